What follows belongs to an exercise in optimizing a design on an open flow for small area and a short achievable clock period; a production flow would make more cautious choices.
RTL that was checked went through simulation tests only; none was proved equivalent to the original.
Order is by start time. A run may have started before the one above it ended, and the first run may already hold edits.
The series may have gaps, and a smaller design here may also do less where the tests do not look.
No functional check of the RTL was part of runs 3, 4, 6, 7 and 10.
Power and IR drop assume default switching activity.

$ cat design/flow/config.mk
export PLATFORM = sky130hd
export DESIGN_NAME = proc
export DESIGN_NICKNAME = proc
export VERILOG_FILES = /design/flow/design.v
export SDC_FILE = /design/flow/constraint.sdc
export NUM_CORES = 4
export LEC_CHECK = 0
export CAP_MARGIN = 20
export CORE_MARGIN = 2
export CORE_UTILIZATION = 40
export SLEW_MARGIN = 20
$ cat design/flow/design.v
module xor2 (in1,in2,out);
    input in1,in2;
    output out;
    assign out = in1 ^ in2;
endmodule
module xor3 (in1,in2,in3,out);
   input in1,in2,in3;
   output out;
   assign out = in1 ^ in2 ^ in3;
endmodule
module nand2 (in1,in2,out);
    input in1,in2;
    output out;
    assign out = ~(in1 & in2);
endmodule
module fullAdder_1b(A, B, C_in, S, C_out);
    input  A, B;
    input  C_in;
    output S;
    output C_out;
    wire AnB, AxB, CnAxB;
    xor3 sum(.in1(A), .in2(B), .in3(C_in), .out(S));
    nand2 part1(.in1(A), .in2(B), .out(AnB));
    xor2 subpart2(.in1(A), .in2(B), .out(AxB));
    nand2 part2(.in1(C_in), .in2(AxB), .out(CnAxB));
    nand2 carry(.in1(AnB), .in2(CnAxB), .out(C_out));
endmodule
module rca_4b(A, B, C_in, S, C_out);
    parameter   N = 4;
    input [N-1: 0] A, B;
    input          C_in;
    output [N-1:0] S;
    output         C_out;
    wire c1, c2, c3;   
    fullAdder_1b adder1(.A(A[0]), .B(B[0]), .C_in(C_in), .S(S[0]), .C_out(c1));
    fullAdder_1b adder2(.A(A[1]), .B(B[1]), .C_in(c1), .S(S[1]), .C_out(c2));
    fullAdder_1b adder3(.A(A[2]), .B(B[2]), .C_in(c2), .S(S[2]), .C_out(c3));
    fullAdder_1b adder4(.A(A[3]), .B(B[3]), .C_in(c3), .S(S[3]), .C_out(C_out));
endmodule
module rca_16b(A, B, C_in, S, C_out);
    parameter   N = 16;
    input [N-1: 0] A, B;
    input          C_in;
    output [N-1:0] S;
    output         C_out;
    wire c4, c8, c12;   
    rca_4b adder4_1(.A(A[3:0]), .B(B[3:0]), .C_in(C_in), .S(S[3:0]), .C_out(c4));
    rca_4b adder4_2(.A(A[7:4]), .B(B[7:4]), .C_in(c4), .S(S[7:4]), .C_out(c8));
    rca_4b adder4_3(.A(A[11:8]), .B(B[11:8]), .C_in(c8), .S(S[11:8]), .C_out(c12));
    rca_4b adder4_4(.A(A[15:12]), .B(B[15:12]), .C_in(c12), .S(S[15:12]), .C_out(C_out));
endmodule
module dff_stall (q, d, clk, rst, enable);
    output         q;
    input          d;
    input          clk;
    input          rst;
    input          enable;
    reg            state;
    assign q = state;
    always @(posedge clk) begin
      state <= rst ? 1'b0 : (enable ? q : d);
    end
endmodule
module register (
            q,
            d, clk, rst, enable
            );
    output [15:0]         q;
    input [15:0]          d;
    input          clk;
    input          rst;
    input          enable;
    dff_stall dff0(.q(q[0]), .d(d[0]), .clk(clk), .rst(rst), .enable(enable)); 
    dff_stall dff_stall1(.q(q[1]), .d(d[1]), .clk(clk), .rst(rst), .enable(enable)); 
    dff_stall dff_stall2(.q(q[2]), .d(d[2]), .clk(clk), .rst(rst), .enable(enable)); 
    dff_stall dff3(.q(q[3]), .d(d[3]), .clk(clk), .rst(rst), .enable(enable)); 
    dff_stall dff4(.q(q[4]), .d(d[4]), .clk(clk), .rst(rst), .enable(enable)); 
    dff_stall dff5(.q(q[5]), .d(d[5]), .clk(clk), .rst(rst), .enable(enable)); 
    dff_stall dff6(.q(q[6]), .d(d[6]), .clk(clk), .rst(rst), .enable(enable)); 
    dff_stall dff7(.q(q[7]), .d(d[7]), .clk(clk), .rst(rst), .enable(enable)); 
    dff_stall dff8(.q(q[8]), .d(d[8]), .clk(clk), .rst(rst), .enable(enable)); 
    dff_stall dff9(.q(q[9]), .d(d[9]), .clk(clk), .rst(rst), .enable(enable)); 
    dff_stall dff10(.q(q[10]), .d(d[10]), .clk(clk), .rst(rst), .enable(enable)); 
    dff_stall dff11(.q(q[11]), .d(d[11]), .clk(clk), .rst(rst), .enable(enable)); 
    dff_stall dff12(.q(q[12]), .d(d[12]), .clk(clk), .rst(rst), .enable(enable)); 
    dff_stall dff13(.q(q[13]), .d(d[13]), .clk(clk), .rst(rst), .enable(enable)); 
    dff_stall dff14(.q(q[14]), .d(d[14]), .clk(clk), .rst(rst), .enable(enable)); 
    dff_stall dff15(.q(q[15]), .d(d[15]), .clk(clk), .rst(rst), .enable(enable)); 
endmodule
module register2b(
            q,
            d, clk, rst, enable
            );
    output [1:0]         q;
    input [1:0]          d;
    input          clk;
    input          rst;
    input          enable;
    dff_stall dff0(.q(q[0]), .d(d[0]), .clk(clk), .rst(rst), .enable(enable)); 
    dff_stall dff1(.q(q[1]), .d(d[1]), .clk(clk), .rst(rst), .enable(enable)); 
endmodule
module register3b(
            q,
            d, clk, rst, enable
            );
    output [2:0]         q;
    input [2:0]          d;
    input          clk;
    input          rst;
    input          enable;
    dff_stall dff0(.q(q[0]), .d(d[0]), .clk(clk), .rst(rst), .enable(enable)); 
    dff_stall dff1(.q(q[1]), .d(d[1]), .clk(clk), .rst(rst), .enable(enable)); 
    dff_stall dff2(.q(q[2]), .d(d[2]), .clk(clk), .rst(rst), .enable(enable)); 
endmodule
module rf (
           readData1, readData2, err,
           clk, rst, readReg1Sel, readReg2Sel, writeRegSel, writeData, writeEn, enable
           );
   input        clk, rst;
   input [2:0]  readReg1Sel;
   input [2:0]  readReg2Sel;
   input [2:0]  writeRegSel;
   input [15:0] writeData;
   input        writeEn;
   input        enable;
   output [15:0] readData1;
   output [15:0] readData2;
   output        err;
   wire [15:0] d0, d1, d2, d3, d4, d5, d6, d7; 
   reg [15:0] readData1i, readData2i;
   wire [15:0] qr0, qr1, qr2, qr3, qr4, qr5, qr6, qr7;
   assign err = 1'b0;
   register r0(.q(qr0), .d(d0), .clk(clk), .rst(rst), .enable(enable));
   register r1(.q(qr1), .d(d1), .clk(clk), .rst(rst), .enable(enable));
   register r2(.q(qr2), .d(d2), .clk(clk), .rst(rst), .enable(enable));
   register r3(.q(qr3), .d(d3), .clk(clk), .rst(rst), .enable(enable));
   register r4(.q(qr4), .d(d4), .clk(clk), .rst(rst), .enable(enable));
   register r5(.q(qr5), .d(d5), .clk(clk), .rst(rst), .enable(enable));
   register r6(.q(qr6), .d(d6), .clk(clk), .rst(rst), .enable(enable));
   register r7(.q(qr7), .d(d7), .clk(clk), .rst(rst), .enable(enable));
   assign d0 = writeEn ? (writeRegSel == 3'b000 ? writeData : qr0) : qr0;
   assign d1 = writeEn ? (writeRegSel == 3'b001 ? writeData : qr1) : qr1;
   assign d2 = writeEn ? (writeRegSel == 3'b010 ? writeData : qr2) : qr2;
   assign d3 = writeEn ? (writeRegSel == 3'b011 ? writeData : qr3) : qr3;
   assign d4 = writeEn ? (writeRegSel == 3'b100 ? writeData : qr4) : qr4;
   assign d5 = writeEn ? (writeRegSel == 3'b101 ? writeData : qr5) : qr5;
   assign d6 = writeEn ? (writeRegSel == 3'b110 ? writeData : qr6) : qr6;
   assign d7 = writeEn ? (writeRegSel == 3'b111 ? writeData : qr7) : qr7;
   always @* case(readReg1Sel)
	3'b000: readData1i = qr0;
        3'b001: readData1i = qr1;
	3'b010: readData1i = qr2;
	3'b011: readData1i = qr3;
	3'b100: readData1i = qr4;
	3'b101: readData1i = qr5;
	3'b110: readData1i = qr6;
	3'b111: readData1i = qr7;
	default: readData1i = readData1i;
   endcase
   assign readData1 = readData1i;
   always @* case(readReg2Sel)
	3'b000: readData2i = qr0;
        3'b001: readData2i = qr1;
	3'b010: readData2i = qr2;
	3'b011: readData2i = qr3;
	3'b100: readData2i = qr4;
	3'b101: readData2i = qr5;
	3'b110: readData2i = qr6;
	3'b111: readData2i = qr7;
	default: readData2i = readData2i;
   endcase
   assign readData2 = readData2i;
endmodule
module rf_hier (
                readData1, readData2, 
                readReg1Sel, readReg2Sel, writeRegSel, writeData, writeEn, enable, clk, rst
                );
   input [2:0]  readReg1Sel;
   input [2:0]  readReg2Sel;
   input [2:0]  writeRegSel;
   input [15:0] writeData;
   input        writeEn;
   input enable;
   output [15:0] readData1;
   output [15:0] readData2;
   input         clk, rst;
   wire          err;
   rf rf0(
          .readData1                    (readData1[15:0]),
          .readData2                    (readData2[15:0]),
          .err                          (err),
          .clk                          (clk),
          .rst                          (rst),
          .readReg1Sel                  (readReg1Sel[2:0]),
          .readReg2Sel                  (readReg2Sel[2:0]),
          .writeRegSel                  (writeRegSel[2:0]),
          .writeData                    (writeData[15:0]),
          .writeEn                      (writeEn),
          .enable                       (enable));
endmodule
module controlCase( 
                RegDst,
                SESel,
                RegWrite,
                DMemWrite,
                DMemEn,
                ALUSrc2,
                PCSrc,
                PCImm,
                MemToReg,
                DMemDump,
                Jump,
                OpCode,
                Funct
                );
   input [4:0]  OpCode;
   input [1:0]  Funct;
   output reg       RegWrite, DMemWrite, DMemEn, ALUSrc2, PCSrc, 
                PCImm, MemToReg, DMemDump, Jump;
   output reg [1:0] RegDst;
   output reg [2:0] SESel;
  always @* 
    casex(OpCode) 
    5'b00000: begin
	RegDst = 2'b00; 
	PCSrc = 1'b0;   
	SESel = 3'b000;
	RegWrite = 1'b0;
	DMemWrite = 1'b0;
	DMemEn = 1'b0;
	ALUSrc2 = 1'b0;
	MemToReg = 1'b0;
	DMemDump = 1'b1;
	PCImm = 1'b0;
	Jump = 1'b0;
    end
    5'b00001: begin
	RegDst = 2'b00; 
	PCSrc = 1'b0;   
	SESel = 3'b000;
	RegWrite = 1'b0;
	DMemWrite = 1'b0;
	DMemEn = 1'b0;
	ALUSrc2 = 1'b0;
	MemToReg = 1'b0;
	DMemDump = 1'b0;
	PCImm = 1'b0;
	Jump = 1'b0;
    end
    5'b01000: begin
	RegDst = 2'b01; 
	PCSrc = 1'b0;   
	SESel = 3'b010;
	RegWrite = 1'b1;
	DMemWrite = 1'b0;
	DMemEn = 1'b0;
	ALUSrc2 = 1'b0;
	MemToReg = 1'b0;
	DMemDump = 1'b0;
	PCImm = 1'b0;
	Jump = 1'b0;
    end
    5'b01001: begin
	RegDst = 2'b01; 
	PCSrc = 1'b0;   
	SESel = 3'b010;
	RegWrite = 1'b1;
	DMemWrite = 1'b0;
	DMemEn = 1'b0;
	ALUSrc2 = 1'b0;
	MemToReg = 1'b0;
	DMemDump = 1'b0;
	PCImm = 1'b0;
	Jump = 1'b0;
    end
    5'b01010: begin
	RegDst = 2'b01; 
	PCSrc = 1'b0;   
	SESel = 3'b000;
	RegWrite = 1'b1;
	DMemWrite = 1'b0;
	DMemEn = 1'b0;
	ALUSrc2 = 1'b0;
	MemToReg = 1'b0;
	DMemDump = 1'b0;
	PCImm = 1'b0;
	Jump = 1'b0;
    end
    5'b01011: begin
        RegDst = 2'b01; 
	PCSrc = 1'b0;   
	SESel = 3'b000;
	RegWrite = 1'b1;
	DMemWrite = 1'b0;
	DMemEn = 1'b0;
	ALUSrc2 = 1'b0;
	MemToReg = 1'b0;
	DMemDump = 1'b0;
	PCImm = 1'b0;
	Jump = 1'b0;
    end
    5'b10100: begin
        RegDst = 2'b01; 
	PCSrc = 1'b0;   
	SESel = 3'b000;
	RegWrite = 1'b1;
	DMemWrite = 1'b0;
	DMemEn = 1'b0;
	ALUSrc2 = 1'b0;
	MemToReg = 1'b0;
	DMemDump = 1'b0;
	PCImm = 1'b0;
	Jump = 1'b0;
    end
    5'b10101: begin
        RegDst = 2'b01; 
	PCSrc = 1'b0;   
	SESel = 3'b000;
	RegWrite = 1'b1;
	DMemWrite = 1'b0;
	DMemEn = 1'b0;
	ALUSrc2 = 1'b0;
	MemToReg = 1'b0;
	DMemDump = 1'b0;
	PCImm = 1'b0;
	Jump = 1'b0;
    end
    5'b10110: begin
        RegDst = 2'b01; 
	PCSrc = 1'b0;   
	SESel = 3'b000;
	RegWrite = 1'b1;
	DMemWrite = 1'b0;
	DMemEn = 1'b0;
	ALUSrc2 = 1'b0;
	MemToReg = 1'b0;
	DMemDump = 1'b0;
	PCImm = 1'b0;
	Jump = 1'b0;
    end
    5'b10111: begin
        RegDst = 2'b01; 
	PCSrc = 1'b0;   
	SESel = 3'b000;
	RegWrite = 1'b1;
	DMemWrite = 1'b0;
	DMemEn = 1'b0;
	ALUSrc2 = 1'b0;
	MemToReg = 1'b0;
	DMemDump = 1'b0;
	PCImm = 1'b0;
	Jump = 1'b0;
    end
    5'b10000: begin
        RegDst = 2'b00; 
	PCSrc = 1'b0;   
	SESel = 3'b010;
	RegWrite = 1'b0;
	DMemWrite = 1'b1;
	DMemEn = 1'b1;
	ALUSrc2 = 1'b0;
	MemToReg = 1'b0;
	DMemDump = 1'b0;
	PCImm = 1'b0;
	Jump = 1'b0;
    end
    5'b10001: begin
        RegDst = 2'b01; 
	PCSrc = 1'b0;   
	SESel = 3'b010;
	RegWrite = 1'b1;
	DMemWrite = 1'b0;
	DMemEn = 1'b1;
	ALUSrc2 = 1'b0;
	MemToReg = 1'b1;
	DMemDump = 1'b0;
	PCImm = 1'b0;
	Jump = 1'b0;
    end
    5'b10011: begin
        RegDst = 2'b10; 
	PCSrc = 1'b0;   
	SESel = 3'b010;
	RegWrite = 1'b1;
	DMemWrite = 1'b1;
	DMemEn = 1'b1;
	ALUSrc2 = 1'b0;
	MemToReg = 1'b0;
	DMemDump = 1'b0;
	PCImm = 1'b0;
	Jump = 1'b0;
    end
    5'b11001: begin
        RegDst = 2'b00; 
	PCSrc = 1'b0;   
	SESel = 3'b010;
	RegWrite = 1'b1;
	DMemWrite = 1'b0;
	DMemEn = 1'b0;
	ALUSrc2 = 1'b0;
	MemToReg = 1'b0;
	DMemDump = 1'b0;
	PCImm = 1'b0;
	Jump = 1'b0;
    end
    5'b11011: begin
        RegDst = 2'b00; 
	PCSrc = 1'b0;   
	SESel = 3'b000;
	RegWrite = 1'b1;
	DMemWrite = 1'b0;
	DMemEn = 1'b0;
	ALUSrc2 = 1'b1;
	MemToReg = 1'b0;
	DMemDump = 1'b0;
	PCImm = 1'b0;
	Jump = 1'b0;
    end
    5'b11010: begin
        RegDst = 2'b00; 
	PCSrc = 1'b0;   
	SESel = 3'b000;
	RegWrite = 1'b1;
	DMemWrite = 1'b0;
	DMemEn = 1'b0;
	ALUSrc2 = 1'b1;
	MemToReg = 1'b0;
	DMemDump = 1'b0;
	PCImm = 1'b0;
	Jump = 1'b0;
    end
    5'b11100: begin
        RegDst = 2'b00; 
	PCSrc = 1'b0;   
	SESel = 3'b000;
	RegWrite = 1'b1;
	DMemWrite = 1'b0;
	DMemEn = 1'b0;
	ALUSrc2 = 1'b1;
	MemToReg = 1'b0;
	DMemDump = 1'b0;
	PCImm = 1'b0;
	Jump = 1'b0;
    end
    5'b11101: begin
        RegDst = 2'b00; 
	PCSrc = 1'b0;   
	SESel = 3'b000;
	RegWrite = 1'b1;
	DMemWrite = 1'b0;
	DMemEn = 1'b0;
	ALUSrc2 = 1'b1;
	MemToReg = 1'b0;
	DMemDump = 1'b0;
	PCImm = 1'b0;
	Jump = 1'b0;
    end
    5'b11110: begin
        RegDst = 2'b00; 
	PCSrc = 1'b0;   
	SESel = 3'b000;
	RegWrite = 1'b1;
	DMemWrite = 1'b0;
	DMemEn = 1'b0;
	ALUSrc2 = 1'b1;
	MemToReg = 1'b0;
	DMemDump = 1'b0;
	PCImm = 1'b0;
	Jump = 1'b0;
    end
    5'b11111: begin
        RegDst = 2'b00; 
	PCSrc = 1'b0;   
	SESel = 3'b000;
	RegWrite = 1'b1;
	DMemWrite = 1'b0;
	DMemEn = 1'b0;
	ALUSrc2 = 1'b1;
	MemToReg = 1'b0;
	DMemDump = 1'b0;
	PCImm = 1'b0;
	Jump = 1'b0;
    end
    5'b011xx: begin
        RegDst = 2'b00; 
	PCSrc = 1'b1;   
	SESel = 3'b100;
	RegWrite = 1'b0;
	DMemWrite = 1'b0;
	DMemEn = 1'b0;
	ALUSrc2 = 1'b0;
	MemToReg = 1'b0;
	DMemDump = 1'b0;
	PCImm = 1'b0;
	Jump = 1'b0;
    end
    5'b11000: begin
        RegDst = 2'b10; 
	PCSrc = 1'b0;   
	SESel = 3'b100;
	RegWrite = 1'b1;
	DMemWrite = 1'b0;
	DMemEn = 1'b0;
	ALUSrc2 = 1'b0;
	MemToReg = 1'b0;
	DMemDump = 1'b0;
	PCImm = 1'b0;
	Jump = 1'b0;
    end
    5'b10010: begin
        RegDst = 2'b10; 
	PCSrc = 1'b0;   
	SESel = 3'b100;
	RegWrite = 1'b1;
	DMemWrite = 1'b0;
	DMemEn = 1'b0;
	ALUSrc2 = 1'b0;
	MemToReg = 1'b0;
	DMemDump = 1'b0;
	PCImm = 1'b0;
	Jump = 1'b0;
    end
    5'b00100: begin
        RegDst = 2'b00; 
	PCSrc = 1'b1;   
	SESel = 3'b110;
	RegWrite = 1'b0;
	DMemWrite = 1'b0;
	DMemEn = 1'b0;
	ALUSrc2 = 1'b0;
	MemToReg = 1'b0;
	DMemDump = 1'b0;
	PCImm = 1'b1;
	Jump = 1'b0;	
    end
    5'b00101: begin
        RegDst = 2'b00; 
	PCSrc = 1'b1;   
	SESel = 3'b100;
	RegWrite = 1'b0;
	DMemWrite = 1'b0;
	DMemEn = 1'b0;
	ALUSrc2 = 1'b0;
	MemToReg = 1'b0;
	DMemDump = 1'b0;
	PCImm = 1'b0;
	Jump = 1'b1;
    end
    5'b00110: begin
        RegDst = 2'b11; 
	PCSrc = 1'b1;   
	SESel = 3'b110;
	RegWrite = 1'b1;
	DMemWrite = 1'b0;
	DMemEn = 1'b0;
	ALUSrc2 = 1'b0;
	MemToReg = 1'b0;
	DMemDump = 1'b0;
	PCImm = 1'b1;
	Jump = 1'b0;
    end
    5'b00111: begin
        RegDst = 2'b11; 
	PCSrc = 1'b1;   
	SESel = 3'b100;
	RegWrite = 1'b1;
	DMemWrite = 1'b0;
	DMemEn = 1'b0;
	ALUSrc2 = 1'b0;
	MemToReg = 1'b0;
	DMemDump = 1'b0;
	PCImm = 1'b0;
	Jump = 1'b1;
    end
    5'b00011: begin
        RegDst = 2'b00; 
	PCSrc = 1'b0;   
	SESel = 3'b000;
	RegWrite = 1'b0;
	DMemWrite = 1'b0;
	DMemEn = 1'b0;
	ALUSrc2 = 1'b0;
	MemToReg = 1'b0;
	DMemDump = 1'b0;
	PCImm = 1'b0;
	Jump = 1'b0;
    end
    default: begin
	RegDst = 2'b01; 
	PCSrc = 1'b0;   
	SESel = 3'b000;
	RegWrite = 1'b0;
	DMemWrite = 1'b0;
	DMemEn = 1'b0;
	ALUSrc2 = 1'b0;
	MemToReg = 1'b0;
	DMemDump = 1'b0;
	PCImm = 1'b0;
	Jump = 1'b0;
    end
  endcase   
endmodule 
module control ( 
                err, 
                RegDst,
                SESel,
                RegWrite,
                DMemWrite,
                DMemEn,
                ALUSrc2,
                PCSrc,
                PCImm,
                MemToReg,
                DMemDump,
                Jump,
                OpCode,
                Funct
                );
   input [4:0]  OpCode;
   input [1:0]  Funct;
   output       err;
   output       RegWrite, DMemWrite, DMemEn, ALUSrc2, PCSrc, 
                PCImm, MemToReg, DMemDump, Jump;
   output [1:0] RegDst;
   output [2:0] SESel;
   assign err = 1'b0;
   controlCase controlCase(
		.RegDst(RegDst),
                .SESel(SESel),
                .RegWrite(RegWrite),
                .DMemWrite(DMemWrite),
                .DMemEn(DMemEn),
                .ALUSrc2(ALUSrc2),
                .PCSrc(PCSrc),
                .PCImm(PCImm),
                .MemToReg(MemToReg),
                .DMemDump(DMemDump),
                .Jump(Jump),
                .OpCode(OpCode),
                .Funct(Funct)
                );
endmodule
module control_hier ( 
                     err, 
                     RegDst,
                     SESel,
                     RegWrite,
                     DMemWrite,
                     DMemEn,
                     ALUSrc2,
                     PCSrc,
                     PCImm,
                     MemToReg,
                     DMemDump,
                     Jump,
                     OpCode,
                     Funct
                     );
   input [4:0]  OpCode;
   input [1:0]  Funct;
   output       err;
   output       RegWrite, DMemWrite, DMemEn, ALUSrc2, PCSrc, 
                PCImm, MemToReg, DMemDump, Jump;
   output [1:0] RegDst;
   output [2:0] SESel;
   wire         clk, rst, errClkRst;
   control c0(
              .err                          (err),
              .RegDst                       (RegDst),
              .SESel                        (SESel),
              .RegWrite                     (RegWrite),
              .DMemWrite                    (DMemWrite),
              .DMemEn                       (DMemEn),
              .ALUSrc2                      (ALUSrc2),
              .PCSrc                        (PCSrc),
              .PCImm                        (PCImm),
              .MemToReg                     (MemToReg),
              .DMemDump                     (DMemDump),
              .Jump                         (Jump),
              .OpCode                       (OpCode),
              .Funct                        (Funct));
endmodule
module rotateLeft (In, Cnt, Out);
   parameter   N = 16;
   parameter   C = 4;
   input [N-1:0]   In;
   input [C-1:0]   Cnt;
   reg [N-1:0] intermediate;
   output [N-1:0]  Out;
   always @* case(Cnt)
   	4'b0000: intermediate = In;
   	4'b0001: intermediate = {In[14:0],In[15]};
  	4'b0010: intermediate = {In[13:0],In[15:14]};
  	4'b0011: intermediate = {In[12:0],In[15:13]};
  	4'b0100: intermediate = {In[11:0],In[15:12]};
  	4'b0101: intermediate = {In[10:0],In[15:11]};
  	4'b0110: intermediate = {In[9:0],In[15:10]};
  	4'b0111: intermediate = {In[8:0],In[15:9]};
  	4'b1000: intermediate = {In[7:0],In[15:8]};
  	4'b1001: intermediate = {In[6:0],In[15:7]};
  	4'b1010: intermediate = {In[5:0],In[15:6]};
  	4'b1011: intermediate = {In[4:0],In[15:5]};
   	4'b1100: intermediate = {In[3:0],In[15:4]};
   	4'b1101: intermediate = {In[2:0],In[15:3]};
  	4'b1110: intermediate = {In[1:0],In[15:2]};
  	4'b1111: intermediate = {In[0],In[15:1]};
	default: intermediate = In;
   endcase
   assign Out = intermediate;
endmodule
module shiftLeft (In, Cnt, Out);
   parameter   N = 16;
   parameter   C = 4;
   input [N-1:0]   In;
   input [C-1:0]   Cnt;
   reg [N-1:0] intermediate;
   output [N-1:0]  Out;
   always @* case(Cnt)
   	4'b0000: intermediate = In;
   	4'b0001: intermediate = {In[14:0],1'b0};
  	4'b0010: intermediate = {In[13:0],2'b0};
  	4'b0011: intermediate = {In[12:0],3'b0};
  	4'b0100: intermediate = {In[11:0],4'b0};
  	4'b0101: intermediate = {In[10:0],5'b0};
  	4'b0110: intermediate = {In[9:0],6'b0};
  	4'b0111: intermediate = {In[8:0],7'b0};
  	4'b1000: intermediate = {In[7:0],8'b0};
  	4'b1001: intermediate = {In[6:0],9'b0};
  	4'b1010: intermediate = {In[5:0],10'b0};
  	4'b1011: intermediate = {In[4:0],11'b0};
   	4'b1100: intermediate = {In[3:0],12'b0};
   	4'b1101: intermediate = {In[2:0],13'b0};
  	4'b1110: intermediate = {In[1:0],14'b0};
  	4'b1111: intermediate = {In[0],15'b0};
	default: intermediate = In;
   endcase
   assign Out = intermediate;
endmodule
module shiftRightA (In, Cnt, Out);
   parameter   N = 16;
   parameter   C = 4;
   input [N-1:0]   In;
   input [C-1:0]   Cnt;
   reg [N-1:0] intermediate;
   output [N-1:0]  Out;
   always @* case(Cnt)
   	4'b0000: intermediate = In;
   	4'b0001: intermediate = {In[15],In[15:1]};
  	4'b0010: intermediate = {{2{In[15]}},In[15:2]};
  	4'b0011: intermediate = {{3{In[15]}},In[15:3]};
  	4'b0100: intermediate = {{4{In[15]}},In[15:4]};
  	4'b0101: intermediate = {{5{In[15]}},In[15:5]};
  	4'b0110: intermediate = {{6{In[15]}},In[15:6]};
  	4'b0111: intermediate = {{7{In[15]}},In[15:7]};
  	4'b1000: intermediate = {{8{In[15]}},In[15:8]};
  	4'b1001: intermediate = {{9{In[15]}},In[15:9]};
  	4'b1010: intermediate = {{10{In[15]}},In[15:10]};
  	4'b1011: intermediate = {{11{In[15]}},In[15:11]};
   	4'b1100: intermediate = {{12{In[15]}},In[15:12]};
   	4'b1101: intermediate = {{13{In[15]}},In[15:13]};
  	4'b1110: intermediate = {{14{In[15]}},In[15:14]};
  	4'b1111: intermediate = {{15{In[15]}},In[15]};
	default: intermediate = In;
   endcase
   assign Out = intermediate;
endmodule
module shiftRightL (In, Cnt, Out);
   parameter   N = 16;
   parameter   C = 4;
   input [N-1:0]   In;
   input [C-1:0]   Cnt;
   reg [N-1:0] intermediate;
   output [N-1:0]  Out;
   always @* case(Cnt)
   	4'b0000: intermediate = In;
   	4'b0001: intermediate = {1'b0,In[15:1]};
  	4'b0010: intermediate = {2'b0,In[15:2]};
  	4'b0011: intermediate = {3'b0,In[15:3]};
  	4'b0100: intermediate = {4'b0,In[15:4]};
  	4'b0101: intermediate = {5'b0,In[15:5]};
  	4'b0110: intermediate = {6'b0,In[15:6]};
  	4'b0111: intermediate = {7'b0,In[15:7]};
  	4'b1000: intermediate = {8'b0,In[15:8]};
  	4'b1001: intermediate = {9'b0,In[15:9]};
  	4'b1010: intermediate = {10'b0,In[15:10]};
  	4'b1011: intermediate = {11'b0,In[15:11]};
   	4'b1100: intermediate = {12'b0,In[15:12]};
   	4'b1101: intermediate = {13'b0,In[15:13]};
  	4'b1110: intermediate = {14'b0,In[15:14]};
  	4'b1111: intermediate = {15'b0,In[15]};
	default: intermediate = In;
   endcase
   assign Out = intermediate;
endmodule
module barrelShifter (In, Cnt, Op, Out);
   parameter   N = 16;
   parameter   C = 4;
   parameter   O = 2;
   input [N-1:0]   In;
   input [C-1:0]   Cnt;
   input [O-1:0]   Op;
   output [N-1:0]  Out;
   wire [15:0] rleft;
   wire [15:0] sleft;
   wire [15:0] sra;
   wire [15:0] srl;
   reg [15:0] intermediate;
   rotateLeft rotateLeft(.In(In), .Cnt(Cnt), .Out(rleft));
   shiftLeft shiftLeft(.In(In), .Cnt(Cnt), .Out(sleft));
   shiftRightL shiftRightL(.In(In), .Cnt(Cnt), .Out(srl));
   shiftRightA shiftRightA(.In(In), .Cnt(Cnt), .Out(sra));
   always @* case(Op)
	2'b00: intermediate = rleft;
        2'b01: intermediate = sleft;
	2'b10: intermediate = sra;
	2'b11: intermediate = srl;
	default: intermediate = In;
   endcase
   assign Out = intermediate;
endmodule
module barrelShifter_hier(In, Cnt, Op, Out);
   parameter N = 16;
   parameter C = 4;
   parameter O = 2;
   input [N-1:0]  In;
   input [C-1:0]  Cnt;
   input [O-1:0]  Op;
   output [N-1:0] Out;
   wire clk;
   wire rst;
   wire err;
   assign err = 1'b0;
   barrelShifter s0(
                    .Out                      (Out),
                    .In                       (In),
                    .Cnt                      (Cnt),
                    .Op                       (Op)
                    );
endmodule  
module alu(opcode, funct, src1, src2, lt, gt, equalto, aluout);
input [15:0] src1, src2;
input [4:0] opcode;
input [1:0] funct;
output reg equalto, lt, gt;
output reg [15:0] aluout;
reg [15:0] bsIn, adderA, adderB, bsCntRight;
wire [15:0] bsOut, adderOut;
wire [6:0] aluCntrl;
reg [3:0] bsCnt;
reg [1:0] bsOp;
reg adderCin, flag;
wire adderCout;
barrelShifter_hier barrelShifter(.In(bsIn), .Cnt(bsCnt), .Op(bsOp), .Out(bsOut));
rca_16b adder(.A(adderA), .B(adderB), .C_in(adderCin), .S(adderOut), .C_out(adderCout));
assign aluCntrl = {opcode, funct};
always @* begin
    equalto = 1'b0;
    lt = 1'b0;
    gt = 1'b0;
    aluout = 16'b0;
    adderA = 16'b0;
    adderB = 16'b0;
    adderCin = 1'b0;
    bsIn = 16'b0;
    bsCnt = 4'b0;
    bsOp = 2'b0;
    bsCntRight = 16'b0;
    flag = 1'b0;
    casex(aluCntrl) 
    7'b00000xx: begin
    		equalto = 1'b0;
		lt = 1'b0;
		gt = 1'b0;
		aluout = 16'b0; 
    end
    7'b00001xx: begin 
    		equalto = 1'b0;
		lt = 1'b0;
		gt = 1'b0;
		aluout = 16'b0; 
    end		 
    7'b01000xx: begin
		equalto = 1'b0;
		lt = 1'b0;
		gt = 1'b0;
		adderA = src2;
		adderB = ~src1;
		adderCin = 1'b1;
		aluout = adderOut;
    end 
    7'b01001xx: begin
    		equalto = 1'b0;
		lt = 1'b0;
		gt = 1'b0;
		adderA = src1;
		adderB = src2;
		adderCin = 1'b0;
		aluout = adderOut;
    end
    7'b01010xx: begin
    		equalto = 1'b0;
		lt = 1'b0;
		gt = 1'b0;
		aluout = src1 & ~src2;
    end
    7'b01011xx: begin
    		equalto = 1'b0;
		lt = 1'b0;
		gt = 1'b0;
		aluout = src1 ^ src2;
    end
    7'b10100xx: begin
    		equalto = 1'b0;
		lt = 1'b0;
		gt = 1'b0;
		bsOp = 2'b00;
		bsIn = src1;
		bsCnt = src2[3:0];
		aluout = bsOut;
    end
    7'b10101xx: begin
    		equalto = 1'b0;
		lt = 1'b0;
		gt = 1'b0;
		bsOp = 2'b01;
		bsIn = src1;
		bsCnt = src2[3:0];
		aluout = bsOut;
    end
    7'b10110xx: begin
    		equalto = 1'b0;
		lt = 1'b0;
		gt = 1'b0;
		bsOp = 2'b00;
		adderA = 16'h10;
		adderB = ~{{12{1'b0}}, src2[3:0]};
		adderCin = 1'b1;
	        bsCntRight = adderOut;
		bsIn = src1;
		bsCnt = bsCntRight[3:0];
		aluout = bsOut;	
    end
    7'b10111xx: begin
    		equalto = 1'b0;
		lt = 1'b0;
		gt = 1'b0;
		bsIn = src1;
		bsOp = 2'b11;
		bsCnt = src2[3:0];
		aluout = bsOut;
    end
    7'b10000xx: begin
    		equalto = 1'b0;
		lt = 1'b0;
		gt = 1'b0;
		adderA = src1;
		adderB = src2;
		adderCin = 1'b0;
		aluout = adderOut;
    end
    7'b10001xx:  begin
    		equalto = 1'b0;
		lt = 1'b0;
		gt = 1'b0;
		adderA = src1;
		adderB = src2;
		adderCin = 1'b0;
		aluout = adderOut;
    end
    7'b10011xx: begin
    		equalto = 1'b0;
		lt = 1'b0;
		gt = 1'b0;
		adderA = src1;
		adderB = src2;
		adderCin = 1'b0;
		aluout = adderOut;
    end
    7'b11001xx: begin
    		equalto = 1'b0;
		lt = 1'b0;
		gt = 1'b0;
		aluout = {src1[0], src1[1], src1[2], src1[3], 
			  src1[4], src1[5], src1[6], src1[7], 
			  src1[8], src1[9], src1[10], src1[11],
			  src1[12], src1[13], src1[14], src1[15]};
    end
    7'b1101100: begin
    		equalto = 1'b0;
		lt = 1'b0;
		gt = 1'b0;
		adderA = src1;
		adderB = src2;
		adderCin = 1'b0;
		aluout = adderOut;
    end
    7'b1101101: begin
    		equalto = 1'b0;
		lt = 1'b0;
		gt = 1'b0;
		adderA = ~src1;
		adderB = src2;
		adderCin = 1'b1;
		aluout = adderOut;
    end
    7'b1101110: begin
    		equalto = 1'b0;
		lt = 1'b0;
		gt = 1'b0;
		aluout = src1 ^ src2;
    end
    7'b1101111: begin
    		equalto = 1'b0;
		lt = 1'b0;
		gt = 1'b0;
		aluout = src1 & (~src2);
    end
    7'b1101000: begin
    		equalto = 1'b0;
		lt = 1'b0;
		gt = 1'b0;
		bsOp = 2'b00;
		bsCnt = src2[3:0];
		bsIn = src1;
		aluout = bsOut;
    end 
    7'b1101001: begin
    		equalto = 1'b0;
		lt = 1'b0;
		gt = 1'b0;
		bsOp = 2'b01;
		bsCnt = src2[3:0];
		bsIn = src1;
		aluout = bsOut;
    end 
    7'b1101010: begin
    		equalto = 1'b0;
		lt = 1'b0;
		gt = 1'b0;
		bsOp = 2'b00;
		adderA = 16'h10;
		adderB = ~{{12{1'b0}}, src2[3:0]};
		adderCin = 1'b1;
	        bsCntRight = adderOut;
		bsIn = src1;
		bsCnt = bsCntRight[3:0];
		aluout = bsOut;	
    end 
    7'b1101011: begin
    		equalto = 1'b0;
		lt = 1'b0;
		gt = 1'b0;
		bsOp = 2'b11;
		bsCnt = src2[3:0];
		bsIn = src1;
		aluout = bsOut;
    end 
    7'b11100xx: begin
    		equalto = 1'b0;
		lt = 1'b0;
		gt = 1'b0;
		aluout = (src1 == src2) ? 16'b1 : 16'b0; 
    end
    7'b11101xx: begin
    		equalto = 1'b0;
		lt = 1'b0;
		gt = 1'b0;
		adderA = src1;
		adderB = ~src2;
	 	flag = (src1[15] & src2[15]) | (~src1[15] & ~src2[15]);
		adderCin = 1'b1;
		aluout = flag ? {{15{1'b0}}, adderOut[15]} : ((src1[15] & ~src2[15]) ? 16'b1 : 16'b0);
    end
    7'b11110xx: begin
    		equalto = 1'b0;
		lt = 1'b0;
		gt = 1'b0;
		adderA = src1;
		adderB = ~src2;
		adderCin = 1'b0;  
	 	flag = (src1[15] & src2[15]) | (~src1[15] & ~src2[15]);
		aluout = flag ? {{15{1'b0}}, adderOut[15]} : ((src1[15] & ~src2[15]) ? 16'b1 : 16'b0);
    end
    7'b11111xx: begin
    		equalto = 1'b0;
		lt = 1'b0;
		gt = 1'b0;
		adderA = src1;
		adderB = src2;
		adderCin = 1'b0; 
		aluout = adderCout ? 16'b1 : 16'b0;
    end
    7'b011xxxx: begin
		equalto = (src1 == 16'b0) ? 1'b1 : 1'b0;
		lt = src1[15];
		gt = ~src1[15];
		aluout = 16'b0;
    end
    7'b11000xx: begin
    		equalto = 1'b0;
		lt = 1'b0;
		gt = 1'b0;
		aluout = src2;
    end
    7'b10010xx: begin
    		equalto = 1'b0;
		lt = 1'b0;
		gt = 1'b0;
		bsOp = 2'b01;
		bsIn = src1;
		bsCnt = 4'd8;
		aluout = {bsOut[15:8], src2[7:0]};
    end
    7'b00100xx: begin
    		equalto = 1'b0;
		lt = 1'b0;
		gt = 1'b0;
    end 
    7'b00101xx: begin
    		equalto = 1'b0;
		lt = 1'b0;
		gt = 1'b0;
		adderA = src1;
		adderB = src2;
		adderCin = 1'b0;
		aluout = adderOut;
    end 
    7'b00110xx: begin
    		equalto = 1'b0;
		lt = 1'b0;
		gt = 1'b0;
    end
    7'b00111xx: begin
    		equalto = 1'b0;
		lt = 1'b0;
		gt = 1'b0;
		adderA = src1;
		adderB = src2;
		adderCin = 1'b0;
		aluout = adderOut;
    end
    default: begin
	   adderA = 16'b0;
           adderB = 16'b0;
    	   adderCin = 1'b0;
    	   bsCnt = 4'b0;
    	   bsOp = 2'b0;
	   bsIn = 16'b0;
    end
  endcase
    end   
endmodule 
module branchLogic(equalto, lt, gt, opcode, muxsel); 
input equalto, lt, gt;
input [4:0] opcode;
output muxsel;
wire BGEZtrue, BEQZtrue, BLTZtrue, BNEZtrue;
assign BGEZtrue = (opcode == 5'b01111) ? 1'b1 : 1'b0;
assign BEQZtrue = (opcode == 5'b01101) ? 1'b1 : 1'b0;
assign BLTZtrue = (opcode == 5'b01110) ? 1'b1 : 1'b0;
assign BNEZtrue = (opcode == 5'b01100) ? 1'b1 : 1'b0;
assign muxsel = (BGEZtrue & (gt | equalto)) ? 1'b1 :
		((BEQZtrue & equalto) ? 1'b1 :
		((BNEZtrue & (~equalto)) ? 1'b1 :
		((BLTZtrue & lt) ? 1'b1 :
		1'b0)));
endmodule
module hazard(muxselA, muxselB, regWriteEn, regdst_dec, regdst_hazard, instr_hazard, instr_dec, checkInstr, checkInstr1, hazard_or_no, rst, clk);
input rst, clk; 
input [1:0] regdst_hazard, regdst_dec;
input    regWriteEn, muxselB, muxselA;
input [15:0] checkInstr, checkInstr1;
input [15:0] instr_hazard, instr_dec;
wire [2:0] checkReg, checkRegInput;
output hazard_or_no;
wire hazardLayer, hazardLayer2, chk1, chk2, hazardLayer3;
wire [2:0] firstReg, secondReg, thirdReg;
   assign firstReg = instr_dec[4:2];
   assign secondReg = instr_dec[7:5];
   assign thirdReg = instr_dec[10:8];
   assign chk1 = checkReg == instr_dec[10:8];
   assign chk2 = checkReg == instr_dec[7:5];
   assign checkReg = ((instr_hazard[15:11] == 5'b11000  ) | (instr_hazard[15:11] == 5'b10010  )) ? instr_hazard[10:8] : checkRegInput;
   assign checkRegInput = (regdst_hazard == 2'b00) ? instr_hazard[4:2] :
			((regdst_hazard == 2'b01) ? instr_hazard[7:5] :
		        ((regdst_hazard == 2'b10) ? instr_hazard[10:8] :
			  3'b111));
   assign hazard_or_no = (instr_hazard[15:11] == 5'b00110 & instr_dec[15:11] == 5'b10000) & instr_dec[7:5] == 3'b111 ? 1'b1 : hazardLayer3;
   assign hazardLayer3 = (instr_dec[15:11] == 5'b00001) ? 1'b0 : (muxselB & (checkInstr[15:11] == 15'b00001)) | (muxselA & (checkInstr1[15:11] == 15'b00001)) ? 1'b0 : hazardLayer2; 
   assign hazardLayer2 = regWriteEn ? ((instr_hazard[15:11] == 5'b00000 | instr_hazard[15:11] == 5'b00100 | instr_hazard[15:11] == 5'b00110) ? 1'b0 : hazardLayer) : 1'b0;
   assign hazardLayer = (instr_hazard[15:11] == 5'b00001) ? 1'b0 : ((checkReg == instr_dec[10:8])) ? 1'b1 : (checkReg == instr_dec[7:5]) ? 1'b1 : 1'b0; 
endmodule
module exforward(muxselB, regWriteEn, regdst_hazard, instr_hazard, instr_dec, checkInstr, forwardAlogic, forwardBlogic, ldStall, stuForward, clk, rst);
input rst, clk; 
input [1:0] regdst_hazard;
input    regWriteEn, muxselB;
input [15:0] checkInstr;
input [15:0] instr_hazard, instr_dec;
wire [2:0] checkReg, checkRegInput;
output [1:0] forwardAlogic, forwardBlogic;
wire forwardAlogic1, forwardAlogic2, forwardAlogic3, chk1, chk2, forwardBlogic1, forwardBlogic2, forwardBlogic3 , forwardBlogic4, doubleLoads;
wire [2:0] firstReg, secondReg, thirdReg;
output stuForward, ldStall;
wire stuForward1;
   assign firstReg = instr_dec[4:2];
   assign secondReg = instr_dec[7:5];
   assign thirdReg = instr_dec[10:8];
   assign chk1 = checkReg == instr_dec[10:8];
   assign chk2 = checkReg == instr_dec[7:5];
   assign wtflag = (instr_hazard[15:11] == 5'b00000 | instr_hazard[15:13] == 5'b00100 | instr_hazard[15:11] == 5'b00110);
   assign checkReg = ((instr_hazard[15:11] == 5'b11000  ) | (instr_hazard[15:11] == 5'b10010  )) ? instr_hazard[10:8] : checkRegInput;
   assign checkRegInput = (regdst_hazard == 2'b00) ? instr_hazard[4:2] :
			((regdst_hazard == 2'b01) ? instr_hazard[7:5] :
		        ((regdst_hazard == 2'b10) ? instr_hazard[10:8] :
			  3'b111)); 
  assign forwardAlogic = forwardAlogic1 ? 2'b10 : 2'b00;
  assign forwardAlogic1 =  (instr_dec[15:11] == 5'b11000) ? 1'b0 : ((muxselB & (checkInstr[15:11] == 5'b00001))   ? 1'b0 : forwardAlogic2);
  assign forwardAlogic2 = regWriteEn ? ((instr_hazard[15:11] == 5'b00000 | instr_hazard[15:11] == 5'b00100 | instr_hazard[15:11] == 5'b00110) ? 1'b0 : forwardAlogic3) : 1'b0;
  assign forwardAlogic3 = (instr_hazard[15:11] == 5'b00001) ? 1'b0 : (checkReg == instr_dec[10:8]) ? 1'b1 : 1'b0;
  assign forwardBlogic = forwardBlogic1 ? 2'b10 : 2'b00;
  assign forwardBlogic1 =  (instr_dec[15:11] == 5'b11000) ? 1'b0 : ((instr_dec[15:11] == 5'b11001) | doubleLoads  ? 1'b0 : (~(instr_dec[15:13] == 3'b111 | instr_dec[15:13] == 3'b110) ? 1'b0 : forwardBlogic2));
  assign forwardBlogic2 = (muxselB & (checkInstr[15:11] == 5'b00001)) ? 1'b0 : forwardBlogic3;
  assign forwardBlogic3 = regWriteEn ? ((instr_hazard[15:11] == 5'b00000 | instr_hazard[15:11] == 5'b00100 | instr_hazard[15:11] == 5'b00110) ? 1'b0 : forwardBlogic4) : 1'b0;
  assign forwardBlogic4 = (instr_hazard[15:11] == 5'b00001) ? 1'b0 : (checkReg == instr_dec[7:5]) ? 1'b1 : 1'b0;
  assign doubleLoads = ((instr_hazard[15:11] == 5'b11000  ) | (instr_hazard[15:11] == 5'b10010  )) & ((instr_dec[15:11] == 5'b11000  ) | (instr_dec[15:11] == 5'b10010  ));
  assign stuForward = (instr_hazard[15:11] == 5'b10000) ? 1'b0 : stuForward1;
  assign stuForward1 = (((instr_dec[15:11] == 5'b10011) | (instr_dec[15:11] == 5'b10000)) & (checkReg == secondReg) & (instr_hazard[15:11] != 5'b10001 ) & instr_hazard[15:11] != 5'b00001) ? 1'b1 : 1'b0;  
  assign ldStall = ((instr_hazard[15:11] == 5'b10001) & ((checkReg == secondReg) | (checkReg == thirdReg))) ? 1'b1 : 1'b0;
endmodule
module memforward(regWriteEn, regdst_hazard, instr_hazard, instr_dec, forwardAlogic, forwardBlogic, stuForward, clk, rst);
input rst, clk; 
input [1:0] regdst_hazard;
input    regWriteEn;
input [15:0] instr_hazard, instr_dec;
wire [2:0] checkReg, checkRegInput;
output [1:0] forwardAlogic, forwardBlogic;
wire forwardAlogic1, forwardAlogic2, forwardAlogic3, chk1, chk2, forwardBlogic1, forwardBlogic2, forwardBlogic3 , forwardBlogic4, doubleLoads;
wire [2:0] firstReg, secondReg, thirdReg;
wire stuForward2, stuForward3, forwardBlogic5;
output stuForward;
   assign firstReg = instr_dec[4:2];
   assign secondReg = instr_dec[7:5];
   assign thirdReg = instr_dec[10:8];
   assign chk1 = checkReg == instr_dec[10:8];
   assign chk2 = checkReg == instr_dec[7:5];
   assign wtflag = (instr_hazard[15:11] == 5'b00000 | instr_hazard[15:13] == 5'b00100 | instr_hazard[15:11] == 5'b00110);
   assign checkReg = ((instr_hazard[15:11] == 5'b11000  ) | (instr_hazard[15:11] == 5'b10010  )) ? instr_hazard[10:8] : checkRegInput;
   assign checkRegInput = (regdst_hazard == 2'b00) ? instr_hazard[4:2] :
			((regdst_hazard == 2'b01) ? instr_hazard[7:5] :
		        ((regdst_hazard == 2'b10) ? instr_hazard[10:8] :
			  3'b111)); 
  assign forwardAlogic = forwardAlogic1 ? 2'b10 : 2'b00;
  assign forwardAlogic1 = (instr_dec[15:11] == 5'b11000) ? 1'b0 : forwardAlogic2;
  assign forwardAlogic2 = regWriteEn ? ((instr_hazard[15:11] == 5'b00000 | instr_hazard[15:11] == 5'b00100 | instr_hazard[15:11] == 5'b00110) ? 1'b0 : forwardAlogic3) : 1'b0;
  assign forwardAlogic3 = (instr_hazard[15:11] == 5'b00001) ? 1'b0 : (checkReg == instr_dec[10:8]) ? 1'b1 : 1'b0;
  assign forwardBlogic = forwardBlogic5 ? 2'b10 : 2'b00;
  assign forwardBlogic5 = (instr_dec[15:11] == 5'b10010) ? 1'b0 : forwardBlogic1; 
  assign forwardBlogic1 = (instr_dec[15:11] == 5'b11000) ? 1'b0 : forwardBlogic2;
  assign forwardBlogic2 = (instr_dec[15:11] == 5'b11001 | doubleLoads  ? 1'b0 : ~(instr_dec[15:13] == 3'b111 | instr_dec[15:13] == 3'b110)) ? 1'b0 : forwardBlogic3;
  assign forwardBlogic3 = regWriteEn ? ((instr_hazard[15:11] == 5'b00000 | instr_hazard[15:11] == 5'b00100 | instr_hazard[15:11] == 5'b00110) ? 1'b0 : forwardBlogic4) : 1'b0;
  assign forwardBlogic4 = (instr_hazard[15:11] == 5'b00001) ? 1'b0 : (checkReg == instr_dec[7:5]) ? 1'b1 : 1'b0;
  assign doubleLoads = ((instr_hazard[15:11] == 5'b11000  ) | (instr_hazard[15:11] == 5'b10010  )) & ((instr_dec[15:11] == 5'b11000  ) | (instr_dec[15:11] == 5'b10010  ));
  assign stuForward = (((instr_dec[15:11] == 5'b10011) | (instr_dec[15:11] == 5'b10000)) & (checkReg == secondReg) & (instr_hazard[15:11] != 5'b10000 & instr_hazard[15:11] != 5'b00001)) ? 1'b1 : stuForward2;
  assign stuForward2 = (((instr_hazard[15:11] == 5'b11000  ) | (instr_hazard[15:11] == 5'b10010  )) & ((instr_dec[15:11] == 5'b10000)) & (checkReg == secondReg)) ? 1'b1: stuForward3;
  assign stuForward3 = (((instr_hazard[15:11] == 5'b11000  ) | (instr_hazard[15:11] == 5'b10010  )) & ((instr_dec[15:11] == 5'b10011)) & (checkReg == secondReg)) ? 1'b1 : 1'b0;
endmodule
module proc ( 
   halt, imem_addr, dmem_addr, dmem_wdata, dmem_rd, dmem_wr,
   clk, rst, imem_data, dmem_rdata
   );
   input clk;
   input rst;
   output [15:0] imem_addr;
   input  [15:0] imem_data;
   output [15:0] dmem_addr;
   output [15:0] dmem_wdata;
   output        dmem_rd;
   output        dmem_wr;
   input  [15:0] dmem_rdata;
   output        halt;
   wire [15:0] instr, readData, read, PC, PCBeforeHalt, ImmSExt5b, ImmSExt8b, ImmZExt5b, ImmSExt11b, ImmZExt8b, PCplus2, src2, aluout, immediate, ALUorMEMdata, jumpALUA;
   wire [15:0] jumpALUout, jumpALUmuxOut, branchOrNo, writeRegData, PCOut;
   wire [2:0] SESel;
   wire [1:0] RegDst;
   wire memwr, instrDump, memDump, cherr, memEnable, ALUSrc2, PCSrc, PCImm, MemToReg, MemDump, Jump, lt, gt, equalto, muxsel;
   wire dummyCout1, dummyCout2, writeEn;  
   wire [15:0] readData1, readData2;
   wire [2:0]  writeRegSel;
   wire idexRegWrite, idexMemwr, idexMemEnable, idexALUSrc2, idexPCImm, idexMemToReg, idexJump, idexPCSrc;
   wire [15:0] idexPCPlus2, idexInstr, idexReadData1, idexReadData2;
   wire [2:0] idexSESel;
   wire [1:0] idexRegDst;
   wire [15:0] idexImmSExt5b, idexImmZExt5b, idexImmSExt8b, idexImmZExt8b, idexImmSExt11b;
   wire hazard_or_no1, hazard_or_no2, hazard_or_no3;
   wire [15:0] ifidInstr, ifidPCplus2, PCpostMux1, PCpostMux2, PCpostMux2Layer;
   wire [15:0] layer1, layer2, layer3;
   wire exmemRegWrite, exmemMemToReg, exmemPCSrc;
   wire [1:0] exmemRegDst;
   wire [15:0] exmemReadData2, exmemAluout, exmemPCPlus2, exmemInstr;
   wire exmemMemwr, exmemMemEnable;
   wire memwbRegWrite, memwbMemToReg, memwbPCSrc, hazard_flag1, hazard_flag2, hazard_or_no2_input, ifidInstMemStall;
   wire [1:0] memwbRegDst;
   wire [15:0] memwbInstr, memwbPCPlus2, memwbReadData, memwbAluout;
   wire [15:0] idexInstrInput, ifidInstrInput, ifidPCPlus2Input;
   wire exmemALUSrc2, exmemPCImm, exmemJump;
   wire [2:0] exmemSESel, memwbSESel;
   wire memwbMemwr, memwbMemEnable, memwbALUSrc2, memwbPCImm, memwbJump, feauxhalt, ifidFeauxhalt, idexFeauxhalt, exmemFeauxhalt, memwbFeauxhalt, finalFeauxhalt;
   wire [15:0] memwbReadData2;
   wire idexFeauxhaltOutput, ifidFeauxhaltInput, isHazard, PCImmFlushStall, JumpFlushStall;
   wire [15:0] feauxhaltLayer1, feauxhaltLayer2;
   wire [15:0] ifidInstrInputFlush, idexInstrInputFlush, ifidInstrLayer1;
   wire ifidFeauxhaltInputFlush, idexFeauxhaltInputFlush, exmemMuxsel, memwbMuxsel, dataMemErr, instMemErr, instMemCacheHit, instMemRd, instMemWrite, instMemStall, instMemDone, PCSrcFlushStall;
   wire [15:0] PCPlusImmOut, ifidPCPlus2InputFlushBeforeStall, jumpALUoutStall, PCBeforeHaltRegOut;
   wire dataMemRead, dataMemWrite, dataMemStall, dataMemCacheHit, dataMemDone, instMemStall1, dataMemStall1, stuForward, stuForwardReg, stuForwardmem, stuForwardmemReg;
   wire [1:0] forwardA, forwardB, forwardAreg, forwardBreg, forwardAmem, forwardBmem, forwardAmemreg, forwardBmemreg;
   wire [15:0] ifidPCPlus2InputFlush, PCBeforeStall, PCOutReg, src1Input, src2Input; 
   rca_16b jumpAdder(.A(jumpALUA), .B(idexPCPlus2), .C_in(1'b0), .S(PCPlusImmOut), .C_out(dummyCout2));
   register ifidInstrR(.q(ifidInstr), .d(ifidInstrInputFlush), .clk(clk), .rst(rst), .enable(dataMemStall)); 
   register ifidPCR(.q(ifidPCplus2), .d(ifidPCPlus2InputFlush), .clk(clk), .rst(rst), .enable(dataMemStall));
   register pcdff(.q(PCOut), .d(PCpostMux2), .clk(clk), .rst(rst), .enable(dataMemStall));
   register jumpALUoutStallR(.q(jumpALUoutStall), .d(jumpALUout), .clk(clk), .rst(rst), .enable(dataMemStall));
   register PCBeforeHaltRegOutR(.q(PCBeforeHaltRegOut), .d(PCBeforeHalt), .clk(clk), .rst(rst), .enable(dataMemStall));
   dff_stall ifidInstMemStallR(.q(ifidInstMemStall), .d(instMemStall), .clk(clk), .rst(rst), .enable(dataMemStall));
   assign ifidFeauxhaltInput = isHazard ? 1'b0 : finalFeauxhalt;
   dff_stall ifidFeauxhaltR(.q(ifidFeauxhalt), .d(ifidFeauxhaltInputFlush), .clk(clk), .rst(rst), .enable(dataMemStall)); 
   assign ifidPCPlus2InputFlush = (instMemStall & ~muxsel) ? PCOut : ifidPCPlus2InputFlushBeforeStall;
   assign ifidPCPlus2InputFlushBeforeStall = ((idexInstr[15:11] == 5'b00111  ) | (idexInstr[15:11] == 5'b00101)   ) ? PCOut : ifidPCPlus2Input;  
   assign ifidPCPlus2Input = (Jump | PCImm) ? ifidPCplus2 : ((isHazard) ? ifidPCplus2: PCplus2);
   rca_16b PCplus2adder(.A(PCOut), .B(16'h2), .C_in(1'b0), .S(PCplus2), .C_out(dummyCout1));   
  wire [15:0] ifidInstrInputFlushLayer, ifidInstrInputBranchFlush, ifidInstrInputFlushBeforeStall;
   assign ifidInstrInputFlush = (instMemStall & ~muxsel) ? ifidInstr : ifidInstrInputFlushBeforeStall;
   assign ifidInstrInputFlushBeforeStall = ((idexPCImm == PCImm)) ? ifidInstrInputFlushLayer : 16'h0800;
   assign ifidInstrInputFlushLayer = ((idexPCImm | idexJump)) ? 16'h0800 : ((PCImm | Jump) & (ImmSExt11b != 16'b0)) ? 16'h0800 : ifidInstrInputBranchFlush; 
   assign ifidInstrInputBranchFlush = muxsel ? 16'h0800 : ifidInstrInput; 
   assign ifidFeauxhaltInputFlush = ((PCImm | Jump)) ? 1'b0 : ifidFeauxhaltInput;
   assign ifidInstrInput = (finalFeauxhalt & ~isHazard) ? 16'h0800 : feauxhaltLayer1;
   assign feauxhaltLayer1 = (finalFeauxhalt & isHazard) ? ifidInstr : feauxhaltLayer2;
   assign feauxhaltLayer2 = (~finalFeauxhalt & isHazard) ? ifidInstr : instr;
   assign imem_addr = PCOut;
   assign instr = imem_data;
   assign instMemDone = 1'b1;
   assign instMemStall = 1'b0;
   assign instMemCacheHit = 1'b1;
   assign instMemErr = 1'b0;
   assign PCBeforeHalt = ifidInstMemStall ? PCBeforeHaltRegOut : ((idexJump | idexPCImm | muxsel) ? (ifidInstMemStall ? jumpALUoutStall : jumpALUout) : ifidPCPlus2Input);  
   assign finalFeauxhalt = instMemStall | ((PCImm | Jump) | (idexPCImm | idexJump) | (muxsel) | (instr[15:11] != 5'b0)) ? 1'b0 : ((instr[15:11] == 5'b0 & ~rst & instMemDone)  ? 1'b1 : 1'b0); 
   assign halt = memwbFeauxhalt;
   assign PCpostMux1 = idexPCSrc | (forwardA != 2'b0 & PCSrc) ? PC : PCplus2; 
   assign PCpostMux2 = (instMemStall)?  PCOut : (isHazard & ~(idexJump | idexPCImm)) ? ifidPCplus2 : PCpostMux1;
   assign PCBeforeStall = (finalFeauxhalt)  ? PCOut : PCBeforeHalt;  
   assign PC = instMemStall ? ifidPCplus2 : PCBeforeStall;
  wire [1:0] RegDstStall;
  control_hier control( 
                     .err(cherr),  
                     .RegDst(RegDst),
                     .SESel(SESel),
                     .RegWrite(writeEn),
                     .DMemWrite(memwr),
                     .DMemEn(memEnable),
                     .ALUSrc2(ALUSrc2),
                     .PCSrc(PCSrc),
                     .PCImm(PCImm),
                     .MemToReg(MemToReg),
                     .DMemDump(memDump),
                     .Jump(Jump),
                     .OpCode(idexInstrInput[15:11]),
                     .Funct(idexInstrInput[1:0])
                     );
   wire writeEnFlush, MemToRegFlush, PCSrcFlush, memwrFlush, memEnableFlush, ALUSrc2Flush, PCImmFlush, JumpFlush;
   assign writeEnFlush = (muxsel | instMemStall) ? 1'b0 : writeEn;
   assign MemToRegFlush = (muxsel) ? 1'b0 : MemToReg;
   assign PCSrcFlush = (muxsel) ? 1'b0 : PCSrc;
   assign memwrFlush = (muxsel) ? 1'b0 : memwr;
   assign memEnableFlush = (muxsel) ? 1'b0 : memEnable;
   assign ALUSrc2Flush = (muxsel) ? 1'b0 : ALUSrc2; 
   assign PCImmFlush = (muxsel) ? 1'b0 : PCImm;
   assign JumpFlush = (muxsel | instMemStall) ? 1'b0 : Jump;
   assign PCSrcFlushStall = (instMemStall) ? idexPCSrc : PCSrcFlush;
   assign PCImmFlushStall = (instMemStall) ? idexPCImm : PCImmFlush;
   assign JumpFlushStall = (instMemStall) ? idexJump : JumpFlush;
   dff_stall idexRegWriteR(.q(idexRegWrite), .d(writeEnFlush), .clk(clk), .rst(rst), .enable(dataMemStall)); 
   register2b idexRegDstR(.q(idexRegDst), .d(RegDst), .clk(clk), .rst(rst), .enable(dataMemStall));  
   dff_stall idexMemToRegR(.q(idexMemToReg), .d(MemToRegFlush), .clk(clk), .rst(rst), .enable(dataMemStall)); 
   dff_stall idexPCSrcR(.q(idexPCSrc), .d(PCSrcFlushStall), .clk(clk), .rst(rst), .enable(dataMemStall)); 
   dff_stall idexMemwrR(.q(idexMemwr), .d(memwrFlush), .clk(clk), .rst(rst), .enable(dataMemStall)); 
   dff_stall idexMemEnableR(.q(idexMemEnable), .d(memEnableFlush), .clk(clk), .rst(rst), .enable(dataMemStall)); 
   dff_stall idexALUSrc2R(.q(idexALUSrc2), .d(ALUSrc2Flush), .clk(clk), .rst(rst), .enable(dataMemStall)); 
   register3b idexSESelR(.q(idexSESel), .d(SESel), .clk(clk), .rst(rst), .enable(dataMemStall));  
   dff_stall idexPCImmR(.q(idexPCImm), .d(PCImmFlushStall), .clk(clk), .rst(rst), .enable(dataMemStall)); 
   dff_stall idexJumpR(.q(idexJump), .d(JumpFlushStall), .clk(clk), .rst(rst), .enable(dataMemStall));
   assign idexInstrInput = isHazard | instMemStall ? 16'h0800 : ifidInstr;
   assign idexInstrInputFlush = (muxsel) ? 16'h0800 : idexInstrInput;  
   assign idexFeauxhaltInputFlush = ((idexJump | idexPCImm) | muxsel) ? 1'b0 : ifidFeauxhalt;
   assign ImmSExt5b = ifidInstr[4] ? {{11{1'b1}},ifidInstr[4:0]} : {{11{1'b0}},ifidInstr[4:0]};
   assign ImmZExt5b = {{11{1'b0}},ifidInstr[4:0]};
   assign ImmSExt8b = ifidInstr[7] ? {{8{1'b1}},ifidInstr[7:0]} : {{8{1'b0}},ifidInstr[7:0]};
   assign ImmZExt8b = {{8{1'b0}},ifidInstr[7:0]};
   assign ImmSExt11b = ifidInstr[10] ? {{5{1'b1}},ifidInstr[10:0]} : {{5{1'b0}},ifidInstr[10:0]};
   dff_stall idexFeauxhaltR(.q(idexFeauxhalt), .d(idexFeauxhaltInputFlush), .clk(clk), .rst(rst), .enable(dataMemStall));
   register idexPCPlus2R(.q(idexPCPlus2), .d(ifidPCplus2), .clk(clk), .rst(rst), .enable(dataMemStall));
   register idexInstrR(.q(idexInstr), .d(idexInstrInputFlush), .clk(clk), .rst(rst), .enable(dataMemStall));
   register idexImmSExt5bR(.q(idexImmSExt5b), .d(ImmSExt5b), .clk(clk), .rst(rst), .enable(dataMemStall));
   register idexImmZExt5bR(.q(idexImmZExt5b), .d(ImmZExt5b), .clk(clk), .rst(rst), .enable(dataMemStall));
   register idexImmSExt8bR(.q(idexImmSExt8b), .d(ImmSExt8b), .clk(clk), .rst(rst), .enable(dataMemStall));
   register idexImmZExt8bR(.q(idexImmZExt8b), .d(ImmZExt8b), .clk(clk), .rst(rst), .enable(dataMemStall));
   register idexImmSExt11bR(.q(idexImmSExt11b), .d(ImmSExt11b), .clk(clk), .rst(rst), .enable(dataMemStall));
   assign src2 = idexALUSrc2 ? idexReadData2 : immediate; 
   wire readAndWrite;
   wire [15:0] readData1Input, idexReadData2Out;
   rf_hier regFile(
                .readData1(readData1Input), .readData2(readData2), 
                .readReg1Sel( idexInstrInput[10:8]), .readReg2Sel(idexInstrInput[7:5]),.writeRegSel(writeRegSel), .writeData(writeRegData), .writeEn(memwbRegWrite), .enable(dataMemStall), .clk(clk), .rst(rst)
                ); 
   register idexReadData1R(.q(idexReadData1), .d(readData1), .clk(clk), .rst(rst), .enable(dataMemStall));
   register idexReadData2R(.q(idexReadData2Out), .d(readData2), .clk(clk), .rst(rst), .enable(dataMemStall));
   assign readAndWrite = ((idexInstrInput[10:8] == writeRegSel) & ~(idexInstrInput[10:8] == 3'b0) & (memwbInstr[15:13] != 3'b011) & (memwbInstr[15:11] != 5'b10000) & (memwbInstr[15:11] != 5'b00101) & (memwbInstr[15:11] != 5'b00100)) ? 1'b1: 1'b0;
   assign readData1 = readAndWrite ? memwbPCPlus2 : readData1Input;
   wire muxselOut, muxselAssign, muxselFlop;
   assign immediate = (idexSESel == 3'b000) ? idexImmZExt5b : layer1;
   assign layer1 = (idexSESel == 3'b001) ? idexImmZExt8b : layer2;
   assign layer2 = (idexSESel == 3'b010) ? idexImmSExt5b : layer3;
   assign layer3 = (idexSESel == 3'b100) ? idexImmSExt8b : idexImmSExt11b;	
   alu alu(.opcode(idexInstr[15:11]), .funct(idexInstr[1:0]), .src1(src1Input), .src2(src2Input), .lt(lt), .gt(gt), .equalto(equalto), .aluout(aluout));
   assign src1Input = (forwardAreg == 2'b10) ? exmemAluout : ((forwardAmemreg == 2'b10) ? ALUorMEMdata : idexReadData1);
   assign src2Input = (forwardBreg == 2'b10 & idexALUSrc2) ? exmemAluout : ((forwardBmemreg == 2'b10) ? ALUorMEMdata : src2); 
  branchLogic bL(.equalto(equalto), .lt(lt), .gt(gt), .opcode(idexInstr[15:11]), .muxsel(muxselOut));
   dff_stall muxselR(.q(muxselFlop), .d(muxselAssign), .clk(clk), .rst(rst), .enable(dataMemStall));
   assign muxsel = muxselFlop | muxselOut;
   assign muxselAssign = ((muxselOut & instMemStall) | (instMemStall & muxselFlop));
   assign jumpALUA = idexPCImm ? idexImmSExt11b : branchOrNo;
   assign jumpALUout = (idexJump) ? aluout : PCPlusImmOut;
   assign branchOrNo = muxsel ? idexImmSExt8b : 16'b0;
    assign idexReadData2 = stuForwardReg ? exmemAluout : ((stuForwardmemReg) ? ALUorMEMdata : idexReadData2Out);
   dff_stall exmemRegWriteR(.q(exmemRegWrite), .d(idexRegWrite), .clk(clk), .rst(rst), .enable(dataMemStall)); 
   register2b exmemRegDstR(.q(exmemRegDst), .d(idexRegDst), .clk(clk), .rst(rst), .enable(dataMemStall));  
   dff_stall exmemMemToRegR(.q(exmemMemToReg), .d(idexMemToReg), .clk(clk), .rst(rst), .enable(dataMemStall)); 
   dff_stall exmemPCSrcR(.q(exmemPCSrc), .d(idexPCSrc), .clk(clk), .rst(rst), .enable(dataMemStall)); 
   dff_stall exmemMemwrR(.q(exmemMemwr), .d(idexMemwr), .clk(clk), .rst(rst), .enable(dataMemStall)); 
   dff_stall exmemMemEnableR(.q(exmemMemEnable), .d(idexMemEnable), .clk(clk), .rst(rst), .enable(dataMemStall)); 
   dff_stall exmemALUSrc2R(.q(exmemALUSrc2), .d(idexALUSrc2), .clk(clk), .rst(rst), .enable(dataMemStall)); 
   register3b exmemSESelR(.q(exmemSESel), .d(idexSESel), .clk(clk), .rst(rst), .enable(dataMemStall));  
   dff_stall exmemPCImmR(.q(exmemPCImm), .d(idexPCImm), .clk(clk), .rst(rst), .enable(dataMemStall)); 
   dff_stall exmemJumpR(.q(exmemJump), .d(idexJump), .clk(clk), .rst(rst), .enable(dataMemStall));
   register exmemReadData2R(.q(exmemReadData2), .d(idexReadData2), .clk(clk), .rst(rst), .enable(dataMemStall));
   register exmemAluoutR(.q(exmemAluout), .d(aluout), .clk(clk), .rst(rst), .enable(dataMemStall));
   register exmemInstrR(.q(exmemInstr), .d(idexInstr), .clk(clk), .rst(rst), .enable(dataMemStall));
   register exmemPCPlus2R(.q(exmemPCPlus2), .d(idexPCPlus2), .clk(clk), .rst(rst), .enable(dataMemStall));
   dff_stall exmemFeauxhaltR(.q(exmemFeauxhalt), .d(idexFeauxhalt), .clk(clk), .rst(rst), .enable(dataMemStall));
   assign dataMemRead = ~exmemMemwr & exmemMemEnable;
   assign dataMemWrite = exmemMemwr & exmemMemEnable;
   assign dmem_addr = exmemAluout;
   assign dmem_wdata = exmemReadData2;
   assign dmem_rd = dataMemRead;
   assign dmem_wr = dataMemWrite;
   assign readData = dmem_rdata;
   assign dataMemDone = 1'b1;
   assign dataMemStall = 1'b0;
   assign dataMemCacheHit = 1'b1;
   assign dataMemErr = 1'b0;
   wire ldStall;
   wire [15:0] hazCheckInstr = muxsel ? 16'h0800 : ifidInstr;
   hazard hazard_memwb(.muxselA(muxsel), .muxselB(exmemMuxsel), .regWriteEn(memwbRegWrite), .regdst_dec(RegDst),  .regdst_hazard(memwbRegDst), .instr_hazard(memwbInstr), .instr_dec(ifidInstr), .checkInstr(hazCheckInstr), .checkInstr1(16'h0800), .hazard_or_no(hazard_or_no1), .rst(rst), .clk(clk));
   register2b forwardAR(.q(forwardAreg), .d(forwardA), .clk(clk), .rst(rst), .enable(dataMemStall));  
   register2b forwardBR(.q(forwardBreg), .d(forwardB), .clk(clk), .rst(rst), .enable(dataMemStall));  
   register2b forwardAmemR(.q(forwardAmemreg), .d(forwardAmem), .clk(clk), .rst(rst), .enable(dataMemStall));  
   register2b forwardBmemR(.q(forwardBmemreg), .d(forwardBmem), .clk(clk), .rst(rst), .enable(dataMemStall));  
   dff_stall stuForwardR(.q(stuForwardReg), .d(stuForward), .clk(clk), .rst(rst), .enable(dataMemStall));
   dff_stall stuForwardmemR(.q(stuForwardmemReg), .d(stuForwardmem), .clk(clk), .rst(rst), .enable(dataMemStall));
   exforward exforwardR(.muxselB(exmemMuxsel), .regWriteEn(idexRegWrite), .regdst_hazard(idexRegDst), .instr_hazard(idexInstr), .instr_dec(ifidInstr), .checkInstr(idexInstrInputFlush), .forwardAlogic(forwardA), .forwardBlogic(forwardB), .stuForward(stuForward), .ldStall(ldStall), .clk(clk), .rst(rst));
   memforward memforwardR(.regWriteEn(exmemRegWrite), .regdst_hazard(exmemRegDst), .instr_hazard(exmemInstr), .instr_dec(ifidInstr), .forwardAlogic(forwardAmem), .forwardBlogic(forwardBmem), .stuForward(stuForwardmem), .clk(clk), .rst(rst));
   assign isHazard = (hazard_or_no1 | ldStall) ? 1'b1 : 1'b0;
   dff_stall memwbRegWriteR(.q(memwbRegWrite), .d(exmemRegWrite), .clk(clk), .rst(rst), .enable(dataMemStall)); 
   register2b memwbRegDstR(.q(memwbRegDst), .d(exmemRegDst), .clk(clk), .rst(rst), .enable(dataMemStall));  
   dff_stall memwbMemToRegR(.q(memwbMemToReg), .d(exmemMemToReg), .clk(clk), .rst(rst), .enable(dataMemStall)); 
   dff_stall memwbPCSrcR(.q(memwbPCSrc), .d(exmemPCSrc), .clk(clk), .rst(rst), .enable(dataMemStall)); 
   register memwbReadDataR(.q(memwbReadData), .d(readData), .clk(clk), .rst(rst), .enable(dataMemStall));
   register memwbAluoutR(.q(memwbAluout), .d(exmemAluout), .clk(clk), .rst(rst), .enable(dataMemStall));
   register memwbInstrR(.q(memwbInstr), .d(exmemInstr), .clk(clk), .rst(rst), .enable(dataMemStall));
   register memwbPCPlus2R(.q(memwbPCPlus2), .d(exmemPCPlus2), .clk(clk), .rst(rst), .enable(dataMemStall));
   register memwbReadData2R(.q(memwbReadData2), .d(exmemReadData2), .clk(clk), .rst(rst), .enable(dataMemStall));
   dff_stall memwbMemwrR(.q(memwbMemwr), .d(exmemMemwr), .clk(clk), .rst(rst), .enable(dataMemStall)); 
   dff_stall memwbMemEnableR(.q(memwbMemEnable), .d(exmemMemEnable), .clk(clk), .rst(rst), .enable(dataMemStall)); 
   dff_stall memwbALUSrc2R(.q(memwbALUSrc2), .d(exmemALUSrc2), .clk(clk), .rst(rst), .enable(dataMemStall)); 
   register3b memwbSESelR(.q(memwbSESel), .d(exmemSESel), .clk(clk), .rst(rst), .enable(dataMemStall));  
   dff_stall memwbPCImmR(.q(memwbPCImm), .d(exmemPCImm), .clk(clk), .rst(rst), .enable(dataMemStall)); 
   dff_stall memwbJumpR(.q(memwbJump), .d(exmemJump), .clk(clk), .rst(rst), .enable(dataMemStall));
   dff_stall exmemMuxselR(.q(exmemMuxsel), .d(muxsel), .clk(clk), .rst(rst), .enable(dataMemStall)); 
   dff_stall memwbMuxselR(.q(memwbMuxsel), .d(exmemMuxsel), .clk(clk), .rst(rst), .enable(dataMemStall));
   dff_stall memwbFeauxhaltR(.q(memwbFeauxhalt), .d(exmemFeauxhalt), .clk(clk), .rst(rst), .enable(dataMemStall));
   dff_stall finalFeauxhaltR(.q(feauxhalt), .d(finalFeauxhalt), .clk(clk), .rst(rst), .enable(dataMemStall));
   assign ALUorMEMdata = memwbMemToReg ? memwbReadData : memwbAluout;
   assign writeRegData = (memwbRegDst == 2'b11) ? memwbPCPlus2 : ALUorMEMdata;
   assign writeRegSel = (memwbRegDst == 2'b00) ? memwbInstr[4:2] :
			((memwbRegDst == 2'b01) ? memwbInstr[7:5] :
		        ((memwbRegDst == 2'b10) ? memwbInstr[10:8] :
			  3'b111));
endmodule  
$ cat design/flow/run.sh
#!/bin/bash
# synth_recipe.tcl (not shown) runs the flow's synth.tcl, then flattens the netlist and writes it again
# the make line also repeats each setting of config.mk as NAME=value (left out here)
make -C /OpenROAD-flow-scripts/flow DESIGN_CONFIG=/design/flow/config.mk WORK_HOME=/design/flow/orfs CLKGATE_MAP_FILE= SYNTH_SCRIPT=/design/flow/synth_recipe.tcl finish
$ cat design/flow/constraint.sdc
create_clock -name core_clock -period 11.0 [get_ports {clk}]
set_input_delay 2.2000 -clock core_clock [delete_from_list [all_inputs] [get_ports {clk}]]
set_output_delay 2.2000 -clock core_clock [all_outputs]
set_load 0.01 [all_outputs]
==> impl_metrics.xml, run 1 <==
<?xml version="1.0" encoding="UTF-8"?>
<metrics>
  <group name="clock_network">
    <metric name="clockRootBuffer" unit="">sky130_fd_sc_hd__clkbuf_16</metric>
    <metric name="cts_tree" unit="">yes</metric>
    <metric name="cts.clk_slew.worst_paths" unit="ps">60</metric>
    <metric name="post_cts_resized" unit="">0</metric>
    <metric name="clkSinkCount" unit="">408</metric>
    <metric name="cts_buffers" unit="">46</metric>
    <metric name="cts_max_path_buffers" unit="">3</metric>
    <metric name="post_cts_hold_buffer_count" unit="">0</metric>
    <metric name="clock_latency" unit="ps">630</metric>
    <metric name="postCtsSetupRepairBufs" unit="">0</metric>
    <metric name="cts_htree_levels" unit="">2</metric>
  </group>
  <group name="power">
    <metric name="p_leak" unit="nW">9.70</metric>
    <metric name="power-per-cell-area" unit="nW/um^2">139</metric>
    <metric name="power" unit="mW">3.78</metric>
    <metric name="irDropWorstVdd" unit="mV">0.128</metric>
  </group>
  <group name="sta">
    <metric name="final-hold-violation-count" unit="">0</metric>
    <metric name="timing.setup.tns" unit="ps">0</metric>
    <metric name="period_share" unit="%">93.7</metric>
    <metric name="worstMarginPinSlew" unit="ps">1170</metric>
    <metric name="setup_repair_after_global_routing_missed_its_margin" unit="">false</metric>
    <metric name="setup_viol" unit="">0</metric>
    <metric name="max_freq" unit="MHz">97.0</metric>
    <metric name="report.final.slew_viol_count" unit="">0</metric>
    <metric name="max-slew-margin-rel" unit="%">21.6</metric>
    <metric name="worst_clock_skew" unit="ps">71.3</metric>
    <metric name="finalCriticalPeriod" unit="ps">10310</metric>
  </group>
  <group name="worst_setup_path">
    <metric name="crit_fanout" unit="">24</metric>
    <metric name="critical_path_required" unit="ps">11480</metric>
    <metric name="worst_path_max_stage_delay" unit="ps">640</metric>
    <metric name="setup.worst_path.end_class" unit="">flop</metric>
    <metric name="worstSetupStartpointType" unit="">flop</metric>
    <metric name="r2r_cells" unit="">31</metric>
    <metric name="arrival" unit="ps">10790</metric>
    <metric name="crit_path_top_delay_cell" unit="">sky130_fd_sc_hd__dfxtp_1</metric>
    <metric name="reg2reg_to" unit="">pcdff.dff15.state$_SDFFE_PP0P_</metric>
    <metric name="rr_startpoint" unit="">memwbMemToRegR.state$_SDFF_PP0_</metric>
    <metric name="cpMostUsedCell" unit="">sky130_fd_sc_hd__fa_1</metric>
    <metric name="worstSetupStartpoint" unit="">memwbMemToRegR.state$_SDFF_PP0_</metric>
    <metric name="setup.reg_to_reg.worst_slack" unit="ps">690</metric>
    <metric name="critPathKind" unit="">flop to flop</metric>
  </group>
  <group name="synthesis">
    <metric name="synth_xor_xnor_area_share" unit="%">0.868</metric>
    <metric name="yosys_warnings" unit="">11</metric>
    <metric name="synth_area_leaders" unit="">sky130_fd_sc_hd__dfxtp_1 (34%), sky130_fd_sc_hd__nor2_1 (8.0%), sky130_fd_sc_hd__mux2i_1 (6.5%), sky130_fd_sc_hd__a21oi_1 (4.0%), sky130_fd_sc_hd__nor2b_1 (3.4%)</metric>
    <metric name="complex_gate_fraction_of_the_synthesized_area" unit="%">23.0</metric>
    <metric name="synth-simple-area-share" unit="%">22.5</metric>
    <metric name="synth-async-reset-ratio" unit="%">0</metric>
    <metric name="mapped_nets" unit="">3132</metric>
    <metric name="number_of_enable_flip_flop_cells_after_synthesis" unit="">0</metric>
    <metric name="synthMostInstantiatedCell" unit="">sky130_fd_sc_hd__nor2_1</metric>
    <metric name="synth_mux_area_share" unit="%">9.52</metric>
    <metric name="primary_flip_flop_cell_chosen_by_synthesis_mapping" unit="">sky130_fd_sc_hd__dfxtp_1</metric>
    <metric name="avgSynthCellArea" unit="um^2">7.97</metric>
    <metric name="yosys-top-cells-count" unit="">sky130_fd_sc_hd__nor2_1 (515), sky130_fd_sc_hd__dfxtp_1 (408), sky130_fd_sc_hd__nand2_1 (211)</metric>
    <metric name="synth_top_cell_by_area" unit="">sky130_fd_sc_hd__dfxtp_1</metric>
    <metric name="syn-cell-area" unit="um^2">24200</metric>
    <metric name="synth_top_family_by_area" unit="">compound AO/OA/AOI/OAI gates</metric>
    <metric name="synth-seq-area-share" unit="%">33.7</metric>
    <metric name="synthCells" unit="">3038</metric>
    <metric name="fraction_of_post_synthesis_cell_area_in_the_top_cell_type_by_area" unit="%">33.7</metric>
    <metric name="synth-adder-area-share" unit="%">4.03</metric>
    <metric name="number_of_synthesized_register_bits" unit="">408</metric>
    <metric name="post_synth_num_cell_types" unit="">91</metric>
  </group>
  <group name="place">
    <metric name="placement.io_buffers" unit="">84</metric>
    <metric name="place.detailed.hpwl" unit="mm">76.7</metric>
    <metric name="routabilityCongestion" unit="">1.02</metric>
  </group>
  <group name="job">
    <metric name="cap_viol_max_count" unit="">0</metric>
  </group>
  <group name="detailed_routing">
    <metric name="iteration_count_of_the_initial_detailed_routing_pass" unit="">9</metric>
    <metric name="routed_wirelength" unit="mm">108</metric>
    <metric name="wl_per_cell" unit="um">28.4</metric>
    <metric name="viasPerCell" unit="">6.40</metric>
    <metric name="drt_first_iter_violations" unit="">3245</metric>
    <metric name="drc" unit="">0</metric>
    <metric name="dr_total_vias" unit="">24200</metric>
    <metric name="antenna_violating_nets_post_route" unit="">0</metric>
  </group>
  <group name="global_routing">
    <metric name="first_pass_grt_wire_length" unit="mm">157</metric>
    <metric name="largest_net_degree_at_the_start_of_global_routing" unit="">86</metric>
    <metric name="overflow" unit="">0</metric>
    <metric name="groute.usage.overall" unit="%">33.3</metric>
    <metric name="first_global_vias" unit="">23300</metric>
    <metric name="grt_antenna_before_repair" unit="">4</metric>
  </group>
  <group name="layout">
    <metric name="area_growth_syn_to_layout" unit="%">12.1</metric>
    <metric name="finish.net_count" unit="">3062</metric>
    <metric name="layout-drive-gt1-share" unit="%">9.75</metric>
    <metric name="num-fill-cells" unit="">5996</metric>
  </group>
  <group name="min_path">
    <metric name="min_path_cells" unit="">1</metric>
    <metric name="timing.hold.worst.class" unit="">flop to flop</metric>
    <metric name="hp-start" unit="">exmemPCPlus2R.dff4.state$_SDFF_PP0_</metric>
    <metric name="worstHoldEndpoint" unit="">memwbPCPlus2R.dff4.state$_SDFF_PP0_</metric>
  </group>
  <group name="floorplan">
    <metric name="ioPinCount" unit="">85</metric>
    <metric name="die_width" unit="um">250</metric>
    <metric name="die_height" unit="um">250</metric>
    <metric name="placement_rows" unit="">90</metric>
    <metric name="start_util" unit="%">40.3</metric>
    <metric name="core_area" unit="um^2">60100</metric>
    <metric name="fp.dieArea" unit="um^2">62500</metric>
  </group>
  <group name="outcome">
    <metric name="run_status" unit="">complete, no violations</metric>
  </group>
</metrics>
-- cell type report --
cell class	count	area, um^2	share of cell area (%)
multi-input combinational	2279	14600	53.8
sequential	408	8170	30.1
timing repair buffer	176	1540	5.66
clock buffer	60	1340	4.92
tap	782	978	3.60
clock inverter	24	305	1.12
inverter	57	214	0.788
antenna	1	2.50	0.00922
-- power breakdown --
| part | leakage [nW] | switching, mW | total (mW) | internal, mW |
|---|---|---|---|---|
| clock | 0.812 | 0.673 | 1.65 | 0.980 |
| combinational | 5.57 | 0.338 | 0.530 | 0.192 |
| sequential | 3.31 | 0.0659 | 1.60 | 1.53 |
-- critical path: cells and delay by family (launching register included) --
family	cells	cell delay, ps
xor+xnor	2	430
fa+ha+maj	15	5850
buf+inv	3	630
compound gates	4	1000
simple gates	5	870
flops	1	640
mux	2	730
-- per-stage QoR --
step	hold slack [ps]	setup WS, ps	instance area (um^2)	util, %	instances
4_1_cts	432	729	27100	45.1	3785
6_report	433	693	27100	45.1	3787
3_3_place_gp	429	1010	25500	42.4	3701
3_5_place_dp	428	827	25500	42.4	3701
2_1_floorplan	414	1160	24200	-	3038
5_1_grt	443	178	27100	45.1	3786
-- layer usage --
| layer | share of wire [%] | wire (um) | vias to the layer above | track usage (%) |
|---|---|---|---|---|
| met2 | 43 | 46300 | 1360 | 50.7 |
| li1 | - | - | 10700 | - |
| met3 | 8.8 | 9510 | 337 | 6.61 |
| met5 | 0.012 | 13 | - | 0 |
| met4 | 6.6 | 7100 | 2 | 19.6 |
| met1 | 42 | 44700 | 11800 | 43.9 |
-- how the worst max path moves through the flow --
stage,endpoint,slack (ps),depth (start not counted)
2_1_floorplan,pcdff.dff15.state$_SDFFE_PP0P_,1160,33
3_3_place_gp,pcdff.dff15.state$_SDFFE_PP0P_,1010,31
3_5_place_dp,pcdff.dff15.state$_SDFFE_PP0P_,830,31
4_1_cts,pcdff.dff15.state$_SDFFE_PP0P_,730,31
5_1_grt,pcdff.dff15.state$_SDFFE_PP0P_,180,31
6_report,pcdff.dff15.state$_SDFFE_PP0P_,690,31
-- placed cells by master (no fill, tap or decap), drive strengths merged, types with 44 or more instances in the layout --
master and n:
nor2 516, nand2b 44, inv 56, clkbuf 61
nand3 51, mux2i 158, buf 92, a21oi 196
a211oi 63, nand2 212, o22ai 61, nor2b 131
dfxtp 408, a221oi 44, nor3 75, o21ai 157
clkdlybuf4s50 83
-- cell families after synthesis --
| family | count (synthesis) |
|---|---|
| AOI/OAI and AO/OA | 819 |
| xor gates and xnor gates | 24 |
| adders and majority gates | 60 |
| buffers and inverters | 351 |
| DFF | 408 |
| muxes | 206 |
| and+or+nand+nor | 1170 |
==> run 2: changes to the inputs <==
==> design/flow/design.v (replaced) <==
module proc ( 
   halt, imem_addr, dmem_addr, dmem_wdata, dmem_rd, dmem_wr,
   clk, rst, imem_data, dmem_rdata
   );
   input clk;
   input rst;
   output [15:0] imem_addr;
   input  [15:0] imem_data;
   output [15:0] dmem_addr;
   output [15:0] dmem_wdata;
   output        dmem_rd;
   output        dmem_wr;
   input  [15:0] dmem_rdata;
   output        halt;
   localparam [15:0] NOP = 16'h0800;
   reg [15:0] pc, if_ins, if_pc2;
   reg        if_halt;
   reg [4:0]  ex_op;
   reg [1:0]  ex_fn;
   reg [2:0]  ex_dst;
   reg        ex_fwd, ex_m2r, ex_pcsrc, ex_rd, ex_wr, ex_src2, ex_pcimm, ex_jump, ex_halt, ex_link;
   reg [15:0] ex_pc2, ex_imm, ex_rd1, ex_rd2;
   reg        fA, fB, fAm, fBm, sF, sFm;
   reg [15:0] mem_alu, mem_rd2, mem_pc2;
   reg [2:0]  mem_dst;
   reg        mem_fwd, mem_jal, mem_nstu, mem_nraw, mem_link, mem_m2r, mem_rd, mem_wr, mem_halt, mem_bt;
   reg [15:0] wb_data, wb_pc2;
   reg [2:0]  wb_dst;
   reg        wb_fwd, wb_jal, wb_nraw, wb_link, wb_halt;
   reg [15:0] r0, r1, r2, r3, r4, r5, r6, r7;
   wire [15:0] I = if_ins;
   wire [4:0]  iop = I[15:11];
   reg        c_we, c_pcsrc, c_src2, c_pcimm, c_jump;
   reg [1:0]  c_rdst;
   reg [2:0]  c_sesel;
   always @* begin
      c_we = 1'b0; c_pcsrc = 1'b0; c_src2 = 1'b0; c_pcimm = 1'b0; c_jump = 1'b0;
      c_rdst = 2'b00; c_sesel = 3'b000;
      casez (iop)
        5'b01000, 5'b01001: begin c_rdst = 2'b01; c_sesel = 3'b010; c_we = 1'b1; end
        5'b01010, 5'b01011, 5'b101??: begin c_rdst = 2'b01; c_we = 1'b1; end
        5'b10000: begin c_sesel = 3'b010; end
        5'b10001: begin c_rdst = 2'b01; c_sesel = 3'b010; c_we = 1'b1; end
        5'b10011: begin c_rdst = 2'b10; c_sesel = 3'b010; c_we = 1'b1; end
        5'b11001: begin c_sesel = 3'b010; c_we = 1'b1; end
        5'b1101?, 5'b111??: begin c_we = 1'b1; c_src2 = 1'b1; end
        5'b011??: begin c_pcsrc = 1'b1; c_sesel = 3'b100; end
        5'b11000, 5'b10010: begin c_rdst = 2'b10; c_sesel = 3'b100; c_we = 1'b1; end
        5'b00100: begin c_pcsrc = 1'b1; c_sesel = 3'b110; c_pcimm = 1'b1; end
        5'b00101: begin c_pcsrc = 1'b1; c_sesel = 3'b100; c_jump = 1'b1; end
        5'b00110: begin c_rdst = 2'b11; c_pcsrc = 1'b1; c_sesel = 3'b110; c_we = 1'b1; c_pcimm = 1'b1; end
        5'b00111: begin c_rdst = 2'b11; c_pcsrc = 1'b1; c_sesel = 3'b100; c_we = 1'b1; c_jump = 1'b1; end
        5'b00010: begin c_rdst = 2'b01; end
        default: ;
      endcase
   end
   reg [15:0] imm;
   always @* begin
      case (c_sesel)
        3'b000:  imm = {11'b0, I[4:0]};
        3'b001:  imm = {8'b0, I[7:0]};
        3'b010:  imm = {{11{I[4]}}, I[4:0]};
        3'b100:  imm = {{8{I[7]}}, I[7:0]};
        default: imm = {{5{I[10]}}, I[10:0]};
      endcase
   end
   reg [2:0] dst_u;
   always @* begin
      case (c_rdst)
        2'b00: dst_u = I[4:2];
        2'b01: dst_u = I[7:5];
        2'b10: dst_u = I[10:8];
        default: dst_u = 3'b111;
      endcase
   end
   wire [15:0] rd2f  = sF ? mem_alu : (sFm ? wb_data : ex_rd2);
   wire [15:0] s2pre = ex_src2 ? rd2f : ex_imm;
   wire [15:0] a     = fA ? mem_alu : (fAm ? wb_data : ex_rd1);
   wire [15:0] b     = (fB & ex_src2) ? mem_alu : (fBm ? wb_data : s2pre);
   wire op_rr   = ex_op == 5'b11011;
   wire op_rs   = ex_op == 5'b11010;
   wire is_sub  = (ex_op == 5'b01000) | (op_rr & ex_fn == 2'b01);
   wire is_slt  = ex_op == 5'b11101;
   wire is_sle  = ex_op == 5'b11110;
   wire is_add  = (ex_op == 5'b01001) | (ex_op == 5'b10000) | (ex_op == 5'b10001) | (ex_op == 5'b10011) |
                  (ex_op == 5'b00101) | (ex_op == 5'b00111) | (op_rr & ex_fn == 2'b00);
   wire is_andn = (ex_op == 5'b01010) | (op_rr & ex_fn == 2'b11);
   wire is_xor  = (ex_op == 5'b01011) | (op_rr & ex_fn == 2'b10);
   wire is_sh   = (ex_op[4:2] == 3'b101) | op_rs;
   wire [1:0] shty = op_rs ? ex_fn : ex_op[1:0];
   wire is_btr  = ex_op == 5'b11001;
   wire is_seq  = ex_op == 5'b11100;
   wire is_sco  = ex_op == 5'b11111;
   wire is_lbi  = ex_op == 5'b11000;
   wire is_slbi = ex_op == 5'b10010;
   wire [15:0] addA = is_sub ? ~a : a;
   wire [15:0] addB = (is_slt | is_sle) ? ~b : b;
   wire        cin  = is_sub | is_slt;
   wire [16:0] sum  = {1'b0, addA} + {1'b0, addB} + {16'b0, cin};
   wire        lt   = (a[15] == b[15]) ? sum[15] : (a[15] & ~b[15]);
   wire [3:0]  cnt   = b[3:0];
   wire        right = shty[1];
   wire [3:0]  amt   = right ? (4'd0 - cnt) : cnt;
   wire [31:0] dbl   = {a, a} << amt;
   wire [15:0] rot   = dbl[31:16];
   wire [15:0] ones  = 16'hffff;
   wire [15:0] mskl  = ones << cnt;
   wire [15:0] mskr  = ones >> cnt;
   wire [15:0] shres = rot & (shty == 2'b01 ? mskl : (shty == 2'b11 ? mskr : ones));
   wire [15:0] btr;
   genvar gi;
   generate for (gi = 0; gi < 16; gi = gi + 1) begin : g_btr
      assign btr[gi] = a[15-gi];
   end endgenerate
   wire [15:0] aluout =
        ({16{is_add | is_sub}} & sum[15:0]) |
        ({16{is_andn}} & (a & ~b)) |
        ({16{is_xor}}  & (a ^ b)) |
        ({16{is_sh}}   & shres) |
        ({16{is_btr}}  & btr) |
        ({16{is_lbi}}  & b) |
        ({16{is_slbi}} & {a[7:0], b[7:0]}) |
        {15'b0, (is_seq & (a == b)) | ((is_slt | is_sle) & lt) | (is_sco & sum[16])};
   wire a_zero = (a == 16'b0);
   reg  bcond;
   always @* begin
      case (ex_op[1:0])
        2'b00: bcond = ~a_zero;
        2'b01: bcond = a_zero;
        2'b10: bcond = a[15];
        default: bcond = ~a[15];
      endcase
   end
   wire muxsel = (ex_op[4:2] == 3'b011) & bcond;
   wire [15:0] target = ex_pc2 + ex_imm;
   wire hz_jal = wb_jal & (iop == 5'b10000) & (I[7:5] == 3'b111);
   wire hz_wb  = (iop != 5'b00001) & ~muxsel & wb_fwd & ((wb_dst == I[10:8]) | (wb_dst == I[7:5]));
   wire ld_stall = (ex_op == 5'b10001) & ((ex_dst == I[7:5]) | (ex_dst == I[10:8]));
   wire isHazard = hz_jal | hz_wb | ld_stall;
   wire flush    = muxsel | isHazard;
   wire bubble_chk = muxsel | isHazard | (iop == 5'b00001);
   wire ex_kill    = mem_bt & bubble_chk;
   wire is_st      = (iop == 5'b10000) | (iop == 5'b10011);
   wire fA_d  = (iop != 5'b11000) & ~ex_kill & ex_fwd & (ex_dst == I[10:8]);
   wire fB_d  = (I[15:14] == 2'b11) & (iop != 5'b11000) & (iop != 5'b11001) & ~ex_kill & ex_fwd & (ex_dst == I[7:5]);
   wire sF_d  = is_st & (ex_dst == I[7:5]) & (ex_op != 5'b10000) & (ex_op != 5'b10001) & (ex_op != 5'b00001);
   wire fAm_d = (iop != 5'b11000) & mem_fwd & (mem_dst == I[10:8]);
   wire fBm_d = (I[15:14] == 2'b11) & (iop != 5'b11000) & mem_fwd & (mem_dst == I[7:5]);
   wire sFm_d = is_st & (mem_dst == I[7:5]) & ~mem_nstu;
   reg [15:0] rf_a, rf_b;
   always @* begin
      case (I[10:8])
        3'd0: rf_a = r0; 3'd1: rf_a = r1; 3'd2: rf_a = r2; 3'd3: rf_a = r3;
        3'd4: rf_a = r4; 3'd5: rf_a = r5; 3'd6: rf_a = r6; default: rf_a = r7;
      endcase
      case (I[7:5])
        3'd0: rf_b = r0; 3'd1: rf_b = r1; 3'd2: rf_b = r2; 3'd3: rf_b = r3;
        3'd4: rf_b = r4; 3'd5: rf_b = r5; 3'd6: rf_b = r6; default: rf_b = r7;
      endcase
   end
   wire raw = (I[10:8] == wb_dst) & (I[10:8] != 3'b000) & ~wb_nraw;
   wire [15:0] rd1_d = raw ? wb_pc2 : rf_a;
   wire [15:0] pcp2 = pc + 16'd2;
   wire pcimm_u = ~isHazard & c_pcimm;
   wire jump_u  = ~isHazard & c_jump;
   wire pcsrc_u = ~isHazard & c_pcsrc;
   wire fF = ~pcimm_u & ~jump_u & ~ex_pcimm & ~ex_jump & ~muxsel & (imem_data[15:11] == 5'b00000);
   wire [15:0] ifpc_in  = (c_jump | c_pcimm | isHazard) ? if_pc2 : pcp2;
   wire [15:0] jmp_out  = ex_jump ? sum[15:0] : target;
   wire        redirect = ex_jump | ex_pcimm | muxsel;
   wire [15:0] pc_bh    = redirect ? jmp_out : ifpc_in;
   wire [15:0] pc_sel   = fF ? pc : pc_bh;
   wire [15:0] pc_m1    = (ex_pcsrc | (fA_d & pcsrc_u)) ? pc_sel : pcp2;
   wire [15:0] pc_d     = (isHazard & ~(ex_jump | ex_pcimm)) ? if_pc2 : pc_m1;
   wire [15:0] if_pc2_d = ((ex_op == 5'b00111) | (ex_op == 5'b00101)) ? pc : ifpc_in;
   wire [15:0] if_in0   = (fF & ~isHazard) ? NOP : (isHazard ? I : imem_data);
   wire        if_kill  = (ex_pcimm | ex_jump) | ((pcimm_u | jump_u) & (I[10:0] != 11'b0)) | muxsel |
                          (ex_pcimm != pcimm_u);
   wire [15:0] if_ins_d = if_kill ? NOP : if_in0;
   wire        if_halt_d = ~isHazard & fF;
   wire        rf_we = wb_fwd | wb_jal;
   wire [15:0] rf_wd = wb_link ? wb_pc2 : wb_data;
   always @(posedge clk) begin
      if (rst) begin
         pc <= 16'b0; if_ins <= 16'b0; if_pc2 <= 16'b0; if_halt <= 1'b0;
         ex_op <= 5'b0; ex_fn <= 2'b0; ex_dst <= 3'b0;
         ex_fwd <= 1'b0; ex_m2r <= 1'b0; ex_pcsrc <= 1'b0; ex_rd <= 1'b0; ex_wr <= 1'b0;
         ex_src2 <= 1'b0; ex_pcimm <= 1'b0; ex_jump <= 1'b0; ex_halt <= 1'b0; ex_link <= 1'b0;
         ex_pc2 <= 16'b0; ex_imm <= 16'b0; ex_rd1 <= 16'b0; ex_rd2 <= 16'b0;
         fA <= 1'b0; fB <= 1'b0; fAm <= 1'b0; fBm <= 1'b0; sF <= 1'b0; sFm <= 1'b0;
         mem_alu <= 16'b0; mem_rd2 <= 16'b0; mem_pc2 <= 16'b0; mem_dst <= 3'b0;
         mem_fwd <= 1'b0; mem_jal <= 1'b0; mem_nstu <= 1'b0; mem_nraw <= 1'b0; mem_link <= 1'b0;
         mem_m2r <= 1'b0; mem_rd <= 1'b0; mem_wr <= 1'b0; mem_halt <= 1'b0; mem_bt <= 1'b0;
         wb_data <= 16'b0; wb_pc2 <= 16'b0; wb_dst <= 3'b0;
         wb_fwd <= 1'b0; wb_jal <= 1'b0; wb_nraw <= 1'b0; wb_link <= 1'b0; wb_halt <= 1'b0;
         r0 <= 16'b0; r1 <= 16'b0; r2 <= 16'b0; r3 <= 16'b0;
         r4 <= 16'b0; r5 <= 16'b0; r6 <= 16'b0; r7 <= 16'b0;
      end else begin
         pc      <= pc_d;
         if_ins  <= if_ins_d;
         if_pc2  <= if_pc2_d;
         if_halt <= if_halt_d;
         ex_op    <= flush ? 5'b00001 : iop;
         ex_fn    <= flush ? 2'b00 : I[1:0];
         ex_dst   <= flush ? ((~isHazard & c_rdst == 2'b11) ? 3'b111 : 3'b000) : dst_u;
         ex_fwd   <= ~flush & c_we & (iop != 5'b00110);
         ex_m2r   <= ~flush & (iop == 5'b10001);
         ex_pcsrc <= ~flush & c_pcsrc;
         ex_rd    <= ~flush & (iop == 5'b10001);
         ex_wr    <= ~flush & is_st;
         ex_src2  <= ~flush & c_src2;
         ex_pcimm <= ~flush & c_pcimm;
         ex_jump  <= ~flush & c_jump;
         ex_halt  <= ~redirect & if_halt;
         ex_link  <= ~isHazard & (c_rdst == 2'b11);
         ex_pc2   <= if_pc2;
         ex_imm   <= imm;
         ex_rd1   <= rd1_d;
         ex_rd2   <= rf_b;
         fA <= fA_d; fB <= fB_d; fAm <= fAm_d; fBm <= fBm_d; sF <= sF_d; sFm <= sFm_d;
         mem_alu  <= aluout;
         mem_rd2  <= rd2f;
         mem_pc2  <= ex_pc2;
         mem_dst  <= ex_dst;
         mem_fwd  <= ex_fwd;
         mem_jal  <= ex_op == 5'b00110;
         mem_nstu <= (ex_op == 5'b10000) | (ex_op == 5'b00001);
         mem_nraw <= (ex_op[4:2] == 3'b011) | (ex_op == 5'b10000) | (ex_op == 5'b00101) | (ex_op == 5'b00100);
         mem_link <= ex_link;
         mem_m2r  <= ex_m2r;
         mem_rd   <= ex_rd;
         mem_wr   <= ex_wr;
         mem_halt <= ex_halt;
         mem_bt   <= muxsel;
         wb_data  <= mem_m2r ? dmem_rdata : mem_alu;
         wb_pc2   <= mem_pc2;
         wb_dst   <= mem_dst;
         wb_fwd   <= mem_fwd;
         wb_jal   <= mem_jal;
         wb_nraw  <= mem_nraw;
         wb_link  <= mem_link;
         wb_halt  <= mem_halt;
         if (rf_we & (wb_dst == 3'd0)) r0 <= rf_wd;
         if (rf_we & (wb_dst == 3'd1)) r1 <= rf_wd;
         if (rf_we & (wb_dst == 3'd2)) r2 <= rf_wd;
         if (rf_we & (wb_dst == 3'd3)) r3 <= rf_wd;
         if (rf_we & (wb_dst == 3'd4)) r4 <= rf_wd;
         if (rf_we & (wb_dst == 3'd5)) r5 <= rf_wd;
         if (rf_we & (wb_dst == 3'd6)) r6 <= rf_wd;
         if (rf_we & (wb_dst == 3'd7)) r7 <= rf_wd;
      end
   end
   assign imem_addr  = pc;
   assign dmem_addr  = mem_alu;
   assign dmem_wdata = mem_rd2;
   assign dmem_rd    = mem_rd;
   assign dmem_wr    = mem_wr;
   assign halt       = wb_halt;
endmodule
==> run 2 against run 1 <==
  * Worst setup slack gained 4700 ps
  * Register-to-register slack better by 4700 ps
  * Synthesized cell count down 21%
  * Largest power group unchanged
  * Still clean on timing, DRC and antenna
  * Core utilization increased by 1.3 points
  * First-iteration DRC count shrank 41%
  * Critical path type unchanged
==> impl_metrics.xml, run 2 <==
<?xml version="1.0" encoding="UTF-8"?>
<metrics>
  <group name="outcome">
    <metric name="run_status" unit="">complete, no violations</metric>
  </group>
  <group name="power">
    <metric name="sequentialPowerShare" unit="%">40.8</metric>
    <metric name="power.share.combinational" unit="%">14.4</metric>
    <metric name="irDropWorstVdd" unit="mV">0.115</metric>
    <metric name="p_leak" unit="nW">7.67</metric>
    <metric name="proportion_of_total_power_due_to_net_switching" unit="%">28.5</metric>
    <metric name="power" unit="mW">3.44</metric>
    <metric name="net-switching-power" unit="mW">0.978</metric>
    <metric name="power-per-cell-area" unit="nW/um^2">151</metric>
    <metric name="clock_power_share" unit="%">44.8</metric>
    <metric name="internal-power" unit="mW">2.46</metric>
  </group>
  <group name="clock_network">
    <metric name="postCtsSetupRepairBufs" unit="">0</metric>
    <metric name="post_cts_resized" unit="">0</metric>
    <metric name="clkSinkCount" unit="">361</metric>
    <metric name="post_cts_hold_buffer_count" unit="">0</metric>
    <metric name="cts_htree_levels" unit="">2</metric>
    <metric name="cts_tree" unit="">yes</metric>
    <metric name="cts.clk_slew.worst_paths" unit="ps">60</metric>
    <metric name="cts_max_path_buffers" unit="">3</metric>
    <metric name="clock_latency" unit="ps">590</metric>
    <metric name="cts_buffers" unit="">42</metric>
    <metric name="clockRootBuffer" unit="">sky130_fd_sc_hd__clkbuf_16</metric>
  </group>
  <group name="worst_setup_path">
    <metric name="crit_path_cell_trace" unit="">and2_1 -&gt; a21oi_1 -&gt; a22oi_1 -&gt; buf_4 -&gt; xnor2_1 -&gt; fa_1 -&gt; inv_1 -&gt; fa_1 -&gt; nor2b_1 -&gt; o21ai_0 -&gt; a21boi_0 -&gt; o31ai_1 -&gt; o21bai_1 -&gt; o41ai_1 -&gt; o21a_1 -&gt; xnor2_1 -&gt; nand2_1 -&gt; o2111ai_1 -&gt; o21ba_2</metric>
    <metric name="setup.worst_path.end_class" unit="">flop</metric>
    <metric name="critical_path_required" unit="ps">11460</metric>
    <metric name="worst_path_max_stage_delay" unit="ps">940</metric>
    <metric name="crit_fanout" unit="">29</metric>
    <metric name="worstSetupStartpointType" unit="">flop</metric>
    <metric name="critPathKind" unit="">flop to flop</metric>
    <metric name="crit_path_top_delay_cell" unit="">sky130_fd_sc_hd__dfxtp_1</metric>
    <metric name="arrival" unit="ps">6020</metric>
  </group>
  <group name="synthesis">
    <metric name="syn-cell-area" unit="um^2">19900</metric>
    <metric name="fraction_of_post_synthesis_cell_area_in_the_top_cell_type_by_area" unit="%">36.4</metric>
    <metric name="synth_area_leaders" unit="">sky130_fd_sc_hd__dfxtp_1 (36%), sky130_fd_sc_hd__mux2i_1 (7.2%), sky130_fd_sc_hd__nor2_1 (6.4%), sky130_fd_sc_hd__a211oi_1 (5.7%), sky130_fd_sc_hd__a21oi_1 (4.1%)</metric>
    <metric name="synth_top_cell_by_area" unit="">sky130_fd_sc_hd__dfxtp_1</metric>
    <metric name="synth-adder-area-share" unit="%">3.56</metric>
    <metric name="yosys_warnings" unit="">1</metric>
    <metric name="synth-simple-area-share" unit="%">19.0</metric>
    <metric name="number_of_synthesized_register_bits" unit="">361</metric>
    <metric name="avgSynthCellArea" unit="um^2">8.26</metric>
    <metric name="yosys-top-cells-count" unit="">sky130_fd_sc_hd__dfxtp_1 (361), sky130_fd_sc_hd__nor2_1 (340), sky130_fd_sc_hd__nand2_1 (195)</metric>
    <metric name="number_of_enable_flip_flop_cells_after_synthesis" unit="">0</metric>
    <metric name="post_synth_num_cell_types" unit="">78</metric>
    <metric name="synth_top_family_by_area" unit="">compound AO/OA/AOI/OAI gates</metric>
    <metric name="mapped_nets" unit="">2495</metric>
    <metric name="primary_flip_flop_cell_chosen_by_synthesis_mapping" unit="">sky130_fd_sc_hd__dfxtp_1</metric>
    <metric name="synth_mux_area_share" unit="%">10.7</metric>
    <metric name="synth_xor_xnor_area_share" unit="%">3.92</metric>
    <metric name="synthCells" unit="">2407</metric>
    <metric name="complex_gate_fraction_of_the_synthesized_area" unit="%">22.3</metric>
    <metric name="synth-seq-area-share" unit="%">36.4</metric>
    <metric name="synthMostInstantiatedCell" unit="">sky130_fd_sc_hd__dfxtp_1</metric>
    <metric name="synth-async-reset-ratio" unit="%">0</metric>
  </group>
  <group name="floorplan">
    <metric name="fp.dieArea" unit="um^2">51500</metric>
    <metric name="core_area" unit="um^2">49000</metric>
    <metric name="placement_rows" unit="">81</metric>
    <metric name="die_width" unit="um">227</metric>
    <metric name="start_util" unit="%">40.6</metric>
    <metric name="ioPinCount" unit="">85</metric>
    <metric name="die_height" unit="um">227</metric>
  </group>
  <group name="detailed_routing">
    <metric name="antenna_violating_nets_post_route" unit="">0</metric>
    <metric name="routed_wirelength" unit="mm">71.2</metric>
    <metric name="wl_per_cell" unit="um">23.1</metric>
    <metric name="viasPerCell" unit="">5.88</metric>
    <metric name="drc" unit="">0</metric>
    <metric name="drt_first_iter_violations" unit="">1911</metric>
    <metric name="iteration_count_of_the_initial_detailed_routing_pass" unit="">6</metric>
    <metric name="dr_total_vias" unit="">18100</metric>
  </group>
  <group name="place">
    <metric name="placement.io_buffers" unit="">84</metric>
    <metric name="dpl-instance-area" unit="um^2">21200</metric>
    <metric name="place.detailed.hpwl" unit="mm">50.0</metric>
    <metric name="routabilityCongestion" unit="">0.954</metric>
  </group>
  <group name="sta">
    <metric name="worst_clock_skew" unit="ps">29.1</metric>
    <metric name="timing.setup.tns" unit="ps">0</metric>
    <metric name="setup_viol" unit="">0</metric>
    <metric name="max_freq" unit="MHz">180</metric>
    <metric name="final-hold-violation-count" unit="">0</metric>
    <metric name="max-slew-margin-rel" unit="%">24.8</metric>
    <metric name="setup_repair_after_global_routing_missed_its_margin" unit="">false</metric>
    <metric name="period_share" unit="%">50.6</metric>
    <metric name="worstMarginPinSlew" unit="ps">1130</metric>
    <metric name="report.final.slew_viol_count" unit="">0</metric>
    <metric name="finalCriticalPeriod" unit="ps">5560</metric>
  </group>
  <group name="job">
    <metric name="cap_viol_max_count" unit="">0</metric>
  </group>
  <group name="layout">
    <metric name="most-common-layout-cells" unit="">sky130_fd_sc_hd__dfxtp_1 (355), sky130_fd_sc_hd__nor2_1 (333), sky130_fd_sc_hd__nand2_1 (195)</metric>
    <metric name="finish.net_count" unit="">2477</metric>
    <metric name="final_cell_area" unit="um^2">22700</metric>
    <metric name="mostFrequentLayoutCell" unit="">sky130_fd_sc_hd__dfxtp_1</metric>
    <metric name="antenna_cells" unit="">0</metric>
    <metric name="num-fill-cells" unit="">4724</metric>
    <metric name="area_growth_syn_to_layout" unit="%">14.4</metric>
    <metric name="layout-drive-gt1-share" unit="%">8.42</metric>
    <metric name="post-route-util" unit="%">46.5</metric>
  </group>
  <group name="global_routing">
    <metric name="first_global_vias" unit="">17000</metric>
    <metric name="grt_antenna_before_repair" unit="">2</metric>
    <metric name="largest_net_degree_at_the_start_of_global_routing" unit="">96</metric>
    <metric name="groute.usage.overall" unit="%">27.5</metric>
    <metric name="overflow" unit="">0</metric>
    <metric name="first_pass_grt_wire_length" unit="mm">108</metric>
  </group>
  <group name="min_path">
    <metric name="timing.hold.worst.class" unit="">flop to flop</metric>
  </group>
</metrics>
[run 2: path summary, 6_finish.rpt]
path | start | to | slack [ps] | cells past startpoint
min reg2reg | mem_pc2[15]$_SDFF_PP0_ | wb_pc2[15]$_SDFF_PP0_ | 430 | 1
max | ex_src2$_SDFF_PP0_ | mem_alu[14]$_SDFF_PP0_ | 5440 | 19
max reg2reg | ex_src2$_SDFF_PP0_ | mem_alu[14]$_SDFF_PP0_ | 5440 | 19
min | mem_pc2[15]$_SDFF_PP0_ | wb_pc2[15]$_SDFF_PP0_ | 430 | 1
[run 2: final cells by class]
class                   count  area (um^2)  share of cell area [%]
flip-flops and latches    361         7230                    31.8
inverters                  38          143                   0.627
well taps                 664          831                    3.65
repair buffers            116         1090                    4.78
clock inverters            21          329                    1.45
multi-input cells        1830        11900                    52.4
clock buffers              57         1200                    5.27
[run 2: metal layers]
metal	GRT usage, %	vias to the layer above	part of all wire, %
met3	4.34	128	7.1
met4	9.00	0	3.1
met2	44.0	663	45
met5	0	-	0
li1	-	8626	-
met1	37.9	8730	45
[run 2: critical path: cells and delay by family (launching register included)]
family	cells	cell delay, ps
flops	1	940
simple gates	3	1000
xor+xnor	2	220
buf+inv	2	340
fa+ha+maj	2	630
compound gates	10	2300
[run 2: kinds of logic (layout without fill, tap and decap cells)]
group	after synthesis	count (layout)
adder cells (fa/ha/maj)	55	55
AND/OR/NAND/NOR	823	823
buffers and inverters	216	232
XOR/XNOR	89	89
flip-flops	361	361
multiplexers	192	192
AO/OA/AOI/OAI	671	671
[run 2: power groups by stage]
stage          clock network (mW)  registers, mW  logic, mW
6_report                     1.54           1.40      0.495
2_1_floorplan                   0           1.40      0.338
3_5_place_dp                    0           1.43      0.486
3_3_place_gp                    0           1.43      0.484
4_1_cts                      1.56           1.40      0.488
5_1_grt                      1.62           1.40      0.534
[run 2: metrics by stage]
stage               setup slack, ps  hold WS (ps)  instances
CTS                            5570           425       3087
global route                   5040           456       3087
global placement               5690           410       3009
detailed placement             5600           405       3009
finish                         5440           426       3087
floorplan                      6340           375       2407
==> run 3: changes to the inputs <==
==> design/flow/design.v (replaced) <==
module proc ( 
   halt, imem_addr, dmem_addr, dmem_wdata, dmem_rd, dmem_wr,
   clk, rst, imem_data, dmem_rdata
   );
   input clk;
   input rst;
   output [15:0] imem_addr;
   input  [15:0] imem_data;
   output [15:0] dmem_addr;
   output [15:0] dmem_wdata;
   output        dmem_rd;
   output        dmem_wr;
   input  [15:0] dmem_rdata;
   output        halt;
   localparam [15:0] NOP = 16'h0800;
   reg [15:0] pc, if_ins, if_pc2;
   reg        if_halt;
   reg        k_inva, k_invb, k_cin, k_sum, k_andn, k_xor, k_sh, k_btr, k_seq, k_lt, k_sco, k_lbi, k_slbi;
   reg [1:0]  k_sht;
   reg        k_bnez, k_beqz, k_bltz, k_bgez;
   reg        ex_nsf, ex_jal, ex_nstu, ex_nraw;
   reg [2:0]  ex_dst;
   reg        ex_fwd, ex_m2r, ex_pcsrc, ex_rd, ex_wr, ex_pcimm, ex_jump, ex_halt, ex_link;
   reg [15:0] ex_pc2, ex_imm, ex_rd1, ex_rd2;
   reg        aM, aW, aR;           
   reg        bM, bW, bR, bI;       
   reg        dM, dW, dR;           
   reg [15:0] mem_alu, mem_rd2, mem_pc2;
   reg [2:0]  mem_dst;
   reg        mem_fwd, mem_jal, mem_nstu, mem_nraw, mem_link, mem_m2r, mem_rd, mem_wr, mem_halt, mem_bt;
   reg [15:0] wb_data, wb_pc2;
   reg [2:0]  wb_dst;
   reg        wb_fwd, wb_jal, wb_nraw, wb_link, wb_halt;
   reg [15:0] r0, r1, r2, r3, r4, r5, r6, r7;
   wire [15:0] I = if_ins;
   wire [4:0]  iop = I[15:11];
   reg        c_we, c_pcsrc, c_src2, c_pcimm, c_jump;
   reg [1:0]  c_rdst;
   reg [2:0]  c_sesel;
   always @* begin
      c_we = 1'b0; c_pcsrc = 1'b0; c_src2 = 1'b0; c_pcimm = 1'b0; c_jump = 1'b0;
      c_rdst = 2'b00; c_sesel = 3'b000;
      casez (iop)
        5'b01000, 5'b01001: begin c_rdst = 2'b01; c_sesel = 3'b010; c_we = 1'b1; end
        5'b01010, 5'b01011, 5'b101??: begin c_rdst = 2'b01; c_we = 1'b1; end
        5'b10000: begin c_sesel = 3'b010; end
        5'b10001: begin c_rdst = 2'b01; c_sesel = 3'b010; c_we = 1'b1; end
        5'b10011: begin c_rdst = 2'b10; c_sesel = 3'b010; c_we = 1'b1; end
        5'b11001: begin c_sesel = 3'b010; c_we = 1'b1; end
        5'b1101?, 5'b111??: begin c_we = 1'b1; c_src2 = 1'b1; end
        5'b011??: begin c_pcsrc = 1'b1; c_sesel = 3'b100; end
        5'b11000, 5'b10010: begin c_rdst = 2'b10; c_sesel = 3'b100; c_we = 1'b1; end
        5'b00100: begin c_pcsrc = 1'b1; c_sesel = 3'b110; c_pcimm = 1'b1; end
        5'b00101: begin c_pcsrc = 1'b1; c_sesel = 3'b100; c_jump = 1'b1; end
        5'b00110: begin c_rdst = 2'b11; c_pcsrc = 1'b1; c_sesel = 3'b110; c_we = 1'b1; c_pcimm = 1'b1; end
        5'b00111: begin c_rdst = 2'b11; c_pcsrc = 1'b1; c_sesel = 3'b100; c_we = 1'b1; c_jump = 1'b1; end
        5'b00010: begin c_rdst = 2'b01; end
        default: ;
      endcase
   end
   reg [15:0] imm;
   always @* begin
      case (c_sesel)
        3'b000:  imm = {11'b0, I[4:0]};
        3'b001:  imm = {8'b0, I[7:0]};
        3'b010:  imm = {{11{I[4]}}, I[4:0]};
        3'b100:  imm = {{8{I[7]}}, I[7:0]};
        default: imm = {{5{I[10]}}, I[10:0]};
      endcase
   end
   wire [1:0] fn = I[1:0];
   wire d_rr   = iop == 5'b11011;
   wire d_rs   = iop == 5'b11010;
   wire d_sub  = (iop == 5'b01000) | (d_rr & fn == 2'b01);
   wire d_slt  = iop == 5'b11101;
   wire d_sle  = iop == 5'b11110;
   wire d_add  = (iop == 5'b01001) | (iop == 5'b10000) | (iop == 5'b10001) | (iop == 5'b10011) |
                 (iop == 5'b00101) | (iop == 5'b00111) | (d_rr & fn == 2'b00);
   wire d_andn = (iop == 5'b01010) | (d_rr & fn == 2'b11);
   wire d_xor  = (iop == 5'b01011) | (d_rr & fn == 2'b10);
   wire d_sh   = (iop[4:2] == 3'b101) | d_rs;
   wire [1:0] d_sht = d_rs ? fn : iop[1:0];
   wire d_btr  = iop == 5'b11001;
   wire d_seq  = iop == 5'b11100;
   wire d_sco  = iop == 5'b11111;
   wire d_lbi  = iop == 5'b11000;
   wire d_slbi = iop == 5'b10010;
   wire d_br   = iop[4:2] == 3'b011;
   reg [2:0] dst_u;
   always @* begin
      case (c_rdst)
        2'b00: dst_u = I[4:2];
        2'b01: dst_u = I[7:5];
        2'b10: dst_u = I[10:8];
        default: dst_u = 3'b111;
      endcase
   end
   wire [15:0] rd2f = ({16{dM}} & mem_alu) | ({16{dW}} & wb_data) | ({16{dR}} & ex_rd2);
   wire [15:0] a    = ({16{aM}} & mem_alu) | ({16{aW}} & wb_data) | ({16{aR}} & ex_rd1);
   wire [15:0] b    = ({16{bM}} & mem_alu) | ({16{bW}} & wb_data) | ({16{bR}} & ex_rd2) | ({16{bI}} & ex_imm);
   wire [15:0] addA = a ^ {16{k_inva}};
   wire [15:0] addB = b ^ {16{k_invb}};
   wire        cin  = k_cin;
   wire [16:0] sum  = {1'b0, addA} + {1'b0, addB} + {16'b0, cin};
   wire        lt   = (a[15] == b[15]) ? sum[15] : (a[15] & ~b[15]);
   wire [3:0]  cnt   = b[3:0];
   wire [1:0]  shty  = k_sht;
   wire        right = shty[1];
   wire [3:0]  amt   = right ? (4'd0 - cnt) : cnt;
   wire [31:0] dbl   = {a, a} << amt;
   wire [15:0] rot   = dbl[31:16];
   wire [15:0] ones  = 16'hffff;
   wire [15:0] mskl  = ones << cnt;
   wire [15:0] mskr  = ones >> cnt;
   wire [15:0] shres = rot & (shty == 2'b01 ? mskl : (shty == 2'b11 ? mskr : ones));
   wire [15:0] btr;
   genvar gi;
   generate for (gi = 0; gi < 16; gi = gi + 1) begin : g_btr
      assign btr[gi] = a[15-gi];
   end endgenerate
   wire [15:0] aluout =
        ({16{k_sum}}  & sum[15:0]) |
        ({16{k_andn}} & (a & ~b)) |
        ({16{k_xor}}  & (a ^ b)) |
        ({16{k_sh}}   & shres) |
        ({16{k_btr}}  & btr) |
        ({16{k_lbi}}  & b) |
        ({16{k_slbi}} & {a[7:0], b[7:0]}) |
        {15'b0, (k_seq & (a == b)) | (k_lt & lt) | (k_sco & sum[16])};
   wire a_zero = (a == 16'b0);
   wire muxsel = (k_bnez & ~a_zero) | (k_beqz & a_zero) | (k_bltz & a[15]) | (k_bgez & ~a[15]);
   wire [15:0] target = ex_pc2 + ex_imm;
   wire hz_jal = wb_jal & (iop == 5'b10000) & (I[7:5] == 3'b111);
   wire hz_wb  = (iop != 5'b00001) & ~muxsel & wb_fwd & ((wb_dst == I[10:8]) | (wb_dst == I[7:5]));
   wire ld_stall = ex_m2r & ((ex_dst == I[7:5]) | (ex_dst == I[10:8]));
   wire isHazard = hz_jal | hz_wb | ld_stall;
   wire flush    = muxsel | isHazard;
   wire bubble_chk = muxsel | isHazard | (iop == 5'b00001);
   wire ex_kill    = mem_bt & bubble_chk;
   wire is_st      = (iop == 5'b10000) | (iop == 5'b10011);
   wire fA_d  = (iop != 5'b11000) & ~ex_kill & ex_fwd & (ex_dst == I[10:8]);
   wire fB_d  = (I[15:14] == 2'b11) & (iop != 5'b11000) & (iop != 5'b11001) & ~ex_kill & ex_fwd & (ex_dst == I[7:5]);
   wire sF_d  = is_st & (ex_dst == I[7:5]) & ~ex_nsf;
   wire fAm_d = (iop != 5'b11000) & mem_fwd & (mem_dst == I[10:8]);
   wire fBm_d = (I[15:14] == 2'b11) & (iop != 5'b11000) & mem_fwd & (mem_dst == I[7:5]);
   wire sFm_d = is_st & (mem_dst == I[7:5]) & ~mem_nstu;
   wire src2_d = ~flush & c_src2;
   wire fBs_d  = fB_d & src2_d;
   wire dM_d = sF_d;
   wire dW_d = ~sF_d & sFm_d;
   wire dR_d = ~sF_d & ~sFm_d;
   wire aM_d = fA_d;
   wire aW_d = ~fA_d & fAm_d;
   wire aR_d = ~fA_d & ~fAm_d;
   wire bM_d = fBs_d | (~fBm_d & src2_d & dM_d);
   wire bW_d = ~fBs_d & (fBm_d | (src2_d & dW_d));
   wire bR_d = ~fBs_d & ~fBm_d & src2_d & dR_d;
   wire bI_d = ~fBs_d & ~fBm_d & ~src2_d;
   reg [15:0] rf_a, rf_b;
   always @* begin
      case (I[10:8])
        3'd0: rf_a = r0; 3'd1: rf_a = r1; 3'd2: rf_a = r2; 3'd3: rf_a = r3;
        3'd4: rf_a = r4; 3'd5: rf_a = r5; 3'd6: rf_a = r6; default: rf_a = r7;
      endcase
      case (I[7:5])
        3'd0: rf_b = r0; 3'd1: rf_b = r1; 3'd2: rf_b = r2; 3'd3: rf_b = r3;
        3'd4: rf_b = r4; 3'd5: rf_b = r5; 3'd6: rf_b = r6; default: rf_b = r7;
      endcase
   end
   wire raw = (I[10:8] == wb_dst) & (I[10:8] != 3'b000) & ~wb_nraw;
   wire [15:0] rd1_d = raw ? wb_pc2 : rf_a;
   wire [15:0] pcp2 = pc + 16'd2;
   wire pcimm_u = ~isHazard & c_pcimm;
   wire jump_u  = ~isHazard & c_jump;
   wire pcsrc_u = ~isHazard & c_pcsrc;
   wire fF = ~pcimm_u & ~jump_u & ~ex_pcimm & ~ex_jump & ~muxsel & (imem_data[15:11] == 5'b00000);
   wire [15:0] ifpc_in  = (c_jump | c_pcimm | isHazard) ? if_pc2 : pcp2;
   wire [15:0] jmp_out  = ex_jump ? sum[15:0] : target;
   wire        redirect = ex_jump | ex_pcimm | muxsel;
   wire [15:0] pc_bh    = redirect ? jmp_out : ifpc_in;
   wire [15:0] pc_sel   = fF ? pc : pc_bh;
   wire [15:0] pc_m1    = (ex_pcsrc | (fA_d & pcsrc_u)) ? pc_sel : pcp2;
   wire [15:0] pc_d     = (isHazard & ~(ex_jump | ex_pcimm)) ? if_pc2 : pc_m1;
   wire [15:0] if_pc2_d = ex_jump ? pc : ifpc_in;
   wire [15:0] if_in0   = (fF & ~isHazard) ? NOP : (isHazard ? I : imem_data);
   wire        if_kill  = (ex_pcimm | ex_jump) | ((pcimm_u | jump_u) & (I[10:0] != 11'b0)) | muxsel |
                          (ex_pcimm != pcimm_u);
   wire [15:0] if_ins_d = if_kill ? NOP : if_in0;
   wire        if_halt_d = ~isHazard & fF;
   wire        rf_we = wb_fwd | wb_jal;
   wire [15:0] rf_wd = wb_link ? wb_pc2 : wb_data;
   always @(posedge clk) begin
      if (rst) begin
         pc <= 16'b0; if_ins <= 16'b0; if_halt <= 1'b0;
         ex_dst <= 3'b0;
         k_inva <= 1'b0; k_invb <= 1'b0; k_cin <= 1'b0; k_sum <= 1'b0; k_andn <= 1'b0; k_xor <= 1'b0;
         k_sh <= 1'b0; k_btr <= 1'b0; k_seq <= 1'b0; k_lt <= 1'b0; k_sco <= 1'b0; k_lbi <= 1'b0; k_slbi <= 1'b0;
         k_bnez <= 1'b0; k_beqz <= 1'b0; k_bltz <= 1'b0; k_bgez <= 1'b0;
         ex_nsf <= 1'b0; ex_jal <= 1'b0; ex_nstu <= 1'b0; ex_nraw <= 1'b0;
         ex_fwd <= 1'b0; ex_m2r <= 1'b0; ex_pcsrc <= 1'b0; ex_rd <= 1'b0; ex_wr <= 1'b0;
         ex_pcimm <= 1'b0; ex_jump <= 1'b0; ex_halt <= 1'b0; ex_link <= 1'b0;
         aM <= 1'b0; aW <= 1'b0; aR <= 1'b1;
         bM <= 1'b0; bW <= 1'b0; bR <= 1'b0; bI <= 1'b1;
         dM <= 1'b0; dW <= 1'b0; dR <= 1'b1;
         mem_dst <= 3'b0;
         mem_fwd <= 1'b0; mem_jal <= 1'b0; mem_nstu <= 1'b0; mem_nraw <= 1'b0; mem_link <= 1'b0;
         mem_m2r <= 1'b0; mem_rd <= 1'b0; mem_wr <= 1'b0; mem_halt <= 1'b0; mem_bt <= 1'b0;
         wb_dst <= 3'b0;
         wb_fwd <= 1'b0; wb_jal <= 1'b0; wb_nraw <= 1'b0; wb_link <= 1'b0; wb_halt <= 1'b0;
      end else begin
         pc      <= pc_d;
         if_ins  <= if_ins_d;
         if_halt <= if_halt_d;
         k_inva   <= ~flush & d_sub;
         k_invb   <= ~flush & (d_slt | d_sle);
         k_cin    <= ~flush & (d_sub | d_slt);
         k_sum    <= ~flush & (d_add | d_sub);
         k_andn   <= ~flush & d_andn;
         k_xor    <= ~flush & d_xor;
         k_sh     <= ~flush & d_sh;
         k_btr    <= ~flush & d_btr;
         k_seq    <= ~flush & d_seq;
         k_lt     <= ~flush & (d_slt | d_sle);
         k_sco    <= ~flush & d_sco;
         k_lbi    <= ~flush & d_lbi;
         k_slbi   <= ~flush & d_slbi;
         k_bnez   <= ~flush & d_br & (iop[1:0] == 2'b00);
         k_beqz   <= ~flush & d_br & (iop[1:0] == 2'b01);
         k_bltz   <= ~flush & d_br & (iop[1:0] == 2'b10);
         k_bgez   <= ~flush & d_br & (iop[1:0] == 2'b11);
         ex_nsf   <= flush | (iop == 5'b10000) | (iop == 5'b10001) | (iop == 5'b00001);
         ex_jal   <= ~flush & (iop == 5'b00110);
         ex_nstu  <= flush | (iop == 5'b10000) | (iop == 5'b00001);
         ex_nraw  <= ~flush & (d_br | (iop == 5'b10000) | (iop == 5'b00101) | (iop == 5'b00100));
         ex_dst   <= flush ? ((~isHazard & c_rdst == 2'b11) ? 3'b111 : 3'b000) : dst_u;
         ex_fwd   <= ~flush & c_we & (iop != 5'b00110);
         ex_m2r   <= ~flush & (iop == 5'b10001);
         ex_pcsrc <= ~flush & c_pcsrc;
         ex_rd    <= ~flush & (iop == 5'b10001);
         ex_wr    <= ~flush & is_st;
         ex_pcimm <= ~flush & c_pcimm;
         ex_jump  <= ~flush & c_jump;
         ex_halt  <= ~redirect & if_halt;
         ex_link  <= ~isHazard & (c_rdst == 2'b11);
         aM <= aM_d; aW <= aW_d; aR <= aR_d;
         bM <= bM_d; bW <= bW_d; bR <= bR_d; bI <= bI_d;
         dM <= dM_d; dW <= dW_d; dR <= dR_d;
         mem_dst  <= ex_dst;
         mem_fwd  <= ex_fwd;
         mem_jal  <= ex_jal;
         mem_nstu <= ex_nstu;
         mem_nraw <= ex_nraw;
         mem_link <= ex_link;
         mem_m2r  <= ex_m2r;
         mem_rd   <= ex_rd;
         mem_wr   <= ex_wr;
         mem_halt <= ex_halt;
         mem_bt   <= muxsel;
         wb_dst   <= mem_dst;
         wb_fwd   <= mem_fwd;
         wb_jal   <= mem_jal;
         wb_nraw  <= mem_nraw;
         wb_link  <= mem_link;
         wb_halt  <= mem_halt;
      end
   end
   always @(posedge clk) begin
         if_pc2  <= if_pc2_d;
         k_sht    <= d_sht;
         ex_pc2   <= if_pc2;
         ex_imm   <= imm;
         ex_rd1   <= rd1_d;
         ex_rd2   <= rf_b;
         mem_alu  <= aluout;
         mem_rd2  <= rd2f;
         mem_pc2  <= ex_pc2;
         wb_data  <= mem_m2r ? dmem_rdata : mem_alu;
         wb_pc2   <= mem_pc2;
   end
   wire [15:0] rf_wdr = rf_wd & {16{~rst}};
   wire [7:0]  rf_en;
   genvar gr;
   generate for (gr = 0; gr < 8; gr = gr + 1) begin : g_rfen
      assign rf_en[gr] = rst | (rf_we & (wb_dst == gr));
   end endgenerate
   always @(posedge clk) begin
      if (rf_en[0]) r0 <= rf_wdr;
      if (rf_en[1]) r1 <= rf_wdr;
      if (rf_en[2]) r2 <= rf_wdr;
      if (rf_en[3]) r3 <= rf_wdr;
      if (rf_en[4]) r4 <= rf_wdr;
      if (rf_en[5]) r5 <= rf_wdr;
      if (rf_en[6]) r6 <= rf_wdr;
      if (rf_en[7]) r7 <= rf_wdr;
   end
   assign imem_addr  = pc;
   assign dmem_addr  = mem_alu;
   assign dmem_wdata = mem_rd2;
   assign dmem_rd    = mem_rd;
   assign dmem_wr    = mem_wr;
   assign halt       = wb_halt;
endmodule
==> run 3 against run 2 <==
  * Core utilization is 0.21 points lower
  * Synthesized cell count is 19% lower
  * Fmax is 6.6% higher
  * Clock power is 3% lower
  * Die area is 3.8% lower
  * Count of clock-buffer cells in the layout is 3 higher
  * Still clean
  * Register-to-register slack better by 340 ps
  * Sequential power is 29% higher
  * Power is 29% higher
  * Highest routed layer is now met5
  * Flip-flop and latch count is 18 higher
  * Final cell count is 15% lower
  * Clock skew is 6.0 ps lower
==> impl_metrics.xml, run 3 <==
<?xml version="1.0" encoding="UTF-8"?>
<metrics>
  <group name="outcome">
    <metric name="run_status" unit="">complete, no violations</metric>
  </group>
  <group name="clock_network">
    <metric name="clock_latency" unit="ps">580</metric>
    <metric name="post_cts_hold_buffer_count" unit="">0</metric>
    <metric name="cts_tree" unit="">yes</metric>
    <metric name="cts_max_path_buffers" unit="">3</metric>
    <metric name="cts.clk_slew.worst_paths" unit="ps">60</metric>
    <metric name="postCtsSetupRepairBufs" unit="">0</metric>
    <metric name="cts_buffers" unit="">42</metric>
    <metric name="post_cts_resized" unit="">0</metric>
    <metric name="clkSinkCount" unit="">379</metric>
    <metric name="clockRootBuffer" unit="">sky130_fd_sc_hd__clkbuf_16</metric>
    <metric name="cts_htree_levels" unit="">2</metric>
  </group>
  <group name="place">
    <metric name="place.detailed.hpwl" unit="mm">48.7</metric>
    <metric name="dpl.cell_count" unit="">2549</metric>
    <metric name="routabilityCongestion" unit="">0.936</metric>
    <metric name="placement.io_buffers" unit="">84</metric>
  </group>
  <group name="detailed_routing">
    <metric name="routed_wirelength" unit="mm">67.6</metric>
    <metric name="wl_per_cell" unit="um">25.7</metric>
    <metric name="antenna_violating_nets_post_route" unit="">0</metric>
    <metric name="dr_total_vias" unit="">16100</metric>
    <metric name="iteration_count_of_the_initial_detailed_routing_pass" unit="">7</metric>
    <metric name="drt_first_iter_violations" unit="">1907</metric>
    <metric name="viasPerCell" unit="">6.11</metric>
    <metric name="drc" unit="">0</metric>
  </group>
  <group name="power">
    <metric name="p_leak" unit="nW">8.39</metric>
    <metric name="irDropWorstVdd" unit="mV">0.132</metric>
    <metric name="power" unit="mW">4.43</metric>
    <metric name="power-per-cell-area" unit="nW/um^2">202</metric>
  </group>
  <group name="layout">
    <metric name="finish.net_count" unit="">2067</metric>
    <metric name="most-common-layout-cells" unit="">sky130_fd_sc_hd__dfxtp_1 (246), sky130_fd_sc_hd__nand2_1 (183), sky130_fd_sc_hd__nor2_1 (151)</metric>
    <metric name="area_growth_syn_to_layout" unit="%">14.9</metric>
    <metric name="num-fill-cells" unit="">4472</metric>
    <metric name="layout-drive-gt1-share" unit="%">9.49</metric>
    <metric name="layout.cells.non_filler" unit="">2630</metric>
    <metric name="mostFrequentLayoutCell" unit="">sky130_fd_sc_hd__dfxtp_1</metric>
  </group>
  <group name="floorplan">
    <metric name="start_util" unit="%">40.3</metric>
    <metric name="die_width" unit="um">223</metric>
    <metric name="placement_rows" unit="">80</metric>
    <metric name="core_area" unit="um^2">47400</metric>
    <metric name="fp.dieArea" unit="um^2">49500</metric>
    <metric name="ioPinCount" unit="">85</metric>
    <metric name="die_height" unit="um">223</metric>
  </group>
  <group name="worst_setup_path">
    <metric name="rr_startpoint" unit="">aM$_SDFF_PP0_</metric>
    <metric name="reg2reg_to" unit="">pc[5]$_SDFFE_PP0P_</metric>
    <metric name="critical_path_required" unit="ps">11430</metric>
    <metric name="worstSetupStartpointType" unit="">flop</metric>
    <metric name="crit_path_top_delay_cell" unit="">sky130_fd_sc_hd__a222oi_1</metric>
    <metric name="worst_path_max_stage_delay" unit="ps">1020</metric>
    <metric name="critPathKind" unit="">flop to flop</metric>
    <metric name="setup.reg_to_reg.worst_slack" unit="ps">5780</metric>
    <metric name="crit_fanout" unit="">26</metric>
    <metric name="crit_path_cell_trace" unit="">a222oi_1 -&gt; nand4_2 -&gt; nor4_4 -&gt; mux2i_1 -&gt; and2_1 -&gt; a31oi_2 -&gt; a2111oi_0 -&gt; a2111o_1 -&gt; a211oi_1</metric>
    <metric name="r2r_cells" unit="">9</metric>
    <metric name="crit_end" unit="">pc[5]$_SDFFE_PP0P_</metric>
    <metric name="arrival" unit="ps">5650</metric>
    <metric name="worstSetupStartpoint" unit="">aM$_SDFF_PP0_</metric>
    <metric name="setup.worst_path.end_class" unit="">flop</metric>
  </group>
  <group name="global_routing">
    <metric name="first_global_vias" unit="">15300</metric>
    <metric name="first_pass_grt_wire_length" unit="mm">100</metric>
    <metric name="grt_antenna_before_repair" unit="">3</metric>
    <metric name="overflow" unit="">0</metric>
    <metric name="groute.usage.overall" unit="%">26.8</metric>
    <metric name="largest_net_degree_at_the_start_of_global_routing" unit="">61</metric>
  </group>
  <group name="synthesis">
    <metric name="complex_gate_fraction_of_the_synthesized_area" unit="%">19.3</metric>
    <metric name="fraction_of_post_synthesis_cell_area_in_the_top_cell_type_by_area" unit="%">26.3</metric>
    <metric name="mapped_nets" unit="">2043</metric>
    <metric name="synth_area_leaders" unit="">sky130_fd_sc_hd__dfxtp_1 (26%), sky130_fd_sc_hd__edfxtp_1 (20%), sky130_fd_sc_hd__mux2i_1 (4.9%), sky130_fd_sc_hd__nand2_1 (3.6%), sky130_fd_sc_hd__ha_1 (3.3%)</metric>
    <metric name="synthMostInstantiatedCell" unit="">sky130_fd_sc_hd__dfxtp_1</metric>
    <metric name="synth-simple-area-share" unit="%">12.7</metric>
    <metric name="synth_top_family_by_area" unit="">compound AO/OA/AOI/OAI gates</metric>
    <metric name="yosys-top-cells-count" unit="">sky130_fd_sc_hd__dfxtp_1 (251), sky130_fd_sc_hd__nand2_1 (183), sky130_fd_sc_hd__nor2_1 (151)</metric>
    <metric name="avgSynthCellArea" unit="um^2">9.77</metric>
    <metric name="post_synth_num_cell_types" unit="">74</metric>
    <metric name="synth-adder-area-share" unit="%">3.65</metric>
    <metric name="syn-cell-area" unit="um^2">19100</metric>
    <metric name="synth-seq-area-share" unit="%">46.4</metric>
    <metric name="synthCells" unit="">1955</metric>
    <metric name="number_of_enable_flip_flop_cells_after_synthesis" unit="">128</metric>
    <metric name="synth-async-reset-ratio" unit="%">0</metric>
    <metric name="synth_top_cell_by_area" unit="">sky130_fd_sc_hd__dfxtp_1</metric>
    <metric name="yosys_warnings" unit="">1</metric>
    <metric name="synth_xor_xnor_area_share" unit="%">4.22</metric>
    <metric name="synth_mux_area_share" unit="%">9.53</metric>
    <metric name="number_of_synthesized_register_bits" unit="">379</metric>
    <metric name="primary_flip_flop_cell_chosen_by_synthesis_mapping" unit="">sky130_fd_sc_hd__dfxtp_1</metric>
  </group>
  <group name="sta">
    <metric name="max_freq" unit="MHz">192</metric>
    <metric name="setup_repair_after_global_routing_missed_its_margin" unit="">false</metric>
    <metric name="max-slew-margin-rel" unit="%">21.2</metric>
    <metric name="final-hold-violation-count" unit="">0</metric>
    <metric name="finalCriticalPeriod" unit="ps">5220</metric>
    <metric name="report.final.slew_viol_count" unit="">0</metric>
    <metric name="period_share" unit="%">47.4</metric>
    <metric name="worst_slack_on_hold_paths" unit="ps">326</metric>
    <metric name="setup_viol" unit="">0</metric>
    <metric name="worst_clock_skew" unit="ps">23.1</metric>
    <metric name="worstMarginPinSlew" unit="ps">1180</metric>
    <metric name="timing.setup.tns" unit="ps">0</metric>
  </group>
  <group name="job">
    <metric name="cap_viol_max_count" unit="">0</metric>
  </group>
  <group name="min_path">
    <metric name="timing.hold.worst.class" unit="">flop to flop</metric>
  </group>
</metrics>
[run 3: changes by cell type in the layout (fill, tap and decap cells not counted), sizes merged, moves of 28 or more]
cell / previous run / this run
a211oi: 152 / 19
a21oi: 164 / 117
a222oi: 0 / 34
dfxtp: 361 / 251
edfxtp: 0 / 128
inv: 40 / 71
mux2i: 143 / 93
nor2: 341 / 152
nor2b: 106 / 34
xor2: 12 / 40
[run 3: power breakdown]
part	leakage (nW)	internal [mW]	switching, mW
Sequential	3.38	1.63	0.172
Combinational	4.28	0.440	0.697
Clock	0.728	0.887	0.603
Total	8.39	2.95	1.47
[run 3: routing by layer]
| metal | up-vias | wire length (um) | share of wire [%] | GRT usage (%) |
|---|---|---|---|---|
| met5 | - | 25 | 0.037 | 0 |
| met4 | 4 | 2230 | 3.3 | 8.85 |
| met3 | 129 | 5280 | 7.8 | 4.79 |
| met2 | 791 | 30200 | 45 | 41.2 |
| met1 | 7847 | 29800 | 44 | 38.1 |
| li1 | 7303 | - | - | - |
[run 3: final cells by class]
cell class / count / area (um^2) / share of cell area [%]
Inverter: 73 / 274 / 1.25
Timing Repair Buffer: 116 / 1080 / 4.91
Antenna cell: 2 / 5.00 / 0.0228
Tap cell: 615 / 769 / 3.51
Sequential cell: 379 / 8870 / 40.4
Multi-Input combinational cell: 1367 / 9470 / 43.2
Clock inverter: 18 / 224 / 1.02
Clock buffer: 60 / 1240 / 5.67
[run 3: worst min-delay path by stage]
| stage | slack [ps] | cells after the start | endpoint | start |
|---|---|---|---|---|
| floorplan | 310 | 0 | wb_pc2[0]$_DFF_P_ | mem_pc2[0]$_DFF_P_ |
| global placement | 320 | 0 | wb_pc2[5]$_DFF_P_ | mem_pc2[5]$_DFF_P_ |
| detailed placement | 310 | 0 | wb_pc2[10]$_DFF_P_ | mem_pc2[10]$_DFF_P_ |
| CTS | 330 | 0 | wb_pc2[10]$_DFF_P_ | mem_pc2[10]$_DFF_P_ |
| global route | 330 | 0 | wb_pc2[5]$_DFF_P_ | mem_pc2[5]$_DFF_P_ |
| finish | 330 | 0 | wb_pc2[10]$_DFF_P_ | mem_pc2[10]$_DFF_P_ |
[run 3: per-stage QoR]
stage | worst slack, ps | cell area (um^2) | util (%)
final | 5780 | 21900 | 46.3
after detailed placement | 5920 | 20400 | 43.1
after global placement | 6300 | 20400 | 43.1
after global routing | 5610 | 21900 | 46.2
after CTS | 5960 | 21900 | 46.2
after floorplan | 7040 | 19100 | -
[run 3: cell families (layout without fill, tap and decap cells)]
kind of cell | Yosys count | in the layout
AO/OA/AOI/OAI | 538 | 538
XOR/XNOR | 92 | 92
adder cells (fa/ha/maj) | 54 | 54
buffers and inverters | 209 | 267
flip-flops | 379 | 379
multiplexers | 151 | 151
other | 0 | 2
AND/OR/NAND/NOR | 532 | 532
[run 3: worst max-delay path, delay by kind of cell, from the launching register on]
kind	cells	cell delay (ps)
AOI/OAI and AO/OA	5	2560
DFF	1	470
muxes	1	370
and+or+nand+nor	3	1650
==> run 4: changes to the inputs <==
--- a/design/flow/config.mk
+++ b/design/flow/config.mk
@@ -7,5 +7,6 @@
 export LEC_CHECK = 0
 export CAP_MARGIN = 20
 export CORE_MARGIN = 2
-export CORE_UTILIZATION = 40
+export CORE_UTILIZATION = 60
+export SETUP_SLACK_MARGIN = 5
 export SLEW_MARGIN = 20
==> run 4 against run 3 <==
  * Still clean on timing, DRC and antenna
  * Worst setup slack improved by 270 ps
  * Worst hold slack barely moved
  * Cell area fell by 1.9%
  * Via count rose by 1.4%
  * Clock skew rose by 11 ps
  * Power fell by 2.4%
  * Synthesized cell count did not move
  * Sequential power barely moved
  * Global-route usage rose by 10 points
  * Sequential share of layout area rose by 0.79 points
  * Fmax rose by 5.4%
  * Synthesized area did not move
  * Largest cell class unchanged
  * Largest power group unchanged
==> impl_metrics.xml, run 4 <==
<?xml version="1.0" encoding="UTF-8"?>
<metrics>
  <group name="place">
    <metric name="place.detailed.hpwl" unit="mm">44.9</metric>
    <metric name="placement.io_buffers" unit="">84</metric>
    <metric name="dpl-instance-area" unit="um^2">20100</metric>
    <metric name="routabilityCongestion" unit="">0.996</metric>
  </group>
  <group name="power">
    <metric name="irDropWorstVdd" unit="mV">0.137</metric>
    <metric name="power-per-cell-area" unit="nW/um^2">201</metric>
    <metric name="p_leak" unit="nW">8.29</metric>
    <metric name="proportion_of_total_power_due_to_net_switching" unit="%">32.7</metric>
    <metric name="internal-power" unit="mW">2.91</metric>
    <metric name="power.share.combinational" unit="%">25.6</metric>
    <metric name="sequentialPowerShare" unit="%">41.8</metric>
    <metric name="net-switching-power" unit="mW">1.41</metric>
    <metric name="clock_power_share" unit="%">32.6</metric>
  </group>
  <group name="worst_setup_path">
    <metric name="critical_path_required" unit="ps">11400</metric>
    <metric name="crit_fanout" unit="">26</metric>
    <metric name="worstSetupStartpointType" unit="">flop</metric>
    <metric name="setup.worst_path.end_class" unit="">flop</metric>
    <metric name="arrival" unit="ps">5350</metric>
    <metric name="critPathKind" unit="">flop to flop</metric>
  </group>
  <group name="synthesis">
    <metric name="number_of_synthesized_register_bits" unit="">379</metric>
    <metric name="avgSynthCellArea" unit="um^2">9.77</metric>
    <metric name="synth_top_cell_by_area" unit="">sky130_fd_sc_hd__dfxtp_1</metric>
    <metric name="primary_flip_flop_cell_chosen_by_synthesis_mapping" unit="">sky130_fd_sc_hd__dfxtp_1</metric>
    <metric name="syn-cell-area" unit="um^2">19100</metric>
    <metric name="synth-seq-area-share" unit="%">46.4</metric>
    <metric name="synth_area_leaders" unit="">sky130_fd_sc_hd__dfxtp_1 (26%), sky130_fd_sc_hd__edfxtp_1 (20%), sky130_fd_sc_hd__mux2i_1 (4.9%), sky130_fd_sc_hd__nand2_1 (3.6%), sky130_fd_sc_hd__ha_1 (3.3%)</metric>
    <metric name="post_synth_num_cell_types" unit="">74</metric>
    <metric name="synthMostInstantiatedCell" unit="">sky130_fd_sc_hd__dfxtp_1</metric>
    <metric name="yosys-top-cells-count" unit="">sky130_fd_sc_hd__dfxtp_1 (251), sky130_fd_sc_hd__nand2_1 (183), sky130_fd_sc_hd__nor2_1 (151)</metric>
    <metric name="mapped_nets" unit="">2043</metric>
    <metric name="synthCells" unit="">1955</metric>
    <metric name="yosys_warnings" unit="">1</metric>
    <metric name="number_of_enable_flip_flop_cells_after_synthesis" unit="">128</metric>
    <metric name="synth-async-reset-ratio" unit="%">0</metric>
    <metric name="fraction_of_post_synthesis_cell_area_in_the_top_cell_type_by_area" unit="%">26.3</metric>
  </group>
  <group name="sta">
    <metric name="report.final.slew_viol_count" unit="">0</metric>
    <metric name="setup_viol" unit="">0</metric>
    <metric name="period_share" unit="%">45.0</metric>
    <metric name="finalCriticalPeriod" unit="ps">4950</metric>
    <metric name="max_freq" unit="MHz">202</metric>
    <metric name="worst_slack_on_hold_paths" unit="ps">326</metric>
    <metric name="final-hold-violation-count" unit="">0</metric>
    <metric name="worst_clock_skew" unit="ps">33.7</metric>
    <metric name="max-slew-margin-rel" unit="%">22.7</metric>
    <metric name="timing.setup.tns" unit="ps">0</metric>
    <metric name="setup_repair_after_global_routing_missed_its_margin" unit="">false</metric>
    <metric name="worstMarginPinSlew" unit="ps">1160</metric>
  </group>
  <group name="floorplan">
    <metric name="placement_rows" unit="">65</metric>
    <metric name="fp.dieArea" unit="um^2">33300</metric>
    <metric name="core_area" unit="um^2">31500</metric>
    <metric name="ioPinCount" unit="">85</metric>
    <metric name="die_width" unit="um">182</metric>
    <metric name="start_util" unit="%">60.7</metric>
    <metric name="die_height" unit="um">182</metric>
  </group>
  <group name="layout">
    <metric name="post-route-util" unit="%">68.4</metric>
    <metric name="antenna_cells" unit="">0</metric>
    <metric name="layout-drive-gt1-share" unit="%">8.80</metric>
    <metric name="most-common-layout-cells" unit="">sky130_fd_sc_hd__dfxtp_1 (246), sky130_fd_sc_hd__nand2_1 (183), sky130_fd_sc_hd__nor2_1 (151)</metric>
    <metric name="area_growth_syn_to_layout" unit="%">12.7</metric>
    <metric name="finish.net_count" unit="">2057</metric>
    <metric name="mostFrequentLayoutCell" unit="">sky130_fd_sc_hd__dfxtp_1</metric>
    <metric name="final_cell_area" unit="um^2">21500</metric>
    <metric name="num-fill-cells" unit="">2453</metric>
  </group>
  <group name="detailed_routing">
    <metric name="iteration_count_of_the_initial_detailed_routing_pass" unit="">12</metric>
    <metric name="dr_total_vias" unit="">16300</metric>
    <metric name="viasPerCell" unit="">6.79</metric>
    <metric name="antenna_violating_nets_post_route" unit="">0</metric>
    <metric name="wl_per_cell" unit="um">26.0</metric>
    <metric name="routed_wirelength" unit="mm">62.3</metric>
    <metric name="drt_first_iter_violations" unit="">2680</metric>
    <metric name="drc" unit="">0</metric>
  </group>
  <group name="job">
    <metric name="cap_viol_max_count" unit="">0</metric>
  </group>
  <group name="global_routing">
    <metric name="groute.usage.overall" unit="%">37.3</metric>
    <metric name="overflow" unit="">0</metric>
    <metric name="first_global_vias" unit="">15200</metric>
    <metric name="grt_antenna_before_repair" unit="">0</metric>
    <metric name="largest_net_degree_at_the_start_of_global_routing" unit="">60</metric>
    <metric name="first_pass_grt_wire_length" unit="mm">94.2</metric>
  </group>
  <group name="clock_network">
    <metric name="clockRootBuffer" unit="">sky130_fd_sc_hd__clkbuf_16</metric>
    <metric name="clkSinkCount" unit="">379</metric>
    <metric name="cts_max_path_buffers" unit="">3</metric>
    <metric name="post_cts_resized" unit="">0</metric>
    <metric name="cts_htree_levels" unit="">2</metric>
    <metric name="postCtsSetupRepairBufs" unit="">0</metric>
    <metric name="post_cts_hold_buffer_count" unit="">0</metric>
    <metric name="cts_buffers" unit="">40</metric>
    <metric name="cts_tree" unit="">yes</metric>
    <metric name="cts.clk_slew.worst_paths" unit="ps">60</metric>
    <metric name="clock_latency" unit="ps">560</metric>
  </group>
  <group name="outcome">
    <metric name="run_status" unit="">complete, no violations</metric>
  </group>
  <group name="min_path">
    <metric name="timing.hold.worst.class" unit="">flop to flop</metric>
  </group>
</metrics>
## run 4: through the flow
| step | setup slack [ps] | power [mW] | cells |
|---|---|---|---|
| 4_1_cts | 6070 | 4.29 | 2401 |
| 5_1_grt | 5740 | 4.47 | 2401 |
| 6_report | 6050 | 4.32 | 2401 |
| 3_3_place_gp | 6400 | 2.88 | 2329 |
| 3_5_place_dp | 6050 | 2.89 | 2329 |
| 2_1_floorplan | 7040 | 2.47 | 1955 |
## run 4: cell type report
cell class | count | area [um^2] | share of cell area (%)
inverters | 73 | 274 | 1.27
multi-input cells | 1367 | 9470 | 44.0
clock buffers | 59 | 1180 | 5.48
well taps | 402 | 503 | 2.34
flip-flops and latches | 379 | 8870 | 41.2
clock inverters | 13 | 209 | 0.971
repair buffers | 108 | 1020 | 4.72
## run 4: cells by family after synthesis
group / synth area share [%]
compound gates: 19.3
mux: 9.53
fa+ha+maj: 3.65
xor+xnor: 4.22
buf+inv: 4.24
simple gates: 12.7
flops: 46.4
## run 4: power groups by stage
stage / clock network [mW] / registers (mW) / logic, mW
3_5_place_dp: 0 / 1.83 / 1.07
6_report: 1.41 / 1.81 / 1.11
2_1_floorplan: 0 / 1.74 / 0.723
5_1_grt: 1.47 / 1.82 / 1.19
4_1_cts: 1.41 / 1.80 / 1.08
3_3_place_gp: 0 / 1.82 / 1.06
## run 4: path summary, 6_finish.rpt
path | startpoint | to | slack, ps | cells past startpoint
worst max-delay path | aM$_SDFF_PP0_ | pc[5]$_SDFFE_PP0P_ | 6050 | 9
worst min-delay path | mem_pc2[13]$_DFF_P_ | wb_pc2[13]$_DFF_P_ | 330 | 0
worst max register to register | aM$_SDFF_PP0_ | pc[5]$_SDFFE_PP0P_ | 6050 | 9
worst min register to register | mem_pc2[13]$_DFF_P_ | wb_pc2[13]$_DFF_P_ | 330 | 0
## run 4: worst max-delay path, cell delays in order (launching register included)
cell and delay, ps:
sky130_fd_sc_hd__dfxtp_1 470, sky130_fd_sc_hd__a222oi_1 1070, sky130_fd_sc_hd__nand4_1 290, sky130_fd_sc_hd__nor4_4 450, sky130_fd_sc_hd__mux2i_1 340, sky130_fd_sc_hd__and2_1 760, sky130_fd_sc_hd__a31oi_2 530, sky130_fd_sc_hd__a2111oi_0 650
sky130_fd_sc_hd__a2111o_1 180, sky130_fd_sc_hd__a211oi_1 70
## run 4: metal layers
layer	global-route usage, %	vias up	share of wire [%]
met5	0	-	0
met4	14.1	0	4.2
met3	6.69	171	10
met2	57.4	1056	44
met1	52.7	7787	41
li1	-	7288	-
==> run 5: changes to the inputs <==
--- a/design/flow/design.v
+++ b/design/flow/design.v
@@ -127,18 +127,21 @@
         ({16{k_lbi}}  & b) |
         ({16{k_slbi}} & {a[7:0], b[7:0]}) |
         {15'b0, (k_seq & (a == b)) | (k_lt & lt) | (k_sco & sum[16])};
-   wire a_zero = (a == 16'b0);
+   wire a_zero = (aM & (mem_alu == 16'b0)) | (aW & (wb_data == 16'b0)) | (aR & (ex_rd1 == 16'b0));
    wire muxsel = (k_bnez & ~a_zero) | (k_beqz & a_zero) | (k_bltz & a[15]) | (k_bgez & ~a[15]);
    wire [15:0] target = ex_pc2 + ex_imm;
    wire hz_jal = wb_jal & (iop == 5'b10000) & (I[7:5] == 3'b111);
-   wire hz_wb  = (iop != 5'b00001) & ~muxsel & wb_fwd & ((wb_dst == I[10:8]) | (wb_dst == I[7:5]));
+   wire hz_wb0 = (iop != 5'b00001) & wb_fwd & ((wb_dst == I[10:8]) | (wb_dst == I[7:5]));
    wire ld_stall = ex_m2r & ((ex_dst == I[7:5]) | (ex_dst == I[10:8]));
-   wire isHazard = hz_jal | hz_wb | ld_stall;
-   wire flush    = muxsel | isHazard;
-   wire bubble_chk = muxsel | isHazard | (iop == 5'b00001);
+   wire isH0     = hz_jal | hz_wb0 | ld_stall;      
+   wire isH1     = hz_jal | ld_stall;               
+   wire isHazard = muxsel ? isH1 : isH0;
+   wire flush    = muxsel | isH0;
+   wire bubble_chk = flush | (iop == 5'b00001);
    wire ex_kill    = mem_bt & bubble_chk;
    wire is_st      = (iop == 5'b10000) | (iop == 5'b10011);
    wire fA_d  = (iop != 5'b11000) & ~ex_kill & ex_fwd & (ex_dst == I[10:8]);
+   wire fA_d0 = (iop != 5'b11000) & ~(mem_bt & (isH0 | (iop == 5'b00001))) & ex_fwd & (ex_dst == I[10:8]);
    wire fB_d  = (I[15:14] == 2'b11) & (iop != 5'b11000) & (iop != 5'b11001) & ~ex_kill & ex_fwd & (ex_dst == I[7:5]);
    wire sF_d  = is_st & (ex_dst == I[7:5]) & ~ex_nsf;
    wire fAm_d = (iop != 5'b11000) & mem_fwd & (mem_dst == I[10:8]);
@@ -170,23 +173,23 @@
    wire raw = (I[10:8] == wb_dst) & (I[10:8] != 3'b000) & ~wb_nraw;
    wire [15:0] rd1_d = raw ? wb_pc2 : rf_a;
    wire [15:0] pcp2 = pc + 16'd2;
-   wire pcimm_u = ~isHazard & c_pcimm;
-   wire jump_u  = ~isHazard & c_jump;
-   wire pcsrc_u = ~isHazard & c_pcsrc;
-   wire fF = ~pcimm_u & ~jump_u & ~ex_pcimm & ~ex_jump & ~muxsel & (imem_data[15:11] == 5'b00000);
-   wire [15:0] ifpc_in  = (c_jump | c_pcimm | isHazard) ? if_pc2 : pcp2;
-   wire [15:0] jmp_out  = ex_jump ? sum[15:0] : target;
+   wire pcimm_u0 = ~isH0 & c_pcimm;
+   wire jump_u0  = ~isH0 & c_jump;
+   wire pcsrc_u0 = ~isH0 & c_pcsrc;
+   wire fF0 = ~pcimm_u0 & ~jump_u0 & ~ex_pcimm & ~ex_jump & (imem_data[15:11] == 5'b00000);
+   wire [15:0] ifpc_in0 = (c_jump | c_pcimm | isH0) ? if_pc2 : pcp2;
+   wire [15:0] pc_nb0   = isH0 ? if_pc2 : ((ex_pcsrc | (fA_d0 & pcsrc_u0)) ? (fF0 ? pc : ifpc_in0) : pcp2);
+   wire [15:0] pc_br    = isH1 ? if_pc2 : target;
+   wire [15:0] pc_d     = ex_jump ? sum[15:0] : (ex_pcimm ? target : (muxsel ? pc_br : pc_nb0));
    wire        redirect = ex_jump | ex_pcimm | muxsel;
-   wire [15:0] pc_bh    = redirect ? jmp_out : ifpc_in;
-   wire [15:0] pc_sel   = fF ? pc : pc_bh;
-   wire [15:0] pc_m1    = (ex_pcsrc | (fA_d & pcsrc_u)) ? pc_sel : pcp2;
-   wire [15:0] pc_d     = (isHazard & ~(ex_jump | ex_pcimm)) ? if_pc2 : pc_m1;
-   wire [15:0] if_pc2_d = ex_jump ? pc : ifpc_in;
-   wire [15:0] if_in0   = (fF & ~isHazard) ? NOP : (isHazard ? I : imem_data);
-   wire        if_kill  = (ex_pcimm | ex_jump) | ((pcimm_u | jump_u) & (I[10:0] != 11'b0)) | muxsel |
-                          (ex_pcimm != pcimm_u);
-   wire [15:0] if_ins_d = if_kill ? NOP : if_in0;
-   wire        if_halt_d = ~isHazard & fF;
+   wire [15:0] if_pc2_d = ex_jump ? pc :
+                          ((c_jump | c_pcimm) ? if_pc2 :
+                           (muxsel ? (isH1 ? if_pc2 : pcp2) : (isH0 ? if_pc2 : pcp2)));
+   wire [15:0] if_in0   = (fF0 & ~isH0) ? NOP : (isH0 ? I : imem_data);
+   wire        if_kill0 = (ex_pcimm | ex_jump) | ((pcimm_u0 | jump_u0) & (I[10:0] != 11'b0)) |
+                          (ex_pcimm != pcimm_u0);
+   wire [15:0] if_ins_d = (muxsel | if_kill0) ? NOP : if_in0;
+   wire        if_halt_d = ~muxsel & ~isH0 & fF0;
    wire        rf_we = wb_fwd | wb_jal;
    wire [15:0] rf_wd = wb_link ? wb_pc2 : wb_data;
    always @(posedge clk) begin
@@ -232,7 +235,7 @@
          ex_jal   <= ~flush & (iop == 5'b00110);
          ex_nstu  <= flush | (iop == 5'b10000) | (iop == 5'b00001);
          ex_nraw  <= ~flush & (d_br | (iop == 5'b10000) | (iop == 5'b00101) | (iop == 5'b00100));
-         ex_dst   <= flush ? ((~isHazard & c_rdst == 2'b11) ? 3'b111 : 3'b000) : dst_u;
+         ex_dst   <= flush ? ((muxsel & ~isH1 & c_rdst == 2'b11) ? 3'b111 : 3'b000) : dst_u;
          ex_fwd   <= ~flush & c_we & (iop != 5'b00110);
          ex_m2r   <= ~flush & (iop == 5'b10001);
          ex_pcsrc <= ~flush & c_pcsrc;
@@ -241,7 +244,7 @@
          ex_pcimm <= ~flush & c_pcimm;
          ex_jump  <= ~flush & c_jump;
          ex_halt  <= ~redirect & if_halt;
-         ex_link  <= ~isHazard & (c_rdst == 2'b11);
+         ex_link  <= (muxsel ? ~isH1 : ~isH0) & (c_rdst == 2'b11);
          aM <= aM_d; aW <= aW_d; aR <= aR_d;
          bM <= bM_d; bW <= bW_d; bR <= bR_d; bI <= bI_d;
          dM <= dM_d; dW <= dW_d; dR <= dR_d;
==> run 5 against run 4 <==
  * Clock power shrank 9%
  * Worst setup slack gained 500 ps
  * Critical path depth grew 7
  * Fmax grew 11%
  * Global-route usage shrank 1.5 points
  * Register-to-register slack gained 500 ps
  * First-iteration DRC count shrank 11%
  * Final cell count shrank 1.8%
  * Power grew 2.1%
  * Combinational power grew 11%
  * Flip-flop and latch count is the same
  * Still clean on timing, DRC and antenna
  * Largest power group unchanged
  * Clock skew grew 16 ps
==> impl_metrics.xml, run 5 <==
<?xml version="1.0" encoding="UTF-8"?>
<metrics>
  <group name="synthesis">
    <metric name="synth-seq-area-share" unit="%">47.1</metric>
    <metric name="synth-simple-area-share" unit="%">13.3</metric>
    <metric name="synthCells" unit="">1891</metric>
    <metric name="syn-cell-area" unit="um^2">19200</metric>
    <metric name="synth_top_family_by_area" unit="">compound AO/OA/AOI/OAI gates</metric>
    <metric name="synth_xor_xnor_area_share" unit="%">4.66</metric>
    <metric name="synth-async-reset-ratio" unit="%">0</metric>
    <metric name="number_of_synthesized_register_bits" unit="">379</metric>
    <metric name="fraction_of_post_synthesis_cell_area_in_the_top_cell_type_by_area" unit="%">24.5</metric>
    <metric name="complex_gate_fraction_of_the_synthesized_area" unit="%">16.0</metric>
    <metric name="synth_top_cell_by_area" unit="">sky130_fd_sc_hd__dfxtp_1</metric>
    <metric name="yosys_warnings" unit="">1</metric>
    <metric name="primary_flip_flop_cell_chosen_by_synthesis_mapping" unit="">sky130_fd_sc_hd__dfxtp_1</metric>
    <metric name="synth-adder-area-share" unit="%">3.64</metric>
    <metric name="yosys-top-cells-count" unit="">sky130_fd_sc_hd__dfxtp_1 (235), sky130_fd_sc_hd__nand2_1 (152), sky130_fd_sc_hd__nor2_1 (146)</metric>
    <metric name="number_of_enable_flip_flop_cells_after_synthesis" unit="">144</metric>
    <metric name="post_synth_num_cell_types" unit="">76</metric>
    <metric name="synth_mux_area_share" unit="%">10.9</metric>
    <metric name="synthMostInstantiatedCell" unit="">sky130_fd_sc_hd__dfxtp_1</metric>
    <metric name="mapped_nets" unit="">1979</metric>
    <metric name="synth_area_leaders" unit="">sky130_fd_sc_hd__dfxtp_1 (25%), sky130_fd_sc_hd__edfxtp_1 (23%), sky130_fd_sc_hd__mux2i_1 (4.7%), sky130_fd_sc_hd__mux4_2 (3.5%), sky130_fd_sc_hd__ha_1 (3.3%)</metric>
    <metric name="avgSynthCellArea" unit="um^2">10.1</metric>
  </group>
  <group name="layout">
    <metric name="most-common-layout-cells" unit="">sky130_fd_sc_hd__dfxtp_1 (230), sky130_fd_sc_hd__nand2_1 (152), sky130_fd_sc_hd__nor2_1 (146)</metric>
    <metric name="layout.cells.non_filler" unit="">2357</metric>
    <metric name="mostFrequentLayoutCell" unit="">sky130_fd_sc_hd__dfxtp_1</metric>
    <metric name="antenna_cells" unit="">0</metric>
    <metric name="layout-drive-gt1-share" unit="%">9.26</metric>
    <metric name="num-fill-cells" unit="">2488</metric>
    <metric name="finish.net_count" unit="">2011</metric>
    <metric name="area_growth_syn_to_layout" unit="%">12.3</metric>
  </group>
  <group name="sta">
    <metric name="worst_slack_on_hold_paths" unit="ps">318</metric>
    <metric name="timing.setup.tns" unit="ps">0</metric>
    <metric name="period_share" unit="%">40.5</metric>
    <metric name="max_freq" unit="MHz">225</metric>
    <metric name="setup_viol" unit="">0</metric>
    <metric name="worst_clock_skew" unit="ps">49.7</metric>
    <metric name="worstMarginPinSlew" unit="ps">1120</metric>
    <metric name="report.final.slew_viol_count" unit="">0</metric>
    <metric name="max-slew-margin-rel" unit="%">25.5</metric>
    <metric name="finalCriticalPeriod" unit="ps">4450</metric>
    <metric name="setup_repair_after_global_routing_missed_its_margin" unit="">false</metric>
    <metric name="final-hold-violation-count" unit="">0</metric>
  </group>
  <group name="detailed_routing">
    <metric name="routed_wirelength" unit="mm">60.4</metric>
    <metric name="viasPerCell" unit="">6.75</metric>
    <metric name="drc" unit="">0</metric>
    <metric name="wl_per_cell" unit="um">25.6</metric>
    <metric name="dr_total_vias" unit="">15900</metric>
    <metric name="drt_first_iter_violations" unit="">2393</metric>
    <metric name="antenna_violating_nets_post_route" unit="">0</metric>
    <metric name="iteration_count_of_the_initial_detailed_routing_pass" unit="">9</metric>
  </group>
  <group name="worst_setup_path">
    <metric name="critical_path_required" unit="ps">11430</metric>
    <metric name="crit_path_cell_trace" unit="">a22oi_1 -&gt; nand2_1 -&gt; buf_4 -&gt; clkinv_1 -&gt; ha_1 -&gt; inv_1 -&gt; ha_1 -&gt; nor2b_1 -&gt; a31oi_2 -&gt; buf_4 -&gt; mux2i_1 -&gt; mux2i_1 -&gt; mux2_2 -&gt; or2_0 -&gt; a221o_1 -&gt; o2111ai_1</metric>
    <metric name="worstSetupStartpointType" unit="">flop</metric>
    <metric name="crit_fanout" unit="">17</metric>
    <metric name="arrival" unit="ps">4880</metric>
    <metric name="path_buf_inv" unit="">4</metric>
    <metric name="worst_path_max_stage_delay" unit="ps">720</metric>
    <metric name="crit_path_top_delay_cell" unit="">sky130_fd_sc_hd__dfxtp_1</metric>
    <metric name="critPathKind" unit="">flop to flop</metric>
    <metric name="critical_path.top_delay_family" unit="">buffers and inverters</metric>
    <metric name="setup.worst_path.end_class" unit="">flop</metric>
  </group>
  <group name="clock_network">
    <metric name="clockRootBuffer" unit="">sky130_fd_sc_hd__clkbuf_16</metric>
    <metric name="clkSinkCount" unit="">379</metric>
    <metric name="post_cts_hold_buffer_count" unit="">0</metric>
    <metric name="clock_latency" unit="ps">560</metric>
    <metric name="cts_max_path_buffers" unit="">3</metric>
    <metric name="cts_htree_levels" unit="">2</metric>
    <metric name="cts.clk_slew.worst_paths" unit="ps">70</metric>
    <metric name="cts_tree" unit="">yes</metric>
    <metric name="post_cts_resized" unit="">0</metric>
    <metric name="cts_buffers" unit="">40</metric>
    <metric name="postCtsSetupRepairBufs" unit="">0</metric>
  </group>
  <group name="floorplan">
    <metric name="core_area" unit="um^2">31600</metric>
    <metric name="start_util" unit="%">60.8</metric>
    <metric name="placement_rows" unit="">65</metric>
    <metric name="ioPinCount" unit="">85</metric>
    <metric name="die_width" unit="um">183</metric>
    <metric name="fp.dieArea" unit="um^2">33400</metric>
    <metric name="die_height" unit="um">183</metric>
  </group>
  <group name="place">
    <metric name="routabilityCongestion" unit="">1.01</metric>
    <metric name="placement.io_buffers" unit="">84</metric>
    <metric name="dpl.cell_count" unit="">2282</metric>
    <metric name="place.detailed.hpwl" unit="mm">43.9</metric>
  </group>
  <group name="global_routing">
    <metric name="overflow" unit="">0</metric>
    <metric name="largest_net_degree_at_the_start_of_global_routing" unit="">64</metric>
    <metric name="grt_antenna_before_repair" unit="">0</metric>
    <metric name="first_global_vias" unit="">15100</metric>
    <metric name="groute.usage.overall" unit="%">35.7</metric>
    <metric name="first_pass_grt_wire_length" unit="mm">90.8</metric>
  </group>
  <group name="outcome">
    <metric name="run_status" unit="">complete, no violations</metric>
  </group>
  <group name="power">
    <metric name="irDropWorstVdd" unit="mV">0.160</metric>
    <metric name="power-per-cell-area" unit="nW/um^2">205</metric>
    <metric name="p_leak" unit="nW">8.49</metric>
  </group>
  <group name="job">
    <metric name="cap_viol_max_count" unit="">0</metric>
  </group>
  <group name="min_path">
    <metric name="timing.hold.worst.class" unit="">flop to flop</metric>
  </group>
</metrics>
-- run 5: worst paths after layout --
| check | start | end | slack [ps] | cells past startpoint |
|---|---|---|---|---|
| setup / recovery | bM$_SDFF_PP0_ | mem_alu[3]$_DFF_P_ | 6550 | 16 |
| setup reg to reg | bM$_SDFF_PP0_ | mem_alu[3]$_DFF_P_ | 6550 | 16 |
| hold / removal | mem_pc2[7]$_DFF_P_ | wb_pc2[7]$_DFF_P_ | 320 | 0 |
| hold reg to reg | mem_pc2[7]$_DFF_P_ | wb_pc2[7]$_DFF_P_ | 320 | 0 |
-- run 5: metrics by stage --
stage	instance area [um^2]	util (%)	power (mW)	setup WS (ps)
6_report	21500	68.3	4.41	6550
5_1_grt	21500	68.3	4.58	6310
4_1_cts	21500	68.2	4.38	6550
3_5_place_dp	20300	64.2	3.10	6220
3_3_place_gp	20300	64.2	3.08	6310
2_1_floorplan	19200	-	2.61	7130
-- run 5: final cells by class --
class | instances | area [um^2] | share of cell area (%)
inverter | 95 | 357 | 1.66
clock buffer | 44 | 1040 | 4.81
clock inverter | 30 | 228 | 1.06
sequential | 379 | 9030 | 41.9
tap | 402 | 503 | 2.33
multi-input combinational | 1296 | 9340 | 43.4
timing repair buffer | 111 | 1040 | 4.84
-- run 5: per-layer routing --
metal  global-route usage (%)  vias to the layer above  routed length, um
li1                         -                     7080                  -
met1                     49.8                     7615              24200
met2                     56.0                     1042              27000
met3                     6.20                      165               6670
met4                     13.9                        0               2470
met5                        0                        -                  0
-- run 5: cell families after synthesis --
kind of cell             Yosys count
multiplexers                     165
XOR/XNOR                         102
flip-flops                       379
adder cells (fa/ha/maj)           54
AO/OA/AOI/OAI                    444
buffers and inverters            216
AND/OR/NAND/NOR                  531
-- run 5: worst reg2reg max path, delay by kind of cell (launching register included) --
kind	cells	cell delay [ps]
flops	1	720
simple gates	3	360
buf+inv	4	1090
compound gates	4	970
mux	3	740
fa+ha+maj	2	450
-- run 5: where the power goes --
| group | switching [mW] | internal, mW |
|---|---|---|
| Clock | 0.575 | 0.717 |
| Sequential | 0.215 | 1.67 |
| Combinational | 0.734 | 0.500 |
| Total | 1.52 | 2.89 |
==> run 6: changes to the inputs <==
--- a/design/flow/design.v
+++ b/design/flow/design.v
@@ -106,8 +106,9 @@
    wire [3:0]  cnt   = b[3:0];
    wire [1:0]  shty  = k_sht;
    wire        right = shty[1];
-   wire [3:0]  amt   = right ? (4'd0 - cnt) : cnt;
-   wire [31:0] dbl   = {a, a} << amt;
+   wire [15:0] a_pre = right ? {a[14:0], a[15]} : a;
+   wire [3:0]  amt   = cnt ^ {4{right}};
+   wire [31:0] dbl   = {a_pre, a_pre} << amt;
    wire [15:0] rot   = dbl[31:16];
    wire [15:0] ones  = 16'hffff;
    wire [15:0] mskl  = ones << cnt;
@@ -135,7 +136,6 @@
    wire ld_stall = ex_m2r & ((ex_dst == I[7:5]) | (ex_dst == I[10:8]));
    wire isH0     = hz_jal | hz_wb0 | ld_stall;      
    wire isH1     = hz_jal | ld_stall;               
-   wire isHazard = muxsel ? isH1 : isH0;
    wire flush    = muxsel | isH0;
    wire bubble_chk = flush | (iop == 5'b00001);
    wire ex_kill    = mem_bt & bubble_chk;
==> design/flow/config.mk (replaced) <==
export PLATFORM = sky130hd
export DESIGN_NAME = proc
export DESIGN_NICKNAME = proc
export VERILOG_FILES = /design/flow/design.v
export SDC_FILE = /design/flow/constraint.sdc
export NUM_CORES = 4
export LEC_CHECK = 0
export CAP_MARGIN = 60
export CORE_MARGIN = 2
export CORE_UTILIZATION = 60
export CTS_BUF_LIST = sky130_fd_sc_hd__clkbuf_8
export SETUP_SLACK_MARGIN = 5
export SLEW_MARGIN = 60
==> run 6 against run 5 <==
  * Critical path depth down 7
  * Still clean on timing, DRC and antenna
  * Power rose by 1.6%
  * Critical path type is now input pin to flop
  * Fmax shrank 2.1%
  * Cell area is 2.8% higher
  * Clock skew shrank 16 ps
==> impl_metrics.xml, run 6 <==
<?xml version="1.0" encoding="UTF-8"?>
<metrics>
  <group name="floorplan">
    <metric name="die_height" unit="um">184</metric>
    <metric name="placement_rows" unit="">65</metric>
    <metric name="fp.dieArea" unit="um^2">33900</metric>
    <metric name="die_width" unit="um">184</metric>
    <metric name="ioPinCount" unit="">85</metric>
    <metric name="core_area" unit="um^2">31700</metric>
    <metric name="start_util" unit="%">61.3</metric>
  </group>
  <group name="clock_network">
    <metric name="clkSinkCount" unit="">379</metric>
    <metric name="postCtsSetupRepairBufs" unit="">0</metric>
    <metric name="clockRootBuffer" unit="">sky130_fd_sc_hd__clkbuf_8</metric>
    <metric name="cts_htree_levels" unit="">2</metric>
    <metric name="cts_buffers" unit="">61</metric>
    <metric name="cts_tree" unit="">yes</metric>
    <metric name="post_cts_resized" unit="">0</metric>
    <metric name="clock_latency" unit="ps">670</metric>
    <metric name="cts.clk_slew.worst_paths" unit="ps">60</metric>
    <metric name="cts_max_path_buffers" unit="">3</metric>
    <metric name="post_cts_hold_buffer_count" unit="">0</metric>
  </group>
  <group name="synthesis">
    <metric name="syn-cell-area" unit="um^2">19400</metric>
    <metric name="yosys-top-cells-count" unit="">sky130_fd_sc_hd__dfxtp_1 (235), sky130_fd_sc_hd__nand2_1 (174), sky130_fd_sc_hd__edfxtp_1 (144)</metric>
    <metric name="synth_top_cell_by_area" unit="">sky130_fd_sc_hd__dfxtp_1</metric>
    <metric name="synthCells" unit="">1935</metric>
    <metric name="fraction_of_post_synthesis_cell_area_in_the_top_cell_type_by_area" unit="%">24.2</metric>
    <metric name="mapped_nets" unit="">2019</metric>
    <metric name="synthMostInstantiatedCell" unit="">sky130_fd_sc_hd__dfxtp_1</metric>
    <metric name="synth_area_leaders" unit="">sky130_fd_sc_hd__dfxtp_1 (24%), sky130_fd_sc_hd__edfxtp_1 (22%), sky130_fd_sc_hd__xnor2_1 (3.4%), sky130_fd_sc_hd__nand2_1 (3.4%), sky130_fd_sc_hd__a21oi_1 (3.3%)</metric>
    <metric name="avgSynthCellArea" unit="um^2">10.0</metric>
    <metric name="number_of_synthesized_register_bits" unit="">379</metric>
    <metric name="number_of_enable_flip_flop_cells_after_synthesis" unit="">144</metric>
    <metric name="post_synth_num_cell_types" unit="">96</metric>
    <metric name="yosys_warnings" unit="">1</metric>
    <metric name="synth-seq-area-share" unit="%">46.4</metric>
    <metric name="synth-async-reset-ratio" unit="%">0</metric>
    <metric name="primary_flip_flop_cell_chosen_by_synthesis_mapping" unit="">sky130_fd_sc_hd__dfxtp_1</metric>
  </group>
  <group name="worst_setup_path">
    <metric name="path_buf_inv" unit="">1</metric>
    <metric name="cpMostUsedCell" unit="">sky130_fd_sc_hd__or3_1</metric>
    <metric name="reg2reg_to" unit="">pc[14]$_SDFFE_PP0P_</metric>
    <metric name="arrival" unit="ps">5110</metric>
    <metric name="crit_path_cell_trace" unit="">clkdlybuf4s50_1 -&gt; or4_1 -&gt; or3_1 -&gt; or3_1 -&gt; nor3_2 -&gt; nand4_2 -&gt; nand2_1 -&gt; a211oi_1 -&gt; a22o_1</metric>
    <metric name="critical_path.top_delay_family" unit="">simple AND/OR/NAND/NOR gates</metric>
    <metric name="critical_path_required" unit="ps">11560</metric>
    <metric name="crit_fanout" unit="">18</metric>
    <metric name="worst_path_max_stage_delay" unit="ps">550</metric>
    <metric name="r2r_cells" unit="">13</metric>
    <metric name="rr_startpoint" unit="">mem_alu[0]$_DFF_P_</metric>
    <metric name="setup.worst_path.end_class" unit="">flop</metric>
    <metric name="critPathKind" unit="">input pin to flop</metric>
    <metric name="crit_path_top_delay_cell" unit="">sky130_fd_sc_hd__or4_1</metric>
    <metric name="setup.reg_to_reg.worst_slack" unit="ps">6670</metric>
    <metric name="worstSetupStartpointType" unit="">input pin</metric>
  </group>
  <group name="sta">
    <metric name="finalCriticalPeriod" unit="ps">4540</metric>
    <metric name="period_share" unit="%">41.3</metric>
    <metric name="worstMarginPinSlew" unit="ps">576</metric>
    <metric name="worst_clock_skew" unit="ps">33.9</metric>
    <metric name="timing.setup.tns" unit="ps">0</metric>
    <metric name="final-hold-violation-count" unit="">0</metric>
    <metric name="setup_viol" unit="">0</metric>
    <metric name="setup_repair_after_global_routing_missed_its_margin" unit="">false</metric>
    <metric name="max-slew-margin-rel" unit="%">61.2</metric>
    <metric name="max_freq" unit="MHz">220</metric>
    <metric name="report.final.slew_viol_count" unit="">0</metric>
  </group>
  <group name="layout">
    <metric name="num-fill-cells" unit="">2385</metric>
    <metric name="multi_input_area" unit="um^2">9710</metric>
    <metric name="most-common-layout-cells" unit="">sky130_fd_sc_hd__dfxtp_1 (210), sky130_fd_sc_hd__nand2_1 (172), sky130_fd_sc_hd__edfxtp_1 (144)</metric>
    <metric name="finish.net_count" unit="">2087</metric>
    <metric name="layout.cells.non_filler" unit="">2455</metric>
    <metric name="mostFrequentLayoutCell" unit="">sky130_fd_sc_hd__dfxtp_1</metric>
    <metric name="antenna_cells" unit="">0</metric>
    <metric name="post-route-util" unit="%">69.8</metric>
    <metric name="area_growth_syn_to_layout" unit="%">14.0</metric>
    <metric name="layout-drive-gt1-share" unit="%">15.0</metric>
    <metric name="final-seq-area" unit="um^2">9060</metric>
  </group>
  <group name="power">
    <metric name="power-per-cell-area" unit="nW/um^2">202</metric>
    <metric name="irDropWorstVdd" unit="mV">0.128</metric>
    <metric name="p_leak" unit="nW">8.53</metric>
  </group>
  <group name="place">
    <metric name="placement.io_buffers" unit="">84</metric>
    <metric name="place.detailed.hpwl" unit="mm">44.4</metric>
    <metric name="routabilityCongestion" unit="">0.964</metric>
    <metric name="dpl.cell_count" unit="">2340</metric>
  </group>
  <group name="outcome">
    <metric name="run_status" unit="">complete, no violations</metric>
  </group>
  <group name="min_path">
    <metric name="worstHoldEndpoint" unit="">wb_pc2[7]$_DFF_P_</metric>
    <metric name="hp-start" unit="">mem_pc2[7]$_DFF_P_</metric>
    <metric name="min_path_cells" unit="">0</metric>
    <metric name="timing.hold.worst.class" unit="">flop to flop</metric>
  </group>
  <group name="detailed_routing">
    <metric name="drt_first_iter_violations" unit="">2797</metric>
    <metric name="route.met3.wl" unit="mm">6.89</metric>
    <metric name="antenna_violating_nets_post_route" unit="">0</metric>
    <metric name="routed_wirelength" unit="mm">62.1</metric>
    <metric name="highest_layer" unit="">met4</metric>
    <metric name="dr_total_vias" unit="">16600</metric>
    <metric name="drt-met1-wl" unit="mm">25.5</metric>
    <metric name="iteration_count_of_the_initial_detailed_routing_pass" unit="">11</metric>
    <metric name="viasPerCell" unit="">6.75</metric>
    <metric name="wl_per_cell" unit="um">25.3</metric>
    <metric name="met2_wirelength" unit="mm">27.4</metric>
    <metric name="drc" unit="">0</metric>
  </group>
  <group name="global_routing">
    <metric name="grt_antenna_before_repair" unit="">0</metric>
    <metric name="first_pass_grt_wire_length" unit="mm">94.0</metric>
    <metric name="first_global_vias" unit="">15800</metric>
    <metric name="groute.usage.overall" unit="%">36.7</metric>
    <metric name="largest_net_degree_at_the_start_of_global_routing" unit="">58</metric>
    <metric name="overflow" unit="">0</metric>
  </group>
  <group name="job">
    <metric name="cap_viol_max_count" unit="">0</metric>
  </group>
</metrics>
-- run 6: cell count changes after synthesis, moves of 18 or more --
cell	previous run	this run
sky130_fd_sc_hd__inv_1	91	70
sky130_fd_sc_hd__mux2i_1	91	61
sky130_fd_sc_hd__nor2_1	146	123
sky130_fd_sc_hd__nand2_1	152	174
sky130_fd_sc_hd__o21ai_0	80	98
sky130_fd_sc_hd__a21oi_1	96	127
-- run 6: final cells by class --
| type | count | share of cell area [%] |
|---|---|---|
| Clock buffer | 78 | 4.85 |
| Clock inverter | 35 | 1.23 |
| Inverter | 77 | 1.30 |
| Multi-Input combinational cell | 1344 | 43.8 |
| Sequential cell | 379 | 40.9 |
| Tap cell | 402 | 2.27 |
| Timing Repair Buffer | 140 | 5.61 |
-- run 6: power by group --
group          internal [mW]  total, mW  switching [mW]
sequential              1.67       1.90           0.230
clock                  0.734       1.31           0.580
combinational          0.529       1.27           0.739
-- run 6: worst max-delay path by stage --
stage,startpoint,to,slack (ps),cells past startpoint
global placement,imem_data[12],pc[7]$_SDFFE_PP0P_,5810,9
detailed placement,imem_data[12],pc[7]$_SDFFE_PP0P_,5760,9
floorplan,imem_data[12],pc[7]$_SDFFE_PP0P_,6700,8
finish,imem_data[12],pc[7]$_SDFFE_PP0P_,6460,9
global route,mem_alu[0]$_DFF_P_,pc[14]$_SDFFE_PP0P_,6310,13
CTS,imem_data[12],pc[7]$_SDFFE_PP0P_,6480,9
-- run 6: cells by family (layout without fill, tap and decap cells) --
family / Yosys count / after routing / share of synthesized area (%)
and+or+nand+nor: 512 / 512 / 12.8
xor gates and xnor gates: 106 / 106 / 4.81
AOI/OAI and AO/OA: 548 / 548 / 19.5
buffers and inverters: 212 / 330 / 4.44
DFF: 379 / 379 / 46.4
muxes: 128 / 128 / 8.64
adders and majority gates: 50 / 50 / 3.33
-- run 6: worst reg2reg max path, delay by kind of cell (launching register included) --
| kind | cells | cell delay [ps] |
|---|---|---|
| AO/OA/AOI/OAI | 7 | 1800 |
| adder cells (fa/ha/maj) | 2 | 930 |
| AND/OR/NAND/NOR | 3 | 760 |
| flip-flops | 1 | 450 |
| XOR/XNOR | 1 | 260 |
-- run 6: metrics by stage --
| step | worst slack, ps | area [um^2] | hold WS (ps) | total power [mW] |
|---|---|---|---|---|
| floorplan | 6700 | 19400 | 310 | 2.63 |
| finish | 6460 | 22200 | 326 | 4.48 |
| global placement | 5810 | 20600 | 310 | 3.11 |
| global route | 6310 | 22200 | 332 | 4.66 |
| detailed placement | 5760 | 20700 | 315 | 3.14 |
| CTS | 6480 | 22100 | 328 | 4.44 |
-- run 6: layer usage --
metal / up-vias / global-route usage (%)
met4: 0 / 13.8
met1: 7955 / 51.0
li1: 7410 / -
met5: - / 0
met3: 154 / 8.44
met2: 1063 / 56.0
==> run 7: changes to the inputs <==
--- a/design/flow/config.mk
+++ b/design/flow/config.mk
@@ -8,6 +8,5 @@
 export CAP_MARGIN = 60
 export CORE_MARGIN = 2
 export CORE_UTILIZATION = 60
-export CTS_BUF_LIST = sky130_fd_sc_hd__clkbuf_8
 export SETUP_SLACK_MARGIN = 5
 export SLEW_MARGIN = 60
==> run 7 against run 6 <==
  * Power rose by 4.2%
  * Wire length grew 0.60%
  * Core utilization rose by 0.45 points
  * Non-clock buffer count unchanged
  * First-iteration DRC count down 10%
  * Sequential power about the same
  * Combinational power about the same
  * Highest routed layer is now met5
==> impl_metrics.xml, run 7 <==
<?xml version="1.0" encoding="UTF-8"?>
<metrics>
  <group name="synthesis">
    <metric name="synthCells" unit="">1935</metric>
    <metric name="synth-async-reset-ratio" unit="%">0</metric>
    <metric name="synth-seq-area-share" unit="%">46.4</metric>
    <metric name="yosys-top-cells-count" unit="">sky130_fd_sc_hd__dfxtp_1 (235), sky130_fd_sc_hd__nand2_1 (174), sky130_fd_sc_hd__edfxtp_1 (144)</metric>
    <metric name="yosys_warnings" unit="">1</metric>
    <metric name="mapped_nets" unit="">2019</metric>
    <metric name="fraction_of_post_synthesis_cell_area_in_the_top_cell_type_by_area" unit="%">24.2</metric>
    <metric name="synth_top_cell_by_area" unit="">sky130_fd_sc_hd__dfxtp_1</metric>
    <metric name="avgSynthCellArea" unit="um^2">10.0</metric>
    <metric name="synthMostInstantiatedCell" unit="">sky130_fd_sc_hd__dfxtp_1</metric>
    <metric name="number_of_enable_flip_flop_cells_after_synthesis" unit="">144</metric>
    <metric name="primary_flip_flop_cell_chosen_by_synthesis_mapping" unit="">sky130_fd_sc_hd__dfxtp_1</metric>
    <metric name="synth_area_leaders" unit="">sky130_fd_sc_hd__dfxtp_1 (24%), sky130_fd_sc_hd__edfxtp_1 (22%), sky130_fd_sc_hd__xnor2_1 (3.4%), sky130_fd_sc_hd__nand2_1 (3.4%), sky130_fd_sc_hd__a21oi_1 (3.3%)</metric>
    <metric name="post_synth_num_cell_types" unit="">96</metric>
    <metric name="number_of_synthesized_register_bits" unit="">379</metric>
    <metric name="syn-cell-area" unit="um^2">19400</metric>
  </group>
  <group name="power">
    <metric name="irDropWorstVdd" unit="mV">0.146</metric>
    <metric name="p_leak" unit="nW">8.50</metric>
    <metric name="power-per-cell-area" unit="nW/um^2">209</metric>
  </group>
  <group name="clock_network">
    <metric name="post_cts_resized" unit="">0</metric>
    <metric name="cts_buffers" unit="">41</metric>
    <metric name="clock_latency" unit="ps">580</metric>
    <metric name="clockRootBuffer" unit="">sky130_fd_sc_hd__clkbuf_16</metric>
    <metric name="post_cts_hold_buffer_count" unit="">0</metric>
    <metric name="cts.clk_slew.worst_paths" unit="ps">60</metric>
    <metric name="cts_tree" unit="">yes</metric>
    <metric name="postCtsSetupRepairBufs" unit="">0</metric>
    <metric name="clkSinkCount" unit="">379</metric>
    <metric name="cts_htree_levels" unit="">2</metric>
    <metric name="cts_max_path_buffers" unit="">3</metric>
  </group>
  <group name="detailed_routing">
    <metric name="viasPerCell" unit="">6.82</metric>
    <metric name="dr_total_vias" unit="">16500</metric>
    <metric name="drc" unit="">0</metric>
    <metric name="drt_first_iter_violations" unit="">2511</metric>
    <metric name="routed_wirelength" unit="mm">62.5</metric>
    <metric name="antenna_violating_nets_post_route" unit="">0</metric>
    <metric name="wl_per_cell" unit="um">25.9</metric>
    <metric name="iteration_count_of_the_initial_detailed_routing_pass" unit="">9</metric>
  </group>
  <group name="layout">
    <metric name="mostFrequentLayoutCell" unit="">sky130_fd_sc_hd__dfxtp_1</metric>
    <metric name="finish.net_count" unit="">2067</metric>
    <metric name="layout.cells.non_filler" unit="">2418</metric>
    <metric name="final-seq-area" unit="um^2">9060</metric>
    <metric name="post-route-util" unit="%">70.3</metric>
    <metric name="area_growth_syn_to_layout" unit="%">14.7</metric>
    <metric name="most-common-layout-cells" unit="">sky130_fd_sc_hd__dfxtp_1 (210), sky130_fd_sc_hd__nand2_1 (172), sky130_fd_sc_hd__edfxtp_1 (144)</metric>
    <metric name="layout-drive-gt1-share" unit="%">13.5</metric>
    <metric name="num-fill-cells" unit="">2365</metric>
    <metric name="multi_input_area" unit="um^2">9710</metric>
  </group>
  <group name="sta">
    <metric name="worstMarginPinSlew" unit="ps">607</metric>
    <metric name="max-slew-margin-rel" unit="%">59.2</metric>
    <metric name="setup_viol" unit="">0</metric>
    <metric name="final_critical_path_setup_slack" unit="ps">6330</metric>
    <metric name="timing.setup.tns" unit="ps">0</metric>
    <metric name="period_share" unit="%">42.4</metric>
    <metric name="worst_clock_skew" unit="ps">24.1</metric>
    <metric name="final-hold-violation-count" unit="">0</metric>
    <metric name="worst_slack_on_hold_paths" unit="ps">328</metric>
    <metric name="max_freq" unit="MHz">214</metric>
    <metric name="finalCriticalPeriod" unit="ps">4670</metric>
    <metric name="report.final.slew_viol_count" unit="">0</metric>
    <metric name="setup_repair_after_global_routing_missed_its_margin" unit="">false</metric>
  </group>
  <group name="worst_setup_path">
    <metric name="arrival" unit="ps">5130</metric>
    <metric name="worstSetupStartpointType" unit="">input pin</metric>
    <metric name="setup.worst_path.end_class" unit="">flop</metric>
    <metric name="crit_fanout" unit="">18</metric>
    <metric name="critPathKind" unit="">input pin to flop</metric>
    <metric name="critical_path_required" unit="ps">11470</metric>
  </group>
  <group name="floorplan">
    <metric name="core_area" unit="um^2">31700</metric>
    <metric name="ioPinCount" unit="">85</metric>
    <metric name="die_width" unit="um">184</metric>
    <metric name="start_util" unit="%">61.3</metric>
    <metric name="placement_rows" unit="">65</metric>
    <metric name="fp.dieArea" unit="um^2">33900</metric>
    <metric name="die_height" unit="um">184</metric>
  </group>
  <group name="global_routing">
    <metric name="grt_antenna_before_repair" unit="">2</metric>
    <metric name="grt-busiest-layer" unit="">met2</metric>
    <metric name="global_route.usage.met2" unit="%">56.8</metric>
    <metric name="overflow" unit="">0</metric>
    <metric name="met1_usage_grt" unit="%">51.1</metric>
    <metric name="groute.usage.overall" unit="%">36.9</metric>
    <metric name="first_global_vias" unit="">15700</metric>
    <metric name="largest_net_degree_at_the_start_of_global_routing" unit="">58</metric>
    <metric name="first_pass_grt_wire_length" unit="mm">94.6</metric>
    <metric name="groute.layer.met3.usage" unit="%">8.84</metric>
  </group>
  <group name="min_path">
    <metric name="timing.hold.worst.class" unit="">flop to flop</metric>
  </group>
  <group name="place">
    <metric name="dp_slack" unit="ps">5760</metric>
    <metric name="routabilityCongestion" unit="">0.964</metric>
    <metric name="placement.io_buffers" unit="">84</metric>
    <metric name="dpl.cell_count" unit="">2340</metric>
    <metric name="place.detailed.hpwl" unit="mm">44.4</metric>
  </group>
  <group name="outcome">
    <metric name="run_status" unit="">complete, no violations</metric>
  </group>
  <group name="job">
    <metric name="cap_viol_max_count" unit="">0</metric>
  </group>
</metrics>
==> run 7: final cells by class <==
class	count	area share [%]
Sequential cell	379	40.7
Timing Repair Buffer	140	5.56
Inverter	77	1.30
Antenna cell	1	0.0112
Clock buffer	57	5.43
Clock inverter	18	1.25
Multi-Input combinational cell	1344	43.5
Tap cell	402	2.26
==> run 7: cell families after synthesis <==
logic type,count (synthesis),synth area share (%)
flops,379,46.4
mux,128,8.64
buf+inv,212,4.44
xor+xnor,106,4.81
simple gates,512,12.8
compound gates,548,19.5
fa+ha+maj,50,3.33
==> run 7: power by group <==
group,internal [mW],total [mW],switching [mW]
clock network,0.919,1.50,0.582
registers,1.67,1.90,0.231
logic,0.528,1.27,0.742
==> run 7: final timing paths <==
| check | start | end | slack (ps) | cells past startpoint |
|---|---|---|---|---|
| worst max-delay path | imem_data[12] | pc[7]$_SDFFE_PP0P_ | 6330 | 9 |
| worst max register to register | bI$_SDFF_PP1_ | pc[14]$_SDFFE_PP0P_ | 6700 | 13 |
| worst min-delay path | mem_pc2[7]$_DFF_P_ | wb_pc2[7]$_DFF_P_ | 330 | 0 |
| worst min register to register | mem_pc2[7]$_DFF_P_ | wb_pc2[7]$_DFF_P_ | 330 | 0 |
==> run 7: routing by layer <==
metal / vias to the layer above / routed length, um / part of all wire [%]
met5: - / 23 / 0.037
met3: 163 / 6790 / 11
met1: 7953 / 25700 / 41
met4: 4 / 2170 / 3.5
met2: 1023 / 27900 / 45
li1: 7341 / - / -
==> run 7: critical path, stage by stage <==
cell and delay, ps:
sky130_fd_sc_hd__clkdlybuf4s50_1 410, sky130_fd_sc_hd__or4_1 550, sky130_fd_sc_hd__or3_1 380, sky130_fd_sc_hd__or3_1 410, sky130_fd_sc_hd__nor3_2 150, sky130_fd_sc_hd__nand4_2 400, sky130_fd_sc_hd__nand2_1 310, sky130_fd_sc_hd__a211oi_1 70
sky130_fd_sc_hd__a22o_1 250
==> run 7: metrics by stage <==
stage               area (um^2)  total power [mW]
floorplan                 19400              2.63
global placement          20600              3.11
detailed placement        20700              3.14
CTS                       22200              4.63
global route              22300              4.84
finish                    22300              4.67
==> run 8: changes to the inputs <==
--- a/design/flow/design.v
+++ b/design/flow/design.v
@@ -106,9 +106,8 @@
    wire [3:0]  cnt   = b[3:0];
    wire [1:0]  shty  = k_sht;
    wire        right = shty[1];
-   wire [15:0] a_pre = right ? {a[14:0], a[15]} : a;
-   wire [3:0]  amt   = cnt ^ {4{right}};
-   wire [31:0] dbl   = {a_pre, a_pre} << amt;
+   wire [3:0]  amt   = right ? (4'd0 - cnt) : cnt;
+   wire [31:0] dbl   = {a, a} << amt;
    wire [15:0] rot   = dbl[31:16];
    wire [15:0] ones  = 16'hffff;
    wire [15:0] mskl  = ones << cnt;
@@ -136,6 +135,7 @@
    wire ld_stall = ex_m2r & ((ex_dst == I[7:5]) | (ex_dst == I[10:8]));
    wire isH0     = hz_jal | hz_wb0 | ld_stall;      
    wire isH1     = hz_jal | ld_stall;               
+   wire isHazard = muxsel ? isH1 : isH0;
    wire flush    = muxsel | isH0;
    wire bubble_chk = flush | (iop == 5'b00001);
    wire ex_kill    = mem_bt & bubble_chk;
==> run 8 against run 7 <==
  * Critical endpoint is now mem_alu[3]$_DFF_P_
  * Highest routed layer is now met4
  * Count of clock-buffer cells in the layout decreased by 6
  * Via count fell by 3.7%
  * Largest power group unchanged
  * First-iteration DRC count down 2.8%
  * Worst setup slack better by 440 ps
  * Global-route usage fell by 0.99 points
  * Flip-flop and latch count stayed put
  * Final cell count fell by 2.2%
  * Cell area is 1.7% lower
==> impl_metrics.xml, run 8 <==
<?xml version="1.0" encoding="UTF-8"?>
<metrics>
  <group name="job">
    <metric name="cap_viol_max_count" unit="">0</metric>
  </group>
  <group name="outcome">
    <metric name="run_status" unit="">complete, no violations</metric>
  </group>
  <group name="worst_setup_path">
    <metric name="critical_path.top_delay_family" unit="">buffers and inverters</metric>
    <metric name="arrival" unit="ps">4670</metric>
    <metric name="crit_path_cell_trace" unit="">a22oi_1 -&gt; nand2_1 -&gt; buf_4 -&gt; clkinv_1 -&gt; ha_1 -&gt; inv_1 -&gt; ha_1 -&gt; nor2b_1 -&gt; a31oi_2 -&gt; buf_4 -&gt; mux2i_1 -&gt; mux2i_1 -&gt; mux2_2 -&gt; or2_0 -&gt; a221o_1 -&gt; o2111ai_1</metric>
    <metric name="worstSetupStartpointType" unit="">flop</metric>
    <metric name="path_buf_inv" unit="">4</metric>
    <metric name="crit_fanout" unit="">17</metric>
    <metric name="setup.worst_path.end_class" unit="">flop</metric>
    <metric name="critPathKind" unit="">flop to flop</metric>
    <metric name="crit_path_top_delay_cell" unit="">sky130_fd_sc_hd__dfxtp_1</metric>
    <metric name="critical_path_required" unit="ps">11450</metric>
    <metric name="worst_path_max_stage_delay" unit="ps">570</metric>
  </group>
  <group name="floorplan">
    <metric name="die_height" unit="um">183</metric>
    <metric name="die_width" unit="um">183</metric>
    <metric name="fp.dieArea" unit="um^2">33400</metric>
    <metric name="start_util" unit="%">60.8</metric>
    <metric name="ioPinCount" unit="">85</metric>
    <metric name="placement_rows" unit="">65</metric>
    <metric name="core_area" unit="um^2">31600</metric>
  </group>
  <group name="synthesis">
    <metric name="fraction_of_post_synthesis_cell_area_in_the_top_cell_type_by_area" unit="%">24.5</metric>
    <metric name="yosys_warnings" unit="">1</metric>
    <metric name="number_of_synthesized_register_bits" unit="">379</metric>
    <metric name="synth_top_cell_by_area" unit="">sky130_fd_sc_hd__dfxtp_1</metric>
    <metric name="synth-seq-area-share" unit="%">47.1</metric>
    <metric name="mapped_nets" unit="">1979</metric>
    <metric name="synth_area_leaders" unit="">sky130_fd_sc_hd__dfxtp_1 (25%), sky130_fd_sc_hd__edfxtp_1 (23%), sky130_fd_sc_hd__mux2i_1 (4.7%), sky130_fd_sc_hd__mux4_2 (3.5%), sky130_fd_sc_hd__ha_1 (3.3%)</metric>
    <metric name="synthMostInstantiatedCell" unit="">sky130_fd_sc_hd__dfxtp_1</metric>
    <metric name="number_of_enable_flip_flop_cells_after_synthesis" unit="">144</metric>
    <metric name="yosys-top-cells-count" unit="">sky130_fd_sc_hd__dfxtp_1 (235), sky130_fd_sc_hd__nand2_1 (152), sky130_fd_sc_hd__nor2_1 (146)</metric>
    <metric name="primary_flip_flop_cell_chosen_by_synthesis_mapping" unit="">sky130_fd_sc_hd__dfxtp_1</metric>
    <metric name="synth-async-reset-ratio" unit="%">0</metric>
    <metric name="post_synth_num_cell_types" unit="">76</metric>
    <metric name="avgSynthCellArea" unit="um^2">10.1</metric>
    <metric name="syn-cell-area" unit="um^2">19200</metric>
    <metric name="synthCells" unit="">1891</metric>
  </group>
  <group name="layout">
    <metric name="finish.net_count" unit="">2021</metric>
    <metric name="area_growth_syn_to_layout" unit="%">14.2</metric>
    <metric name="antenna_cells" unit="">0</metric>
    <metric name="mostFrequentLayoutCell" unit="">sky130_fd_sc_hd__dfxtp_1</metric>
    <metric name="post-route-util" unit="%">69.5</metric>
    <metric name="num-fill-cells" unit="">2392</metric>
    <metric name="layout.cells.non_filler" unit="">2365</metric>
    <metric name="layout-drive-gt1-share" unit="%">12.4</metric>
    <metric name="final_cell_area" unit="um^2">21900</metric>
    <metric name="most-common-layout-cells" unit="">sky130_fd_sc_hd__dfxtp_1 (205), sky130_fd_sc_hd__nand2_1 (151), sky130_fd_sc_hd__edfxtp_1 (144)</metric>
  </group>
  <group name="place">
    <metric name="place.detailed.hpwl" unit="mm">44.1</metric>
    <metric name="routabilityCongestion" unit="">1.01</metric>
    <metric name="dpl-instance-area" unit="um^2">20500</metric>
    <metric name="dpl.cell_count" unit="">2289</metric>
    <metric name="placement.io_buffers" unit="">84</metric>
    <metric name="dp_slack" unit="ps">6580</metric>
  </group>
  <group name="global_routing">
    <metric name="first_global_vias" unit="">15200</metric>
    <metric name="largest_net_degree_at_the_start_of_global_routing" unit="">64</metric>
    <metric name="overflow" unit="">0</metric>
    <metric name="grt_antenna_before_repair" unit="">0</metric>
    <metric name="groute.usage.overall" unit="%">35.9</metric>
    <metric name="first_pass_grt_wire_length" unit="mm">91.3</metric>
  </group>
  <group name="sta">
    <metric name="final-hold-violation-count" unit="">0</metric>
    <metric name="setup_repair_after_global_routing_missed_its_margin" unit="">false</metric>
    <metric name="setup_viol" unit="">0</metric>
    <metric name="worstMarginPinSlew" unit="ps">602</metric>
    <metric name="max_freq" unit="MHz">237</metric>
    <metric name="finalCriticalPeriod" unit="ps">4220</metric>
    <metric name="final_critical_path_setup_slack" unit="ps">6780</metric>
    <metric name="max-slew-margin-rel" unit="%">59.6</metric>
    <metric name="period_share" unit="%">38.4</metric>
    <metric name="timing.setup.tns" unit="ps">0</metric>
    <metric name="report.final.slew_viol_count" unit="">0</metric>
    <metric name="worst_clock_skew" unit="ps">13.8</metric>
  </group>
  <group name="clock_network">
    <metric name="cts_buffers" unit="">39</metric>
    <metric name="cts.clk_slew.worst_paths" unit="ps">70</metric>
    <metric name="post_cts_resized" unit="">0</metric>
    <metric name="postCtsSetupRepairBufs" unit="">0</metric>
    <metric name="clock_latency" unit="ps">540</metric>
    <metric name="post_cts_hold_buffer_count" unit="">0</metric>
    <metric name="cts_htree_levels" unit="">2</metric>
    <metric name="cts_tree" unit="">yes</metric>
    <metric name="clkSinkCount" unit="">379</metric>
    <metric name="clockRootBuffer" unit="">sky130_fd_sc_hd__clkbuf_16</metric>
    <metric name="cts_max_path_buffers" unit="">3</metric>
  </group>
  <group name="detailed_routing">
    <metric name="drt_first_iter_violations" unit="">2440</metric>
    <metric name="antenna_violating_nets_post_route" unit="">0</metric>
    <metric name="dr_total_vias" unit="">15900</metric>
    <metric name="routed_wirelength" unit="mm">60.6</metric>
    <metric name="iteration_count_of_the_initial_detailed_routing_pass" unit="">9</metric>
    <metric name="viasPerCell" unit="">6.71</metric>
    <metric name="wl_per_cell" unit="um">25.6</metric>
    <metric name="drc" unit="">0</metric>
  </group>
  <group name="power">
    <metric name="p_leak" unit="nW">8.62</metric>
    <metric name="power-per-cell-area" unit="nW/um^2">206</metric>
    <metric name="irDropWorstVdd" unit="mV">0.171</metric>
  </group>
  <group name="min_path">
    <metric name="timing.hold.worst.class" unit="">flop to flop</metric>
  </group>
</metrics>
## run 8: cell count changes in the layout (fill, tap and decap cells not counted), moves of 9 or more
cell,previous run,this run
sky130_fd_sc_hd__a21oi_1,127,95
sky130_fd_sc_hd__a31oi_1,20,11
sky130_fd_sc_hd__buf_1,12,1
sky130_fd_sc_hd__buf_4,36,23
sky130_fd_sc_hd__inv_1,67,91
sky130_fd_sc_hd__mux2i_1,61,91
sky130_fd_sc_hd__nand2_1,172,151
sky130_fd_sc_hd__nor2_1,113,137
sky130_fd_sc_hd__o211ai_1,17,6
sky130_fd_sc_hd__o21ai_0,96,72
sky130_fd_sc_hd__xnor2_1,74,58
sky130_fd_sc_hd__xor2_1,29,43
## run 8: through the flow
step	total power [mW]	hold slack (ps)
final	4.51	324
after global routing	4.68	334
after CTS	4.47	327
after detailed placement	3.11	312
after global placement	3.08	311
after floorplan	2.61	310
## run 8: routing by layer
metal / GRT usage, % / vias to the layer above / part of all wire (%) / wire length, um
met2: 56.9 / 1020 / 45 / 27200
met5: 0 / - / 0 / 0
met3: 6.79 / 163 / 11 / 6510
met4: 13.3 / 0 / 4.0 / 2450
met1: 49.3 / 7593 / 40 / 24400
li1: - / 7096 / - / -
## run 8: power by group
| group | switching [mW] | total (mW) | leakage (nW) | internal, mW |
|---|---|---|---|---|
| clock network | 0.565 | 1.38 | 0.643 | 0.810 |
| logic | 0.741 | 1.25 | 4.53 | 0.510 |
| registers | 0.218 | 1.89 | 3.45 | 1.67 |
| total | 1.52 | 4.51 | 8.62 | 2.99 |
## run 8: cell families after synthesis
family,synth area share (%)
and+or+nand+nor,13.3
AOI/OAI and AO/OA,16.0
DFF,47.1
buffers and inverters,4.51
muxes,10.9
xor gates and xnor gates,4.66
adders and majority gates,3.64
## run 8: area by class of cell
| class | instances | area [um^2] | share of cell area [%] |
|---|---|---|---|
| multi-input combinational | 1296 | 9500 | 43.4 |
| clock inverter | 20 | 264 | 1.20 |
| sequential | 379 | 9070 | 41.4 |
| inverter | 95 | 359 | 1.64 |
| timing repair buffer | 122 | 1160 | 5.30 |
| tap | 402 | 503 | 2.29 |
| clock buffer | 51 | 1060 | 4.85 |
## run 8: path summary, 6_finish.rpt
kind	start	end	slack (ps)	cells after the start
min reg2reg	mem_pc2[13]$_DFF_P_	wb_pc2[13]$_DFF_P_	320	0
max reg2reg	mem_alu[0]$_DFF_P_	mem_alu[3]$_DFF_P_	6780	16
min	mem_pc2[13]$_DFF_P_	wb_pc2[13]$_DFF_P_	320	0
max	mem_alu[0]$_DFF_P_	mem_alu[3]$_DFF_P_	6780	16
==> run 9: changes to the inputs <==
--- a/design/flow/design.v
+++ b/design/flow/design.v
@@ -106,8 +106,9 @@
    wire [3:0]  cnt   = b[3:0];
    wire [1:0]  shty  = k_sht;
    wire        right = shty[1];
-   wire [3:0]  amt   = right ? (4'd0 - cnt) : cnt;
-   wire [31:0] dbl   = {a, a} << amt;
+   wire [15:0] a_pre = right ? {a[14:0], a[15]} : a;
+   wire [3:0]  amt   = cnt ^ {4{right}};
+   wire [31:0] dbl   = {a_pre, a_pre} << amt;
    wire [15:0] rot   = dbl[31:16];
    wire [15:0] ones  = 16'hffff;
    wire [15:0] mskl  = ones << cnt;
@@ -135,7 +136,6 @@
    wire ld_stall = ex_m2r & ((ex_dst == I[7:5]) | (ex_dst == I[10:8]));
    wire isH0     = hz_jal | hz_wb0 | ld_stall;      
    wire isH1     = hz_jal | ld_stall;               
-   wire isHazard = muxsel ? isH1 : isH0;
    wire flush    = muxsel | isH0;
    wire bubble_chk = flush | (iop == 5'b00001);
    wire ex_kill    = mem_bt & bubble_chk;
@@ -176,20 +176,24 @@
    wire pcimm_u0 = ~isH0 & c_pcimm;
    wire jump_u0  = ~isH0 & c_jump;
    wire pcsrc_u0 = ~isH0 & c_pcsrc;
-   wire fF0 = ~pcimm_u0 & ~jump_u0 & ~ex_pcimm & ~ex_jump & (imem_data[15:11] == 5'b00000);
+   wire imem_halt = imem_data[15:11] == 5'b00000;
+   wire fF0r = ~pcimm_u0 & ~jump_u0 & ~ex_pcimm & ~ex_jump;
+   wire fF0  = fF0r & imem_halt;
    wire [15:0] ifpc_in0 = (c_jump | c_pcimm | isH0) ? if_pc2 : pcp2;
-   wire [15:0] pc_nb0   = isH0 ? if_pc2 : ((ex_pcsrc | (fA_d0 & pcsrc_u0)) ? (fF0 ? pc : ifpc_in0) : pcp2);
+   wire        sel_m1   = ex_pcsrc | (fA_d0 & pcsrc_u0);
+   wire [15:0] pc_nb0x  = isH0 ? if_pc2 : (sel_m1 ? ifpc_in0 : pcp2);
+   wire [15:0] pc_nb0   = (imem_halt & fF0r & ~isH0 & sel_m1) ? pc : pc_nb0x;
    wire [15:0] pc_br    = isH1 ? if_pc2 : target;
    wire [15:0] pc_d     = ex_jump ? sum[15:0] : (ex_pcimm ? target : (muxsel ? pc_br : pc_nb0));
    wire        redirect = ex_jump | ex_pcimm | muxsel;
    wire [15:0] if_pc2_d = ex_jump ? pc :
                           ((c_jump | c_pcimm) ? if_pc2 :
                            (muxsel ? (isH1 ? if_pc2 : pcp2) : (isH0 ? if_pc2 : pcp2)));
-   wire [15:0] if_in0   = (fF0 & ~isH0) ? NOP : (isH0 ? I : imem_data);
+   wire [15:0] if_in0   = isH0 ? I : ((imem_halt & fF0r) ? NOP : imem_data);
    wire        if_kill0 = (ex_pcimm | ex_jump) | ((pcimm_u0 | jump_u0) & (I[10:0] != 11'b0)) |
                           (ex_pcimm != pcimm_u0);
    wire [15:0] if_ins_d = (muxsel | if_kill0) ? NOP : if_in0;
-   wire        if_halt_d = ~muxsel & ~isH0 & fF0;
+   wire        if_halt_d = ~muxsel & ~isH0 & fF0r & imem_halt;
    wire        rf_we = wb_fwd | wb_jal;
    wire [15:0] rf_wd = wb_link ? wb_pc2 : wb_data;
    always @(posedge clk) begin
==> design/flow/flow/run.sh (new file) <==
#!/bin/bash
# The standard layout (standard.sh: standard synthesis, floorplan,
# placement, CTS, routing) with two changes to how the layout is made:
#  - timing repair aims for a larger setup slack at the design's clock period
#    (the SDC and its clock are unchanged);
#  - every input and output port still gets a buffer, but a plain buf_2
#    instead of the delay cell buffer_ports picks by default.
set -euo pipefail
export SETUP_SLACK_MARGIN=7.5
export BUFFER_PORTS_ARGS="-buffer_cell sky130_fd_sc_hd__buf_2"
bash standard.sh > standard_flow.log 2>&1
==> design/flow/standard.sh (new file) <==
#!/bin/bash
# synth_recipe.tcl (not shown) runs the flow's synth.tcl, then flattens the netlist and writes it again
# the make line also repeats each setting of config.mk as NAME=value (left out here)
make -C /OpenROAD-flow-scripts/flow DESIGN_CONFIG=/design/flow/config.mk WORK_HOME=/design/flow/orfs CLKGATE_MAP_FILE= SYNTH_SCRIPT=/design/flow/synth_recipe.tcl "${@:-finish}"
--- a/design/flow/config.mk
+++ b/design/flow/config.mk
@@ -8,5 +8,5 @@
 export CAP_MARGIN = 60
 export CORE_MARGIN = 2
 export CORE_UTILIZATION = 60
-export SETUP_SLACK_MARGIN = 5
+export CTS_BUF_LIST = sky130_fd_sc_hd__clkbuf_8
 export SLEW_MARGIN = 60
removed: design/flow/run.sh
==> run 9 against run 8 <==
  * Still clean on timing, DRC and antenna
  * Worst setup slack better by 740 ps
  * Register-to-register slack better by 820 ps
  * Clock skew grew 14 ps
  * Power is 0.20% higher
  * Critical path type is now flop to output port
  * Largest power group unchanged
==> impl_metrics.xml, run 9 <==
<?xml version="1.0" encoding="UTF-8"?>
<metrics>
  <group name="global_routing">
    <metric name="groute.layer.met3.usage" unit="%">8.08</metric>
    <metric name="largest_net_degree_at_the_start_of_global_routing" unit="">63</metric>
    <metric name="grt_antenna_before_repair" unit="">0</metric>
    <metric name="groute.usage.overall" unit="%">37.8</metric>
    <metric name="first_pass_grt_wire_length" unit="mm">96.2</metric>
    <metric name="met1_usage_grt" unit="%">52.3</metric>
    <metric name="overflow" unit="">0</metric>
    <metric name="first_global_vias" unit="">15900</metric>
    <metric name="global_route.usage.met2" unit="%">57.5</metric>
    <metric name="grt-busiest-layer" unit="">met2</metric>
  </group>
  <group name="detailed_routing">
    <metric name="iteration_count_of_the_initial_detailed_routing_pass" unit="">9</metric>
    <metric name="drt_first_iter_violations" unit="">2671</metric>
    <metric name="routed_wirelength" unit="mm">64.0</metric>
    <metric name="antenna_violating_nets_post_route" unit="">0</metric>
    <metric name="drc" unit="">0</metric>
    <metric name="wl_per_cell" unit="um">25.6</metric>
    <metric name="dr_total_vias" unit="">16900</metric>
    <metric name="viasPerCell" unit="">6.76</metric>
  </group>
  <group name="synthesis">
    <metric name="synthMostInstantiatedCell" unit="">sky130_fd_sc_hd__dfxtp_1</metric>
    <metric name="post_synth_num_cell_types" unit="">79</metric>
    <metric name="synth_top_cell_by_area" unit="">sky130_fd_sc_hd__dfxtp_1</metric>
    <metric name="synth_area_leaders" unit="">sky130_fd_sc_hd__dfxtp_1 (24%), sky130_fd_sc_hd__edfxtp_1 (22%), sky130_fd_sc_hd__nand2_1 (3.7%), sky130_fd_sc_hd__mux2i_1 (3.5%), sky130_fd_sc_hd__mux4_2 (3.2%)</metric>
    <metric name="mapped_nets" unit="">2052</metric>
    <metric name="fraction_of_post_synthesis_cell_area_in_the_top_cell_type_by_area" unit="%">24.2</metric>
    <metric name="synthCells" unit="">1968</metric>
    <metric name="primary_flip_flop_cell_chosen_by_synthesis_mapping" unit="">sky130_fd_sc_hd__dfxtp_1</metric>
    <metric name="yosys-top-cells-count" unit="">sky130_fd_sc_hd__dfxtp_1 (235), sky130_fd_sc_hd__nand2_1 (193), sky130_fd_sc_hd__nor2_1 (146)</metric>
    <metric name="synth-async-reset-ratio" unit="%">0</metric>
    <metric name="avgSynthCellArea" unit="um^2">9.87</metric>
    <metric name="syn-cell-area" unit="um^2">19400</metric>
    <metric name="number_of_synthesized_register_bits" unit="">379</metric>
    <metric name="synth-seq-area-share" unit="%">46.5</metric>
    <metric name="yosys_warnings" unit="">1</metric>
    <metric name="number_of_enable_flip_flop_cells_after_synthesis" unit="">144</metric>
  </group>
  <group name="layout">
    <metric name="final-seq-area" unit="um^2">9130</metric>
    <metric name="area_growth_syn_to_layout" unit="%">14.2</metric>
    <metric name="most-common-layout-cells" unit="">sky130_fd_sc_hd__nand2_1 (190), sky130_fd_sc_hd__dfxtp_1 (179), sky130_fd_sc_hd__edfxtp_1 (144)</metric>
    <metric name="finish.net_count" unit="">2135</metric>
    <metric name="num-fill-cells" unit="">2483</metric>
    <metric name="layout-drive-gt1-share" unit="%">21.2</metric>
    <metric name="multi_input_area" unit="um^2">9880</metric>
    <metric name="mostFrequentLayoutCell" unit="">sky130_fd_sc_hd__nand2_1</metric>
  </group>
  <group name="sta">
    <metric name="timing.setup.tns" unit="ps">0</metric>
    <metric name="max-slew-margin-rel" unit="%">55.3</metric>
    <metric name="max_freq" unit="MHz">287</metric>
    <metric name="setup_viol" unit="">0</metric>
    <metric name="worst_clock_skew" unit="ps">27.7</metric>
    <metric name="final-hold-violation-count" unit="">0</metric>
    <metric name="setup_repair_after_global_routing_missed_its_margin" unit="">true</metric>
    <metric name="finalCriticalPeriod" unit="ps">3490</metric>
    <metric name="period_share" unit="%">31.7</metric>
    <metric name="worstMarginPinSlew" unit="ps">665</metric>
    <metric name="worst_slack_on_hold_paths" unit="ps">331</metric>
    <metric name="report.final.slew_viol_count" unit="">0</metric>
  </group>
  <group name="clock_network">
    <metric name="cts_htree_levels" unit="">2</metric>
    <metric name="cts_tree" unit="">yes</metric>
    <metric name="post_cts_hold_buffer_count" unit="">0</metric>
    <metric name="cts_buffers" unit="">60</metric>
    <metric name="clock_latency" unit="ps">680</metric>
    <metric name="clockRootBuffer" unit="">sky130_fd_sc_hd__clkbuf_8</metric>
    <metric name="cts_max_path_buffers" unit="">3</metric>
    <metric name="cts.clk_slew.worst_paths" unit="ps">60</metric>
    <metric name="clkSinkCount" unit="">379</metric>
  </group>
  <group name="worst_setup_path">
    <metric name="crit_path_cell_trace" unit="">buf_2</metric>
    <metric name="critPathKind" unit="">flop to output port</metric>
    <metric name="rr_startpoint" unit="">aM$_SDFF_PP0_</metric>
    <metric name="critical_path.top_delay_family" unit="">flip-flops</metric>
    <metric name="reg2reg_to" unit="">pc[14]$_SDFFE_PP0P_</metric>
    <metric name="r2r_cells" unit="">14</metric>
    <metric name="crit_fanout" unit="">6</metric>
    <metric name="setup.worst_path.end_class" unit="">output port</metric>
    <metric name="worst_path_max_stage_delay" unit="ps">450</metric>
    <metric name="setup.reg_to_reg.worst_slack" unit="ps">7600</metric>
    <metric name="path_buf_inv" unit="">1</metric>
    <metric name="worstSetupStartpointType" unit="">flop</metric>
    <metric name="arrival" unit="ps">1290</metric>
    <metric name="critical_path_required" unit="ps">8800</metric>
    <metric name="crit_path_top_delay_cell" unit="">sky130_fd_sc_hd__dfxtp_2</metric>
    <metric name="worstSetupStartpoint" unit="">mem_alu[2]$_DFF_P_</metric>
  </group>
  <group name="min_path">
    <metric name="worstHoldEndpoint" unit="">wb_pc2[14]$_DFF_P_</metric>
    <metric name="hp-start" unit="">mem_pc2[14]$_DFF_P_</metric>
    <metric name="min_path_cells" unit="">0</metric>
    <metric name="timing.hold.worst.class" unit="">flop to flop</metric>
  </group>
  <group name="floorplan">
    <metric name="fp.dieArea" unit="um^2">33800</metric>
    <metric name="ioPinCount" unit="">85</metric>
    <metric name="die_width" unit="um">184</metric>
    <metric name="core_area" unit="um^2">31700</metric>
    <metric name="die_height" unit="um">184</metric>
    <metric name="placement_rows" unit="">65</metric>
    <metric name="start_util" unit="%">61.2</metric>
  </group>
  <group name="power">
    <metric name="irDropWorstVdd" unit="mV">0.180</metric>
    <metric name="p_leak" unit="nW">8.92</metric>
    <metric name="power-per-cell-area" unit="nW/um^2">204</metric>
  </group>
  <group name="job">
    <metric name="cap_viol_max_count" unit="">0</metric>
  </group>
  <group name="place">
    <metric name="routabilityCongestion" unit="">1.00</metric>
    <metric name="placement.io_buffers" unit="">84</metric>
    <metric name="place.detailed.hpwl" unit="mm">46.1</metric>
  </group>
  <group name="outcome">
    <metric name="run_status" unit="">complete, no violations</metric>
  </group>
</metrics>
[run 9: per-stage QoR]
step | setup slack [ps] | util (%) | instance area (um^2) | total power, mW | cells
6_report | 7510 | 69.9 | 22200 | 4.52 | 2501
5_1_grt | 7430 | 69.9 | 22200 | 4.70 | 2500
2_1_floorplan | 7020 | - | 19500 | 2.63 | 1968
3_5_place_dp | 6550 | 64.0 | 20300 | 3.11 | 2365
4_1_cts | 7410 | 68.8 | 21800 | 4.43 | 2482
3_3_place_gp | 6590 | 63.1 | 20000 | 3.08 | 2348
[run 9: where the power goes]
part	total, mW	internal (mW)	leakage (nW)	switching [mW]
sequential	1.90	1.67	3.46	0.225
clock	1.32	0.750	0.753	0.575
combinational	1.30	0.520	4.71	0.780
total	4.52	2.94	8.92	1.58
[run 9: logic make-up after synthesis]
family          Yosys count  synth area share (%)
simple gates            597                  14.5
xor+xnor                106                  4.82
buf+inv                 219                  4.73
fa+ha+maj                50                  3.34
compound gates          483                  17.2
mux                     134                  8.95
flops                   379                  46.5
[run 9: final cells by class]
class / instances / share of cell area, %
multi-input cells: 1370 / 44.6
inverters: 84 / 1.48
clock inverters: 38 / 1.57
clock buffers: 71 / 4.41
repair buffers: 156 / 4.52
flip-flops and latches: 379 / 41.2
diodes: 1 / 0.0113
well taps: 402 / 2.27
[run 9: worst register-to-register path, stage by stage, from the launching register on]
cell and delay [ps]:
sky130_fd_sc_hd__dfxtp_4 400, sky130_fd_sc_hd__a222oi_1 340, sky130_fd_sc_hd__buf_2 190, sky130_fd_sc_hd__xor2_1 80, sky130_fd_sc_hd__fa_2 400, sky130_fd_sc_hd__fa_1 470
sky130_fd_sc_hd__nor2b_1 120, sky130_fd_sc_hd__o21ai_0 120, sky130_fd_sc_hd__a21oi_2 240, sky130_fd_sc_hd__o211ai_1 150, sky130_fd_sc_hd__nand3_1 130, sky130_fd_sc_hd__a41oi_2 170
sky130_fd_sc_hd__xnor2_2 240, sky130_fd_sc_hd__nand2_1 90, sky130_fd_sc_hd__a31oi_1 190
[run 9: worst max-delay path by stage]
stage	slack [ps]	cells after the start	endpoint
floorplan	7020	10	pc[5]$_SDFFE_PP0P_
global placement	6590	4	r5[11]$_DFFE_PP_
detailed placement	6550	9	pc[5]$_SDFFE_PP0P_
CTS	7410	9	pc[5]$_SDFFE_PP0P_
global route	7430	9	pc[5]$_SDFFE_PP0P_
finish	7510	1	dmem_addr[2]
[run 9: what timing repair did]
action / 4_1_cts / 5_1_grt
setup buffers: 8 / 15
pin swaps: 12 / 17
setup endpoints to repair: 54 / 119
gates cloned: 0 / 0
gates resized for setup: 62 / 41
[run 9: per-layer routing]
metal	routed length, um	vias to the layer above
met5	0	-
met4	2950	0
met3	6980	203
met2	28100	1126
met1	26000	8127
li1	-	7446
==> run 10: changes to the inputs <==
--- a/design/flow/design.v
+++ b/design/flow/design.v
@@ -131,6 +131,7 @@
    wire a_zero = (aM & (mem_alu == 16'b0)) | (aW & (wb_data == 16'b0)) | (aR & (ex_rd1 == 16'b0));
    wire muxsel = (k_bnez & ~a_zero) | (k_beqz & a_zero) | (k_bltz & a[15]) | (k_bgez & ~a[15]);
    wire [15:0] target = ex_pc2 + ex_imm;
+   wire [15:0] jr_target = a + ex_imm;
    wire hz_jal = wb_jal & (iop == 5'b10000) & (I[7:5] == 3'b111);
    wire hz_wb0 = (iop != 5'b00001) & wb_fwd & ((wb_dst == I[10:8]) | (wb_dst == I[7:5]));
    wire ld_stall = ex_m2r & ((ex_dst == I[7:5]) | (ex_dst == I[10:8]));
@@ -184,7 +185,7 @@
    wire [15:0] pc_nb0x  = isH0 ? if_pc2 : (sel_m1 ? ifpc_in0 : pcp2);
    wire [15:0] pc_nb0   = (imem_halt & fF0r & ~isH0 & sel_m1) ? pc : pc_nb0x;
    wire [15:0] pc_br    = isH1 ? if_pc2 : target;
-   wire [15:0] pc_d     = ex_jump ? sum[15:0] : (ex_pcimm ? target : (muxsel ? pc_br : pc_nb0));
+   wire [15:0] pc_d     = ex_jump ? jr_target : (ex_pcimm ? target : (muxsel ? pc_br : pc_nb0));
    wire        redirect = ex_jump | ex_pcimm | muxsel;
    wire [15:0] if_pc2_d = ex_jump ? pc :
                           ((c_jump | c_pcimm) ? if_pc2 :
--- a/design/flow/flow/run.sh
+++ b/design/flow/flow/run.sh
@@ -6,6 +6,6 @@
 #  - every input and output port still gets a buffer, but a plain buf_2
 #    instead of the delay cell buffer_ports picks by default.
 set -euo pipefail
-export SETUP_SLACK_MARGIN=7.5
+export SETUP_SLACK_MARGIN=7.8
 export BUFFER_PORTS_ARGS="-buffer_cell sky130_fd_sc_hd__buf_2"
 bash standard.sh > standard_flow.log 2>&1
==> run 10 against run 9 <==
  * Cell area grew 9.2%
  * Clock skew grew 9.3 ps
  * Largest power group is now combinational logic
  * Flip-flop and latch count unchanged
  * Critical path type is now input pin to flop
==> impl_metrics.xml, run 10 <==
<?xml version="1.0" encoding="UTF-8"?>
<metrics>
  <group name="outcome">
    <metric name="run_status" unit="">complete, no violations</metric>
  </group>
  <group name="synthesis">
    <metric name="synth_top_cell_by_area" unit="">sky130_fd_sc_hd__dfxtp_1</metric>
    <metric name="yosys_warnings" unit="">1</metric>
    <metric name="synth-seq-area-share" unit="%">44.5</metric>
    <metric name="synth-async-reset-ratio" unit="%">0</metric>
    <metric name="mapped_nets" unit="">2177</metric>
    <metric name="post_synth_num_cell_types" unit="">80</metric>
    <metric name="synth_area_leaders" unit="">sky130_fd_sc_hd__dfxtp_1 (23%), sky130_fd_sc_hd__edfxtp_1 (21%), sky130_fd_sc_hd__ha_1 (3.8%), sky130_fd_sc_hd__xnor2_1 (3.5%), sky130_fd_sc_hd__nand2_1 (3.5%)</metric>
    <metric name="synthCells" unit="">2077</metric>
    <metric name="fraction_of_post_synthesis_cell_area_in_the_top_cell_type_by_area" unit="%">23.2</metric>
    <metric name="synthMostInstantiatedCell" unit="">sky130_fd_sc_hd__dfxtp_1</metric>
    <metric name="syn-cell-area" unit="um^2">20300</metric>
    <metric name="primary_flip_flop_cell_chosen_by_synthesis_mapping" unit="">sky130_fd_sc_hd__dfxtp_1</metric>
    <metric name="yosys-top-cells-count" unit="">sky130_fd_sc_hd__dfxtp_1 (235), sky130_fd_sc_hd__nand2_1 (188), sky130_fd_sc_hd__nor2_1 (162)</metric>
    <metric name="number_of_enable_flip_flop_cells_after_synthesis" unit="">144</metric>
    <metric name="number_of_synthesized_register_bits" unit="">379</metric>
    <metric name="avgSynthCellArea" unit="um^2">9.77</metric>
  </group>
  <group name="min_path">
    <metric name="worstHoldEndpoint" unit="">wb_pc2[8]$_DFF_P_</metric>
    <metric name="min_path_cells" unit="">0</metric>
    <metric name="timing.hold.worst.class" unit="">flop to flop</metric>
    <metric name="hp-start" unit="">mem_pc2[8]$_DFF_P_</metric>
  </group>
  <group name="floorplan">
    <metric name="placement_rows" unit="">67</metric>
    <metric name="die_height" unit="um">188</metric>
    <metric name="fp.dieArea" unit="um^2">35300</metric>
    <metric name="start_util" unit="%">60.6</metric>
    <metric name="die_width" unit="um">188</metric>
    <metric name="ioPinCount" unit="">85</metric>
    <metric name="core_area" unit="um^2">33400</metric>
  </group>
  <group name="power">
    <metric name="p_leak" unit="nW">9.85</metric>
    <metric name="power" unit="mW">5.43</metric>
    <metric name="irDropWorstVdd" unit="mV">0.140</metric>
    <metric name="power-per-cell-area" unit="nW/um^2">224</metric>
  </group>
  <group name="global_routing">
    <metric name="grt_antenna_before_repair" unit="">0</metric>
    <metric name="overflow" unit="">0</metric>
    <metric name="first_pass_grt_wire_length" unit="mm">102</metric>
    <metric name="groute.usage.overall" unit="%">37.7</metric>
    <metric name="largest_net_degree_at_the_start_of_global_routing" unit="">59</metric>
    <metric name="first_global_vias" unit="">16800</metric>
  </group>
  <group name="clock_network">
    <metric name="cts_max_path_buffers" unit="">3</metric>
    <metric name="post_cts_hold_buffer_count" unit="">0</metric>
    <metric name="clock_latency" unit="ps">680</metric>
    <metric name="clkSinkCount" unit="">379</metric>
    <metric name="cts.clk_slew.worst_paths" unit="ps">70</metric>
    <metric name="cts_htree_levels" unit="">2</metric>
    <metric name="clockRootBuffer" unit="">sky130_fd_sc_hd__clkbuf_8</metric>
    <metric name="cts_buffers" unit="">60</metric>
    <metric name="cts_tree" unit="">yes</metric>
  </group>
  <group name="place">
    <metric name="placement.io_buffers" unit="">84</metric>
    <metric name="dp_slack" unit="ps">6610</metric>
    <metric name="routabilityCongestion" unit="">0.978</metric>
    <metric name="dpl-instance-area" unit="um^2">21300</metric>
    <metric name="dpl.cell_count" unit="">2498</metric>
    <metric name="place.detailed.hpwl" unit="mm">47.1</metric>
  </group>
  <group name="sta">
    <metric name="setup_viol" unit="">0</metric>
    <metric name="max-slew-margin-rel" unit="%">59.9</metric>
    <metric name="timing.setup.tns" unit="ps">0</metric>
    <metric name="worstMarginPinSlew" unit="ps">599</metric>
    <metric name="worst_clock_skew" unit="ps">37.0</metric>
    <metric name="finalCriticalPeriod" unit="ps">3500</metric>
    <metric name="final-hold-violation-count" unit="">0</metric>
    <metric name="max_freq" unit="MHz">286</metric>
    <metric name="report.final.slew_viol_count" unit="">0</metric>
    <metric name="setup_repair_after_global_routing_missed_its_margin" unit="">true</metric>
    <metric name="worst_slack_on_hold_paths" unit="ps">302</metric>
    <metric name="period_share" unit="%">31.8</metric>
    <metric name="final_critical_path_setup_slack" unit="ps">7500</metric>
  </group>
  <group name="worst_setup_path">
    <metric name="worstSetupStartpointType" unit="">input pin</metric>
    <metric name="setup.worst_path.end_class" unit="">flop</metric>
    <metric name="r2r_cells" unit="">12</metric>
    <metric name="crit_fanout" unit="">7</metric>
    <metric name="critical_path_required" unit="ps">11530</metric>
    <metric name="setup.reg_to_reg.worst_slack" unit="ps">7650</metric>
    <metric name="critPathKind" unit="">input pin to flop</metric>
    <metric name="rr_startpoint" unit="">wb_data[12]$_DFF_P_</metric>
    <metric name="reg2reg_to" unit="">pc[15]$_SDFFE_PP0P_</metric>
    <metric name="arrival" unit="ps">4030</metric>
  </group>
  <group name="detailed_routing">
    <metric name="drc" unit="">0</metric>
    <metric name="wl_per_cell" unit="um">25.1</metric>
    <metric name="drt_first_iter_violations" unit="">2170</metric>
    <metric name="viasPerCell" unit="">6.68</metric>
    <metric name="antenna_violating_nets_post_route" unit="">0</metric>
    <metric name="routed_wirelength" unit="mm">68.1</metric>
    <metric name="iteration_count_of_the_initial_detailed_routing_pass" unit="">13</metric>
    <metric name="dr_total_vias" unit="">18100</metric>
  </group>
  <group name="layout">
    <metric name="final_cell_area" unit="um^2">24200</metric>
    <metric name="area_growth_syn_to_layout" unit="%">19.4</metric>
    <metric name="layout.cells.non_filler" unit="">2711</metric>
    <metric name="post-route-util" unit="%">72.4</metric>
    <metric name="layout-drive-gt1-share" unit="%">25.6</metric>
    <metric name="mostFrequentLayoutCell" unit="">sky130_fd_sc_hd__nand2_1</metric>
    <metric name="finish.net_count" unit="">2312</metric>
    <metric name="most-common-layout-cells" unit="">sky130_fd_sc_hd__nand2_1 (185), sky130_fd_sc_hd__dfxtp_1 (164), sky130_fd_sc_hd__nor2_1 (146)</metric>
  </group>
  <group name="job">
    <metric name="cap_viol_max_count" unit="">0</metric>
  </group>
</metrics>
## run 10: timing repair
| action | CTS | global route |
|---|---|---|
| gates cloned | 2 | 1 |
| endpoints found under the setup margin | 263 | 128 |
| gates resized for setup | 146 | 80 |
| pin swaps | 18 | 43 |
| setup buffers | 50 | 41 |
## run 10: cell families after synthesis
group | Yosys count | synth area share, %
muxes | 141 | 9.04
adders and majority gates | 66 | 4.22
and+or+nand+nor | 605 | 14.0
AOI/OAI and AO/OA | 529 | 18.2
xor gates and xnor gates | 121 | 5.30
DFF | 379 | 44.5
buffers and inverters | 236 | 4.66
## run 10: critical path: stages
cell,delay [ps]
sky130_fd_sc_hd__buf_8,100
sky130_fd_sc_hd__nor3_4,180
sky130_fd_sc_hd__nand3_2,100
sky130_fd_sc_hd__or2_4,270
sky130_fd_sc_hd__or3b_4,430
sky130_fd_sc_hd__buf_12,150
sky130_fd_sc_hd__or3_4,400
sky130_fd_sc_hd__nor2_1,140
sky130_fd_sc_hd__a211oi_1,60
## run 10: worst max-delay path by stage
| stage | startpoint | slack, ps | end |
|---|---|---|---|
| final | imem_data[12] | 7500 | pc[7]$_SDFFE_PP0P_ |
| after CTS | imem_data[12] | 7580 | pc[3]$_SDFFE_PP0P_ |
| after global placement | rst | 5930 | ex_dst[1]$_SDFF_PP0_ |
| after detailed placement | imem_data[12] | 6610 | pc[3]$_SDFFE_PP0P_ |
| after global routing | imem_data[12] | 7450 | pc[7]$_SDFFE_PP0P_ |
| after floorplan | imem_data[12] | 7100 | pc[2]$_SDFFE_PP0P_ |
## run 10: power by group
part / switching [mW] / internal [mW] / total [mW]
combinational: 1.21 / 0.872 / 2.08
sequential: 0.291 / 1.78 / 2.07
clock: 0.582 / 0.692 / 1.27
## run 10: layout make-up
class | instances | area, um^2
Antenna cell | 1 | 2.50
Clock buffer | 72 | 991
Clock inverter | 40 | 297
Fill cell | 2446 | 9230
Inverter | 90 | 393
Multi-Input combinational cell | 1464 | 11000
Sequential cell | 379 | 9220
Tap cell | 448 | 561
Timing Repair Buffer | 216 | 1730
Timing Repair inverter | 1 | 8.76
## run 10: routing by layer
layer  vias up  wire length, um  track usage [%]
met1      8785            27800             52.9
met3       188             7080             7.15
met2      1140            30400             58.3
met4         0             2900             14.2
li1       7983                -                -
met5         -                0                0
==> run 11: changes to the inputs <==
--- a/design/flow/design.v
+++ b/design/flow/design.v
@@ -131,7 +131,6 @@
    wire a_zero = (aM & (mem_alu == 16'b0)) | (aW & (wb_data == 16'b0)) | (aR & (ex_rd1 == 16'b0));
    wire muxsel = (k_bnez & ~a_zero) | (k_beqz & a_zero) | (k_bltz & a[15]) | (k_bgez & ~a[15]);
    wire [15:0] target = ex_pc2 + ex_imm;
-   wire [15:0] jr_target = a + ex_imm;
    wire hz_jal = wb_jal & (iop == 5'b10000) & (I[7:5] == 3'b111);
    wire hz_wb0 = (iop != 5'b00001) & wb_fwd & ((wb_dst == I[10:8]) | (wb_dst == I[7:5]));
    wire ld_stall = ex_m2r & ((ex_dst == I[7:5]) | (ex_dst == I[10:8]));
@@ -183,9 +182,10 @@
    wire [15:0] ifpc_in0 = (c_jump | c_pcimm | isH0) ? if_pc2 : pcp2;
    wire        sel_m1   = ex_pcsrc | (fA_d0 & pcsrc_u0);
    wire [15:0] pc_nb0x  = isH0 ? if_pc2 : (sel_m1 ? ifpc_in0 : pcp2);
-   wire [15:0] pc_nb0   = (imem_halt & fF0r & ~isH0 & sel_m1) ? pc : pc_nb0x;
    wire [15:0] pc_br    = isH1 ? if_pc2 : target;
-   wire [15:0] pc_d     = ex_jump ? jr_target : (ex_pcimm ? target : (muxsel ? pc_br : pc_nb0));
+   wire [15:0] pc_oth   = ex_jump ? sum[15:0] : (ex_pcimm ? target : (muxsel ? pc_br : pc_nb0x));
+   wire        pc_hold  = fF0r & ~isH0 & sel_m1 & ~muxsel;
+   wire [15:0] pc_d     = (imem_halt & pc_hold) ? pc : pc_oth;
    wire        redirect = ex_jump | ex_pcimm | muxsel;
    wire [15:0] if_pc2_d = ex_jump ? pc :
                           ((c_jump | c_pcimm) ? if_pc2 :
--- a/design/flow/flow/run.sh
+++ b/design/flow/flow/run.sh
@@ -6,6 +6,6 @@
 #  - every input and output port still gets a buffer, but a plain buf_2
 #    instead of the delay cell buffer_ports picks by default.
 set -euo pipefail
-export SETUP_SLACK_MARGIN=7.8
+export SETUP_SLACK_MARGIN=7.5
 export BUFFER_PORTS_ARGS="-buffer_cell sky130_fd_sc_hd__buf_2"
 bash standard.sh > standard_flow.log 2>&1
==> run 11 against run 10 <==
  * Still clean
  * Power down 18%
  * Non-clock buffer count is 57 lower
  * Final cell count decreased by 7.1%
  * Largest cell class unchanged
==> impl_metrics.xml, run 11 <==
<?xml version="1.0" encoding="UTF-8"?>
<metrics>
  <group name="global_routing">
    <metric name="grt_antenna_before_repair" unit="">2</metric>
    <metric name="overflow" unit="">0</metric>
    <metric name="first_pass_grt_wire_length" unit="mm">94.3</metric>
    <metric name="largest_net_degree_at_the_start_of_global_routing" unit="">56</metric>
    <metric name="first_global_vias" unit="">15700</metric>
    <metric name="groute.usage.overall" unit="%">36.9</metric>
  </group>
  <group name="synthesis">
    <metric name="synth-adder-area-share" unit="%">3.31</metric>
    <metric name="synth-async-reset-ratio" unit="%">0</metric>
    <metric name="synth_area_leaders" unit="">sky130_fd_sc_hd__dfxtp_1 (24%), sky130_fd_sc_hd__edfxtp_1 (22%), sky130_fd_sc_hd__mux4_2 (3.9%), sky130_fd_sc_hd__xnor2_1 (3.1%), sky130_fd_sc_hd__nand2_1 (3.0%)</metric>
    <metric name="synth_xor_xnor_area_share" unit="%">4.73</metric>
    <metric name="synth-seq-area-share" unit="%">46.1</metric>
    <metric name="synth_mux_area_share" unit="%">9.21</metric>
    <metric name="mapped_nets" unit="">2014</metric>
    <metric name="synthMostInstantiatedCell" unit="">sky130_fd_sc_hd__dfxtp_1</metric>
    <metric name="synth_top_family_by_area" unit="">compound AO/OA/AOI/OAI gates</metric>
    <metric name="complex_gate_fraction_of_the_synthesized_area" unit="%">18.5</metric>
    <metric name="post_synth_num_cell_types" unit="">95</metric>
    <metric name="syn-cell-area" unit="um^2">19600</metric>
    <metric name="synthCells" unit="">1930</metric>
    <metric name="yosys-top-cells-count" unit="">sky130_fd_sc_hd__dfxtp_1 (235), sky130_fd_sc_hd__nand2_1 (159), sky130_fd_sc_hd__nor2_1 (146)</metric>
    <metric name="number_of_synthesized_register_bits" unit="">379</metric>
    <metric name="yosys_warnings" unit="">1</metric>
    <metric name="synth_top_cell_by_area" unit="">sky130_fd_sc_hd__dfxtp_1</metric>
    <metric name="primary_flip_flop_cell_chosen_by_synthesis_mapping" unit="">sky130_fd_sc_hd__dfxtp_1</metric>
    <metric name="synth-simple-area-share" unit="%">13.3</metric>
    <metric name="fraction_of_post_synthesis_cell_area_in_the_top_cell_type_by_area" unit="%">24.0</metric>
    <metric name="avgSynthCellArea" unit="um^2">10.1</metric>
    <metric name="number_of_enable_flip_flop_cells_after_synthesis" unit="">144</metric>
  </group>
  <group name="worst_setup_path">
    <metric name="crit_path_cell_trace" unit="">buf_2</metric>
    <metric name="critical_path_required" unit="ps">8800</metric>
    <metric name="path_buf_inv" unit="">1</metric>
    <metric name="r2r_cells" unit="">11</metric>
    <metric name="reg2reg_to" unit="">mem_alu[0]$_DFF_P_</metric>
    <metric name="arrival" unit="ps">1280</metric>
    <metric name="setup.reg_to_reg.worst_slack" unit="ps">7590</metric>
    <metric name="crit_path_top_delay_cell" unit="">sky130_fd_sc_hd__dfxtp_1</metric>
    <metric name="critPathKind" unit="">flop to output port</metric>
    <metric name="worst_path_max_stage_delay" unit="ps">500</metric>
    <metric name="critical_path.top_delay_family" unit="">flip-flops</metric>
    <metric name="rr_startpoint" unit="">bR$_SDFF_PP0_</metric>
    <metric name="setup.worst_path.end_class" unit="">output port</metric>
    <metric name="worstSetupStartpointType" unit="">flop</metric>
    <metric name="crit_fanout" unit="">6</metric>
  </group>
  <group name="floorplan">
    <metric name="die_height" unit="um">185</metric>
    <metric name="core_area" unit="um^2">32400</metric>
    <metric name="start_util" unit="%">60.5</metric>
    <metric name="ioPinCount" unit="">85</metric>
    <metric name="fp.dieArea" unit="um^2">34100</metric>
    <metric name="placement_rows" unit="">66</metric>
    <metric name="die_width" unit="um">185</metric>
  </group>
  <group name="clock_network">
    <metric name="cts_htree_levels" unit="">3</metric>
    <metric name="clockRootBuffer" unit="">sky130_fd_sc_hd__clkbuf_8</metric>
    <metric name="post_cts_hold_buffer_count" unit="">0</metric>
    <metric name="cts_max_path_buffers" unit="">3</metric>
    <metric name="cts_buffers" unit="">66</metric>
    <metric name="cts_tree" unit="">yes</metric>
    <metric name="clock_latency" unit="ps">600</metric>
    <metric name="clkSinkCount" unit="">379</metric>
    <metric name="cts.clk_slew.worst_paths" unit="ps">60</metric>
  </group>
  <group name="detailed_routing">
    <metric name="antenna_violating_nets_post_route" unit="">0</metric>
    <metric name="routed_wirelength" unit="mm">63.6</metric>
    <metric name="viasPerCell" unit="">6.62</metric>
    <metric name="iteration_count_of_the_initial_detailed_routing_pass" unit="">7</metric>
    <metric name="drt_first_iter_violations" unit="">2169</metric>
    <metric name="dr_total_vias" unit="">16700</metric>
    <metric name="wl_per_cell" unit="um">25.3</metric>
    <metric name="drc" unit="">0</metric>
  </group>
  <group name="layout">
    <metric name="most-common-layout-cells" unit="">sky130_fd_sc_hd__dfxtp_1 (189), sky130_fd_sc_hd__nand2_1 (156), sky130_fd_sc_hd__edfxtp_1 (144)</metric>
    <metric name="layout.cells.non_filler" unit="">2519</metric>
    <metric name="multi_input_area" unit="um^2">10000</metric>
    <metric name="mostFrequentLayoutCell" unit="">sky130_fd_sc_hd__dfxtp_1</metric>
    <metric name="post-route-util" unit="%">68.8</metric>
    <metric name="final-seq-area" unit="um^2">9100</metric>
    <metric name="layout-drive-gt1-share" unit="%">21.8</metric>
    <metric name="antenna_cells" unit="">0</metric>
    <metric name="num-fill-cells" unit="">2532</metric>
    <metric name="finish.net_count" unit="">2111</metric>
    <metric name="area_growth_syn_to_layout" unit="%">13.7</metric>
    <metric name="final_cell_area" unit="um^2">22300</metric>
  </group>
  <group name="sta">
    <metric name="report.final.slew_viol_count" unit="">0</metric>
    <metric name="worst_clock_skew" unit="ps">27.4</metric>
    <metric name="final-hold-violation-count" unit="">0</metric>
    <metric name="setup_repair_after_global_routing_missed_its_margin" unit="">true</metric>
    <metric name="max_freq" unit="MHz">287</metric>
    <metric name="setup_viol" unit="">0</metric>
    <metric name="finalCriticalPeriod" unit="ps">3480</metric>
    <metric name="max-slew-margin-rel" unit="%">60.9</metric>
    <metric name="timing.setup.tns" unit="ps">0</metric>
    <metric name="period_share" unit="%">31.6</metric>
    <metric name="final_critical_path_setup_slack" unit="ps">7520</metric>
    <metric name="worst_slack_on_hold_paths" unit="ps">320</metric>
    <metric name="worstMarginPinSlew" unit="ps">585</metric>
  </group>
  <group name="min_path">
    <metric name="hp-start" unit="">mem_pc2[8]$_DFF_P_</metric>
    <metric name="worstHoldEndpoint" unit="">wb_pc2[8]$_DFF_P_</metric>
    <metric name="timing.hold.worst.class" unit="">flop to flop</metric>
    <metric name="min_path_cells" unit="">0</metric>
  </group>
  <group name="place">
    <metric name="dp_slack" unit="ps">6900</metric>
    <metric name="placement.io_buffers" unit="">84</metric>
    <metric name="dpl.cell_count" unit="">2381</metric>
    <metric name="place.detailed.hpwl" unit="mm">46.1</metric>
    <metric name="routabilityCongestion" unit="">1.01</metric>
    <metric name="dpl-instance-area" unit="um^2">20600</metric>
  </group>
  <group name="power">
    <metric name="p_leak" unit="nW">8.88</metric>
    <metric name="power" unit="mW">4.47</metric>
    <metric name="power-per-cell-area" unit="nW/um^2">201</metric>
    <metric name="irDropWorstVdd" unit="mV">0.134</metric>
  </group>
  <group name="outcome">
    <metric name="run_status" unit="">complete, no violations</metric>
  </group>
  <group name="job">
    <metric name="cap_viol_max_count" unit="">0</metric>
  </group>
</metrics>
-- run 11: cell count changes after synthesis, sizes merged, moves of 11 or more --
cell,previous run,this run
and2,26,13
xnor2,83,72
o21ai,106,87
clkbuf,103,84
ha,62,47
nor2,164,146
a21oi,88,126
a22oi,67,49
nand2,189,161
a211oi,33,22
-- run 11: timing repair --
action / in CTS / in global routing
setup buffers: 7 / 7
endpoints found under the setup margin: 37 / 52
hold endpoints to repair: 0 / 0
gates resized for setup: 25 / 29
pin swaps: 7 / 10
cloned: 0 / 1
-- run 11: worst max path at each step --
stage                                 startpoint  depth (start not counted)  slack, ps                   to
after floorplan                    bM$_SDFF_PP0_                         14       7520  mem_alu[13]$_DFF_P_
after global placement             bM$_SDFF_PP0_                         13       6800  pc[15]$_SDFFE_PP0P_
after detailed placement           bM$_SDFF_PP0_                         13       6900  pc[15]$_SDFFE_PP0P_
after CTS                          bR$_SDFF_PP0_                         11       7480   mem_alu[0]$_DFF_P_
after global routing      if_ins[6]$_SDFFE_PP0N_                         10       7440   pc[9]$_SDFFE_PP0P_
final                         mem_alu[8]$_DFF_P_                          1       7520         dmem_addr[8]
-- run 11: layout make-up --
type                    instances  area share, %
clock buffers                  70           4.33
clock inverters                48           1.47
inverters                      84           1.46
multi-input cells            1337           45.0
flip-flops and latches        379           40.9
well taps                     442           2.48
repair buffers                159           4.35
-- run 11: cell families after synthesis --
kind of cell | after synthesis
buffers and inverters | 215
DFF | 379
AOI/OAI and AO/OA | 514
and+or+nand+nor | 536
xor gates and xnor gates | 104
muxes | 132
adders and majority gates | 50
-- run 11: power by group --
group	internal (mW)	total (mW)	switching, mW	leakage (nW)
combinational	0.528	1.30	0.777	4.67
sequential	1.67	1.90	0.224	3.45
clock	0.687	1.27	0.581	0.753
-- run 11: per-layer routing --
| metal | wire length [um] | part of all wire (%) | up-vias | track usage [%] |
|---|---|---|---|---|
| met5 | 9 | 0.014 | - | 0 |
| met4 | 2360 | 3.7 | 2 | 13.1 |
| met3 | 6680 | 10 | 170 | 7.69 |
| met2 | 28600 | 45 | 1055 | 57.6 |
| met1 | 26000 | 41 | 8027 | 51.0 |
| li1 | - | - | 7417 | - |
==> run 12: changes to the inputs <==
--- a/design/flow/flow/run.sh
+++ b/design/flow/flow/run.sh
@@ -6,6 +6,6 @@
 #  - every input and output port still gets a buffer, but a plain buf_2
 #    instead of the delay cell buffer_ports picks by default.
 set -euo pipefail
-export SETUP_SLACK_MARGIN=7.5
+export SETUP_SLACK_MARGIN=7.65
 export BUFFER_PORTS_ARGS="-buffer_cell sky130_fd_sc_hd__buf_2"
 bash standard.sh > standard_flow.log 2>&1
==> run 12 against run 11 <==
  * Count of clock-buffer cells in the layout grew 2
  * Non-clock buffer count grew 56
  * Fmax shrank 0.70%
  * Critical path type is now flop to flop
==> impl_metrics.xml, run 12 <==
<?xml version="1.0" encoding="UTF-8"?>
<metrics>
  <group name="worst_setup_path">
    <metric name="critPathKind" unit="">flop to flop</metric>
    <metric name="reg2reg_to" unit="">mem_alu[0]$_DFF_P_</metric>
    <metric name="worstSetupStartpointType" unit="">flop</metric>
    <metric name="arrival" unit="ps">4010</metric>
    <metric name="setup.reg_to_reg.worst_slack" unit="ps">7490</metric>
    <metric name="rr_startpoint" unit="">aM$_SDFF_PP0_</metric>
    <metric name="setup.worst_path.end_class" unit="">flop</metric>
    <metric name="r2r_cells" unit="">12</metric>
    <metric name="worstSetupStartpoint" unit="">aM$_SDFF_PP0_</metric>
    <metric name="crit_fanout" unit="">6</metric>
    <metric name="critical_path_required" unit="ps">11500</metric>
    <metric name="crit_end" unit="">mem_alu[0]$_DFF_P_</metric>
  </group>
  <group name="global_routing">
    <metric name="grt_antenna_before_repair" unit="">0</metric>
    <metric name="overflow" unit="">0</metric>
    <metric name="groute.layer.met3.usage" unit="%">8.63</metric>
    <metric name="met1_usage_grt" unit="%">50.1</metric>
    <metric name="largest_net_degree_at_the_start_of_global_routing" unit="">57</metric>
    <metric name="grt-busiest-layer" unit="">met2</metric>
    <metric name="global_route.usage.met2" unit="%">58.8</metric>
    <metric name="first_pass_grt_wire_length" unit="mm">95.5</metric>
    <metric name="groute.usage.overall" unit="%">37.2</metric>
    <metric name="first_global_vias" unit="">16000</metric>
  </group>
  <group name="detailed_routing">
    <metric name="iteration_count_of_the_initial_detailed_routing_pass" unit="">9</metric>
    <metric name="viasPerCell" unit="">6.54</metric>
    <metric name="wl_per_cell" unit="um">25.0</metric>
    <metric name="routed_wirelength" unit="mm">64.3</metric>
    <metric name="antenna_violating_nets_post_route" unit="">0</metric>
    <metric name="dr_total_vias" unit="">16800</metric>
    <metric name="drc" unit="">0</metric>
    <metric name="drt_first_iter_violations" unit="">2231</metric>
  </group>
  <group name="place">
    <metric name="dpl.cell_count" unit="">2384</metric>
    <metric name="dp_slack" unit="ps">6630</metric>
    <metric name="place.detailed.hpwl" unit="mm">45.1</metric>
    <metric name="placement.io_buffers" unit="">84</metric>
    <metric name="routabilityCongestion" unit="">0.965</metric>
  </group>
  <group name="synthesis">
    <metric name="mapped_nets" unit="">2014</metric>
    <metric name="primary_flip_flop_cell_chosen_by_synthesis_mapping" unit="">sky130_fd_sc_hd__dfxtp_1</metric>
    <metric name="yosys_warnings" unit="">1</metric>
    <metric name="synth_top_cell_by_area" unit="">sky130_fd_sc_hd__dfxtp_1</metric>
    <metric name="yosys-top-cells-count" unit="">sky130_fd_sc_hd__dfxtp_1 (235), sky130_fd_sc_hd__nand2_1 (159), sky130_fd_sc_hd__nor2_1 (146)</metric>
    <metric name="synth-seq-area-share" unit="%">46.1</metric>
    <metric name="number_of_enable_flip_flop_cells_after_synthesis" unit="">144</metric>
    <metric name="synth_area_leaders" unit="">sky130_fd_sc_hd__dfxtp_1 (24%), sky130_fd_sc_hd__edfxtp_1 (22%), sky130_fd_sc_hd__mux4_2 (3.9%), sky130_fd_sc_hd__xnor2_1 (3.1%), sky130_fd_sc_hd__nand2_1 (3.0%)</metric>
    <metric name="syn-cell-area" unit="um^2">19600</metric>
    <metric name="fraction_of_post_synthesis_cell_area_in_the_top_cell_type_by_area" unit="%">24.0</metric>
    <metric name="synthCells" unit="">1930</metric>
    <metric name="synth-async-reset-ratio" unit="%">0</metric>
    <metric name="post_synth_num_cell_types" unit="">95</metric>
    <metric name="avgSynthCellArea" unit="um^2">10.1</metric>
    <metric name="number_of_synthesized_register_bits" unit="">379</metric>
    <metric name="synthMostInstantiatedCell" unit="">sky130_fd_sc_hd__dfxtp_1</metric>
  </group>
  <group name="sta">
    <metric name="setup_viol" unit="">0</metric>
    <metric name="period_share" unit="%">31.9</metric>
    <metric name="timing.setup.tns" unit="ps">0</metric>
    <metric name="setup_repair_after_global_routing_missed_its_margin" unit="">true</metric>
    <metric name="worst_clock_skew" unit="ps">35.6</metric>
    <metric name="finalCriticalPeriod" unit="ps">3510</metric>
    <metric name="max-slew-margin-rel" unit="%">56.0</metric>
    <metric name="report.final.slew_viol_count" unit="">0</metric>
    <metric name="final_critical_path_setup_slack" unit="ps">7490</metric>
    <metric name="final-hold-violation-count" unit="">0</metric>
    <metric name="max_freq" unit="MHz">285</metric>
    <metric name="worstMarginPinSlew" unit="ps">660</metric>
  </group>
  <group name="power">
    <metric name="p_leak" unit="nW">9.24</metric>
    <metric name="power-per-cell-area" unit="nW/um^2">199</metric>
    <metric name="irDropWorstVdd" unit="mV">0.132</metric>
  </group>
  <group name="clock_network">
    <metric name="cts_tree" unit="">yes</metric>
    <metric name="cts.clk_slew.worst_paths" unit="ps">70</metric>
    <metric name="post_cts_hold_buffer_count" unit="">0</metric>
    <metric name="cts_htree_levels" unit="">2</metric>
    <metric name="cts_buffers" unit="">60</metric>
    <metric name="clkSinkCount" unit="">379</metric>
    <metric name="cts_max_path_buffers" unit="">3</metric>
    <metric name="clock_latency" unit="ps">650</metric>
    <metric name="clockRootBuffer" unit="">sky130_fd_sc_hd__clkbuf_8</metric>
  </group>
  <group name="job">
    <metric name="cap_viol_max_count" unit="">0</metric>
  </group>
  <group name="floorplan">
    <metric name="die_height" unit="um">185</metric>
    <metric name="ioPinCount" unit="">85</metric>
    <metric name="die_width" unit="um">185</metric>
    <metric name="placement_rows" unit="">66</metric>
    <metric name="start_util" unit="%">60.5</metric>
    <metric name="core_area" unit="um^2">32400</metric>
    <metric name="fp.dieArea" unit="um^2">34100</metric>
  </group>
  <group name="outcome">
    <metric name="run_status" unit="">complete, no violations</metric>
  </group>
  <group name="layout">
    <metric name="finish.net_count" unit="">2161</metric>
    <metric name="antenna_cells" unit="">0</metric>
    <metric name="layout.cells.non_filler" unit="">2571</metric>
    <metric name="layout-drive-gt1-share" unit="%">26.7</metric>
    <metric name="area_growth_syn_to_layout" unit="%">17.9</metric>
    <metric name="most-common-layout-cells" unit="">sky130_fd_sc_hd__dfxtp_1 (176), sky130_fd_sc_hd__nand2_1 (153), sky130_fd_sc_hd__edfxtp_1 (144)</metric>
    <metric name="mostFrequentLayoutCell" unit="">sky130_fd_sc_hd__dfxtp_1</metric>
  </group>
  <group name="min_path">
    <metric name="timing.hold.worst.class" unit="">flop to flop</metric>
  </group>
</metrics>
## run 12: cell counts after synthesis
Identical to the previous run, type by type.
## run 12: routing by layer
metal | vias up | wire length (um) | part of all wire [%]
met3 | 200 | 6630 | 10
met1 | 8108 | 26100 | 40
met4 | 0 | 2530 | 3.9
met2 | 1003 | 29100 | 45
met5 | - | 0 | 0
li1 | 7515 | - | -
## run 12: cell type report
| class | count | area (um^2) |
|---|---|---|
| tap | 442 | 553 |
| timing repair buffer | 215 | 1480 |
| inverter | 84 | 335 |
| clock buffer | 72 | 991 |
| fill | 2464 | 9290 |
| clock inverter | 42 | 323 |
| multi-input combinational | 1337 | 10200 |
| sequential | 379 | 9200 |
## run 12: how the worst min path moves through the flow
stage	from	end	slack [ps]	cells past startpoint
floorplan	mem_pc2[0]$_DFF_P_	wb_pc2[0]$_DFF_P_	310	0
global placement	mem_pc2[11]$_DFF_P_	wb_pc2[11]$_DFF_P_	310	0
detailed placement	mem_pc2[7]$_DFF_P_	wb_pc2[7]$_DFF_P_	310	0
CTS	mem_pc2[10]$_DFF_P_	wb_pc2[10]$_DFF_P_	330	0
global route	mem_pc2[10]$_DFF_P_	wb_pc2[10]$_DFF_P_	330	0
finish	mem_pc2[10]$_DFF_P_	wb_pc2[10]$_DFF_P_	330	0
## run 12: critical path: stages (launching register included)
cell and delay [ps]:
sky130_fd_sc_hd__dfxtp_4 370, sky130_fd_sc_hd__buf_6 130, sky130_fd_sc_hd__a222oi_1 440, sky130_fd_sc_hd__buf_4 210, sky130_fd_sc_hd__xnor2_2 80, sky130_fd_sc_hd__ha_1 330, sky130_fd_sc_hd__nor2b_4 130, sky130_fd_sc_hd__o31a_1 270
sky130_fd_sc_hd__o311ai_4 350, sky130_fd_sc_hd__o31a_1 240, sky130_fd_sc_hd__o21a_2 220, sky130_fd_sc_hd__o311ai_4 170, sky130_fd_sc_hd__a311o_1 400
## run 12: logic make-up (layout without fill, tap and decap cells)
kind of cell               after synthesis  after routing  synth area share (%)
buffers and inverters                  215            413                  4.87
and+or+nand+nor                        536            537                  13.3
adders and majority gates               50             50                  3.31
xor gates and xnor gates               104            104                  4.73
AOI/OAI and AO/OA                      514            514                  18.5
muxes                                  132            132                  9.21
DFF                                    379            379                  46.1
## run 12: through the flow
step	util [%]	total power, mW	hold WS (ps)	instance area, um^2
detailed placement	63.7	3.11	312	20600
global placement	62.7	3.07	310	20300
CTS	69.8	4.46	326	22600
finish	71.3	4.59	326	23100
floorplan	-	2.65	310	19800
global route	71.3	4.75	330	23100
## run 12: what timing repair did
action	4_1_cts	5_1_grt
pin swaps	16	41
setup endpoints to repair	147	65
setup buffers	45	27
gates cloned	1	0
gates resized for setup	108	61
## run 12: power breakdown
part | internal [mW] | switching (mW)
registers | 1.68 | 0.203
clock network | 0.700 | 0.598
logic | 0.592 | 0.822
==> run 13: changes to the inputs <==
--- a/design/flow/flow/run.sh
+++ b/design/flow/flow/run.sh
@@ -6,6 +6,6 @@
 #  - every input and output port still gets a buffer, but a plain buf_2
 #    instead of the delay cell buffer_ports picks by default.
 set -euo pipefail
-export SETUP_SLACK_MARGIN=7.65
+export SETUP_SLACK_MARGIN=7.5
 export BUFFER_PORTS_ARGS="-buffer_cell sky130_fd_sc_hd__buf_2"
 bash standard.sh > standard_flow.log 2>&1
--- a/design/flow/config.mk
+++ b/design/flow/config.mk
@@ -8,5 +8,7 @@
 export CAP_MARGIN = 60
 export CORE_MARGIN = 2
 export CORE_UTILIZATION = 60
-export CTS_BUF_LIST = sky130_fd_sc_hd__clkbuf_8
+export CTS_BUF_LIST = sky130_fd_sc_hd__clkbuf_16
+export CTS_CLUSTER_DIAMETER = 100
+export CTS_CLUSTER_SIZE = 30
 export SLEW_MARGIN = 60
==> run 13 against run 12 <==
  * Largest power group unchanged
  * Die area unchanged
  * Non-clock buffer count down 54
  * Final cell count down 5.4%
  * Count of clock-buffer cells in the layout down 55
  * Critical endpoint is now imem_addr[3]
  * Still clean on timing, DRC and antenna
  * Wire length down 2.5%
  * Via count down 3.1%
  * Synthesized area unchanged
  * Critical path type is now flop to output port
  * First-iteration DRC count down 3.3%
  * Largest cell class unchanged
  * Critical path depth down 11
  * Sequential power about the same
  * Global-route usage down 0.95 points
  * Worst setup slack better by 20 ps
==> impl_metrics.xml, run 13 <==
<?xml version="1.0" encoding="UTF-8"?>
<metrics>
  <group name="detailed_routing">
    <metric name="drc" unit="">0</metric>
    <metric name="dr_total_vias" unit="">16300</metric>
    <metric name="viasPerCell" unit="">6.70</metric>
    <metric name="iteration_count_of_the_initial_detailed_routing_pass" unit="">10</metric>
    <metric name="drt_first_iter_violations" unit="">2157</metric>
    <metric name="routed_wirelength" unit="mm">62.7</metric>
    <metric name="antenna_violating_nets_post_route" unit="">0</metric>
    <metric name="wl_per_cell" unit="um">25.8</metric>
  </group>
  <group name="worst_setup_path">
    <metric name="critical_path.top_delay_family" unit="">flip-flops</metric>
    <metric name="worst_path_max_stage_delay" unit="ps">540</metric>
    <metric name="worstSetupStartpoint" unit="">pc[3]$_SDFFE_PP0P_</metric>
    <metric name="arrival" unit="ps">1290</metric>
    <metric name="critical_path_required" unit="ps">8800</metric>
    <metric name="setup.worst_path.end_class" unit="">output port</metric>
    <metric name="crit_fanout" unit="">7</metric>
    <metric name="crit_path_top_delay_cell" unit="">sky130_fd_sc_hd__dfxtp_1</metric>
    <metric name="critPathKind" unit="">flop to output port</metric>
    <metric name="worstSetupStartpointType" unit="">flop</metric>
    <metric name="rr_startpoint" unit="">mem_alu[3]$_DFF_P_</metric>
    <metric name="path_buf_inv" unit="">1</metric>
    <metric name="crit_path_cell_trace" unit="">buf_2</metric>
  </group>
  <group name="sta">
    <metric name="max_freq" unit="MHz">287</metric>
    <metric name="timing.setup.tns" unit="ps">0</metric>
    <metric name="report.final.slew_viol_count" unit="">0</metric>
    <metric name="period_share" unit="%">31.7</metric>
    <metric name="setup_viol" unit="">0</metric>
    <metric name="worst_clock_skew" unit="ps">30.4</metric>
    <metric name="final_critical_path_setup_slack" unit="ps">7510</metric>
    <metric name="final-hold-violation-count" unit="">0</metric>
    <metric name="max-slew-margin-rel" unit="%">57.3</metric>
    <metric name="worstMarginPinSlew" unit="ps">635</metric>
    <metric name="finalCriticalPeriod" unit="ps">3490</metric>
    <metric name="setup_repair_after_global_routing_missed_its_margin" unit="">true</metric>
  </group>
  <group name="synthesis">
    <metric name="number_of_synthesized_register_bits" unit="">379</metric>
    <metric name="synth_top_cell_by_area" unit="">sky130_fd_sc_hd__dfxtp_1</metric>
    <metric name="synthMostInstantiatedCell" unit="">sky130_fd_sc_hd__dfxtp_1</metric>
    <metric name="number_of_enable_flip_flop_cells_after_synthesis" unit="">144</metric>
    <metric name="primary_flip_flop_cell_chosen_by_synthesis_mapping" unit="">sky130_fd_sc_hd__dfxtp_1</metric>
    <metric name="syn-cell-area" unit="um^2">19600</metric>
    <metric name="mapped_nets" unit="">2014</metric>
    <metric name="synth_area_leaders" unit="">sky130_fd_sc_hd__dfxtp_1 (24%), sky130_fd_sc_hd__edfxtp_1 (22%), sky130_fd_sc_hd__mux4_2 (3.9%), sky130_fd_sc_hd__xnor2_1 (3.1%), sky130_fd_sc_hd__nand2_1 (3.0%)</metric>
    <metric name="yosys_warnings" unit="">1</metric>
    <metric name="avgSynthCellArea" unit="um^2">10.1</metric>
    <metric name="synthCells" unit="">1930</metric>
    <metric name="synth-async-reset-ratio" unit="%">0</metric>
    <metric name="synth-seq-area-share" unit="%">46.1</metric>
    <metric name="yosys-top-cells-count" unit="">sky130_fd_sc_hd__dfxtp_1 (235), sky130_fd_sc_hd__nand2_1 (159), sky130_fd_sc_hd__nor2_1 (146)</metric>
    <metric name="post_synth_num_cell_types" unit="">95</metric>
    <metric name="fraction_of_post_synthesis_cell_area_in_the_top_cell_type_by_area" unit="%">24.0</metric>
  </group>
  <group name="clock_network">
    <metric name="cts.clk_slew.worst_paths" unit="ps">110</metric>
    <metric name="clockRootBuffer" unit="">sky130_fd_sc_hd__clkbuf_16</metric>
    <metric name="cts_max_path_buffers" unit="">3</metric>
    <metric name="clock_latency" unit="ps">550</metric>
    <metric name="cts_buffers" unit="">17</metric>
    <metric name="cts_tree" unit="">yes</metric>
    <metric name="clkSinkCount" unit="">379</metric>
    <metric name="cts_htree_levels" unit="">1</metric>
  </group>
  <group name="layout">
    <metric name="post-route-util" unit="%">66.3</metric>
    <metric name="layout-drive-gt1-share" unit="%">18.7</metric>
    <metric name="area_growth_syn_to_layout" unit="%">9.58</metric>
    <metric name="final-seq-area" unit="um^2">9090</metric>
    <metric name="antenna_cells" unit="">0</metric>
    <metric name="most-common-layout-cells" unit="">sky130_fd_sc_hd__dfxtp_1 (203), sky130_fd_sc_hd__nand2_1 (156), sky130_fd_sc_hd__edfxtp_1 (144)</metric>
    <metric name="layout.cells.non_filler" unit="">2433</metric>
    <metric name="finish.net_count" unit="">2064</metric>
    <metric name="multi_input_area" unit="um^2">10000</metric>
    <metric name="num-fill-cells" unit="">2625</metric>
    <metric name="mostFrequentLayoutCell" unit="">sky130_fd_sc_hd__dfxtp_1</metric>
  </group>
  <group name="place">
    <metric name="routabilityCongestion" unit="">1.01</metric>
    <metric name="dpl.cell_count" unit="">2381</metric>
    <metric name="placement.io_buffers" unit="">84</metric>
    <metric name="dp_slack" unit="ps">6900</metric>
    <metric name="place.detailed.hpwl" unit="mm">46.1</metric>
  </group>
  <group name="global_routing">
    <metric name="global_route.usage.met2" unit="%">57.5</metric>
    <metric name="first_pass_grt_wire_length" unit="mm">92.9</metric>
    <metric name="groute.layer.met3.usage" unit="%">4.92</metric>
    <metric name="grt-busiest-layer" unit="">met2</metric>
    <metric name="met1_usage_grt" unit="%">51.4</metric>
    <metric name="grt_antenna_before_repair" unit="">1</metric>
    <metric name="overflow" unit="">0</metric>
    <metric name="largest_net_degree_at_the_start_of_global_routing" unit="">56</metric>
    <metric name="groute.usage.overall" unit="%">36.2</metric>
    <metric name="first_global_vias" unit="">15200</metric>
  </group>
  <group name="power">
    <metric name="p_leak" unit="nW">8.40</metric>
    <metric name="power" unit="mW">3.95</metric>
    <metric name="power-per-cell-area" unit="nW/um^2">184</metric>
    <metric name="irDropWorstVdd" unit="mV">0.173</metric>
  </group>
  <group name="floorplan">
    <metric name="fp.dieArea" unit="um^2">34100</metric>
    <metric name="core_area" unit="um^2">32400</metric>
    <metric name="die_height" unit="um">185</metric>
    <metric name="placement_rows" unit="">66</metric>
    <metric name="die_width" unit="um">185</metric>
    <metric name="start_util" unit="%">60.5</metric>
    <metric name="ioPinCount" unit="">85</metric>
  </group>
  <group name="outcome">
    <metric name="run_status" unit="">complete, no violations</metric>
  </group>
  <group name="min_path">
    <metric name="hp-start" unit="">mem_pc2[11]$_DFF_P_</metric>
    <metric name="timing.hold.worst.class" unit="">flop to flop</metric>
  </group>
  <group name="job">
    <metric name="cap_viol_max_count" unit="">0</metric>
  </group>
</metrics>
run 13: cell types whose count changed in the layout (fill, tap and decap cells not counted), moves of 6 or more:
cell and delta:
sky130_fd_sc_hd__dfxtp_4 -33, sky130_fd_sc_hd__dfxtp_2 +6, sky130_fd_sc_hd__dfxtp_1 +27, sky130_fd_sc_hd__clkbuf_16 +17
sky130_fd_sc_hd__xnor2_1 +6, sky130_fd_sc_hd__clkinv_2 -13, sky130_fd_sc_hd__buf_6 -9, sky130_fd_sc_hd__clkbuf_8 -73
sky130_fd_sc_hd__buf_4 -52, sky130_fd_sc_hd__clkinv_1 -6
run 13: stage by stage:
step           hold WS [ps]  area (um^2)
6_report                339        21500
5_1_grt                 338        21500
4_1_cts                 338        21300
3_5_place_dp            312        20600
3_3_place_gp            312        20300
2_1_floorplan           310        19700
run 13: logic make-up after synthesis:
family                     after synthesis  synth area share (%)
AOI/OAI and AO/OA                      514                  18.5
xor gates and xnor gates               104                  4.73
adders and majority gates               50                  3.31
buffers and inverters                  215                  4.87
DFF                                    379                  46.1
muxes                                  132                  9.21
and+or+nand+nor                        536                  13.3
run 13: path summary, 6_finish.rpt:
check / endpoint / slack (ps) / cells past startpoint
max: imem_addr[3] / 7510 / 1
min: wb_pc2[11]$_DFF_P_ / 340 / 0
max reg2reg: mem_alu[0]$_DFF_P_ / 7580 / 11
min reg2reg: wb_pc2[11]$_DFF_P_ / 340 / 0
run 13: per-layer routing:
layer | share of wire (%) | vias to the layer above | routed length [um]
met4 | 3.8 | 0 | 2410
li1 | - | 7278 | -
met3 | 10 | 130 | 6340
met2 | 45 | 998 | 28300
met1 | 41 | 7899 | 25700
met5 | 0 | - | 0
run 13: power by group:
| part | switching (mW) | total, mW | internal, mW |
|---|---|---|---|
| clock | 0.459 | 0.758 | 0.299 |
| sequential | 0.224 | 1.89 | 1.67 |
| combinational | 0.772 | 1.30 | 0.526 |
| total | 1.45 | 3.95 | 2.49 |
run 13: worst reg2reg max path, cell delays in order (launching register included):
cell and delay, ps:
sky130_fd_sc_hd__dfxtp_1 420, sky130_fd_sc_hd__a222oi_1 510, sky130_fd_sc_hd__buf_4 250, sky130_fd_sc_hd__xnor2_1 80, sky130_fd_sc_hd__ha_1 340, sky130_fd_sc_hd__o21a_1 140, sky130_fd_sc_hd__o31a_1 240, sky130_fd_sc_hd__o311ai_4 140
sky130_fd_sc_hd__o31a_1 310, sky130_fd_sc_hd__o211ai_1 290, sky130_fd_sc_hd__o311ai_4 200, sky130_fd_sc_hd__a311o_1 410
run 13: area by class of cell:
| type | instances | area share [%] |
|---|---|---|
| clock buffers | 17 | 1.98 |
| repair buffers | 161 | 4.48 |
| multi-input cells | 1337 | 46.7 |
| well taps | 442 | 2.58 |
| clock inverters | 13 | 0.420 |
| inverters | 84 | 1.52 |
| flip-flops and latches | 379 | 42.3 |
run 13: timing repair:
action / in CTS / in global routing
buffers inserted: 8 / 9
setup endpoints to repair: 32 / 38
pin swaps: 9 / 8
gates resized for setup: 25 / 15
hold buffers: 0 / 0
gates cloned: 1 / 0
==> run 14: changes to the inputs <==
--- a/design/flow/config.mk
+++ b/design/flow/config.mk
@@ -10,5 +10,5 @@
 export CORE_UTILIZATION = 60
 export CTS_BUF_LIST = sky130_fd_sc_hd__clkbuf_16
 export CTS_CLUSTER_DIAMETER = 100
-export CTS_CLUSTER_SIZE = 30
+export CTS_CLUSTER_SIZE = 22
 export SLEW_MARGIN = 60
==> run 14 against run 13 <==
  * Power up 2.0%
  * Critical path depth unchanged
  * Clock power rose by 9.6%
  * Combinational power barely moved
  * Count of clock-buffer cells in the layout is 5 higher
  * Cell area grew 0.91%
  * Die area unchanged
  * Wire length rose by 0.62%
==> impl_metrics.xml, run 14 <==
<?xml version="1.0" encoding="UTF-8"?>
<metrics>
  <group name="outcome">
    <metric name="run_status" unit="">complete, no violations</metric>
  </group>
  <group name="synthesis">
    <metric name="synth_top_cell_by_area" unit="">sky130_fd_sc_hd__dfxtp_1</metric>
    <metric name="number_of_synthesized_register_bits" unit="">379</metric>
    <metric name="post_synth_num_cell_types" unit="">95</metric>
    <metric name="mapped_nets" unit="">2014</metric>
    <metric name="fraction_of_post_synthesis_cell_area_in_the_top_cell_type_by_area" unit="%">24.0</metric>
    <metric name="synth-async-reset-ratio" unit="%">0</metric>
    <metric name="primary_flip_flop_cell_chosen_by_synthesis_mapping" unit="">sky130_fd_sc_hd__dfxtp_1</metric>
    <metric name="synth-seq-area-share" unit="%">46.1</metric>
    <metric name="avgSynthCellArea" unit="um^2">10.1</metric>
    <metric name="yosys-top-cells-count" unit="">sky130_fd_sc_hd__dfxtp_1 (235), sky130_fd_sc_hd__nand2_1 (159), sky130_fd_sc_hd__nor2_1 (146)</metric>
    <metric name="synthMostInstantiatedCell" unit="">sky130_fd_sc_hd__dfxtp_1</metric>
    <metric name="synthCells" unit="">1930</metric>
    <metric name="syn-cell-area" unit="um^2">19600</metric>
    <metric name="synth_area_leaders" unit="">sky130_fd_sc_hd__dfxtp_1 (24%), sky130_fd_sc_hd__edfxtp_1 (22%), sky130_fd_sc_hd__mux4_2 (3.9%), sky130_fd_sc_hd__xnor2_1 (3.1%), sky130_fd_sc_hd__nand2_1 (3.0%)</metric>
    <metric name="yosys_warnings" unit="">1</metric>
    <metric name="number_of_enable_flip_flop_cells_after_synthesis" unit="">144</metric>
  </group>
  <group name="floorplan">
    <metric name="placement_rows" unit="">66</metric>
    <metric name="die_height" unit="um">185</metric>
    <metric name="die_width" unit="um">185</metric>
    <metric name="ioPinCount" unit="">85</metric>
    <metric name="core_area" unit="um^2">32400</metric>
    <metric name="start_util" unit="%">60.5</metric>
    <metric name="fp.dieArea" unit="um^2">34100</metric>
  </group>
  <group name="layout">
    <metric name="most-common-layout-cells" unit="">sky130_fd_sc_hd__dfxtp_1 (202), sky130_fd_sc_hd__nand2_1 (156), sky130_fd_sc_hd__edfxtp_1 (144)</metric>
    <metric name="finish.net_count" unit="">2077</metric>
    <metric name="num-fill-cells" unit="">2613</metric>
    <metric name="layout-drive-gt1-share" unit="%">19.2</metric>
    <metric name="area_growth_syn_to_layout" unit="%">10.6</metric>
    <metric name="mostFrequentLayoutCell" unit="">sky130_fd_sc_hd__dfxtp_1</metric>
  </group>
  <group name="min_path">
    <metric name="timing.hold.worst.class" unit="">flop to flop</metric>
  </group>
  <group name="global_routing">
    <metric name="first_global_vias" unit="">15400</metric>
    <metric name="grt_antenna_before_repair" unit="">3</metric>
    <metric name="overflow" unit="">0</metric>
    <metric name="largest_net_degree_at_the_start_of_global_routing" unit="">56</metric>
    <metric name="groute.usage.overall" unit="%">36.5</metric>
    <metric name="first_pass_grt_wire_length" unit="mm">93.6</metric>
  </group>
  <group name="clock_network">
    <metric name="cts_max_path_buffers" unit="">3</metric>
    <metric name="clkSinkCount" unit="">379</metric>
    <metric name="cts.clk_slew.worst_paths" unit="ps">90</metric>
    <metric name="post_cts_hold_buffer_count" unit="">0</metric>
    <metric name="cts_tree" unit="">yes</metric>
    <metric name="clock_latency" unit="ps">550</metric>
    <metric name="clockRootBuffer" unit="">sky130_fd_sc_hd__clkbuf_16</metric>
    <metric name="cts_buffers" unit="">21</metric>
    <metric name="cts_htree_levels" unit="">1</metric>
  </group>
  <group name="detailed_routing">
    <metric name="route.met3.wl" unit="mm">6.39</metric>
    <metric name="drt_first_iter_violations" unit="">2150</metric>
    <metric name="drc" unit="">0</metric>
    <metric name="routed_wirelength" unit="mm">63.1</metric>
    <metric name="iteration_count_of_the_initial_detailed_routing_pass" unit="">9</metric>
    <metric name="antenna_violating_nets_post_route" unit="">0</metric>
    <metric name="highest_layer" unit="">met5</metric>
    <metric name="dr_total_vias" unit="">16400</metric>
    <metric name="met2_wirelength" unit="mm">28.6</metric>
    <metric name="drt-met1-wl" unit="mm">25.6</metric>
    <metric name="wl_per_cell" unit="um">25.8</metric>
    <metric name="viasPerCell" unit="">6.69</metric>
  </group>
  <group name="place">
    <metric name="placement.io_buffers" unit="">84</metric>
    <metric name="dp_slack" unit="ps">6900</metric>
    <metric name="routabilityCongestion" unit="">1.01</metric>
    <metric name="place.detailed.hpwl" unit="mm">46.1</metric>
  </group>
  <group name="sta">
    <metric name="finalCriticalPeriod" unit="ps">3480</metric>
    <metric name="timing.setup.tns" unit="ps">0</metric>
    <metric name="final_critical_path_setup_slack" unit="ps">7520</metric>
    <metric name="max_freq" unit="MHz">288</metric>
    <metric name="worst_slack_on_hold_paths" unit="ps">334</metric>
    <metric name="period_share" unit="%">31.6</metric>
    <metric name="max-slew-margin-rel" unit="%">60.1</metric>
    <metric name="worst_clock_skew" unit="ps">28.5</metric>
    <metric name="setup_repair_after_global_routing_missed_its_margin" unit="">false</metric>
    <metric name="setup_viol" unit="">0</metric>
    <metric name="worstMarginPinSlew" unit="ps">597</metric>
    <metric name="final-hold-violation-count" unit="">0</metric>
    <metric name="report.final.slew_viol_count" unit="">0</metric>
  </group>
  <group name="worst_setup_path">
    <metric name="critical_path_required" unit="ps">8800</metric>
    <metric name="arrival" unit="ps">1280</metric>
    <metric name="crit_path_cell_trace" unit="">buf_2</metric>
    <metric name="worst_path_max_stage_delay" unit="ps">540</metric>
    <metric name="critical_path.top_delay_family" unit="">flip-flops</metric>
    <metric name="setup.worst_path.end_class" unit="">output port</metric>
    <metric name="worstSetupStartpointType" unit="">flop</metric>
    <metric name="crit_path_top_delay_cell" unit="">sky130_fd_sc_hd__dfxtp_1</metric>
    <metric name="crit_fanout" unit="">6</metric>
    <metric name="path_buf_inv" unit="">1</metric>
    <metric name="critPathKind" unit="">flop to output port</metric>
  </group>
  <group name="power">
    <metric name="power" unit="mW">4.03</metric>
    <metric name="irDropWorstVdd" unit="mV">0.105</metric>
    <metric name="p_leak" unit="nW">8.51</metric>
    <metric name="power-per-cell-area" unit="nW/um^2">186</metric>
  </group>
  <group name="job">
    <metric name="cap_viol_max_count" unit="">0</metric>
  </group>
</metrics>
run 14: changes by cell type in the layout (fill, tap and decap cells not counted), moves of 2 or more:
cell	previous run	this run
sky130_fd_sc_hd__buf_4	47	56
sky130_fd_sc_hd__clkbuf_16	17	22
sky130_fd_sc_hd__dfxtp_2	25	27
sky130_fd_sc_hd__inv_1	88	90
sky130_fd_sc_hd__buf_6	6	4
run 14: layout make-up:
type,count,area [um^2],area share (%)
repair buffers,170,1040,4.78
clock buffers,22,551,2.54
multi-input cells,1337,10000,46.3
inverters,84,325,1.50
clock inverters,14,70.1,0.324
diodes,1,2.50,0.0116
well taps,442,553,2.55
flip-flops and latches,379,9080,42.0
run 14: worst paths after layout:
check	startpoint	endpoint	slack, ps	cells past startpoint
hold / removal	mem_pc2[11]$_DFF_P_	wb_pc2[11]$_DFF_P_	330	0
setup reg to reg	aR$_SDFF_PP1_	mem_alu[0]$_DFF_P_	7550	12
hold reg to reg	mem_pc2[11]$_DFF_P_	wb_pc2[11]$_DFF_P_	330	0
setup / recovery	mem_alu[15]$_DFF_P_	dmem_addr[15]	7520	1
run 14: cells by family after synthesis:
kind of cell	after synthesis	synth area share, %
AND/OR/NAND/NOR	536	13.3
AO/OA/AOI/OAI	514	18.5
buffers and inverters	215	4.87
XOR/XNOR	104	4.73
adder cells (fa/ha/maj)	50	3.31
multiplexers	132	9.21
flip-flops	379	46.1
run 14: power by group:
| part | total (mW) | internal [mW] | leakage (nW) | switching (mW) |
|---|---|---|---|---|
| clock | 0.831 | 0.367 | 0.343 | 0.464 |
| sequential | 1.89 | 1.67 | 3.45 | 0.223 |
| combinational | 1.30 | 0.529 | 4.71 | 0.776 |
run 14: per-stage QoR:
stage | instance area, um^2 | utilization, % | cells
floorplan | 19700 | - | 1930
global placement | 20300 | 62.7 | 2354
detailed placement | 20600 | 63.7 | 2381
CTS | 21300 | 65.9 | 2423
global route | 21700 | 66.9 | 2448
finish | 21700 | 66.9 | 2449
run 14: metal layers:
layer | vias to the layer above | track usage, %
li1 | 7319 | -
met1 | 7905 | 51.5
met2 | 1012 | 57.6
met3 | 153 | 5.63
met4 | 4 | 12.4
met5 | - | 0
run 14: repair_timing:
action | in CTS | in global routing
cloned | 1 | 0
gates resized for setup | 22 | 21
setup buffers | 5 | 20
pin swaps | 4 | 15
setup endpoints to repair | 31 | 45

## afterwards: timing with drivers on the ports
How much do the figures lean on ideal ports? The routed layouts below were timed once more, with nothing changed but the port constraints.
Step 1: set_driving_cell puts a clkbuf_16 on clk and a buf_2 on each other input, an assumption about the parent block.
Step 2 moves the port delays by t, midway between the first and last clock arrival at a register: inputs arrive t later, outputs are due t later. That takes back most of the time a late clock gives input paths.
a / b / c = ideal / step 1 / step 2; a / b = the first two.
| run | t, ns | slack for setup (ns) | worst hold slack (ns) | clock arrival spread, ns |
|---|---|---|---|---|
| run 1 | 0.654 | 0.693 / 0.693 / 0.693 | 0.433 / 0.433 / 0.433 | 0.071 / 0.071 |
| run 2 | 0.637 | 5.439 / 5.439 / 5.439 | 0.426 / 0.426 / 0.426 | 0.029 / 0.029 |
| run 3 | 0.629 | 5.782 / 5.782 / 5.782 | 0.326 / 0.326 / 0.326 | 0.023 / 0.023 |
| run 4 | 0.594 | 6.048 / 6.048 / 6.048 | 0.326 / 0.326 / 0.326 | 0.034 / 0.034 |
| run 5 | 0.591 | 6.550 / 6.516 / 6.203 | 0.318 / 0.318 / 0.318 | 0.050 / 0.051 |
| run 6 | 0.703 | 6.455 / 6.484 / 5.782 | 0.326 / 0.326 / 0.326 | 0.035 / 0.035 |
| run 7 | 0.616 | 6.332 / 6.363 / 5.747 | 0.328 / 0.328 / 0.328 | 0.025 / 0.026 |
| run 8 | 0.585 | 6.776 / 6.776 / 6.530 | 0.324 / 0.324 / 0.324 | 0.015 / 0.015 |
| run 9 | 0.710 | 7.514 / 7.466 / 6.828 | 0.331 / 0.331 / 0.331 | 0.028 / 0.028 |
| run 10 | 0.716 | 7.501 / 7.511 / 6.796 | 0.302 / 0.302 / 0.302 | 0.037 / 0.037 |
| run 11 | 0.638 | 7.519 / 7.468 / 7.180 | 0.320 / 0.320 / 0.320 | 0.028 / 0.028 |
| run 12 | 0.687 | 7.494 / 7.480 / 7.090 | 0.326 / 0.326 / 0.326 | 0.037 / 0.038 |
| run 13 | 0.584 | 7.515 / 7.461 / 7.164 | 0.339 / 0.339 / 0.339 | 0.031 / 0.030 |
| run 14 | 0.591 | 7.524 / 7.469 / 7.162 | 0.334 / 0.334 / 0.334 | 0.030 / 0.029 |
After both steps every run listed still meets setup and hold. The setup slack of run 10, which loses most, moves by +0.010 ns with the drivers and by -0.705 ns with both steps.
